Source: an optimization exercise on an open RTL-to-GDS flow (aim: small area). Production flows keep margins and buffers that such runs may drop. RTL that was checked went through simulation tests only; none was proved equivalent to the original. Runs are listed by start time; runs that overlapped did not see each other's results, and the first one shown may already differ from the original design. The series may have gaps, and a smaller design here may also do less where the tests do not look. For runs 2 and 3, only the layout was checked, not whether the RTL still works. Power and IR drop assume default switching activity.

===== flow/run.sh =====
#!/bin/bash
# synth_recipe.tcl (not shown) runs the flow's synth.tcl, then flattens the netlist and writes it again
# the make line also repeats each setting of config.mk as NAME=value (left out here)
make -C /OpenROAD-flow-scripts/flow DESIGN_CONFIG=/design/flow/config.mk WORK_HOME=/design/flow/orfs CLKGATE_MAP_FILE= SYNTH_SCRIPT=/design/flow/synth_recipe.tcl finish

===== flow/config.mk =====
export PLATFORM = sky130hd
export DESIGN_NAME = filter
export DESIGN_NICKNAME = filter
export VERILOG_FILES = /design/flow/design.v
export SDC_FILE = /design/flow/constraint.sdc
export NUM_CORES = 4
export LEC_CHECK = 0
export CAP_MARGIN = 20
export CORE_MARGIN = 2
export CORE_UTILIZATION = 40
export SLEW_MARGIN = 20

===== flow/constraint.sdc =====
create_clock -name core_clock -period 20.0 [get_ports {clk}]
set_input_delay 4.0000 -clock core_clock [delete_from_list [all_inputs] [get_ports {clk}]]
set_output_delay 4.0000 -clock core_clock [all_outputs]
set_load 0.01 [all_outputs]

===== flow/design.v =====
module filter (
  input  wire               clk,        
  input  wire               reset,      
  input  wire signed [15:0] data_in,    
  output reg  signed [34:0] data_out    
);
  localparam INPUT_WIDTH  = 16;
  localparam COEFF_WIDTH  = 16;
  localparam OUTPUT_WIDTH = 35;
  localparam NUM_TAPS     = 101;
  localparam [NUM_TAPS*COEFF_WIDTH-1:0] COEFFS = {
    -16'sd7,
    -16'sd24,
    -16'sd61,
    -16'sd123,
    -16'sd214,
    -16'sd327,
    -16'sd446,
    -16'sd539,
    -16'sd568,
    -16'sd493,
    -16'sd287,
    16'sd58,
    16'sd512,
    16'sd1017,
    16'sd1485,
    16'sd1820,
    16'sd1943,
    16'sd1813,
    16'sd1445,
    16'sd916,
    16'sd343,
    -16'sd140,
    -16'sd419,
    -16'sd436,
    -16'sd210,
    16'sd170,
    16'sd567,
    16'sd837,
    16'sd878,
    16'sd664,
    16'sd258,
    -16'sd206,
    -16'sd567,
    -16'sd691,
    -16'sd522,
    -16'sd108,
    16'sd408,
    16'sd833,
    16'sd984,
    16'sd763,
    16'sd201,
    -16'sd537,
    -16'sd1186,
    -16'sd1461,
    -16'sd1143,
    -16'sd156,
    16'sd1387,
    16'sd3210,
    16'sd4925,
    16'sd6149,
    16'sd6590,
    16'sd6149,
    16'sd4925,
    16'sd3210,
    16'sd1387,
    -16'sd156,
    -16'sd1143,
    -16'sd1461,
    -16'sd1186,
    -16'sd537,
    16'sd201,
    16'sd763,
    16'sd984,
    16'sd833,
    16'sd408,
    -16'sd108,
    -16'sd522,
    -16'sd691,
    -16'sd567,
    -16'sd206,
    16'sd258,
    16'sd664,
    16'sd878,
    16'sd837,
    16'sd567,
    16'sd170,
    -16'sd210,
    -16'sd436,
    -16'sd419,
    -16'sd140,
    16'sd343,
    16'sd916,
    16'sd1445,
    16'sd1813,
    16'sd1943,
    16'sd1820,
    16'sd1485,
    16'sd1017,
    16'sd512,
    16'sd58,
    -16'sd287,
    -16'sd493,
    -16'sd568,
    -16'sd539,
    -16'sd446,
    -16'sd327,
    -16'sd214,
    -16'sd123,
    -16'sd61,
    -16'sd24,
    -16'sd7
  };
  reg signed [INPUT_WIDTH-1:0] x [0:NUM_TAPS-1];
  integer k;
  always @(posedge clk) begin
    if (reset) begin
      for (k = 0; k < NUM_TAPS; k = k + 1)
        x[k] <= 0;
    end else begin
      x[0] <= data_in;
      for (k = 1; k < NUM_TAPS; k = k + 1)
        x[k] <= x[k-1];
    end
  end
  wire signed [INPUT_WIDTH+COEFF_WIDTH-1:0] prod [0:NUM_TAPS-1];
  genvar g;
  generate
    for (g = 0; g < NUM_TAPS; g = g + 1) begin : taps
      assign prod[g] = x[g] * $signed(COEFFS[g*COEFF_WIDTH +: COEFF_WIDTH]);
    end
  endgenerate
  reg signed [OUTPUT_WIDTH-1:0] acc;
  integer t;
  always @(*) begin
    acc = 0;
    for (t = 0; t < NUM_TAPS; t = t + 1)
      acc = acc + prod[t];
  end
  always @(posedge clk) begin
    if (reset)
      data_out <= 0;
    else
      data_out <= acc;
  end
endmodule

==> impl_metrics.py, run 1 <==
metrics = {
    "global_route": {
        "gr-total-overflow": 0,
        "grt_pass1_vias": 290000,
        "antenna_found_initial": 45,
        "grt_pass1_wl_um": 1820000,
        "grt_usage_pct": 24.3,
        "grt_max_degree": 112,
    },
    "timing": {
        "finalWorstSetupSlack_ps": 5120,
        "fin_crit_sh_pct": 74.4,
        "setup_violations": 0,
        "rsz0062_at_grt": "false",
        "max_freq_mhz": 67.2,
        "drv_slew": 0,
        "hold_violations": 0,
        "tns_ps": 0,
        "hold_ws_ps": 478,
        "fin_skew_ps": 110,
        "slew_headroom_pct": 20.6,
        "layout_min_cycle_time_ps": 14880,
        "tightestPinTransition_ps": 1180,
    },
    "synth": {
        "synth.avg_cell_area_sq_um": 9.69,
        "ys.flop_type": "dfxtp_1",
        "syn_nets": 56200,
        "yosysTopAreaCell": "fa_1",
        "synth_most_common_cell": "inv_1",
        "synth_area_sq_um": 397000,
        "muxShareOfSynthArea_pct": 0.295,
        "synth_compound_area_share_pct": 6.18,
        "synth-edff-count": 0,
        "synth_fa_ha_area_share_pct": 62.1,
        "async_flop_share_pct": 0,
        "netlist_instances": 40900,
        "yosysTopAreaCellShare_pct": 37.5,
        "ys_seq_area_share_pct": 8.33,
        "synth_top_family_by_area": "adder cells",
        "yosys.area_share.simple_pct": 6.15,
        "yosys_warnings": 2,
        "synth.distinct_cells": 94,
        "synth_xor_area_share_pct": 5.03,
        "synthTopCellsByArea": "fa_1 (37%), ha_1 (25%), inv_1 (12%)",
        "ys_ff_latch": 1651,
        "synth_commonest_cells": "inv_1 (12400), ha_1 (7802), fa_1 (7434), nor2_1 (2278), dfxtp_1 (1651)",
    },
    "route": {
        "vias": 270000,
        "postRouteAntennaNets": 0,
        "drt_pre_antenna_iters": 6,
        "first_iter_violations": 16700,
        "drcViolationCount": 0,
        "vias_per_cell": 4.94,
        "routedWlPerCell_um": 21.9,
        "drt-total-wl_um": 1200000,
    },
    "cts": {
        "hold_buffers": 0,
        "clock_latency_ps": 1050,
        "cts_buffer_depth": 5,
        "clkSinkCount": 1651,
        "cts_root_buffer": "clkbuf_16",
        "cts-htree-levels": 5,
        "cts_tree": "done",
        "cts_setup_buffers": 0,
        "cts_buffers": 282,
        "cts.repair.resized": 0,
        "cts.clk_slew.worst_paths_ps": 60,
    },
    "outcome": {
        "status": "no timing/DRC/antenna violations",
    },
    "final_layout": {
        "seq_area_sq_um": 33100,
        "area_growth_pct": 6.76,
        "nFillCells": 95900,
        "final_net_count": 56400,
        "multi_input_area_sq_um": 317000,
        "drive_above_1_share_pct": 1.83,
    },
    "flow_run": {
        "drv_cap": 0,
    },
    "floorplan": {
        "coreArea_sq_um": 988000,
        "die_h_um": 1000,
        "fp.dieW_um": 1000,
        "die_area_sq_um": 1000000,
        "start_util_pct": 40.2,
        "ioPinCount": 53,
        "rows": 365,
    },
    "worst_setup_path": {
        "crit_fanout": 6,
        "crit_path_end_kind": "flop",
        "critPathKind": "flop to flop",
        "path_common_cell": "fa_1",
        "required_ps": 20920,
        "max_stage_delay_ps": 830,
        "crit_buf_inv": 7,
        "critical_path.top_delay_family": "adder cells",
        "slowest_stage": "fa_1",
        "arrival_ps": 15800,
        "start_kind": "flop",
    },
    "place": {
        "port_buffers": 52,
        "hpwl_um": 1070000,
        "post-place-ws_ps": 5080,
        "gp_congestion": 1.02,
    },
    "pwr": {
        "powerDensity_nw_per_um2": 87.5,
        "leakage_nw": 233,
        "ir_drop_mv": 1.40,
        "power_w": 0.0371,
    },
    "min_path": {
        "min_path_type": "flop to flop",
    },
}
[logic make-up (layout without fill, tap and decap cells)]
family,Yosys count,after routing
XOR/XNOR,2280,2280
buffers and inverters,12600,13000
AND/OR/NAND/NOR,5216,5216
AO/OA/AOI/OAI,3850,3850
multiplexers,109,109
adder cells (fa/ha/maj),15200,15200
flip-flops,1651,1651
other,0,80
[layout make-up]
cell class,count,area share [%]
diodes,80,0.0472
clock buffers,376,1.91
clock inverters,110,0.415
inverters,12400,10.9
multi-input cells,26700,74.7
flip-flops and latches,1651,7.80
well taps,13200,3.90
repair buffers,125,0.261
[power breakdown]
| group | leakage [nW] | switching, W | total [W] | internal (W) |
|---|---|---|---|---|
| Sequential | 13.3 | 0.0000916 | 0.00355 | 0.00345 |
| Combinational | 215 | 0.0183 | 0.0280 | 0.00975 |
| Clock | 4.80 | 0.00214 | 0.00553 | 0.00339 |
| Total | 233 | 0.0205 | 0.0371 | 0.0166 |
[worst paths after layout]
path	from	end	slack, ps	cells past startpoint
max	x[13][4]	data_out[34]	5120	42
min	x[62][2]	x[63][2]	480	1
max reg2reg	x[13][4]	data_out[34]	5120	42
min reg2reg	x[62][2]	x[63][2]	480	1
[layout by cell type, fill, tap and decap left out, drive strengths merged, types with 41 or more instances in the layout]
cell	count
nand2	709
a211o	48
or3	162
o211ai	65
o21bai	190
clkdlybuf4s50	51
nor2b	680
o31ai	63
inv	12400
a21boi	86
nor3	393
a21oi	1230
clkbuf	376
xnor2	1539
fa	7434
o41ai	56
xor2	741
ha	7802
nor2	2278
diode	80
a21o	402
dfxtp	1651
or2	113
mux2i	46
and3	130
nand2b	270
a211oi	110
clkinv	47
mux2	63
a31oi	116
bufinv	43
and2	73
o21ai	809
nand4	41
nand3	289
buf	74
o21a	266
[registers in the layout, summed over array words and instances (netlist names)]
name      count
data_out     35
x          1616
[through the flow]
stage                     cells  area, sq um  utilization [%]
after floorplan           40900       397000                -
after global placement    54000       414000             41.9
after detailed placement  54000       414000             41.9
after CTS                 54500       424000             42.9
after global routing      54600       424000             42.9
final                     54600       424000             42.9
[per-layer routing]
layer	vias up	routed length [um]	GRT usage [%]
li1	125000	-	-
met1	137000	530000	33.3
met2	6058	529000	38.1
met3	1321	81200	4.86
met4	20	54900	9.02
met5	-	1360	0.643
==> run 2: too many edits to list; what changed since run 1 <==
flow/design.v: 146 -> 12982 lines; modules unchanged: 0
  fa: new, 4 lines
  ha: new, 4 lines
  filter: edited, 146 -> 12974 lines, shown in part
==> module fa as of run 2 <==
module fa (input wire a, input wire b, input wire c, output wire s, output wire co);
  assign s  = a ^ b ^ c;
  assign co = (a & b) | (a & c) | (b & c);
endmodule
==> module ha as of run 2 <==
module ha (input wire a, input wire b, output wire s, output wire co);
  assign s  = a ^ b;
  assign co = a & b;
endmodule
==> module filter, changes in run 2, first 96 of 13113 lines <==
@@ -1,146 +1,12974 @@
 module filter (
-  input  wire               clk,        
-  input  wire               reset,      
-  input  wire signed [15:0] data_in,    
-  output reg  signed [34:0] data_out    
+  input  wire               clk,
+  input  wire               reset,
+  input  wire signed [15:0] data_in,
+  output wire signed [34:0] data_out
 );
-  localparam INPUT_WIDTH  = 16;
-  localparam COEFF_WIDTH  = 16;
-  localparam OUTPUT_WIDTH = 35;
-  localparam NUM_TAPS     = 101;
-  localparam [NUM_TAPS*COEFF_WIDTH-1:0] COEFFS = {
-    -16'sd7,
-    -16'sd24,
-    -16'sd61,
-    -16'sd123,
-    -16'sd214,
-    -16'sd327,
-    -16'sd446,
-    -16'sd539,
-    -16'sd568,
-    -16'sd493,
-    -16'sd287,
-    16'sd58,
-    16'sd512,
-    16'sd1017,
-    16'sd1485,
-    16'sd1820,
-    16'sd1943,
-    16'sd1813,
-    16'sd1445,
-    16'sd916,
-    16'sd343,
-    -16'sd140,
-    -16'sd419,
-    -16'sd436,
-    -16'sd210,
-    16'sd170,
-    16'sd567,
-    16'sd837,
-    16'sd878,
-    16'sd664,
-    16'sd258,
-    -16'sd206,
-    -16'sd567,
-    -16'sd691,
-    -16'sd522,
-    -16'sd108,
-    16'sd408,
-    16'sd833,
-    16'sd984,
-    16'sd763,
-    16'sd201,
-    -16'sd537,
-    -16'sd1186,
-    -16'sd1461,
-    -16'sd1143,
-    -16'sd156,
-    16'sd1387,
-    16'sd3210,
-    16'sd4925,
-    16'sd6149,
-    16'sd6590,
-    16'sd6149,
-    16'sd4925,
-    16'sd3210,
-    16'sd1387,
-    -16'sd156,
-    -16'sd1143,
-    -16'sd1461,
-    -16'sd1186,
-    -16'sd537,
-    16'sd201,
-    16'sd763,
-    16'sd984,
-    16'sd833,
-    16'sd408,
-    -16'sd108,
-    -16'sd522,
-    -16'sd691,
-    -16'sd567,
-    -16'sd206,
-    16'sd258,
-    16'sd664,
-    16'sd878,
-    16'sd837,
-    16'sd567,
-    16'sd170,
-    -16'sd210,
-    -16'sd436,
-    -16'sd419,
-    -16'sd140,
--- a/flow/config.mk
+++ b/flow/config.mk
@@ -6,6 +6,9 @@
 export NUM_CORES = 4
 export LEC_CHECK = 0
+export ABC_AREA = 1
 export CAP_MARGIN = 20
 export CORE_MARGIN = 2
 export CORE_UTILIZATION = 40
 export SLEW_MARGIN = 20
+export SYNTH_HIERARCHICAL = 1
+export SYNTH_MINIMUM_KEEP_SIZE = 0
==> impl_metrics.py, run 2 <==
metrics = {
    "outcome": {
        "status": "did not finish",
        "stop_stage": "5_1_grt",
        "error": "[ERROR GRT-0116] Global routing finished with congestion. Check the congestion regions in the DRC Viewer.",
    },
    "floorplan": {
        "start_util_pct": 40.1,
        "ioPinCount": 53,
        "fp.dieW_um": 563,
        "rows": 205,
        "die_h_um": 563,
    },
    "place": {
        "hpwl_um": 628000,
        "gp_congestion": 1.26,
        "place_area_sq_um": 152000,
        "port_buffers": 52,
        "post-place-ws_ps": -4480,
    },
    "synth": {
        "yosysTopAreaCellShare_pct": 66.5,
        "syn_nets": 12200,
        "async_flop_share_pct": 0,
        "ys_ff_latch": 1632,
        "synth.avg_cell_area_sq_um": 15.7,
        "synth-edff-count": 0,
        "synth_commonest_cells": "fa_1 (4158), dfxtp_1 (1632), nand2_1 (816), nor2_1 (816), inv_1 (293)",
        "yosys_warnings": 7,
        "synth_area_sq_um": 125000,
        "synth.distinct_cells": 10,
        "synthTopCellsByArea": "fa_1 (67%), dfxtp_1 (26%), nand2_1 (2.4%)",
        "yosysTopAreaCell": "fa_1",
        "synth_most_common_cell": "fa_1",
        "ys.flop_type": "dfxtp_1",
        "ys_seq_area_share_pct": 26.1,
        "netlist_instances": 7977,
    },
    "cts": {
        "clkSinkCount": 1632,
        "cts-htree-levels": 4,
        "cts_buffer_depth": 4,
        "cts_buffers": 180,
        "cts_root_buffer": "clkbuf_16",
    },
    "global_route": {
        "grt_max_degree": 203,
    },
}
==> run 2: timing repair <==
action                                  in CTS
pin swaps                                   58
endpoints found under the setup margin      15
resized for setup                          248
buffers inserted                            18
hold buffers                                 0
==> run 2: cell families after synthesis <==
family	Yosys count	share of synthesized area (%)
flip-flops	1632	26.1
adder cells (fa/ha/maj)	4216	67.1
AND/OR/NAND/NOR	1632	4.90
buffers and inverters	497	1.89
==> run 2: Yosys stat by module, one instance, submodules excluded <==
module,cell area (sq um),cells inside,times used,flip-flops and latches
fa,20.0,1,4158,0
ha,12.5,1,52,0
filter,41200,3767,1,1632
==> run 2: how the worst max path moves through the flow <==
stage               startpoint      endpoint  slack [ps]  cells after the start
CTS                     x15[0]  data_out[34]       -4270                     46
detailed placement      x39[0]  data_out[34]       -4480                     48
global placement        x39[0]  data_out[33]       -4580                     48
floorplan               x19[0]  data_out[32]       -2100                     47
==> run 2: stage by stage <==
stage | TNS [ps] | hold WS (ps) | instances
CTS | -30260 | 353 | 14200
detailed placement | -32790 | 355 | 13900
global placement | -33800 | 353 | 13900
floorplan | -9590 | 351 | 7977
## Run 3: large edit since run 2, in outline
flow/design.v: 12982 -> 13481 lines; modules unchanged: 2
  filter: edited, 12974 -> 13473 lines, shown in part
==> module filter as of run 3, first 97 of 13473 lines <==
module filter (
  input  wire               clk,
  input  wire               reset,
  input  wire signed [15:0] data_in,
  output wire signed [34:0] data_out
);
  reg [15:0] x0;
  reg [15:0] x1;
  reg [15:0] x2;
  reg [15:0] x3;
  reg [15:0] x4;
  reg [15:0] x5;
  reg [15:0] x6;
  reg [15:0] x7;
  reg [15:0] x8;
  reg [15:0] x9;
  reg [15:0] x10;
  reg [15:0] x11;
  reg [15:0] x12;
  reg [15:0] x13;
  reg [15:0] x14;
  reg [15:0] x15;
  reg [15:0] x16;
  reg [15:0] x17;
  reg [15:0] x18;
  reg [15:0] x19;
  reg [15:0] x20;
  reg [15:0] x21;
  reg [15:0] x22;
  reg [15:0] x23;
  reg [15:0] x24;
  reg [15:0] x25;
  reg [15:0] x26;
  reg [15:0] x27;
  reg [15:0] x28;
  reg [15:0] x29;
  reg [15:0] x30;
  reg [15:0] x31;
  reg [15:0] x32;
  reg [15:0] x33;
  reg [15:0] x34;
  reg [15:0] x35;
  reg [15:0] x36;
  reg [15:0] x37;
  reg [15:0] x38;
  reg [15:0] x39;
  reg [15:0] x40;
  reg [15:0] x41;
  reg [15:0] x42;
  reg [15:0] x43;
  reg [15:0] x44;
  reg [15:0] x45;
  reg [15:0] x46;
  reg [15:0] x47;
  reg [15:0] x48;
  reg [15:0] x49;
  reg [15:0] x50;
  reg [15:0] x51;
  reg [15:0] x52;
  reg [15:0] x53;
  reg [15:0] x54;
  reg [15:0] x55;
  reg [15:0] x56;
  reg [15:0] x57;
  reg [15:0] x58;
  reg [15:0] x59;
  reg [15:0] x60;
  reg [15:0] x61;
  reg [15:0] x62;
  reg [15:0] x63;
  reg [15:0] x64;
  reg [15:0] x65;
  reg [15:0] x66;
  reg [15:0] x67;
  reg [15:0] x68;
  reg [15:0] x69;
  reg [15:0] x70;
  reg [15:0] x71;
  reg [15:0] x72;
  reg [15:0] x73;
  reg [15:0] x74;
  reg [15:0] x75;
  reg [15:0] x76;
  reg [15:0] x77;
  reg [15:0] x78;
  reg [15:0] x79;
  reg [15:0] x80;
  reg [15:0] x81;
  reg [15:0] x82;
  reg [15:0] x83;
  reg [15:0] x84;
  reg [15:0] x85;
  reg [15:0] x86;
  reg [15:0] x87;
  reg [15:0] x88;
  reg [15:0] x89;
  reg [15:0] x90;
==> impl_metrics.py, run 3 <==
metrics = {
    "route": {
        "first_iter_violations": 7410,
        "postRouteAntennaNets": 0,
        "drt_pre_antenna_iters": 5,
        "wl_met2_um": 238000,
        "routedWlPerCell_um": 41.0,
        "drcViolationCount": 0,
        "vias": 67600,
        "drt-total-wl_um": 516000,
        "wl_met3_um": 38900,
        "top_layer": "met4",
        "vias_per_cell": 5.38,
        "wl_met1_um": 200000,
    },
    "synth": {
        "synth_most_common_cell": "fa_1",
        "yosysTopAreaCell": "fa_1",
        "ys.flop_type": "dfxtp_1",
        "synth_area_sq_um": 126000,
        "yosysTopAreaCellShare_pct": 65.7,
        "async_flop_share_pct": 0,
        "synth_commonest_cells": "fa_1 (4154), dfxtp_1 (1658), nand2_1 (860), nor2_1 (845), inv_1 (257)",
        "syn_nets": 12400,
        "synth.avg_cell_area_sq_um": 15.5,
        "yosys_warnings": 7,
        "synth-edff-count": 0,
        "synth.distinct_cells": 28,
        "ys_seq_area_share_pct": 26.2,
        "netlist_instances": 8154,
        "synthTopCellsByArea": "fa_1 (66%), dfxtp_1 (26%), nand2_1 (2.6%)",
        "ys_ff_latch": 1658,
    },
    "flow_run": {
        "drv_cap": 0,
    },
    "timing": {
        "fin_skew_ps": 108,
        "setup_violations": 0,
        "drv_slew": 0,
        "hold_violations": 0,
        "fin_crit_sh_pct": 74.5,
        "tns_ps": 0,
        "tightestPinTransition_ps": 1080,
        "slew_headroom_pct": 27.6,
        "layout_min_cycle_time_ps": 14900,
        "max_freq_mhz": 67.1,
        "rsz0062_at_grt": "false",
        "hold_ws_ps": 345,
    },
    "worst_setup_path": {
        "critPathLaunch": "x82[0]",
        "endpoint": "r22_0",
        "reg2reg_slack_ps": 5100,
        "timing.rr.start": "x82[0]",
        "slowest_stage": "fa_1",
        "rr_worst_depth": 30,
        "path_common_cell": "fa_1",
        "crit_fanout": 6,
        "required_ps": 20760,
        "r2r_end": "r22_0",
        "crit_path_end_kind": "flop",
        "max_stage_delay_ps": 750,
        "start_kind": "flop",
        "arrival_ps": 15650,
        "critPathKind": "flop to flop",
    },
    "cts": {
        "cts_setup_buffers": 0,
        "hold_buffers": 0,
        "cts_tree": "done",
        "cts_root_buffer": "clkbuf_16",
        "cts.clk_slew.worst_paths_ps": 60,
        "cts_buffer_depth": 4,
        "clkSinkCount": 1658,
        "cts_buffers": 196,
        "cts-htree-levels": 4,
        "cts.repair.resized": 0,
        "clock_latency_ps": 980,
    },
    "final_layout": {
        "final_net_count": 12500,
        "layout_commonest_cell": "fa_1",
        "drive_above_1_share_pct": 4.78,
        "most-common-layout-cells": "fa_1 (4154), dfxtp_1 (1658), nand2_1 (860), nor2_1 (845), inv_1 (257)",
        "stdcell_area_sq_um": 138000,
        "area_growth_pct": 9.23,
    },
    "pwr": {
        "leakage_nw": 51.2,
        "powerDensity_nw_per_um2": 144,
        "ir_drop_mv": 1.31,
    },
    "min_path": {
        "hp-start": "x91[3]",
        "min_path_type": "flop to flop",
    },
    "place": {
        "hpwl_um": 464000,
        "place_area_sq_um": 131000,
        "gp_congestion": 1.03,
        "port_buffers": 52,
    },
    "global_route": {
        "gr-total-overflow": 0,
        "grt_pass1_wl_um": 713000,
        "grt_usage_pct": 33.6,
        "antenna_found_initial": 4,
        "grt_max_degree": 136,
        "grt_pass1_vias": 79700,
    },
    "floorplan": {
        "fp.dieW_um": 566,
        "die_h_um": 566,
        "start_util_pct": 40.2,
        "ioPinCount": 53,
        "die_area_sq_um": 321000,
        "coreArea_sq_um": 315000,
        "rows": 206,
    },
    "outcome": {
        "status": "no timing/DRC/antenna violations",
    },
}
[run 3: cell types whose count changed after synthesis, moves of 13 or more]
| cell | change |
|---|---|
| buf_6 | -25 |
| nor2_1 | +29 |
| buf_2 | +27 |
| or2_2 | +17 |
| ha_1 | +35 |
| nand2_1 | +44 |
| dfxtp_1 | +26 |
| inv_1 | -36 |
| clkbuf_1 | +13 |
[run 3: per-layer routing]
layer	GRT usage (%)	vias to the layer above
li1	-	24600
met1	44.9	38900
met2	51.5	3363
met3	6.78	824
met4	19.5	0
met5	0	-
[run 3: worst max-delay path: cells and delay by family (launching register included)]
family	cells	cell delay, ps
fa+ha+maj	28	14260
buf+inv	1	80
flops	1	320
simple gates	1	40
[run 3: metrics by stage]
stage,worst slack (ps),util [%],power (W),cells
after floorplan,6670,-,0.0117,8154
after global placement,5140,41.8,0.0163,12200
after detailed placement,5170,41.8,0.0163,12200
after CTS,5130,43.9,0.0201,12500
after global routing,4790,43.9,0.0210,12600
final,5100,43.9,0.0198,12600
[run 3: report_power, final]
group | internal (W) | switching [W]
clock | 0.00221 | 0.00155
combinational | 0.00484 | 0.00775
sequential | 0.00346 | 0.0000243
[run 3: worst min path at each step]
stage	endpoint	cells past startpoint
2_1_floorplan	x1[0]	1
3_3_place_gp	x1[11]	1
3_5_place_dp	x1[14]	1
4_1_cts	x92[3]	1
5_1_grt	x92[3]	1
6_report	x92[3]	1
[run 3: per-module statistics from Yosys (local to each module, per instance)]
| module | area, sq um | cells inside | flops+latches |
|---|---|---|---|
| filter | 42700 | 3949 | 1658 |
| fa | 20.0 | 1 | 0 |
| ha | 12.5 | 1 | 0 |
[run 3: logic make-up (layout without fill, tap and decap cells)]
group	count (synthesis)	in the layout	synth area share, %
compound gates	16	16	0.0712
fa+ha+maj	4247	4247	66.7
xor+xnor	9	9	0.0623
flops	1658	1658	26.2
other cells	0	24	0
simple gates	1746	1746	5.27
buf+inv	478	711	1.69
[run 3: area by class of cell]
cell class	count	area (sq um)
fillers	27900	177000
repair buffers	100	898
flip-flops and latches	1658	33200
inverters	259	980
clock buffers	279	5740
clock inverters	73	936
multi-input cells	6018	91200
diodes	24	60.1
well taps	4160	5200
## Run 4: large edit since run 3, in outline
flow/design.v: 13481 -> 9856 lines; modules unchanged: 2
  filter: edited, 13473 -> 9848 lines, shown in part
==> module filter, changes in run 4, first 90 of 9154 lines <==
@@ -334,9 +334,12 @@
   reg r17_1;
   reg r18_0;
+  reg r18_1;
   reg r19_0;
   reg r20_0;
+  reg r20_1;
   reg r21_0;
   reg r21_1;
   reg r22_0;
+  reg r22_1;
   reg r23_0;
   reg r23_1;
@@ -346,5 +349,4 @@
   reg r25_1;
   reg r26_0;
-  reg r26_1;
   reg r27_0;
   reg r27_1;
@@ -353,5 +355,7 @@
   reg r29_1;
   reg r30_0;
+  reg r30_1;
   reg r31_0;
+  reg r31_1;
   reg r32_0;
   always @(posedge clk) begin
@@ -360,86 +364,94 @@
       r1_0 <= 1'b0;
       r2_0 <= 1'b0;
-      r3_0 <= 1'b1;
-      r4_0 <= 1'b0;
+      r3_0 <= 1'b0;
+      r4_0 <= 1'b1;
       r5_0 <= 1'b0;
-      r6_0 <= 1'b0;
+      r6_0 <= 1'b1;
       r7_0 <= 1'b0;
-      r8_0 <= 1'b1;
+      r8_0 <= 1'b0;
       r9_0 <= 1'b0;
-      r10_0 <= 1'b1;
-      r11_0 <= 1'b1;
+      r10_0 <= 1'b0;
+      r11_0 <= 1'b0;
       r12_0 <= 1'b0;
-      r13_0 <= 1'b1;
+      r13_0 <= 1'b0;
       r14_0 <= 1'b0;
       r15_0 <= 1'b0;
       r16_0 <= 1'b0;
-      r16_1 <= 1'b0;
-      r17_0 <= 1'b1;
-      r17_1 <= 1'b0;
+      r16_1 <= 1'b1;
+      r17_0 <= 1'b0;
+      r17_1 <= 1'b1;
       r18_0 <= 1'b0;
-      r19_0 <= 1'b0;
-      r20_0 <= 1'b1;
+      r18_1 <= 1'b1;
+      r19_0 <= 1'b1;
+      r20_0 <= 1'b0;
+      r20_1 <= 1'b1;
       r21_0 <= 1'b0;
       r21_1 <= 1'b1;
       r22_0 <= 1'b0;
-      r23_0 <= 1'b0;
-      r23_1 <= 1'b0;
+      r22_1 <= 1'b1;
+      r23_0 <= 1'b1;
+      r23_1 <= 1'b1;
       r24_0 <= 1'b1;
-      r24_1 <= 1'b0;
-      r25_0 <= 1'b0;
-      r25_1 <= 1'b0;
-      r26_0 <= 1'b1;
-      r26_1 <= 1'b1;
-      r27_0 <= 1'b1;
-      r27_1 <= 1'b1;
-      r28_0 <= 1'b1;
+      r24_1 <= 1'b1;
+      r25_0 <= 1'b1;
+      r25_1 <= 1'b1;
+      r26_0 <= 1'b0;
+      r27_0 <= 1'b0;
+      r27_1 <= 1'b0;
+      r28_0 <= 1'b0;
       r29_0 <= 1'b1;
       r29_1 <= 1'b0;
==> impl_metrics.py, run 4 <==
metrics = {
    "timing": {
        "layout_min_cycle_time_ps": 19240,
        "setup_violations": 0,
        "fin_crit_sh_pct": 96.2,
        "drv_slew": 0,
        "fin_skew_ps": 83.4,
        "hold_violations": 0,
        "tns_ps": 0,
        "max_freq_mhz": 52.0,
        "tightestPinTransition_ps": 1190,
        "slew_headroom_pct": 20.4,
        "rsz0062_at_grt": "false",
    },
    "worst_setup_path": {
        "max_stage_delay_ps": 790,
        "crit_path_end_kind": "flop",
        "crit_buf_inv": 5,
        "crit_fanout": 2,
        "start_kind": "flop",
        "required_ps": 20720,
        "critical_path.top_delay_family": "adder cells",
        "slowest_stage": "fa_1",
        "arrival_ps": 19960,
        "critPathLaunch": "x16[0]",
        "timing.rr.start": "x16[0]",
        "r2r_end": "r26_0",
        "critPathKind": "flop to flop",
        "reg2reg_slack_ps": 760,
        "rr_worst_depth": 45,
        "path_common_cell": "fa_1",
    },
    "flow_run": {
        "drv_cap": 0,
    },
    "final_layout": {
        "instances_no_fill": 11000,
        "nFillCells": 23000,
        "layout_commonest_cell": "fa_1",
        "drive_above_1_share_pct": 5.21,
        "multi_input_area_sq_um": 65400,
        "seq_area_sq_um": 33300,
        "most-common-layout-cells": "fa_1 (2785), dfxtp_1 (1662), nand2_1 (856), nor2_1 (846), inv_1 (707)",
        "final_core_util_pct": 44.5,
        "final_net_count": 10500,
        "stdcell_area_sq_um": 113000,
        "area_growth_pct": 10.4,
    },
    "cts": {
        "hold_buffers": 0,
        "cts.repair.resized": 0,
        "cts_buffers": 193,
        "clkSinkCount": 1662,
        "cts-htree-levels": 4,
        "cts_setup_buffers": 0,
        "cts_tree": "done",
        "cts_buffer_depth": 4,
        "cts.clk_slew.worst_paths_ps": 70,
        "cts_root_buffer": "clkbuf_16",
        "clock_latency_ps": 910,
    },
    "route": {
        "vias_per_cell": 5.09,
        "drt-total-wl_um": 470000,
        "drcViolationCount": 0,
        "drt_pre_antenna_iters": 5,
        "first_iter_violations": 4718,
        "postRouteAntennaNets": 0,
        "routedWlPerCell_um": 42.7,
        "vias": 56000,
    },
    "global_route": {
        "grt_pass1_wl_um": 619000,
        "grt_usage_pct": 37.3,
        "gr-total-overflow": 0,
        "grt_pass1_vias": 64200,
        "grt_max_degree": 194,
        "antenna_found_initial": 10,
    },
    "synth": {
        "synth.avg_cell_area_sq_um": 13.9,
        "yosysTopAreaCellShare_pct": 54.4,
        "async_flop_share_pct": 0,
        "synth_most_common_cell": "fa_1",
        "syn_nets": 10400,
        "yosysTopAreaCell": "fa_1",
        "synth.distinct_cells": 24,
        "ys.flop_type": "dfxtp_1",
        "synthTopCellsByArea": "fa_1 (54%), dfxtp_1 (32%), nand2_1 (3.1%)",
        "yosys_warnings": 7,
        "synth_commonest_cells": "fa_1 (2785), dfxtp_1 (1662), nand2_1 (856), nor2_1 (846), inv_1 (707)",
        "synth-edff-count": 0,
        "ys_seq_area_share_pct": 32.5,
        "ys_ff_latch": 1662,
        "netlist_instances": 7369,
        "synth_area_sq_um": 103000,
    },
    "floorplan": {
        "ioPinCount": 53,
        "coreArea_sq_um": 254000,
        "fp.dieW_um": 510,
        "start_util_pct": 40.3,
        "rows": 185,
        "die_area_sq_um": 260000,
        "die_h_um": 510,
    },
    "place": {
        "dp.cells": 10600,
        "gp_congestion": 1.07,
        "port_buffers": 52,
        "place_area_sq_um": 106000,
        "hpwl_um": 429000,
    },
    "min_path": {
        "min_path_type": "flop to flop",
        "min_to": "x68[11]",
        "min_path_cells": 1,
        "hp-start": "x67[11]",
    },
    "outcome": {
        "status": "no timing/DRC/antenna violations",
    },
}
[run 4: how the worst max path moves through the flow]
stage            end  slack, ps  depth (start not counted)
5_1_grt        r26_0        420                         45
4_1_cts        r26_0        760                         45
3_5_place_dp   r26_0        810                         45
6_report       r26_0        760                         45
2_1_floorplan  r26_0       2360                         46
3_3_place_gp   r26_0        690                         45
[run 4: logic make-up after synthesis]
| logic type | synth area share, % |
|---|---|
| buffers and inverters | 3.75 |
| and+or+nand+nor | 6.51 |
| adders and majority gates | 57.0 |
| AOI/OAI and AO/OA | 0.0537 |
| DFF | 32.5 |
| xor gates and xnor gates | 0.188 |
[run 4: cell type report]
cell class,count,share of cell area [%]
sequential,1662,29.4
clock buffer,259,4.79
clock inverter,90,1.09
timing repair buffer,98,0.806
antenna,24,0.0531
inverter,708,2.36
tap,3366,3.72
multi-input combinational,4780,57.8
[run 4: worst register-to-register path: cells and delay by family (launching register included)]
family                     cells  cell delay (ps)
and+or+nand+nor                1               40
adders and majority gates     39            18360
buffers and inverters          5              380
DFF                            1              320
[run 4: Yosys stat by module, one instance, submodules excluded]
module / copies in the design / cells inside
fa: 2781 / 1
ha: 133 / 1
filter: 1 / 4455
[run 4: layer usage]
layer | track usage, % | vias to the layer above | part of all wire [%]
met5 | 0 | - | 0.0058
met4 | 31.7 | 4 | 11
met3 | 5.14 | 884 | 4.3
met2 | 62.5 | 1958 | 50
met1 | 42.4 | 31200 | 35
li1 | - | 21900 | -
[run 4: per-stage QoR]
| step | hold WS [ps] | setup slack (ps) |
|---|---|---|
| 2_1_floorplan | 368 | 2360 |
| 3_3_place_gp | 373 | 688 |
| 3_5_place_dp | 372 | 812 |
| 4_1_cts | 333 | 761 |
| 5_1_grt | 380 | 425 |
| 6_report | 349 | 756 |
Power of run 4 is not shown: the default activity estimate is doubtful for this run.
==> inputs of run 5 (changes only) <==
--- a/flow/config.mk
+++ b/flow/config.mk
@@ -9,5 +9,7 @@
 export CAP_MARGIN = 20
 export CORE_MARGIN = 2
-export CORE_UTILIZATION = 40
+export CORE_UTILIZATION = 50
+export CTS_BUF_LIST = sky130_fd_sc_hd__clkbuf_4 sky130_fd_sc_hd__clkbuf_8
+export CTS_CLUSTER_SIZE = 30
 export SLEW_MARGIN = 20
 export SYNTH_HIERARCHICAL = 1
==> impl_metrics.py, run 5 <==
metrics = {
    "final_layout": {
        "stdcell_area_sq_um": 112000,
        "instances_no_fill": 10400,
        "nFillCells": 16800,
        "multi_input_area_sq_um": 65400,
        "drive_above_1_share_pct": 7.53,
        "most-common-layout-cells": "fa_1 (2785), dfxtp_1 (1662), nand2_1 (856), nor2_1 (846), inv_1 (707)",
        "seq_area_sq_um": 33300,
        "final_net_count": 10600,
        "layout_commonest_cell": "fa_1",
        "area_growth_pct": 8.99,
    },
    "outcome": {
        "status": "no timing/DRC/antenna violations",
    },
    "min_path": {
        "min_path_type": "flop to flop",
        "min_path_cells": 1,
    },
    "synth": {
        "synth.distinct_cells": 24,
        "yosys_warnings": 7,
        "synthTopCellsByArea": "fa_1 (54%), dfxtp_1 (32%), nand2_1 (3.1%)",
        "syn_nets": 10400,
        "synth_most_common_cell": "fa_1",
        "ys_ff_latch": 1662,
        "ys_seq_area_share_pct": 32.5,
        "async_flop_share_pct": 0,
        "synth_commonest_cells": "fa_1 (2785), dfxtp_1 (1662), nand2_1 (856), nor2_1 (846), inv_1 (707)",
        "synth_area_sq_um": 103000,
        "synth-edff-count": 0,
        "yosysTopAreaCell": "fa_1",
        "synth.avg_cell_area_sq_um": 13.9,
        "ys.flop_type": "dfxtp_1",
        "netlist_instances": 7369,
        "yosysTopAreaCellShare_pct": 54.4,
    },
    "route": {
        "drt-total-wl_um": 457000,
        "first_iter_violations": 5855,
        "routedWlPerCell_um": 43.8,
        "drt_pre_antenna_iters": 5,
        "drcViolationCount": 0,
        "vias": 58700,
        "vias_per_cell": 5.61,
        "postRouteAntennaNets": 0,
    },
    "worst_setup_path": {
        "slowest_stage": "fa_1",
        "critPathLaunch": "x16[0]",
        "crit_fanout": 2,
        "max_stage_delay_ps": 710,
        "crit_path_end_kind": "flop",
        "timing.rr.start": "x16[0]",
        "reg2reg_slack_ps": 520,
        "r2r_end": "r26_0",
        "endpoint": "r26_0",
        "arrival_ps": 20350,
        "start_kind": "flop",
        "required_ps": 20880,
        "path_common_cell": "fa_1",
        "rr_worst_depth": 45,
        "critPathKind": "flop to flop",
    },
    "global_route": {
        "grt_pass1_wl_um": 607000,
        "grt_util_met3_pct": 10.2,
        "grt_max_degree": 216,
        "use_met1_pct": 50.1,
        "grt_usage_pct": 45.4,
        "gr-total-overflow": 0,
        "grt.met2_usage_pct": 71.1,
        "grt_pass1_vias": 67000,
        "grt.busiest_layer": "met2",
        "antenna_found_initial": 12,
    },
    "cts": {
        "cts.repair.resized": 0,
        "cts-htree-levels": 5,
        "cts_buffers": 300,
        "clock_latency_ps": 1170,
        "hold_buffers": 0,
        "cts_setup_buffers": 0,
        "cts_root_buffer": "clkbuf_8",
        "clkSinkCount": 1662,
        "cts_buffer_depth": 4,
        "cts_tree": "done",
        "cts.clk_slew.worst_paths_ps": 70,
    },
    "place": {
        "hpwl_um": 414000,
        "dp.cells": 9948,
        "post-place-ws_ps": 635,
        "place_area_sq_um": 106000,
        "port_buffers": 52,
        "gp_congestion": 1.09,
    },
    "floorplan": {
        "fp.dieW_um": 457,
        "ioPinCount": 53,
        "die_h_um": 457,
        "die_area_sq_um": 209000,
        "coreArea_sq_um": 204000,
        "rows": 166,
        "start_util_pct": 50.2,
    },
    "timing": {
        "slew_headroom_pct": 24.4,
        "setup_violations": 0,
        "fin_skew_ps": 137,
        "tightestPinTransition_ps": 1130,
        "max_freq_mhz": 51.3,
        "drv_slew": 0,
        "finalWorstSetupSlack_ps": 524,
        "fin_crit_sh_pct": 97.4,
        "hold_violations": 0,
        "rsz0062_at_grt": "false",
        "layout_min_cycle_time_ps": 19480,
        "tns_ps": 0,
    },
    "flow_run": {
        "drv_cap": 0,
    },
}
[run 5: cells by family (layout without fill, tap and decap cells)]
logic type / Yosys count / after routing / share of synthesized area (%)
AO/OA/AOI/OAI: 9 / 9 / 0.0537
XOR/XNOR: 22 / 22 / 0.188
adder cells (fa/ha/maj): 3002 / 3002 / 57.0
buffers and inverters: 927 / 1311 / 3.75
flip-flops: 1662 / 1662 / 32.5
other: 0 / 8 / 0
AND/OR/NAND/NOR: 1747 / 1747 / 6.51
[run 5: layout make-up]
class,count,share of cell area [%]
Antenna cell,8,0.0179
Clock buffer,433,4.90
Sequential cell,1662,29.8
Inverter,708,2.39
Timing Repair Buffer,111,0.889
Tap cell,2688,3.01
Multi-Input combinational cell,4780,58.5
Clock inverter,59,0.483
[run 5: per-layer routing]
layer / vias to the layer above / share of wire, % / wire (um)
met5: - / 0.010 / 48
li1: 22200 / - / -
met1: 31800 / 33 / 151000
met3: 1456 / 7.0 / 32100
met2: 3221 / 47 / 214000
met4: 8 / 13 / 60600
[run 5: critical path, delay by kind of cell (launching register included)]
kind | cells | cell delay, ps
fa+ha+maj | 39 | 18500
buf+inv | 5 | 420
flops | 1 | 320
simple gates | 1 | 50
[run 5: modules after synthesis (local to each module, per instance)]
module | flops+latches | cells | area [sq um]
ha | 0 | 1 | 12.5
filter | 1662 | 4455 | 45200
fa | 0 | 1 | 20.0
[run 5: worst min-delay path by stage]
stage,startpoint,end,slack (ps)
after floorplan,x0[0],x1[0],370
after global placement,x0[15],x1[15],370
after detailed placement,x0[11],x1[11],370
after CTS,x91[12],x92[12],330
after global routing,x91[12],x92[12],340
final,x25[8],x26[8],340
[run 5: stage by stage]
step	util [%]	hold slack (ps)
6_report	54.7	341
5_1_grt	54.7	343
4_1_cts	54.7	331
3_5_place_dp	51.8	371
3_3_place_gp	51.8	370
2_1_floorplan	-	368
Power of run 5 is not shown: default switching activity piles up to over one toggle a cycle in this logic, so the estimate is an artifact.
--- run 6: outline of the changes from run 5 ---
flow/design.v: 9856 -> 9347 lines; modules unchanged: 2
  filter: edited, 9848 -> 9339 lines, shown in part
==> module filter, changes in run 6, first 93 of 6880 lines <==
@@ -330,14 +330,9 @@
   reg r15_0;
   reg r16_0;
-  reg r16_1;
   reg r17_0;
-  reg r17_1;
   reg r18_0;
-  reg r18_1;
   reg r19_0;
   reg r20_0;
-  reg r20_1;
   reg r21_0;
-  reg r21_1;
   reg r22_0;
   reg r22_1;
@@ -345,8 +340,8 @@
   reg r23_1;
   reg r24_0;
-  reg r24_1;
   reg r25_0;
   reg r25_1;
   reg r26_0;
+  reg r26_1;
   reg r27_0;
   reg r27_1;
@@ -355,13 +350,13 @@
   reg r29_1;
   reg r30_0;
-  reg r30_1;
   reg r31_0;
   reg r31_1;
   reg r32_0;
+  reg r32_1;
   always @(posedge clk) begin
     if (reset) begin
-      r0_0 <= 1'b1;
+      r0_0 <= 1'b0;
       r1_0 <= 1'b0;
-      r2_0 <= 1'b0;
+      r2_0 <= 1'b1;
       r3_0 <= 1'b0;
       r4_0 <= 1'b1;
@@ -369,5 +364,5 @@
       r6_0 <= 1'b1;
       r7_0 <= 1'b0;
-      r8_0 <= 1'b0;
+      r8_0 <= 1'b1;
       r9_0 <= 1'b0;
       r10_0 <= 1'b0;
@@ -375,83 +370,73 @@
       r12_0 <= 1'b0;
       r13_0 <= 1'b0;
-      r14_0 <= 1'b0;
+      r14_0 <= 1'b1;
       r15_0 <= 1'b0;
       r16_0 <= 1'b0;
-      r16_1 <= 1'b1;
       r17_0 <= 1'b0;
-      r17_1 <= 1'b1;
       r18_0 <= 1'b0;
-      r18_1 <= 1'b1;
-      r19_0 <= 1'b1;
+      r19_0 <= 1'b0;
       r20_0 <= 1'b0;
-      r20_1 <= 1'b1;
-      r21_0 <= 1'b0;
-      r21_1 <= 1'b1;
-      r22_0 <= 1'b0;
-      r22_1 <= 1'b1;
-      r23_0 <= 1'b1;
+      r21_0 <= 1'b1;
+      r22_0 <= 1'b1;
+      r22_1 <= 1'b0;
+      r23_0 <= 1'b0;
       r23_1 <= 1'b1;
-      r24_0 <= 1'b1;
-      r24_1 <= 1'b1;
-      r25_0 <= 1'b1;
+      r24_0 <= 1'b0;
+      r25_0 <= 1'b0;
       r25_1 <= 1'b1;
-      r26_0 <= 1'b0;
-      r27_0 <= 1'b0;
+      r26_0 <= 1'b1;
+      r26_1 <= 1'b1;
+      r27_0 <= 1'b1;
       r27_1 <= 1'b0;
-      r28_0 <= 1'b0;
+      r28_0 <= 1'b1;
       r29_0 <= 1'b1;
-      r29_1 <= 1'b0;
+      r29_1 <= 1'b1;
       r30_0 <= 1'b1;
--- a/flow/config.mk
+++ b/flow/config.mk
@@ -10,6 +10,4 @@
 export CORE_MARGIN = 2
 export CORE_UTILIZATION = 50
-export CTS_BUF_LIST = sky130_fd_sc_hd__clkbuf_4 sky130_fd_sc_hd__clkbuf_8
-export CTS_CLUSTER_SIZE = 30
 export SLEW_MARGIN = 20
 export SYNTH_HIERARCHICAL = 1
==> impl_metrics.py, run 6 <==
metrics = {
    "timing": {
        "tns_ps": 0,
        "rsz0062_at_grt": "false",
        "drv_slew": 0,
        "hold_violations": 0,
        "fin_skew_ps": 77.1,
        "tightestPinTransition_ps": 1290,
        "slew_headroom_pct": 13.7,
        "layout_min_cycle_time_ps": 18020,
        "max_freq_mhz": 55.5,
        "fin_crit_sh_pct": 90.1,
        "setup_violations": 0,
    },
    "floorplan": {
        "ioPinCount": 53,
        "coreArea_sq_um": 197000,
        "die_area_sq_um": 202000,
        "rows": 163,
        "fp.dieW_um": 450,
        "start_util_pct": 50.4,
        "die_h_um": 450,
    },
    "global_route": {
        "gr-total-overflow": 0,
        "grt_pass1_vias": 61600,
        "grt_pass1_wl_um": 554000,
        "grt_max_degree": 205,
        "grt_usage_pct": 42.8,
        "antenna_found_initial": 20,
    },
    "synth": {
        "synth.distinct_cells": 16,
        "synthTopCellsByArea": "fa_1 (54%), dfxtp_1 (33%), nand2_1 (3.1%)",
        "ys.flop_type": "dfxtp_1",
        "yosys_warnings": 7,
        "synth_most_common_cell": "fa_1",
        "synth.avg_cell_area_sq_um": 14.2,
        "syn_nets": 9934,
        "netlist_instances": 7018,
        "synth_area_sq_um": 99400,
        "yosysTopAreaCellShare_pct": 54.3,
        "async_flop_share_pct": 0,
        "ys_ff_latch": 1657,
        "synth_commonest_cells": "fa_1 (2698), dfxtp_1 (1657), nand2_1 (834), nor2_1 (825), inv_1 (550)",
        "synth-edff-count": 0,
        "yosysTopAreaCell": "fa_1",
        "ys_seq_area_share_pct": 33.4,
    },
    "route": {
        "drt_pre_antenna_iters": 5,
        "vias": 56400,
        "routedWlPerCell_um": 43.1,
        "postRouteAntennaNets": 0,
        "vias_per_cell": 5.73,
        "drt-total-wl_um": 424000,
        "first_iter_violations": 7502,
        "drcViolationCount": 0,
    },
    "worst_setup_path": {
        "timing.rr.start": "x16[0]",
        "endpoint": "r28_0",
        "max_stage_delay_ps": 900,
        "critPathLaunch": "x16[0]",
        "arrival_ps": 18740,
        "crit_fanout": 2,
        "required_ps": 20710,
        "rr_worst_depth": 38,
        "reg2reg_slack_ps": 1980,
        "path_common_cell": "fa_1",
        "start_kind": "flop",
        "crit_path_end_kind": "flop",
        "r2r_end": "r28_0",
        "critPathKind": "flop to flop",
        "slowest_stage": "fa_1",
    },
    "outcome": {
        "status": "no timing/DRC/antenna violations",
    },
    "cts": {
        "hold_buffers": 0,
        "cts_tree": "done",
        "clock_latency_ps": 880,
        "cts.repair.resized": 0,
        "cts_setup_buffers": 0,
        "cts_buffer_depth": 3,
        "cts.clk_slew.worst_paths_ps": 60,
        "cts_root_buffer": "clkbuf_16",
        "cts_buffers": 175,
        "cts-htree-levels": 4,
        "clkSinkCount": 1657,
    },
    "final_layout": {
        "most-common-layout-cells": "fa_1 (2698), dfxtp_1 (1657), nand2_1 (834), nor2_1 (825), inv_1 (550)",
        "final_net_count": 9966,
        "area_growth_pct": 9.07,
        "final_core_util_pct": 54.9,
        "layout_commonest_cell": "fa_1",
        "drive_above_1_share_pct": 4.53,
    },
    "place": {
        "gp_congestion": 1.08,
        "port_buffers": 52,
        "hpwl_um": 378000,
    },
    "flow_run": {
        "drv_cap": 0,
    },
    "min_path": {
        "min_path_type": "flop to flop",
        "min_path_cells": 1,
    },
}
## run 6: worst min path at each step
stage,to,slack [ps],start
CTS,x34[0],370,x33[0]
global route,x34[0],390,x33[0]
detailed placement,x28[0],380,x27[0]
global placement,x50[0],380,x49[0]
finish,x34[0],380,x33[0]
floorplan,x88[0],370,x87[0]
## run 6: through the flow
stage                     hold WS [ps]  instances  setup WS, ps  area (sq um)
after floorplan                    370       7018          3460         99400
after global placement             376       9513          2120        102000
after CTS                          373       9832          2030        108000
after global routing               395       9833          1710        108000
after detailed placement           378       9513          2090        102000
final                              379       9839          1980        108000
## run 6: per-layer routing
metal / part of all wire, % / up-vias / global-route usage, %
li1: - / 20900 / -
met1: 44 / 31700 / 64.5
met2: 37 / 3432 / 51.5
met3: 17 / 408 / 26.8
met4: 2.1 / 16 / 8.22
met5: 0.030 / - / 0
## run 6: final cells by class
cell class | instances | area [sq um]
fillers | 16200 | 89000
multi-input cells | 4598 | 63000
flip-flops and latches | 1657 | 33200
clock buffers | 238 | 4990
well taps | 2640 | 3300
inverters | 551 | 2080
clock inverters | 81 | 1150
repair buffers | 67 | 688
diodes | 7 | 17.5
## run 6: modules after synthesis, one instance, submodules excluded
module | times used | flip-flops and latches | cell area (sq um) | cells inside
fa | 2695 | 0 | 20.0 | 1
ha | 139 | 0 | 12.5 | 1
filter | 1 | 1657 | 43700 | 4184
## run 6: kinds of logic (layout without fill, tap and decap cells)
group | count (synthesis) | after routing | share of synthesized area (%)
simple gates | 1680 | 1680 | 6.39
xor+xnor | 19 | 19 | 0.167
compound gates | 1 | 1 | 0.00503
fa+ha+maj | 2898 | 2898 | 56.8
flops | 1657 | 1657 | 33.4
buf+inv | 763 | 937 | 3.23
other cells | 0 | 7 | 0
## run 6: critical path: cells and delay by family (launching register included)
| family | cells | cell delay [ps] |
|---|---|---|
| adder cells (fa/ha/maj) | 37 | 17190 |
| flip-flops | 1 | 330 |
| AND/OR/NAND/NOR | 1 | 290 |
Power of run 6 is not shown: the default activity estimate is doubtful for this run.
==> inputs of run 7 (changes only) <==
==> flow/flow/run.sh (new file) <==
#!/bin/bash
# The standard layout, except for the clock tree: sinks are clustered in
# groups of at most 16 within 100 um, driven by clkbuf_8 leaf buffers, and no
# dummy balancing loads are added.  Everything else (synthesis, floorplan,
# placement, routing) is the standard flow.
set -euo pipefail
export CTS_ARGS="-sink_clustering_enable -repair_clock_nets -dont_use_dummy_load -buf_list sky130_fd_sc_hd__clkbuf_8 -sink_clustering_size 16 -sink_clustering_max_diameter 100"
bash standard.sh > standard.log 2>&1
==> flow/standard.sh (new file) <==
#!/bin/bash
# synth_recipe.tcl (not shown) runs the flow's synth.tcl, then flattens the netlist and writes it again
# the make line also repeats each setting of config.mk as NAME=value (left out here)
make -C /OpenROAD-flow-scripts/flow DESIGN_CONFIG=/design/flow/config.mk WORK_HOME=/design/flow/orfs CLKGATE_MAP_FILE= SYNTH_SCRIPT=/design/flow/synth_recipe.tcl "${@:-finish}"
removed: flow/run.sh
==> impl_metrics.py, run 7 <==
metrics = {
    "floorplan": {
        "die_area_sq_um": 202000,
        "coreArea_sq_um": 197000,
        "start_util_pct": 50.4,
        "fp.dieW_um": 450,
        "rows": 163,
        "ioPinCount": 53,
        "die_h_um": 450,
    },
    "worst_setup_path": {
        "crit_path_end_kind": "flop",
        "arrival_ps": 18820,
        "reg2reg_slack_ps": 1990,
        "crit_fanout": 2,
        "critPathKind": "flop to flop",
        "start_kind": "flop",
        "r2r_end": "r28_0",
        "required_ps": 20810,
        "path_common_cell": "fa_1",
        "max_stage_delay_ps": 910,
        "timing.rr.start": "x16[0]",
        "slowest_stage": "fa_1",
        "rr_worst_depth": 38,
    },
    "synth": {
        "synth.distinct_cells": 16,
        "ys_seq_area_share_pct": 33.4,
        "synth-edff-count": 0,
        "yosys_warnings": 7,
        "yosysTopAreaCell": "fa_1",
        "synth.avg_cell_area_sq_um": 14.2,
        "ys.flop_type": "dfxtp_1",
        "synth_commonest_cells": "fa_1 (2698), dfxtp_1 (1657), nand2_1 (834), nor2_1 (825), inv_1 (550)",
        "async_flop_share_pct": 0,
        "synth_area_sq_um": 99400,
        "syn_nets": 9934,
        "synth_most_common_cell": "fa_1",
        "yosysTopAreaCellShare_pct": 54.3,
        "synthTopCellsByArea": "fa_1 (54%), dfxtp_1 (33%), nand2_1 (3.1%)",
        "ys_ff_latch": 1657,
        "netlist_instances": 7018,
    },
    "place": {
        "port_buffers": 52,
        "gp_congestion": 1.08,
        "place_area_sq_um": 102000,
        "post-place-ws_ps": 2090,
        "hpwl_um": 378000,
    },
    "global_route": {
        "antenna_found_initial": 21,
        "grt_pass1_vias": 60700,
        "grt_pass1_wl_um": 550000,
        "grt_usage_pct": 42.6,
        "grt_max_degree": 205,
        "gr-total-overflow": 0,
    },
    "route": {
        "drcViolationCount": 0,
        "vias_per_cell": 5.78,
        "drt_pre_antenna_iters": 8,
        "postRouteAntennaNets": 0,
        "drt-total-wl_um": 422000,
        "first_iter_violations": 7750,
        "routedWlPerCell_um": 43.7,
        "vias": 55800,
    },
    "final_layout": {
        "area_growth_pct": 4.70,
        "drive_above_1_share_pct": 2.34,
        "most-common-layout-cells": "fa_1 (2698), dfxtp_1 (1657), nand2_1 (834), nor2_1 (825), inv_1 (550)",
        "nFillCells": 16700,
        "layout_commonest_cell": "fa_1",
        "stdcell_area_sq_um": 104000,
        "final_net_count": 9921,
    },
    "outcome": {
        "status": "no timing/DRC/antenna violations",
    },
    "timing": {
        "rsz0062_at_grt": "false",
        "finalWorstSetupSlack_ps": 1990,
        "hold_ws_ps": 358,
        "max_freq_mhz": 55.5,
        "setup_violations": 0,
        "fin_skew_ps": 109,
        "layout_min_cycle_time_ps": 18010,
        "fin_crit_sh_pct": 90.0,
        "drv_slew": 0,
        "hold_violations": 0,
        "tns_ps": 0,
        "tightestPinTransition_ps": 1310,
        "slew_headroom_pct": 12.2,
    },
    "cts": {
        "cts.clk_slew.worst_paths_ps": 110,
        "cts_buffers": 130,
        "cts_buffer_depth": 3,
        "cts_tree": "done",
        "hold_buffers": 0,
        "clkSinkCount": 1657,
        "cts-htree-levels": 4,
        "cts_setup_buffers": 0,
        "cts_root_buffer": "clkbuf_8",
        "clock_latency_ps": 950,
        "cts.repair.resized": 0,
    },
    "min_path": {
        "min_path_cells": 1,
        "min_to": "x6[14]",
        "hp-start": "x5[14]",
        "min_path_type": "flop to flop",
    },
    "flow_run": {
        "drv_cap": 0,
    },
}
[run 7: cell count changes in the layout (fill, tap and decap cells not counted), sizes merged]
cell | before | now
bufinv | 15 | 0
diode | 7 | 10
clkinvlp | 10 | 0
inv | 559 | 551
clkbuf | 238 | 130
clkinv | 48 | 0
[run 7: worst max-delay path by stage]
stage | slack [ps] | to | startpoint
floorplan | 3460 | r28_0 | x20[0]
global placement | 2120 | r28_0 | x20[0]
detailed placement | 2090 | r28_0 | x16[0]
CTS | 2050 | r28_0 | x16[0]
global route | 1710 | r28_0 | x16[0]
finish | 1990 | r28_0 | x16[0]
[run 7: area by class of cell]
type                            count  area (sq um)  area share [%]
Sequential cell                  1657         33200            31.9
Inverter                          551          2080            1.99
Tap cell                         2640          3300            3.17
Clock buffer                      130          1790            1.72
Timing Repair Buffer               67           688           0.661
Multi-Input combinational cell   4598         63000            60.6
Antenna cell                       10          25.0          0.0240
[run 7: cells by family after synthesis]
family	after synthesis	synth area share (%)
AO/OA/AOI/OAI	1	0.00503
XOR/XNOR	19	0.167
adder cells (fa/ha/maj)	2898	56.8
buffers and inverters	763	3.23
flip-flops	1657	33.4
AND/OR/NAND/NOR	1680	6.39
[run 7: through the flow]
| step | utilization, % | cells |
|---|---|---|
| after floorplan | - | 7018 |
| after global placement | 51.8 | 9513 |
| after detailed placement | 51.8 | 9513 |
| after CTS | 52.7 | 9643 |
| after global routing | 52.7 | 9649 |
| final | 52.7 | 9653 |
[run 7: layer usage]
metal	vias up	track usage [%]	part of all wire (%)
met5	-	0	0.038
met4	22	7.84	2.1
met3	384	26.9	18
met2	3322	51.1	36
met1	31500	64.2	43
li1	20600	-	-
[run 7: Yosys stat by module (local to each module, per instance)]
module / area (sq um) / flops+latches / copies in the design
fa: 20.0 / 0 / 2695
ha: 12.5 / 0 / 139
filter: 43700 / 1657 / 1
[run 7: critical path: cells and delay by family (launching register included)]
| family | cells | cell delay, ps |
|---|---|---|
| fa+ha+maj | 37 | 17210 |
| flops | 1 | 340 |
| simple gates | 1 | 290 |
Power of run 7 is not shown: the default activity estimate is doubtful for this run.
--- run 8: outline of the changes from run 7 ---
flow/design.v: 9347 -> 9214 lines; modules unchanged: 2
  filter: edited, 9339 -> 9206 lines, shown in part
==> module filter, changes in run 8, first 90 of 4670 lines <==
@@ -336,20 +336,16 @@
   reg r21_0;
   reg r22_0;
-  reg r22_1;
   reg r23_0;
-  reg r23_1;
   reg r24_0;
   reg r25_0;
-  reg r25_1;
   reg r26_0;
   reg r26_1;
   reg r27_0;
-  reg r27_1;
   reg r28_0;
+  reg r28_1;
   reg r29_0;
-  reg r29_1;
   reg r30_0;
+  reg r30_1;
   reg r31_0;
-  reg r31_1;
   reg r32_0;
   reg r32_1;
@@ -358,12 +354,12 @@
       r0_0 <= 1'b0;
       r1_0 <= 1'b0;
-      r2_0 <= 1'b1;
+      r2_0 <= 1'b0;
       r3_0 <= 1'b0;
-      r4_0 <= 1'b1;
+      r4_0 <= 1'b0;
       r5_0 <= 1'b0;
       r6_0 <= 1'b1;
       r7_0 <= 1'b0;
       r8_0 <= 1'b1;
-      r9_0 <= 1'b0;
+      r9_0 <= 1'b1;
       r10_0 <= 1'b0;
       r11_0 <= 1'b0;
@@ -377,66 +373,58 @@
       r19_0 <= 1'b0;
       r20_0 <= 1'b0;
-      r21_0 <= 1'b1;
-      r22_0 <= 1'b1;
-      r22_1 <= 1'b0;
+      r21_0 <= 1'b0;
+      r22_0 <= 1'b0;
       r23_0 <= 1'b0;
-      r23_1 <= 1'b1;
       r24_0 <= 1'b0;
-      r25_0 <= 1'b0;
-      r25_1 <= 1'b1;
+      r25_0 <= 1'b1;
       r26_0 <= 1'b1;
-      r26_1 <= 1'b1;
-      r27_0 <= 1'b1;
-      r27_1 <= 1'b0;
-      r28_0 <= 1'b1;
+      r26_1 <= 1'b0;
+      r27_0 <= 1'b0;
+      r28_0 <= 1'b0;
+      r28_1 <= 1'b0;
       r29_0 <= 1'b1;
-      r29_1 <= 1'b1;
       r30_0 <= 1'b1;
-      r31_0 <= 1'b1;
-      r31_1 <= 1'b0;
-      r32_0 <= 1'b1;
+      r30_1 <= 1'b1;
+      r31_0 <= 1'b0;
+      r32_0 <= 1'b0;
       r32_1 <= 1'b0;
     end else begin
-      r0_0 <= s3593;
-      r1_0 <= s3621;
-      r2_0 <= s3661;
-      r3_0 <= s3713;
-      r4_0 <= s3773;
-      r5_0 <= s3839;
-      r6_0 <= s3909;
-      r7_0 <= s3989;
-      r8_0 <= s4075;
-      r9_0 <= s4171;
-      r10_0 <= s4275;
-      r11_0 <= s4385;
-      r12_0 <= s4499;
-      r13_0 <= s4615;
-      r14_0 <= s4731;
-      r15_0 <= s4849;
-      r16_0 <= s4967;
removed: flow/flow/run.sh
removed: flow/standard.sh
==> flow/run.sh (new file) <==
#!/bin/bash
# synth_recipe.tcl (not shown) runs the flow's synth.tcl, then flattens the netlist and writes it again
# the make line also repeats each setting of config.mk as NAME=value (left out here)
make -C /OpenROAD-flow-scripts/flow DESIGN_CONFIG=/design/flow/config.mk WORK_HOME=/design/flow/orfs CLKGATE_MAP_FILE= SYNTH_SCRIPT=/design/flow/synth_recipe.tcl finish
==> impl_metrics.py, run 8 <==
metrics = {
    "worst_setup_path": {
        "r2r_end": "r29_0",
        "crit_fanout": 2,
        "start_kind": "flop",
        "path_common_cell": "fa_1",
        "max_stage_delay_ps": 750,
        "crit_buf_inv": 3,
        "critical_path.top_delay_family": "adder cells",
        "crit_path_end_kind": "flop",
        "required_ps": 20680,
        "reg2reg_slack_ps": 410,
        "rr_worst_depth": 43,
        "critPathKind": "flop to flop",
        "slowest_stage": "fa_1",
        "timing.rr.start": "x45[0]",
        "arrival_ps": 20270,
    },
    "route": {
        "drt-total-wl_um": 397000,
        "drcViolationCount": 0,
        "routedWlPerCell_um": 40.0,
        "vias_per_cell": 5.36,
        "drt_pre_antenna_iters": 7,
        "postRouteAntennaNets": 0,
        "first_iter_violations": 4622,
        "vias": 53200,
    },
    "place": {
        "gp_congestion": 1.06,
        "port_buffers": 52,
        "place_area_sq_um": 103000,
        "hpwl_um": 360000,
    },
    "final_layout": {
        "layout_commonest_cell": "fa_1",
        "most-common-layout-cells": "fa_1 (2664), dfxtp_1 (1653), nor2_1 (828), nand2_1 (827), inv_1 (575)",
        "drive_above_1_share_pct": 6.02,
        "final_net_count": 10000,
        "area_growth_pct": 10.1,
        "stdcell_area_sq_um": 109000,
    },
    "timing": {
        "max_freq_mhz": 51.0,
        "tns_ps": 0,
        "layout_min_cycle_time_ps": 19590,
        "fin_skew_ps": 57.6,
        "fin_crit_sh_pct": 98.0,
        "hold_violations": 0,
        "slew_headroom_pct": 29.9,
        "setup_violations": 0,
        "tightestPinTransition_ps": 1050,
        "rsz0062_at_grt": "false",
        "drv_slew": 0,
    },
    "synth": {
        "synth_area_sq_um": 99000,
        "synth_most_common_cell": "fa_1",
        "ys.flop_type": "dfxtp_1",
        "netlist_instances": 6994,
        "syn_nets": 9883,
        "yosysTopAreaCell": "fa_1",
        "yosysTopAreaCellShare_pct": 54.3,
        "async_flop_share_pct": 0,
        "synth.distinct_cells": 15,
        "synthTopCellsByArea": "fa_1 (54%), dfxtp_1 (33%), nor2_1 (3.1%)",
        "synth.avg_cell_area_sq_um": 14.1,
        "yosys_warnings": 7,
        "synth-edff-count": 0,
        "ys_seq_area_share_pct": 33.4,
        "ys_ff_latch": 1653,
        "synth_commonest_cells": "fa_1 (2682), dfxtp_1 (1653), nor2_1 (828), nand2_1 (827), inv_1 (575)",
    },
    "floorplan": {
        "die_h_um": 449,
        "start_util_pct": 50.2,
        "die_area_sq_um": 201000,
        "coreArea_sq_um": 197000,
        "rows": 163,
        "ioPinCount": 53,
        "fp.dieW_um": 449,
    },
    "cts": {
        "clkSinkCount": 1653,
        "cts_tree": "done",
        "cts.clk_slew.worst_paths_ps": 60,
        "cts_buffers": 180,
        "cts-htree-levels": 4,
        "clock_latency_ps": 850,
        "hold_buffers": 0,
        "cts_root_buffer": "clkbuf_16",
        "cts_buffer_depth": 3,
    },
    "global_route": {
        "grt_max_degree": 162,
        "grt_usage_pct": 41.1,
        "grt_pass1_vias": 61800,
        "gr-total-overflow": 0,
        "grt_pass1_wl_um": 541000,
        "antenna_found_initial": 8,
    },
    "min_path": {
        "min_to": "x96[13]",
        "min_path_cells": 1,
        "min_path_type": "flop to flop",
        "hp-start": "x95[13]",
    },
    "outcome": {
        "status": "no timing/DRC/antenna violations",
    },
    "flow_run": {
        "drv_cap": 0,
    },
}
-- run 8: cell type report --
| cell class | instances | area (sq um) |
|---|---|---|
| inverters | 576 | 2170 |
| clock inverters | 71 | 1110 |
| fillers | 16300 | 88100 |
| multi-input cells | 4552 | 62500 |
| diodes | 3 | 7.51 |
| well taps | 2640 | 3300 |
| repair buffers | 168 | 1500 |
| clock buffers | 259 | 5240 |
| flip-flops and latches | 1653 | 33100 |
-- run 8: logic make-up (layout without fill, tap and decap cells) --
group | after synthesis | after routing | synth area share (%)
DFF | 1653 | 1653 | 33.4
and+or+nand+nor | 1666 | 1666 | 6.34
adders and majority gates | 2871 | 2871 | 56.6
xor gates and xnor gates | 15 | 15 | 0.133
buffers and inverters | 789 | 1074 | 3.44
other | 0 | 3 | 0
-- run 8: modules after synthesis (local to each module, per instance) --
module	cell area, sq um	flops+latches	times used	cells inside
filter	43700	1653	1	4183
fa	20.0	0	2678	1
ha	12.5	0	133	1
-- run 8: stage by stage --
stage	std cells	utilization (%)	setup WS, ps	hold slack [ps]
after floorplan	6994	-	1400	369
after global placement	9588	52.0	350	378
after detailed placement	9588	52.0	348	380
after CTS	9918	55.3	302	366
after global routing	9921	55.3	1.62	401
final	9922	55.3	409	366
-- run 8: timing repair --
action	4_1_cts	5_1_grt
buffers inserted	0	1
endpoints found under the hold margin	0	0
gates resized for setup	0	18
endpoints found under the setup margin	0	4
-- run 8: metal layers --
metal / track usage (%) / share of wire [%] / wire [um]
met1: 46.9 / 34 / 137000
met2: 67.1 / 49 / 193000
met3: 5.36 / 4.3 / 17100
met4: 39.3 / 13 / 49900
met5: 0 / 0 / 0
-- run 8: worst max path at each step --
stage	start	to	slack, ps	cells after the start
finish	x45[0]	r29_0	410	43
global route	x19[0]	r29_0	2	45
CTS	x9[0]	r29_0	300	44
detailed placement	x9[0]	r29_0	350	44
global placement	x4[0]	r29_0	350	44
floorplan	x14[0]	r29_0	1400	44
Power of run 8 is not shown: default switching activity piles up to over one toggle a cycle in this logic, so the estimate is an artifact.
==> inputs of run 9 (changes only) <==
==> flow/flow/run.sh (new file) <==
#!/bin/bash
# The standard layout (standard.sh, every step unchanged) with two
# settings of its own:
#  - clock tree: sinks clustered in groups of at most 12 within 80 um, each
#    cluster driven by a clkbuf_8, and no dummy balancing loads;
#  - port buffers: buf_1 cells.
# The make output goes to standard.log; each step's log is under orfs/logs.
set -euo pipefail
export CTS_ARGS="-sink_clustering_enable -repair_clock_nets -dont_use_dummy_load -buf_list sky130_fd_sc_hd__clkbuf_8 -sink_clustering_size 12 -sink_clustering_max_diameter 80"
export BUFFER_PORTS_ARGS="-buffer_cell sky130_fd_sc_hd__buf_1"
bash standard.sh > standard.log 2>&1
==> flow/standard.sh (new file) <==
#!/bin/bash
# synth_recipe.tcl (not shown) runs the flow's synth.tcl, then flattens the netlist and writes it again
# the make line also repeats each setting of config.mk as NAME=value (left out here)
make -C /OpenROAD-flow-scripts/flow DESIGN_CONFIG=/design/flow/config.mk WORK_HOME=/design/flow/orfs CLKGATE_MAP_FILE= SYNTH_SCRIPT=/design/flow/synth_recipe.tcl "${@:-finish}"
removed: flow/run.sh
==> impl_metrics.py, run 9 <==
metrics = {
    "place": {
        "port_buffers": 52,
        "gp_congestion": 1.06,
        "post-place-ws_ps": 344,
        "hpwl_um": 368000,
    },
    "global_route": {
        "grt_pass1_wl_um": 546000,
        "antenna_found_initial": 10,
        "gr-total-overflow": 0,
        "grt_usage_pct": 41.7,
        "grt_max_degree": 123,
        "grt_pass1_vias": 61600,
    },
    "timing": {
        "drv_slew": 0,
        "setup_violations": 0,
        "tns_ps": 0,
        "tightestPinTransition_ps": 1120,
        "hold_violations": 0,
        "fin_crit_sh_pct": 97.8,
        "fin_skew_ps": 113,
        "finalWorstSetupSlack_ps": 448,
        "max_freq_mhz": 51.1,
        "slew_headroom_pct": 25.2,
        "hold_ws_ps": 361,
        "layout_min_cycle_time_ps": 19550,
    },
    "route": {
        "drt_pre_antenna_iters": 5,
        "first_iter_violations": 4535,
        "drcViolationCount": 0,
        "vias_per_cell": 5.39,
        "vias": 52900,
        "postRouteAntennaNets": 0,
        "routedWlPerCell_um": 41.1,
        "drt-total-wl_um": 403000,
    },
    "synth": {
        "async_flop_share_pct": 0,
        "synth-edff-count": 0,
        "netlist_instances": 6994,
        "synth_fa_ha_area_share_pct": 56.6,
        "yosys.area_share.simple_pct": 6.34,
        "muxShareOfSynthArea_pct": 0,
        "synth.distinct_cells": 15,
        "syn_nets": 9883,
        "yosysTopAreaCellShare_pct": 54.3,
        "synth_top_family_by_area": "adder cells",
        "ys_seq_area_share_pct": 33.4,
        "synth_commonest_cells": "fa_1 (2682), dfxtp_1 (1653), nor2_1 (828), nand2_1 (827), inv_1 (575)",
        "yosysTopAreaCell": "fa_1",
        "synth_xor_area_share_pct": 0.133,
        "yosys_warnings": 7,
        "ys.flop_type": "dfxtp_1",
        "synth_most_common_cell": "fa_1",
        "synthTopCellsByArea": "fa_1 (54%), dfxtp_1 (33%), nor2_1 (3.1%)",
        "ys_ff_latch": 1653,
        "synth_compound_area_share_pct": 0,
        "synth.avg_cell_area_sq_um": 14.1,
        "synth_area_sq_um": 99000,
    },
    "flow_run": {
        "drv_cap": 0,
    },
    "worst_setup_path": {
        "path_common_cell": "fa_1",
        "arrival_ps": 20300,
        "max_stage_delay_ps": 750,
        "crit_path_end_kind": "flop",
        "required_ps": 20740,
        "critPathKind": "flop to flop",
        "crit_fanout": 2,
        "slowest_stage": "fa_1",
        "start_kind": "flop",
    },
    "final_layout": {
        "final_core_util_pct": 53.3,
        "final_net_count": 10100,
        "area_growth_pct": 6.06,
        "drive_above_1_share_pct": 5.14,
        "nFillCells": 16700,
        "most-common-layout-cells": "fa_1 (2658), dfxtp_1 (1653), nor2_1 (828), nand2_1 (827), inv_1 (575)",
        "layout_commonest_cell": "fa_1",
    },
    "cts": {
        "cts_buffers": 167,
        "clock_latency_ps": 960,
        "cts.clk_slew.worst_paths_ps": 80,
        "cts_buffer_depth": 3,
        "cts_root_buffer": "clkbuf_8",
        "hold_buffers": 0,
        "cts_tree": "done",
        "clkSinkCount": 1653,
        "cts-htree-levels": 4,
    },
    "floorplan": {
        "ioPinCount": 53,
        "die_h_um": 449,
        "rows": 163,
        "start_util_pct": 50.2,
        "die_area_sq_um": 201000,
        "coreArea_sq_um": 197000,
        "fp.dieW_um": 449,
    },
    "outcome": {
        "status": "no timing/DRC/antenna violations",
    },
    "min_path": {
        "min_path_type": "flop to flop",
    },
}
[run 9: changes by cell type in the layout (fill, tap and decap cells not counted), sizes merged]
cell	previous run	this run
buf	117	217
clkdlybuf4s50	51	0
clkinvlp	8	0
clkinv	33	0
inv	587	576
clkbuf	259	168
bufinv	19	0
diode	3	8
[run 9: layer usage]
metal	vias to the layer above	global-route usage [%]	routed length (um)
met5	-	0.0237	0
li1	20900	-	-
met2	2014	69.1	199000
met3	1008	4.93	15400
met4	0	40.9	51900
met1	29000	46.3	136000
[run 9: critical path: cells and delay by family (launching register included)]
family / cells / cell delay (ps)
buffers and inverters: 3 / 200
AND/OR/NAND/NOR: 1 / 270
flip-flops: 1 / 320
adder cells (fa/ha/maj): 40 / 18530
[run 9: final cells by class]
cell class / instances / area (sq um) / area share (%)
multi-input combinational: 4552 / 62500 / 59.6
timing repair buffer: 218 / 1550 / 1.47
clock buffer: 167 / 2300 / 2.19
sequential: 1653 / 33100 / 31.5
inverter: 576 / 2170 / 2.07
tap: 2640 / 3300 / 3.15
antenna: 8 / 20.0 / 0.0191
[run 9: Yosys stat by module (local to each module, per instance)]
module,area [sq um],copies in the design
fa,20.0,2678
filter,43700,1
ha,12.5,133
[run 9: worst paths after layout]
kind	start	end	slack, ps	cells after the start
worst max-delay path	x14[0]	r29_0	450	44
worst min-delay path	x93[14]	x94[14]	360	1
worst max register to register	x14[0]	r29_0	450	44
worst min register to register	x93[14]	x94[14]	360	1
[run 9: cells by family (layout without fill, tap and decap cells)]
kind of cell / after synthesis / count (layout)
fa+ha+maj: 2871 / 2871
simple gates: 1666 / 1666
flops: 1653 / 1653
buf+inv: 789 / 961
xor+xnor: 15 / 15
other cells: 0 / 8
[run 9: per-stage QoR]
stage / instance area, sq um / std cells
after floorplan: 99000 / 6994
after global placement: 103000 / 9638
after detailed placement: 103000 / 9638
after CTS: 105000 / 9805
after global routing: 105000 / 9813
final: 105000 / 9814
[run 9: what timing repair did]
action	in CTS	in global routing
buffers inserted	0	1
gates resized for setup	0	24
endpoints found under the setup margin	0	4
Power of run 9 is left out for the same reason.
==> inputs of run 10 (changes only) <==
==> flow/flow/run.sh (replaced) <==
#!/bin/bash
# The standard layout (standard.sh, every step unchanged) with one
# settings of its own:
#  - clock tree: sinks clustered in groups of at most 12 within 80 um, each
#    cluster driven by a clkbuf_8, and no dummy balancing loads;

# The make output goes to standard.log; each step's log is under orfs/logs.
set -euo pipefail
export CTS_ARGS="-sink_clustering_enable -repair_clock_nets -dont_use_dummy_load -buf_list sky130_fd_sc_hd__clkbuf_8 -sink_clustering_size 12 -sink_clustering_max_diameter 80"
bash standard.sh > standard.log 2>&1
--- a/flow/config.mk
+++ b/flow/config.mk
@@ -10,4 +10,5 @@
 export CORE_MARGIN = 2
 export CORE_UTILIZATION = 50
+export GPL_TIMING_DRIVEN = 0
 export SLEW_MARGIN = 20
 export SYNTH_HIERARCHICAL = 1
==> impl_metrics.py, run 10 <==
metrics = {
    "outcome": {
        "status": "no timing/DRC/antenna violations",
    },
    "place": {
        "hpwl_um": 410000,
        "gp_congestion": 1.07,
        "port_buffers": 51,
        "place_area_sq_um": 103000,
    },
    "synth": {
        "syn_nets": 9883,
        "ys.flop_type": "dfxtp_1",
        "synth_commonest_cells": "fa_1 (2682), dfxtp_1 (1653), nor2_1 (828), nand2_1 (827), inv_1 (575)",
        "synth_most_common_cell": "fa_1",
        "netlist_instances": 6994,
        "yosys_warnings": 7,
        "ys_seq_area_share_pct": 33.4,
        "synth.distinct_cells": 15,
        "async_flop_share_pct": 0,
        "synthTopCellsByArea": "fa_1 (54%), dfxtp_1 (33%), nor2_1 (3.1%)",
        "ys_ff_latch": 1653,
        "synth_area_sq_um": 99000,
        "yosysTopAreaCell": "fa_1",
        "synth.avg_cell_area_sq_um": 14.1,
        "yosysTopAreaCellShare_pct": 54.3,
        "synth-edff-count": 0,
    },
    "timing": {
        "fin_skew_ps": 93.1,
        "rsz0062_at_grt": "false",
        "max_freq_mhz": 51.0,
        "setup_violations": 0,
        "layout_min_cycle_time_ps": 19620,
        "slew_headroom_pct": 24.1,
        "drv_slew": 0,
        "tightestPinTransition_ps": 1130,
        "hold_ws_ps": 348,
        "hold_violations": 0,
        "fin_crit_sh_pct": 98.1,
    },
    "worst_setup_path": {
        "slowest_stage": "fa_2",
        "crit_fanout": 2,
        "timing.rr.start": "x8[0]",
        "rr_worst_depth": 42,
        "path_common_cell": "fa_1",
        "arrival_ps": 20510,
        "critPathKind": "flop to flop",
        "start_kind": "flop",
        "required_ps": 20890,
        "crit_path_end_kind": "flop",
        "reg2reg_slack_ps": 380,
        "r2r_end": "r29_0",
        "max_stage_delay_ps": 770,
        "critPathLaunch": "x8[0]",
    },
    "global_route": {
        "grt_pass1_wl_um": 586000,
        "grt_pass1_vias": 61700,
        "antenna_found_initial": 15,
        "grt_usage_pct": 45.6,
        "gr-total-overflow": 0,
        "grt_max_degree": 17,
    },
    "cts": {
        "cts_buffers": 164,
        "cts_root_buffer": "clkbuf_8",
        "cts_tree": "done",
        "cts_buffer_depth": 3,
        "clkSinkCount": 1653,
        "cts-htree-levels": 4,
        "cts.clk_slew.worst_paths_ps": 80,
        "clock_latency_ps": 1050,
    },
    "min_path": {
        "min_path_type": "flop to flop",
        "hp-start": "x83[0]",
        "min_path_cells": 1,
        "min_to": "x84[0]",
    },
    "route": {
        "routedWlPerCell_um": 44.7,
        "drcViolationCount": 0,
        "drt-total-wl_um": 442000,
        "vias_per_cell": 5.62,
        "postRouteAntennaNets": 0,
        "vias": 55700,
        "first_iter_violations": 6352,
        "drt_pre_antenna_iters": 6,
    },
    "final_layout": {
        "drive_above_1_share_pct": 7.68,
        "area_growth_pct": 6.84,
        "final_net_count": 10100,
        "final_core_util_pct": 53.7,
        "most-common-layout-cells": "fa_1 (2562), dfxtp_1 (1650), nor2_1 (828), nand2_1 (827), inv_1 (575)",
        "layout_commonest_cell": "fa_1",
        "stdcell_area_sq_um": 106000,
    },
    "floorplan": {
        "fp.dieW_um": 449,
        "ioPinCount": 53,
        "rows": 163,
        "die_area_sq_um": 201000,
        "coreArea_sq_um": 197000,
        "die_h_um": 449,
        "start_util_pct": 50.2,
    },
    "flow_run": {
        "drv_cap": 0,
    },
}
## run 10: area by class of cell
| class | count | area, sq um |
|---|---|---|
| Fill cell | 16800 | 91300 |
| Multi-Input combinational cell | 4552 | 62800 |
| Sequential cell | 1653 | 33100 |
| Tap cell | 2640 | 3300 |
| Clock buffer | 164 | 2260 |
| Inverter | 576 | 2160 |
| Buffer | 213 | 1240 |
| Timing Repair Buffer | 81 | 761 |
| Antenna cell | 23 | 57.6 |
## run 10: repair_timing
item                                    in CTS  in global routing
endpoints found under the setup margin       9                  5
hold endpoints to repair                     0                  0
hold buffers                                 0                  0
cloned                                       0                  0
pin swaps                                    9                 36
buffers inserted                             7                 22
gates resized for setup                     40                103
## run 10: routing by layer
| metal | vias to the layer above | GRT usage (%) | share of wire [%] |
|---|---|---|---|
| li1 | 21000 | - | - |
| met1 | 30500 | 55.6 | 36 |
| met2 | 3072 | 68.1 | 45 |
| met3 | 1060 | 7.83 | 6.7 |
| met4 | 2 | 45.5 | 13 |
| met5 | - | 0 | 0.0029 |
## run 10: cells by family (layout without fill, tap and decap cells)
group,Yosys count,count (layout),synth area share [%]
adder cells (fa/ha/maj),2871,2871,56.6
AND/OR/NAND/NOR,1666,1666,6.34
flip-flops,1653,1653,33.4
buffers and inverters,789,1034,3.44
XOR/XNOR,15,15,0.133
other,0,23,0
## run 10: through the flow
step,setup WS [ps],TNS [ps],cells
2_1_floorplan,1400,0,6994
3_3_place_gp,-541,-1790,9685
3_5_place_dp,-669,-2770,9686
4_1_cts,3.68,0,9857
5_1_grt,3.44,0,9898
6_report,381,0,9902
## run 10: worst max-delay path: cells and delay by family (launching register included)
family / cells / cell delay (ps)
flip-flops: 1 / 320
buffers and inverters: 3 / 190
AND/OR/NAND/NOR: 1 / 280
adder cells (fa/ha/maj): 38 / 18640
## run 10: worst max path at each step
stage                  to  slack (ps)  cells after the start
floorplan           r29_0        1400                     44
global placement    r29_0        -540                     44
detailed placement  r29_0        -670                     44
CTS                 r29_0           4                     44
global route        r29_0           3                     45
finish              r29_0         380                     42
## run 10: modules after synthesis, one instance, submodules excluded
module,cells inside,copies in the design,flops+latches,cell area [sq um]
fa,1,2678,0,20.0
filter,4183,1,1653,43700
ha,1,133,0,12.5
Power of run 10 is left out for the same reason.
==> inputs of run 11 (changes only) <==
==> flow/design.v: back to that of run 6 <==
--- a/flow/flow/run.sh
+++ b/flow/flow/run.sh
@@ -1,5 +1,5 @@
 #!/bin/bash
 # The standard layout (standard.sh, every step unchanged) with one
-# settings of its own:
+# setting of its own:
 #  - clock tree: sinks clustered in groups of at most 12 within 80 um, each
 #    cluster driven by a clkbuf_8, and no dummy balancing loads;
--- a/flow/config.mk
+++ b/flow/config.mk
@@ -10,5 +10,4 @@
 export CORE_MARGIN = 2
 export CORE_UTILIZATION = 50
-export GPL_TIMING_DRIVEN = 0
 export SLEW_MARGIN = 20
 export SYNTH_HIERARCHICAL = 1
==> impl_metrics.py, run 11 <==
metrics = {
    "outcome": {
        "status": "no timing/DRC/antenna violations",
    },
    "worst_setup_path": {
        "critPathKind": "flop to flop",
        "required_ps": 20800,
        "max_stage_delay_ps": 890,
        "slowest_stage": "fa_1",
        "start_kind": "flop",
        "path_common_cell": "fa_1",
        "arrival_ps": 18820,
        "crit_fanout": 2,
        "crit_path_end_kind": "flop",
    },
    "cts": {
        "cts-htree-levels": 4,
        "cts.clk_slew.worst_paths_ps": 90,
        "cts_buffers": 169,
        "cts_buffer_depth": 3,
        "cts_root_buffer": "clkbuf_8",
        "hold_buffers": 0,
        "cts.repair.resized": 0,
        "cts_tree": "done",
        "cts_setup_buffers": 0,
        "clock_latency_ps": 1000,
        "clkSinkCount": 1657,
    },
    "route": {
        "drcViolationCount": 0,
        "vias_per_cell": 5.79,
        "postRouteAntennaNets": 0,
        "drt_pre_antenna_iters": 6,
        "first_iter_violations": 7569,
        "vias": 56100,
        "drt-total-wl_um": 422000,
        "routedWlPerCell_um": 43.6,
    },
    "place": {
        "port_buffers": 52,
        "dp.cells": 9513,
        "hpwl_um": 378000,
        "gp_congestion": 1.08,
    },
    "global_route": {
        "grt.busiest_layer": "met1",
        "grt_max_degree": 205,
        "gr-total-overflow": 0,
        "grt_util_met3_pct": 26.7,
        "grt_usage_pct": 42.6,
        "antenna_found_initial": 16,
        "use_met1_pct": 64.5,
        "grt.met2_usage_pct": 51.2,
        "grt_pass1_wl_um": 552000,
        "grt_pass1_vias": 61000,
    },
    "synth": {
        "synth_most_common_cell": "fa_1",
        "synth_area_sq_um": 99400,
        "async_flop_share_pct": 0,
        "synth-edff-count": 0,
        "synthTopCellsByArea": "fa_1 (54%), dfxtp_1 (33%), nand2_1 (3.1%)",
        "ys.flop_type": "dfxtp_1",
        "yosysTopAreaCellShare_pct": 54.3,
        "yosysTopAreaCell": "fa_1",
        "synth.avg_cell_area_sq_um": 14.2,
        "syn_nets": 9934,
        "ys_seq_area_share_pct": 33.4,
        "synth_commonest_cells": "fa_1 (2698), dfxtp_1 (1657), nand2_1 (834), nor2_1 (825), inv_1 (550)",
        "netlist_instances": 7018,
        "synth.distinct_cells": 16,
        "yosys_warnings": 7,
        "ys_ff_latch": 1657,
    },
    "floorplan": {
        "die_area_sq_um": 202000,
        "fp.dieW_um": 450,
        "rows": 163,
        "start_util_pct": 50.4,
        "ioPinCount": 53,
        "die_h_um": 450,
        "coreArea_sq_um": 197000,
    },
    "final_layout": {
        "seq_area_sq_um": 33200,
        "drive_above_1_share_pct": 2.90,
        "most-common-layout-cells": "fa_1 (2698), dfxtp_1 (1657), nand2_1 (834), nor2_1 (825), inv_1 (550)",
        "instances_no_fill": 9691,
        "nFillCells": 16700,
        "final_core_util_pct": 53.0,
        "layout_commonest_cell": "fa_1",
        "area_growth_pct": 5.24,
        "multi_input_area_sq_um": 63000,
        "final_net_count": 9960,
    },
    "timing": {
        "hold_ws_ps": 338,
        "drv_slew": 0,
        "tightestPinTransition_ps": 1270,
        "rsz0062_at_grt": "false",
        "layout_min_cycle_time_ps": 18010,
        "slew_headroom_pct": 15.1,
        "fin_skew_ps": 111,
        "hold_violations": 0,
        "setup_violations": 0,
        "tns_ps": 0,
        "max_freq_mhz": 55.5,
        "fin_crit_sh_pct": 90.1,
    },
    "flow_run": {
        "drv_cap": 0,
    },
    "min_path": {
        "min_path_type": "flop to flop",
    },
}
-- run 11: cell types whose count changed after synthesis, moves of 2 or more --
cell,previous run,this run
ha_1,189,200
or2_2,9,17
nand3_1,2,4
nand2_1,827,834
buf_4,65,32
clkbuf_1,1,4
dfxtp_1,1653,1657
xnor2_1,8,14
nor2_1,828,825
buf_2,145,175
inv_1,575,550
fa_1,2682,2698
xor2_1,7,5
-- run 11: layer usage --
layer	wire (um)	share of wire [%]	vias to the layer above
li1	-	-	20700
met4	8390	2.0	10
met2	155000	37	3393
met3	75100	18	379
met1	184000	44	31700
met5	92	0.022	-
-- run 11: Yosys stat by module (local to each module, per instance) --
module / copies in the design / flip-flops and latches / cell area (sq um)
fa: 2695 / 0 / 20.0
filter: 1 / 1657 / 43700
ha: 139 / 0 / 12.5
-- run 11: path summary, 6_finish.rpt --
kind / startpoint / to / slack [ps] / cells after the start
worst max-delay path: x16[0] / r28_0 / 1990 / 38
worst min-delay path: x73[12] / x74[12] / 340 / 1
worst max register to register: x16[0] / r28_0 / 1990 / 38
worst min register to register: x73[12] / x74[12] / 340 / 1
-- run 11: cells by family after synthesis --
| logic type | synth area share [%] |
|---|---|
| flops | 33.4 |
| compound gates | 0.00503 |
| xor+xnor | 0.167 |
| buf+inv | 3.23 |
| simple gates | 6.39 |
| fa+ha+maj | 56.8 |
-- run 11: through the flow --
step / cell area, sq um / setup slack (ps)
5_1_grt: 105000 / 1740
4_1_cts: 105000 / 2030
6_report: 105000 / 1990
3_5_place_dp: 102000 / 2090
3_3_place_gp: 102000 / 2120
2_1_floorplan: 99400 / 3460
-- run 11: critical path: cells and delay by family (launching register included) --
| family | cells | cell delay, ps |
|---|---|---|
| AND/OR/NAND/NOR | 1 | 290 |
| adder cells (fa/ha/maj) | 37 | 17180 |
| flip-flops | 1 | 330 |
-- run 11: area by class of cell --
cell class                      instances  area share, %
Clock buffer                          169           2.22
Antenna cell                            9         0.0215
Tap cell                             2640           3.16
Multi-Input combinational cell       4598           60.3
Sequential cell                      1657           31.7
Inverter                              551           1.98
Timing Repair Buffer                   67          0.658
Power of run 11 is not shown: the default activity estimate is doubtful for this run.
## Run 12: large edit since run 11, in outline
flow/design.v: 9347 -> 9320 lines; modules unchanged: 2
  filter: edited, 9339 -> 9312 lines, shown in part
==> module filter, changes in run 12, first 89 of 4733 lines <==
@@ -336,5 +336,4 @@
   reg r21_0;
   reg r22_0;
-  reg r22_1;
   reg r23_0;
   reg r23_1;
@@ -343,23 +342,22 @@
   reg r25_1;
   reg r26_0;
-  reg r26_1;
   reg r27_0;
-  reg r27_1;
   reg r28_0;
+  reg r28_1;
   reg r29_0;
   reg r29_1;
   reg r30_0;
+  reg r30_1;
   reg r31_0;
-  reg r31_1;
   reg r32_0;
   reg r32_1;
   always @(posedge clk) begin
     if (reset) begin
-      r0_0 <= 1'b0;
+      r0_0 <= 1'b1;
       r1_0 <= 1'b0;
-      r2_0 <= 1'b1;
+      r2_0 <= 1'b0;
       r3_0 <= 1'b0;
-      r4_0 <= 1'b1;
-      r5_0 <= 1'b0;
+      r4_0 <= 1'b0;
+      r5_0 <= 1'b1;
       r6_0 <= 1'b1;
       r7_0 <= 1'b0;
@@ -367,5 +365,5 @@
       r9_0 <= 1'b0;
       r10_0 <= 1'b0;
-      r11_0 <= 1'b0;
+      r11_0 <= 1'b1;
       r12_0 <= 1'b0;
       r13_0 <= 1'b0;
@@ -377,66 +375,62 @@
       r19_0 <= 1'b0;
       r20_0 <= 1'b0;
-      r21_0 <= 1'b1;
-      r22_0 <= 1'b1;
-      r22_1 <= 1'b0;
+      r21_0 <= 1'b0;
+      r22_0 <= 1'b0;
       r23_0 <= 1'b0;
-      r23_1 <= 1'b1;
+      r23_1 <= 1'b0;
       r24_0 <= 1'b0;
-      r25_0 <= 1'b0;
-      r25_1 <= 1'b1;
-      r26_0 <= 1'b1;
-      r26_1 <= 1'b1;
-      r27_0 <= 1'b1;
-      r27_1 <= 1'b0;
-      r28_0 <= 1'b1;
-      r29_0 <= 1'b1;
-      r29_1 <= 1'b1;
-      r30_0 <= 1'b1;
-      r31_0 <= 1'b1;
-      r31_1 <= 1'b0;
-      r32_0 <= 1'b1;
+      r25_0 <= 1'b1;
+      r25_1 <= 1'b0;
+      r26_0 <= 1'b0;
+      r27_0 <= 1'b0;
+      r28_0 <= 1'b0;
+      r28_1 <= 1'b0;
+      r29_0 <= 1'b0;
+      r29_1 <= 1'b0;
+      r30_0 <= 1'b0;
+      r30_1 <= 1'b0;
+      r31_0 <= 1'b0;
+      r32_0 <= 1'b0;
       r32_1 <= 1'b0;
     end else begin
-      r0_0 <= s3593;
-      r1_0 <= s3621;
-      r2_0 <= s3661;
-      r3_0 <= s3713;
-      r4_0 <= s3773;
-      r5_0 <= s3839;
-      r6_0 <= s3909;
==> flow/flow/run.sh (replaced) <==
#!/bin/bash
# The standard layout (standard.sh, every step unchanged) with one
# setting of its own: the clock tree clusters its sinks in groups of at most
# 14 within 70 um, drives each cluster with a clkbuf_8, and adds no dummy
# balancing loads.
# The make output goes to standard.log; each step's log is under orfs/logs.
set -euo pipefail
export CTS_ARGS="-sink_clustering_enable -repair_clock_nets -dont_use_dummy_load -buf_list sky130_fd_sc_hd__clkbuf_8 -sink_clustering_size 14 -sink_clustering_max_diameter 70"
bash standard.sh > standard.log 2>&1
==> impl_metrics.py, run 12 <==
metrics = {
    "final_layout": {
        "area_growth_pct": 4.92,
        "layout_commonest_cell": "fa_1",
        "final_net_count": 9920,
        "drive_above_1_share_pct": 2.55,
        "most-common-layout-cells": "fa_1 (2688), dfxtp_1 (1655), nand2_1 (840), nor2_1 (836), inv_1 (536)",
    },
    "place": {
        "hpwl_um": 370000,
        "gp_congestion": 1.10,
        "port_buffers": 52,
    },
    "timing": {
        "hold_ws_ps": 383,
        "max_freq_mhz": 52.8,
        "hold_violations": 0,
        "slew_headroom_pct": 20.0,
        "drv_slew": 0,
        "setup_violations": 0,
        "tns_ps": 0,
        "tightestPinTransition_ps": 1200,
        "fin_skew_ps": 104,
        "fin_crit_sh_pct": 94.7,
        "rsz0062_at_grt": "false",
        "layout_min_cycle_time_ps": 18940,
    },
    "flow_run": {
        "drv_cap": 0,
    },
    "route": {
        "postRouteAntennaNets": 0,
        "wl_met3_um": 69600,
        "vias_per_cell": 5.70,
        "vias": 55100,
        "drt_pre_antenna_iters": 5,
        "routedWlPerCell_um": 42.6,
        "drcViolationCount": 0,
        "first_iter_violations": 7009,
        "drt-total-wl_um": 412000,
        "top_layer": "met5",
        "wl_met2_um": 157000,
        "wl_met1_um": 176000,
    },
    "cts": {
        "cts_buffers": 149,
        "cts.clk_slew.worst_paths_ps": 90,
        "clock_latency_ps": 980,
        "cts.repair.resized": 0,
        "cts_root_buffer": "clkbuf_8",
        "clkSinkCount": 1655,
        "cts-htree-levels": 4,
        "cts_setup_buffers": 0,
        "hold_buffers": 0,
        "cts_tree": "done",
        "cts_buffer_depth": 3,
    },
    "synth": {
        "yosysTopAreaCellShare_pct": 54.3,
        "synth_fa_ha_area_share_pct": 56.8,
        "synth_commonest_cells": "fa_1 (2688), dfxtp_1 (1655), nand2_1 (840), nor2_1 (836), inv_1 (536)",
        "synth_most_common_cell": "fa_1",
        "synth_compound_area_share_pct": 0.0202,
        "yosys.area_share.simple_pct": 6.43,
        "async_flop_share_pct": 0,
        "syn_nets": 9908,
        "synth_top_family_by_area": "adder cells",
        "ys_seq_area_share_pct": 33.4,
        "ys.flop_type": "dfxtp_1",
        "ys_ff_latch": 1655,
        "netlist_instances": 7001,
        "synth.distinct_cells": 16,
        "yosysTopAreaCell": "fa_1",
        "synth_area_sq_um": 99200,
        "synth.avg_cell_area_sq_um": 14.2,
        "yosys_warnings": 7,
        "synth-edff-count": 0,
        "synth_xor_area_share_pct": 0.115,
        "synthTopCellsByArea": "fa_1 (54%), dfxtp_1 (33%), nand2_1 (3.2%)",
        "muxShareOfSynthArea_pct": 0,
    },
    "global_route": {
        "gr-total-overflow": 0,
        "grt_pass1_wl_um": 545000,
        "grt_pass1_vias": 61200,
        "antenna_found_initial": 15,
        "grt_usage_pct": 41.9,
        "grt_max_degree": 170,
    },
    "worst_setup_path": {
        "required_ps": 20740,
        "max_stage_delay_ps": 740,
        "crit_fanout": 3,
        "critPathKind": "flop to flop",
        "path_common_cell": "fa_1",
        "crit_buf_inv": 4,
        "start_kind": "flop",
        "slowest_stage": "fa_1",
        "crit_path_end_kind": "flop",
        "critical_path.top_delay_family": "adder cells",
        "arrival_ps": 19680,
    },
    "floorplan": {
        "start_util_pct": 50.3,
        "ioPinCount": 53,
        "rows": 163,
        "coreArea_sq_um": 197000,
        "die_area_sq_um": 202000,
        "die_h_um": 449,
        "fp.dieW_um": 449,
    },
    "outcome": {
        "status": "no timing/DRC/antenna violations",
    },
    "min_path": {
        "min_path_type": "flop to flop",
    },
}
[run 12: changes by cell type in the layout (fill, tap and decap cells not counted), moves of 3 or more]
cell / delta
clkbuf_8: -20
inv_1: -14
nor2_1: +11
fa_1: -10
or2_2: -10
buf_4: +8
nand2_1: +6
xnor2_1: -6
a21oi_1: +3
diode_2: -3
nand3_1: +3
[run 12: worst paths after layout]
| check | start | to | slack, ps | cells past startpoint |
|---|---|---|---|---|
| setup / recovery | x14[0] | r29_1 | 1060 | 43 |
| hold / removal | x87[7] | x88[7] | 380 | 1 |
| setup reg to reg | x14[0] | r29_1 | 1060 | 43 |
| hold reg to reg | x87[7] | x88[7] | 380 | 1 |
[run 12: metal layers]
layer | vias up | track usage [%]
met5 | - | 0
met1 | 30900 | 61.5
met3 | 420 | 25.4
li1 | 20600 | -
met2 | 3185 | 52.8
met4 | 14 | 7.92
[run 12: final cells by class]
| cell class | instances | area, sq um |
|---|---|---|
| antenna | 6 | 15.0 |
| clock buffer | 149 | 2050 |
| fill | 16900 | 93100 |
| inverter | 537 | 2020 |
| multi-input combinational | 4597 | 62800 |
| sequential | 1655 | 33100 |
| tap | 2640 | 3300 |
| timing repair buffer | 73 | 708 |
[run 12: cells by family after synthesis]
group                    after synthesis
adder cells (fa/ha/maj)             2889
AND/OR/NAND/NOR                     1691
flip-flops                          1655
buffers and inverters                749
XOR/XNOR                              13
AO/OA/AOI/OAI                          4
[run 12: modules after synthesis (local to each module, per instance)]
module | cells inside | times used | cell area (sq um) | flops+latches
filter | 4176 | 1 | 43700 | 1655
fa | 1 | 2686 | 20.0 | 0
ha | 1 | 139 | 12.5 | 0
[run 12: stage by stage]
stage                     cells  cell area, sq um  setup WS [ps]  util, %
after detailed placement   9502            102000           1320     51.7
final                      9657            104000           1060     52.8
after global routing       9654            104000            863     52.8
after floorplan            7001             99200           3050        -
after global placement     9502            102000           1400     51.7
after CTS                  9651            104000           1240     52.8
Power of run 12 is not shown: the default activity estimate is doubtful for this run.
==> run 13: too many edits to list; what changed since run 12 <==
flow/design.v: 9320 -> 8587 lines; modules unchanged: 2
  filter: edited, 9312 -> 8579 lines, shown in part
==> module filter, changes in run 13, first 89 of 6587 lines <==
@@ -337,10 +337,10 @@
   reg r22_0;
   reg r23_0;
-  reg r23_1;
   reg r24_0;
   reg r25_0;
-  reg r25_1;
   reg r26_0;
+  reg r26_1;
   reg r27_0;
+  reg r27_1;
   reg r28_0;
   reg r28_1;
@@ -348,29 +348,29 @@
   reg r29_1;
   reg r30_0;
-  reg r30_1;
   reg r31_0;
+  reg r31_1;
   reg r32_0;
   reg r32_1;
   always @(posedge clk) begin
     if (reset) begin
-      r0_0 <= 1'b1;
+      r0_0 <= 1'b0;
       r1_0 <= 1'b0;
       r2_0 <= 1'b0;
-      r3_0 <= 1'b0;
+      r3_0 <= 1'b1;
       r4_0 <= 1'b0;
       r5_0 <= 1'b1;
-      r6_0 <= 1'b1;
+      r6_0 <= 1'b0;
       r7_0 <= 1'b0;
-      r8_0 <= 1'b1;
-      r9_0 <= 1'b0;
+      r8_0 <= 1'b0;
+      r9_0 <= 1'b1;
       r10_0 <= 1'b0;
-      r11_0 <= 1'b1;
+      r11_0 <= 1'b0;
       r12_0 <= 1'b0;
       r13_0 <= 1'b0;
-      r14_0 <= 1'b1;
-      r15_0 <= 1'b0;
+      r14_0 <= 1'b0;
+      r15_0 <= 1'b1;
       r16_0 <= 1'b0;
       r17_0 <= 1'b0;
-      r18_0 <= 1'b0;
+      r18_0 <= 1'b1;
       r19_0 <= 1'b0;
       r20_0 <= 1'b0;
@@ -378,59 +378,59 @@
       r22_0 <= 1'b0;
       r23_0 <= 1'b0;
-      r23_1 <= 1'b0;
       r24_0 <= 1'b0;
-      r25_0 <= 1'b1;
-      r25_1 <= 1'b0;
+      r25_0 <= 1'b0;
       r26_0 <= 1'b0;
-      r27_0 <= 1'b0;
+      r26_1 <= 1'b1;
+      r27_0 <= 1'b1;
+      r27_1 <= 1'b1;
       r28_0 <= 1'b0;
-      r28_1 <= 1'b0;
-      r29_0 <= 1'b0;
-      r29_1 <= 1'b0;
+      r28_1 <= 1'b1;
+      r29_0 <= 1'b1;
+      r29_1 <= 1'b1;
       r30_0 <= 1'b0;
-      r30_1 <= 1'b0;
-      r31_0 <= 1'b0;
-      r32_0 <= 1'b0;
+      r31_0 <= 1'b1;
+      r31_1 <= 1'b0;
+      r32_0 <= 1'b1;
       r32_1 <= 1'b0;
     end else begin
-      r0_0 <= s3661;
-      r1_0 <= s3683;
-      r2_0 <= s3715;
-      r3_0 <= s3757;
-      r4_0 <= s3805;
-      r5_0 <= s3861;
-      r6_0 <= s3927;
==> impl_metrics.py, run 13 <==
metrics = {
    "synth": {
        "yosysTopAreaCellShare_pct": 52.7,
        "synth_most_common_cell": "fa_1",
        "ys_ff_latch": 1655,
        "ys_seq_area_share_pct": 34.6,
        "async_flop_share_pct": 0,
        "synth-edff-count": 0,
        "synth.avg_cell_area_sq_um": 13.8,
        "syn_nets": 9635,
        "synthTopCellsByArea": "fa_1 (53%), dfxtp_1 (35%), nand2_1 (3.3%)",
        "synth_area_sq_um": 95700,
        "yosys_warnings": 7,
        "netlist_instances": 6952,
        "synth.distinct_cells": 16,
        "synth_commonest_cells": "fa_1 (2518), dfxtp_1 (1655), nand2_1 (830), nor2_1 (827), inv_1 (740)",
        "ys.flop_type": "dfxtp_1",
        "yosysTopAreaCell": "fa_1",
    },
    "cts": {
        "cts_buffers": 150,
        "cts_buffer_depth": 3,
        "cts_tree": "done",
        "cts-htree-levels": 4,
        "clock_latency_ps": 1030,
        "clkSinkCount": 1655,
        "hold_buffers": 0,
        "cts_root_buffer": "clkbuf_8",
        "cts.repair.resized": 0,
        "cts.clk_slew.worst_paths_ps": 90,
        "cts_setup_buffers": 0,
    },
    "floorplan": {
        "rows": 160,
        "die_h_um": 442,
        "ioPinCount": 53,
        "start_util_pct": 50.3,
        "die_area_sq_um": 195000,
        "coreArea_sq_um": 190000,
        "fp.dieW_um": 442,
    },
    "timing": {
        "slew_headroom_pct": 23.4,
        "fin_skew_ps": 139,
        "drv_slew": 0,
        "tns_ps": 0,
        "fin_crit_sh_pct": 95.4,
        "rsz0062_at_grt": "false",
        "hold_violations": 0,
        "tightestPinTransition_ps": 1150,
        "layout_min_cycle_time_ps": 19090,
        "max_freq_mhz": 52.4,
        "setup_violations": 0,
    },
    "min_path": {
        "min_to": "x47[8]",
        "min_path_cells": 1,
        "hp-start": "x46[8]",
        "min_path_type": "flop to flop",
    },
    "route": {
        "vias": 52400,
        "drcViolationCount": 0,
        "drt-total-wl_um": 358000,
        "postRouteAntennaNets": 0,
        "vias_per_cell": 5.53,
        "first_iter_violations": 5478,
        "drt_pre_antenna_iters": 5,
        "routedWlPerCell_um": 37.8,
    },
    "worst_setup_path": {
        "crit_path_end_kind": "flop",
        "rr_worst_depth": 43,
        "crit_fanout": 3,
        "required_ps": 20820,
        "max_stage_delay_ps": 770,
        "arrival_ps": 19900,
        "critPathKind": "flop to flop",
        "start_kind": "flop",
        "r2r_end": "r31_0",
        "timing.rr.start": "x46[0]",
        "slowest_stage": "fa_1",
        "path_common_cell": "fa_1",
        "reg2reg_slack_ps": 910,
    },
    "final_layout": {
        "nFillCells": 16300,
        "seq_area_sq_um": 33100,
        "multi_input_area_sq_um": 58600,
        "layout_commonest_cell": "fa_1",
        "area_growth_pct": 4.91,
        "drive_above_1_share_pct": 2.62,
        "final_net_count": 9643,
        "most-common-layout-cells": "fa_1 (2518), dfxtp_1 (1655), nand2_1 (830), nor2_1 (827), inv_1 (740)",
    },
    "place": {
        "hpwl_um": 320000,
        "port_buffers": 52,
        "gp_congestion": 1.10,
    },
    "flow_run": {
        "drv_cap": 0,
    },
    "global_route": {
        "grt_pass1_wl_um": 486000,
        "grt_usage_pct": 38.3,
        "antenna_found_initial": 27,
        "grt_pass1_vias": 58100,
        "gr-total-overflow": 0,
        "grt_max_degree": 222,
    },
    "outcome": {
        "status": "no timing/DRC/antenna violations",
    },
}
## run 13: cell types whose count changed after synthesis, moves of 6 or more
cell     change
inv_1      +204
xnor2_1      -6
nor2_1       -9
ha_1        -54
fa_1       -170
nand2_1     -10
or2_2        +6
## run 13: per-module statistics from Yosys (local to each module, per instance)
module  times used  cells  flip-flops and latches  cell area, sq um
fa            2516      1                       0              20.0
filter           1   4352                    1655             44300
ha              84      1                       0              12.5
## run 13: through the flow
stage / setup WS, ps / hold slack, ps / instance area [sq um] / util, % / instances
after floorplan: 2310 / 369 / 95700 / - / 6952
after global placement: 1100 / 376 / 98400 / 51.7 / 9319
after detailed placement: 1010 / 380 / 98400 / 51.7 / 9319
after CTS: 930 / 319 / 100000 / 52.8 / 9469
after global routing: 478 / 342 / 100000 / 52.8 / 9472
final: 913 / 324 / 100000 / 52.8 / 9477
## run 13: layout make-up
type,instances,area share (%)
diodes,8,0.0199
clock buffers,150,2.06
inverters,741,2.78
multi-input cells,4343,58.3
flip-flops and latches,1655,33.0
well taps,2511,3.13
repair buffers,69,0.688
## run 13: per-layer routing
layer / share of wire, % / track usage, %
met3: 12 / 16.9
met5: 0.12 / 0.220
met2: 43 / 54.4
met4: 4.4 / 14.3
met1: 40 / 52.0
## run 13: how the worst max path moves through the flow
stage	start	endpoint
global route	x46[0]	r31_0
floorplan	x46[0]	r31_0
detailed placement	x46[0]	r31_0
finish	x46[0]	r31_0
global placement	x43[0]	r26_1
CTS	x46[0]	r31_0
## run 13: worst max-delay path, delay by kind of cell, from the launching register on
kind / cells / cell delay, ps
AND/OR/NAND/NOR: 1 / 280
flip-flops: 1 / 330
adder cells (fa/ha/maj): 42 / 18310
## run 13: kinds of logic after synthesis
group	share of synthesized area [%]
XOR/XNOR	0.0274
AND/OR/NAND/NOR	6.61
buffers and inverters	4.18
flip-flops	34.6
adder cells (fa/ha/maj)	54.6
Power of run 13 is left out: the tool's default activity adds up to more than one toggle a clock period on the data nets, which glitch-free logic cannot reach.
==> run 14: too many edits to list; what changed since run 13 <==
flow/design.v: 8587 -> 8519 lines; modules unchanged: 2
  filter: edited, 8579 -> 8511 lines, shown in part
==> module filter, changes in run 14, first 86 of 5737 lines <==
@@ -342,35 +342,33 @@
   reg r26_1;
   reg r27_0;
-  reg r27_1;
   reg r28_0;
   reg r28_1;
   reg r29_0;
-  reg r29_1;
   reg r30_0;
+  reg r30_1;
   reg r31_0;
-  reg r31_1;
   reg r32_0;
   reg r32_1;
   always @(posedge clk) begin
     if (reset) begin
-      r0_0 <= 1'b0;
-      r1_0 <= 1'b0;
+      r0_0 <= 1'b1;
+      r1_0 <= 1'b1;
       r2_0 <= 1'b0;
-      r3_0 <= 1'b1;
+      r3_0 <= 1'b0;
       r4_0 <= 1'b0;
-      r5_0 <= 1'b1;
+      r5_0 <= 1'b0;
       r6_0 <= 1'b0;
       r7_0 <= 1'b0;
-      r8_0 <= 1'b0;
-      r9_0 <= 1'b1;
+      r8_0 <= 1'b1;
+      r9_0 <= 1'b0;
       r10_0 <= 1'b0;
-      r11_0 <= 1'b0;
+      r11_0 <= 1'b1;
       r12_0 <= 1'b0;
-      r13_0 <= 1'b0;
+      r13_0 <= 1'b1;
       r14_0 <= 1'b0;
-      r15_0 <= 1'b1;
+      r15_0 <= 1'b0;
       r16_0 <= 1'b0;
       r17_0 <= 1'b0;
-      r18_0 <= 1'b1;
+      r18_0 <= 1'b0;
       r19_0 <= 1'b0;
       r20_0 <= 1'b0;
@@ -382,55 +380,51 @@
       r26_0 <= 1'b0;
       r26_1 <= 1'b1;
-      r27_0 <= 1'b1;
-      r27_1 <= 1'b1;
+      r27_0 <= 1'b0;
       r28_0 <= 1'b0;
       r28_1 <= 1'b1;
-      r29_0 <= 1'b1;
-      r29_1 <= 1'b1;
-      r30_0 <= 1'b0;
-      r31_0 <= 1'b1;
-      r31_1 <= 1'b0;
-      r32_0 <= 1'b1;
+      r29_0 <= 1'b0;
+      r30_0 <= 1'b1;
+      r30_1 <= 1'b0;
+      r31_0 <= 1'b0;
+      r32_0 <= 1'b0;
       r32_1 <= 1'b0;
     end else begin
-      r0_0 <= s4541;
-      r1_0 <= s4549;
-      r2_0 <= s4559;
-      r3_0 <= s4571;
-      r4_0 <= s4585;
-      r5_0 <= s4601;
-      r6_0 <= s4621;
-      r7_0 <= s4645;
-      r8_0 <= s4671;
-      r9_0 <= s4699;
-      r10_0 <= s4731;
-      r11_0 <= s4765;
-      r12_0 <= s4801;
-      r13_0 <= s4837;
-      r14_0 <= s4873;
-      r15_0 <= s4909;
-      r16_0 <= s4947;
-      r17_0 <= s4983;
--- a/flow/config.mk
+++ b/flow/config.mk
@@ -9,5 +9,5 @@
 export CAP_MARGIN = 20
 export CORE_MARGIN = 2
-export CORE_UTILIZATION = 50
+export CORE_UTILIZATION = 65
 export SLEW_MARGIN = 20
 export SYNTH_HIERARCHICAL = 1
==> impl_metrics.py, run 14 <==
metrics = {
    "timing": {
        "slew_headroom_pct": 27.4,
        "tightestPinTransition_ps": 1090,
        "layout_min_cycle_time_ps": 19630,
        "hold_violations": 0,
        "drv_slew": 0,
        "rsz0062_at_grt": "false",
        "tns_ps": 0,
        "fin_skew_ps": 173,
        "max_freq_mhz": 50.9,
        "setup_violations": 0,
        "fin_crit_sh_pct": 98.2,
    },
    "cts": {
        "cts.clk_slew.worst_paths_ps": 90,
        "cts_setup_buffers": 0,
        "cts_buffer_depth": 3,
        "cts_buffers": 147,
        "cts_tree": "done",
        "cts_root_buffer": "clkbuf_8",
        "clkSinkCount": 1653,
        "cts-htree-levels": 4,
        "clock_latency_ps": 970,
    },
    "floorplan": {
        "die_area_sq_um": 149000,
        "die_h_um": 386,
        "rows": 140,
        "ioPinCount": 53,
        "start_util_pct": 65.4,
        "coreArea_sq_um": 145000,
        "fp.dieW_um": 386,
    },
    "place": {
        "port_buffers": 52,
        "hpwl_um": 324000,
        "gp_congestion": 1.16,
    },
    "worst_setup_path": {
        "arrival_ps": 20410,
        "required_ps": 20780,
        "crit_path_end_kind": "flop",
        "rr_worst_depth": 48,
        "slowest_stage": "fa_1",
        "crit_fanout": 2,
        "path_common_cell": "fa_1",
        "critPathKind": "flop to flop",
        "start_kind": "flop",
        "max_stage_delay_ps": 890,
    },
    "min_path": {
        "min_path_type": "flop to flop",
        "min_path_cells": 1,
    },
    "global_route": {
        "use_met1_pct": 68.8,
        "grt_pass1_wl_um": 488000,
        "grt.met2_usage_pct": 62.5,
        "grt_usage_pct": 50.4,
        "grt_util_met3_pct": 34.4,
        "grt_pass1_vias": 59000,
        "antenna_found_initial": 22,
        "gr-total-overflow": 0,
        "grt.busiest_layer": "met1",
        "grt_max_degree": 170,
    },
    "route": {
        "first_iter_violations": 8028,
        "vias_per_cell": 6.32,
        "drt-total-wl_um": 365000,
        "postRouteAntennaNets": 0,
        "drcViolationCount": 0,
        "vias": 55500,
        "routedWlPerCell_um": 41.5,
        "drt_pre_antenna_iters": 8,
    },
    "synth": {
        "ys_seq_area_share_pct": 34.8,
        "synthTopCellsByArea": "fa_1 (53%), dfxtp_1 (35%), nor2_1 (3.3%)",
        "synth-edff-count": 0,
        "yosys_warnings": 7,
        "yosysTopAreaCellShare_pct": 52.8,
        "ys.flop_type": "dfxtp_1",
        "synth_commonest_cells": "fa_1 (2509), dfxtp_1 (1653), nor2_1 (832), nand2_1 (829), inv_1 (664)",
        "async_flop_share_pct": 0,
        "synth.avg_cell_area_sq_um": 13.9,
        "ys_ff_latch": 1653,
        "netlist_instances": 6853,
        "synth_most_common_cell": "fa_1",
        "syn_nets": 9516,
        "synth_area_sq_um": 95100,
        "synth.distinct_cells": 17,
        "yosysTopAreaCell": "fa_1",
    },
    "final_layout": {
        "multi_input_area_sq_um": 58300,
        "layout_commonest_cell": "fa_1",
        "drive_above_1_share_pct": 2.71,
        "area_growth_pct": 4.18,
        "nFillCells": 10200,
        "seq_area_sq_um": 33100,
        "final_net_count": 9529,
        "most-common-layout-cells": "fa_1 (2505), dfxtp_1 (1653), nor2_1 (832), nand2_1 (829), inv_1 (664)",
    },
    "flow_run": {
        "drv_cap": 0,
    },
    "outcome": {
        "status": "no timing/DRC/antenna violations",
    },
}
[run 14: critical path, delay by kind of cell (launching register included)]
family / cells / cell delay (ps)
adders and majority gates: 43 / 18760
buffers and inverters: 4 / 280
DFF: 1 / 350
and+or+nand+nor: 1 / 90
[run 14: path summary, 6_finish.rpt]
path	slack, ps	end	from
worst max register to register	370	r31_0	x27[0]
worst min register to register	340	x76[11]	x75[11]
worst max-delay path	370	r31_0	x27[0]
worst min-delay path	340	x76[11]	x75[11]
[run 14: what timing repair did]
action | CTS | global route
hold buffers | 0 | 0
gates resized for setup | 0 | 5
setup endpoints to repair | 0 | 2
[run 14: through the flow]
stage	instances	hold WS [ps]	instance area, sq um	util (%)	setup slack [ps]
after floorplan	6853	369	95100	-	1900
after global placement	8634	377	97000	66.7	609
after detailed placement	8634	378	97000	66.7	492
after CTS	8781	330	99000	68.1	371
after global routing	8784	345	99000	68.1	19.3
final	8787	336	99000	68.1	370
[run 14: logic make-up after synthesis]
kind of cell / after synthesis / synth area share, %
xor gates and xnor gates: 4 / 0.0369
buffers and inverters: 878 / 3.90
adders and majority gates: 2645 / 54.6
DFF: 1653 / 34.8
and+or+nand+nor: 1673 / 6.63
[run 14: cell type report]
type / instances / share of cell area (%)
inverter: 665 / 2.53
tap: 1917 / 2.42
antenna: 6 / 0.0152
clock buffer: 147 / 2.04
timing repair buffer: 77 / 0.733
sequential: 1653 / 33.4
multi-input combinational: 4322 / 58.8
[run 14: layer usage]
layer  wire length (um)  up-vias
met3              75200      835
met5                725        -
met2             139000     4925
li1                   -    19900
met1             132000    29800
met4              17700       42
[run 14: modules after synthesis (local to each module, per instance)]
module | area, sq um | cells inside | copies in the design | flip-flops and latches
fa | 20.0 | 1 | 2508 | 0
filter | 44000 | 4273 | 1 | 1653
ha | 12.5 | 1 | 72 | 0
Power of run 14 is left out for the same reason.
==> inputs of run 15 (changes only) <==
==> flow/flow/run.sh (replaced) <==
#!/bin/bash
# The standard layout (standard.sh, every step unchanged) with two
# settings of its own:
#  - the clock tree clusters its sinks in groups of at most 14 within 70 um,
#    drives each cluster with a clkbuf_8, and adds no dummy balancing loads;
#  - the port buffers are buf_2 cells.
# The make output goes to standard.log; each step's log is under orfs/logs.
set -euo pipefail
export CTS_ARGS="-sink_clustering_enable -repair_clock_nets -dont_use_dummy_load -buf_list sky130_fd_sc_hd__clkbuf_8 -sink_clustering_size 14 -sink_clustering_max_diameter 70"
export BUFFER_PORTS_ARGS="-buffer_cell sky130_fd_sc_hd__buf_2"
bash standard.sh > standard.log 2>&1
==> impl_metrics.py, run 15 <==
metrics = {
    "global_route": {
        "gr-total-overflow": 0,
        "antenna_found_initial": 21,
        "grt_pass1_vias": 59400,
        "grt_max_degree": 174,
        "grt_usage_pct": 50.4,
        "grt_pass1_wl_um": 489000,
    },
    "final_layout": {
        "layout_commonest_cell": "fa_1",
        "most-common-layout-cells": "fa_1 (2509), dfxtp_1 (1653), nor2_1 (832), nand2_1 (829), inv_1 (664)",
        "area_growth_pct": 3.95,
        "nFillCells": 10300,
        "final_net_count": 9529,
        "multi_input_area_sq_um": 58300,
        "drive_above_1_share_pct": 3.38,
        "seq_area_sq_um": 33100,
    },
    "timing": {
        "max_freq_mhz": 51.5,
        "tns_ps": 0,
        "layout_min_cycle_time_ps": 19430,
        "slew_headroom_pct": 24.4,
        "rsz0062_at_grt": "false",
        "drv_slew": 0,
        "setup_violations": 0,
        "tightestPinTransition_ps": 1130,
        "fin_crit_sh_pct": 97.2,
        "fin_skew_ps": 128,
        "hold_violations": 0,
    },
    "place": {
        "port_buffers": 52,
        "gp_congestion": 1.14,
        "hpwl_um": 325000,
    },
    "route": {
        "postRouteAntennaNets": 0,
        "drt-total-wl_um": 365000,
        "vias": 55600,
        "drt_pre_antenna_iters": 8,
        "drcViolationCount": 0,
        "vias_per_cell": 6.31,
        "first_iter_violations": 8136,
        "routedWlPerCell_um": 41.5,
    },
    "outcome": {
        "status": "no timing/DRC/antenna violations",
    },
    "worst_setup_path": {
        "reg2reg_slack_ps": 570,
        "timing.rr.start": "x14[0]",
        "crit_fanout": 2,
        "slowest_stage": "fa_1",
        "required_ps": 20860,
        "rr_worst_depth": 47,
        "arrival_ps": 20290,
        "crit_path_end_kind": "flop",
        "r2r_end": "r31_0",
        "start_kind": "flop",
        "critPathKind": "flop to flop",
        "path_common_cell": "fa_1",
        "max_stage_delay_ps": 790,
    },
    "synth": {
        "yosysTopAreaCellShare_pct": 52.8,
        "syn_nets": 9516,
        "ys_ff_latch": 1653,
        "synth_area_sq_um": 95100,
        "synth_commonest_cells": "fa_1 (2509), dfxtp_1 (1653), nor2_1 (832), nand2_1 (829), inv_1 (664)",
        "netlist_instances": 6853,
        "yosys_warnings": 7,
        "synth.avg_cell_area_sq_um": 13.9,
        "yosysTopAreaCell": "fa_1",
        "synth.distinct_cells": 17,
        "ys_seq_area_share_pct": 34.8,
        "synth_most_common_cell": "fa_1",
        "ys.flop_type": "dfxtp_1",
        "synth-edff-count": 0,
        "async_flop_share_pct": 0,
        "synthTopCellsByArea": "fa_1 (53%), dfxtp_1 (35%), nor2_1 (3.3%)",
    },
    "floorplan": {
        "ioPinCount": 53,
        "start_util_pct": 65.4,
        "coreArea_sq_um": 145000,
        "die_area_sq_um": 149000,
        "die_h_um": 386,
        "rows": 140,
        "fp.dieW_um": 386,
    },
    "min_path": {
        "min_path_type": "flop to flop",
        "min_path_cells": 1,
        "min_to": "x82[12]",
        "hp-start": "x81[12]",
    },
    "cts": {
        "cts.repair.resized": 0,
        "clkSinkCount": 1653,
        "hold_buffers": 0,
        "cts_buffers": 148,
        "cts_root_buffer": "clkbuf_8",
        "cts_setup_buffers": 0,
        "cts-htree-levels": 4,
        "cts.clk_slew.worst_paths_ps": 100,
        "clock_latency_ps": 970,
        "cts_tree": "done",
        "cts_buffer_depth": 3,
    },
    "flow_run": {
        "drv_cap": 0,
    },
}
-- run 15: cell count changes in the layout (fill, tap and decap cells not counted) --
cell             delta
clkdlybuf4s50_1    -51
buf_4               -1
ha_2                -1
fa_2                -4
diode_2            +17
clkbuf_8            +1
ha_1                +1
buf_2              +51
fa_1                +4
-- run 15: final cells by class --
cell class | instances | share of cell area, %
multi-input cells | 4322 | 59.0
diodes | 23 | 0.0582
flip-flops and latches | 1653 | 33.5
repair buffers | 76 | 0.468
well taps | 1917 | 2.43
inverters | 665 | 2.53
clock buffers | 148 | 2.06
-- run 15: worst max path at each step --
stage | from | to | slack (ps)
after floorplan | x14[0] | r31_0 | 1900
after global placement | x14[0] | r31_0 | 650
after detailed placement | x48[0] | r31_0 | 670
after CTS | x14[0] | r31_0 | 660
after global routing | x48[0] | r31_0 | 180
final | x14[0] | r31_0 | 570
-- run 15: Yosys stat by module, one instance, submodules excluded --
module / flip-flops and latches / cells inside / times used / cell area [sq um]
ha: 0 / 1 / 72 / 12.5
filter: 1653 / 4273 / 1 / 44000
fa: 0 / 1 / 2508 / 20.0
-- run 15: cells by family (layout without fill, tap and decap cells) --
group                    count (synthesis)  count (layout)  synth area share, %
XOR/XNOR                                 4               4               0.0369
adder cells (fa/ha/maj)               2645            2645                 54.6
buffers and inverters                  878             889                 3.90
flip-flops                            1653            1653                 34.8
other                                    0              23                    0
AND/OR/NAND/NOR                       1673            1673                 6.63
-- run 15: through the flow --
stage	setup WS [ps]	area (sq um)	utilization, %	instances	hold WS, ps
3_3_place_gp	654	96700	66.5	8633	376
3_5_place_dp	672	96700	66.5	8633	377
5_1_grt	184	98800	67.9	8784	368
4_1_cts	664	98800	67.9	8781	346
6_report	566	98800	68.0	8804	359
2_1_floorplan	1900	95100	-	6853	369
-- run 15: per-layer routing --
metal / global-route usage, % / vias to the layer above / share of wire [%]
met4: 17.1 / 32 / 4.3
met5: 3.77 / - / 0.30
li1: - / 20000 / -
met2: 62.4 / 4808 / 38
met3: 37.1 / 832 / 21
met1: 67.9 / 29900 / 36
-- run 15: worst max-delay path: cells and delay by family (launching register included) --
| kind | cells | cell delay (ps) |
|---|---|---|
| fa+ha+maj | 42 | 18640 |
| flops | 1 | 340 |
| buf+inv | 4 | 270 |
| simple gates | 1 | 100 |
Power of run 15 is left out for the same reason.
==> inputs of run 16 (changes only) <==
--- a/flow/design.v
+++ b/flow/design.v
@@ -5719,51 +5719,18 @@
   wire g5281;
   wire g5282;
-  wire g5283;
-  wire g5284;
-  wire g5285;
-  wire g5286;
-  wire g5287;
-  wire g5288;
-  wire g5289;
-  wire g5290;
-  wire g5291;
-  wire g5292;
-  wire g5293;
-  wire g5294;
-  wire g5295;
-  wire g5296;
-  wire g5297;
-  wire g5298;
-  wire g5299;
-  wire g5300;
-  wire g5301;
-  wire g5302;
-  wire g5303;
-  wire g5304;
-  wire g5305;
-  wire g5306;
-  wire g5307;
-  wire g5308;
-  wire g5309;
-  wire g5310;
-  wire g5311;
-  wire g5312;
-  wire g5313;
-  wire g5314;
-  wire g5315;
-  wire g5316;
-  wire g5317;
-  wire g5318;
-  wire g5319;
-  wire g5320;
-  wire g5321;
-  wire g5322;
-  wire g5323;
-  wire g5324;
-  wire g5325;
-  wire g5326;
-  wire g5327;
-  wire g5328;
-  wire g5329;
+  wire s5283;
+  wire c5284;
+  wire s5285;
+  wire c5286;
+  wire s5287;
+  wire c5288;
+  wire s5289;
+  wire c5290;
+  wire s5291;
+  wire c5292;
+  wire s5293;
+  wire c5294;
+  wire s5295;
+  wire c5296;
   ha us1 (.a(x48[0]), .b(x52[0]), .s(s1), .co(c2));
   fa us3 (.a(x48[1]), .b(x52[1]), .c(c2), .s(s3), .co(c4));
@@ -8468,52 +8435,13 @@
   assign g5281 = ~(s5279 ^ c5278);
   assign g5282 = s5279 | c5278;
-  assign g5283 = r26_0 & ~r26_1;
-  assign g5284 = r26_0 ^ ~r26_1;
-  assign g5285 = r28_0 & ~r28_1;
-  assign g5286 = r28_0 ^ ~r28_1;
-  assign g5287 = ~r30_0 & r30_1;
-  assign g5288 = ~r30_0 ^ r30_1;
-  assign g5289 = r32_0 & r32_1;
-  assign g5290 = r32_0 ^ r32_1;
-  assign g5291 = r21_0 & r20_0;
-  assign g5292 = r23_0 & r22_0;
-  assign g5293 = r25_0 & r24_0;
-  assign g5294 = r27_0 & g5283;
-  assign g5295 = r27_0 & g5284;
-  assign g5296 = r29_0 & g5285;
-  assign g5297 = r29_0 & g5286;
-  assign g5298 = r31_0 & g5287;
-  assign g5299 = r31_0 & g5288;
-  assign g5300 = r22_0 & g5291;
-  assign g5301 = g5292 & g5291;
-  assign g5302 = g5284 & g5293;
-  assign g5303 = g5295 & g5293;
-  assign g5304 = g5287 | (g5288 & g5296);
-  assign g5305 = g5288 & g5297;
-  assign g5306 = g5298 | (g5299 & g5296);
-  assign g5307 = g5299 & g5297;
-  assign g5308 = r24_0 & g5301;
-  assign g5309 = g5293 & g5301;
-  assign g5310 = g5302 & g5301;
-  assign g5311 = g5303 & g5301;
-  assign g5312 = g5289 | (g5290 & g5306);
-  assign g5313 = g5290 & g5307;
-  assign g5314 = g5285 | (g5286 & g5294);
-  assign g5315 = g5286 & g5311;
-  assign g5316 = g5296 | (g5297 & g5294);
-  assign g5317 = g5297 & g5311;
-  assign g5318 = g5304 | (g5305 & g5294);
-  assign g5319 = g5305 & g5311;
-  assign g5320 = g5306 | (g5307 & g5294);
-  assign g5321 = g5307 & g5311;
-  assign g5322 = g5312 | (g5313 & g5294);
-  assign g5323 = g5313 & g5311;
-  assign g5324 = r27_0 ^ g5283;
-  assign g5325 = g5286 ^ g5294;
-  assign g5326 = r29_0 ^ g5314;
-  assign g5327 = g5288 ^ g5316;
-  assign g5328 = r31_0 ^ g5318;
-  assign g5329 = g5290 ^ g5320;
-  wire [32:0] y = {g5329, g5328, g5327, g5326, g5325, g5324, g5284, r25_0, r24_0, r23_0, r22_0, r21_0, r20_0, r19_0, r18_0, r17_0, r16_0, r15_0, r14_0, ~r13_0, r12_0, ~r11_0, r10_0, r9_0, ~r8_0, r7_0, r6_0, r5_0, r4_0, r3_0, r2_0, ~r1_0, ~r0_0};
+  assign s5283 = r26_0 ^ ~r26_1;
+  assign c5284 = r26_0 & ~r26_1;
+  ha us5285 (.a(r27_0), .b(c5284), .s(s5285), .co(c5286));
+  fa us5287 (.a(r28_0), .b(~r28_1), .c(c5286), .s(s5287), .co(c5288));
+  ha us5289 (.a(r29_0), .b(c5288), .s(s5289), .co(c5290));
+  fa us5291 (.a(r30_1), .b(~r30_0), .c(c5290), .s(s5291), .co(c5292));
+  ha us5293 (.a(r31_0), .b(c5292), .s(s5293), .co(c5294));
+  fa us5295 (.a(r32_1), .b(r32_0), .c(c5294), .s(s5295), .co(c5296));
+  wire [32:0] y = {s5295, s5293, s5291, s5289, s5287, s5285, s5283, r25_0, r24_0, r23_0, r22_0, r21_0, r20_0, r19_0, r18_0, r17_0, r16_0, r15_0, r14_0, ~r13_0, r12_0, ~r11_0, r10_0, r9_0, ~r8_0, r7_0, r6_0, r5_0, r4_0, r3_0, r2_0, ~r1_0, ~r0_0};
   assign data_out = {y[32], y[32], y};
 endmodule
==> impl_metrics.py, run 16 <==
metrics = {
    "outcome": {
        "status": "no timing/DRC/antenna violations",
    },
    "global_route": {
        "gr-total-overflow": 0,
        "antenna_found_initial": 24,
        "grt_pass1_wl_um": 490000,
        "grt_usage_pct": 51.2,
        "grt_max_degree": 166,
        "grt_pass1_vias": 58800,
    },
    "synth": {
        "synth_area_sq_um": 95000,
        "synth_compound_area_share_pct": 0,
        "synth.distinct_cells": 13,
        "synth_top_family_by_area": "adder cells",
        "synthTopCellsByArea": "fa_1 (53%), dfxtp_1 (35%), nor2_1 (3.3%)",
        "synth-edff-count": 0,
        "synth_most_common_cell": "fa_1",
        "netlist_instances": 6833,
        "muxShareOfSynthArea_pct": 0,
        "synth_commonest_cells": "fa_1 (2511), dfxtp_1 (1653), nor2_1 (829), nand2_1 (820), inv_1 (663)",
        "ys_ff_latch": 1653,
        "async_flop_share_pct": 0,
        "synth.avg_cell_area_sq_um": 13.9,
        "synth_xor_area_share_pct": 0,
        "yosysTopAreaCell": "fa_1",
        "ys.flop_type": "dfxtp_1",
        "syn_nets": 9498,
        "yosys.area_share.simple_pct": 6.56,
        "synth_fa_ha_area_share_pct": 54.7,
        "yosys_warnings": 7,
        "yosysTopAreaCellShare_pct": 52.9,
        "ys_seq_area_share_pct": 34.8,
    },
    "final_layout": {
        "seq_area_sq_um": 33100,
        "most-common-layout-cells": "fa_1 (2509), dfxtp_1 (1653), nor2_1 (829), nand2_1 (820), inv_1 (663)",
        "final_core_util_pct": 68.0,
        "multi_input_area_sq_um": 58200,
        "area_growth_pct": 4.00,
        "layout_commonest_cell": "fa_1",
        "drive_above_1_share_pct": 3.52,
        "nFillCells": 10400,
        "final_net_count": 9519,
    },
    "worst_setup_path": {
        "arrival_ps": 20370,
        "crit_fanout": 3,
        "r2r_end": "r31_0",
        "crit_path_end_kind": "flop",
        "endpoint": "r31_0",
        "rr_worst_depth": 48,
        "max_stage_delay_ps": 950,
        "slowest_stage": "fa_1",
        "reg2reg_slack_ps": 400,
        "path_common_cell": "fa_1",
        "timing.rr.start": "x48[0]",
        "critPathLaunch": "x48[0]",
        "critPathKind": "flop to flop",
        "start_kind": "flop",
        "required_ps": 20770,
    },
    "timing": {
        "drv_slew": 0,
        "finalWorstSetupSlack_ps": 404,
        "hold_violations": 0,
        "tns_ps": 0,
        "slew_headroom_pct": 28.6,
        "setup_violations": 0,
        "tightestPinTransition_ps": 1070,
        "hold_ws_ps": 351,
        "rsz0062_at_grt": "false",
        "fin_crit_sh_pct": 98.0,
        "layout_min_cycle_time_ps": 19600,
        "max_freq_mhz": 51.0,
        "fin_skew_ps": 145,
    },
    "min_path": {
        "min_path_type": "flop to flop",
    },
    "cts": {
        "hold_buffers": 0,
        "cts.repair.resized": 0,
        "cts-htree-levels": 4,
        "cts_tree": "done",
        "cts_setup_buffers": 0,
        "cts_root_buffer": "clkbuf_8",
        "clock_latency_ps": 990,
        "cts.clk_slew.worst_paths_ps": 90,
        "clkSinkCount": 1653,
        "cts_buffer_depth": 3,
        "cts_buffers": 149,
    },
    "floorplan": {
        "coreArea_sq_um": 145000,
        "die_h_um": 386,
        "start_util_pct": 65.3,
        "die_area_sq_um": 149000,
        "fp.dieW_um": 386,
        "rows": 140,
        "ioPinCount": 53,
    },
    "route": {
        "drt_pre_antenna_iters": 8,
        "drt-total-wl_um": 366000,
        "drcViolationCount": 0,
        "vias": 55200,
        "postRouteAntennaNets": 0,
        "wl_met3_um": 68400,
        "routedWlPerCell_um": 41.7,
        "wl_met2_um": 142000,
        "top_layer": "met5",
        "wl_met1_um": 131000,
        "first_iter_violations": 7749,
        "vias_per_cell": 6.29,
    },
    "place": {
        "post-place-ws_ps": 574,
        "hpwl_um": 328000,
        "port_buffers": 52,
        "gp_congestion": 1.12,
    },
    "flow_run": {
        "drv_cap": 0,
    },
}
## run 16: changes by cell type in the layout (fill, tap and decap cells not counted), sizes merged, moves of 2 or more
cell | previous run | this run
diode | 23 | 13
nand2 | 829 | 820
nor2 | 832 | 829
xor2 | 3 | 0
fa | 2509 | 2511
buf | 76 | 83
nand3 | 3 | 0
## run 16: cell type report
type / instances / area share, %
antenna: 13 / 0.0329
multi-input combinational: 4303 / 58.9
tap: 1917 / 2.43
sequential: 1653 / 33.5
inverter: 664 / 2.53
timing repair buffer: 83 / 0.522
clock buffer: 149 / 2.08
## run 16: worst max-delay path: cells and delay by family, from the launching register on
family / cells / cell delay [ps]
adder cells (fa/ha/maj): 42 / 18610
buffers and inverters: 5 / 450
flip-flops: 1 / 340
AND/OR/NAND/NOR: 1 / 100
## run 16: cells by family (layout without fill, tap and decap cells)
kind of cell  after synthesis  in the layout
fa+ha+maj                2647           2647
buf+inv                   877            896
other cells                 0             13
flops                    1653           1653
simple gates             1656           1656
## run 16: modules after synthesis, one instance, submodules excluded
module	flip-flops and latches	copies in the design	cell area, sq um	cells inside
fa	0	2511	20.0	1
ha	0	75	12.5	1
filter	1653	1	43800	4247
## run 16: through the flow
step                cell area, sq um  cells
finish                         98800   8782
global route                   98800   8770
CTS                            98800   8769
detailed placement             96700   8620
global placement               96700   8620
floorplan                      95000   6833
## run 16: worst min path at each step
stage / start / endpoint / slack [ps] / cells after the start
floorplan: x9[0] / x10[0] / 370 / 1
global placement: x51[0] / x52[0] / 370 / 1
detailed placement: x69[0] / x70[0] / 380 / 1
CTS: x9[0] / x10[0] / 350 / 1
global route: x9[0] / x10[0] / 370 / 1
finish: x9[0] / x10[0] / 350 / 1
## run 16: per-layer routing
layer  GRT usage [%]  vias up
met5          0.0325        -
met4            26.6       22
met3            31.0      940
met2            64.6     4637
met1            68.9    29700
li1                -    19900
Power of run 16 is left out for the same reason.
==> run 17: too many edits to list; what changed since run 16 <==
flow/design.v: 8447 -> 8431 lines; modules unchanged: 2
  filter: edited, 8439 -> 8423 lines, shown in part
==> module filter, changes in run 17, first 86 of 5682 lines <==
@@ -337,5 +337,7 @@
   reg r22_0;
   reg r23_0;
+  reg r23_1;
   reg r24_0;
+  reg r24_1;
   reg r25_0;
   reg r26_0;
@@ -345,4 +347,5 @@
   reg r28_1;
   reg r29_0;
+  reg r29_1;
   reg r30_0;
   reg r30_1;
@@ -352,9 +355,9 @@
   always @(posedge clk) begin
     if (reset) begin
-      r0_0 <= 1'b1;
+      r0_0 <= 1'b0;
       r1_0 <= 1'b1;
       r2_0 <= 1'b0;
       r3_0 <= 1'b0;
-      r4_0 <= 1'b0;
+      r4_0 <= 1'b1;
       r5_0 <= 1'b0;
       r6_0 <= 1'b0;
@@ -363,5 +366,5 @@
       r9_0 <= 1'b0;
       r10_0 <= 1'b0;
-      r11_0 <= 1'b1;
+      r11_0 <= 1'b0;
       r12_0 <= 1'b0;
       r13_0 <= 1'b1;
@@ -376,55 +379,61 @@
       r22_0 <= 1'b0;
       r23_0 <= 1'b0;
+      r23_1 <= 1'b0;
       r24_0 <= 1'b0;
+      r24_1 <= 1'b0;
       r25_0 <= 1'b0;
       r26_0 <= 1'b0;
-      r26_1 <= 1'b1;
+      r26_1 <= 1'b0;
       r27_0 <= 1'b0;
-      r28_0 <= 1'b0;
-      r28_1 <= 1'b1;
+      r28_0 <= 1'b1;
+      r28_1 <= 1'b0;
       r29_0 <= 1'b0;
-      r30_0 <= 1'b1;
-      r30_1 <= 1'b0;
+      r29_1 <= 1'b1;
+      r30_0 <= 1'b0;
+      r30_1 <= 1'b1;
       r31_0 <= 1'b0;
       r32_0 <= 1'b0;
-      r32_1 <= 1'b0;
+      r32_1 <= 1'b1;
     end else begin
-      r0_0 <= s4531;
-      r1_0 <= s4539;
-      r2_0 <= s4551;
-      r3_0 <= s4565;
-      r4_0 <= s4581;
-      r5_0 <= s4597;
-      r6_0 <= s4615;
-      r7_0 <= s4635;
-      r8_0 <= s4655;
-      r9_0 <= s4681;
-      r10_0 <= s4711;
-      r11_0 <= s4743;
-      r12_0 <= s4777;
-      r13_0 <= s4811;
+      r0_0 <= s4427;
+      r1_0 <= s4439;
+      r2_0 <= s4457;
+      r3_0 <= s4479;
+      r4_0 <= s4503;
+      r5_0 <= s4529;
+      r6_0 <= s4557;
+      r7_0 <= s4587;
+      r8_0 <= s4617;
+      r9_0 <= s4651;
+      r10_0 <= s4687;
+      r11_0 <= s4725;
+      r12_0 <= s4765;
==> impl_metrics.py, run 17 <==
metrics = {
    "timing": {
        "fin_crit_sh_pct": 97.5,
        "drv_slew": 0,
        "tightestPinTransition_ps": 1060,
        "setup_violations": 0,
        "hold_ws_ps": 317,
        "hold_violations": 0,
        "max_freq_mhz": 51.3,
        "slew_headroom_pct": 29.6,
        "tns_ps": 0,
        "layout_min_cycle_time_ps": 19500,
        "fin_skew_ps": 85.7,
        "rsz0062_at_grt": "false",
    },
    "final_layout": {
        "instances_no_fill": 8725,
        "stdcell_area_sq_um": 98500,
        "area_growth_pct": 3.17,
        "drive_above_1_share_pct": 3.40,
        "layout_commonest_cell": "fa_1",
        "most-common-layout-cells": "fa_1 (2509), dfxtp_1 (1656), nor2_1 (832), nand2_1 (822), inv_1 (619)",
        "nFillCells": 10500,
        "final_net_count": 9461,
    },
    "synth": {
        "synth_fa_ha_area_share_pct": 54.4,
        "synth.distinct_cells": 12,
        "yosysTopAreaCell": "fa_1",
        "muxShareOfSynthArea_pct": 0,
        "ys.flop_type": "dfxtp_1",
        "synth_xor_area_share_pct": 0,
        "yosys_warnings": 7,
        "ys_seq_area_share_pct": 34.7,
        "yosysTopAreaCellShare_pct": 52.6,
        "syn_nets": 9455,
        "synth_most_common_cell": "fa_1",
        "ys_ff_latch": 1656,
        "synth_compound_area_share_pct": 0,
        "synth_commonest_cells": "fa_1 (2511), dfxtp_1 (1656), nor2_1 (832), nand2_1 (822), inv_1 (619)",
        "synth-edff-count": 0,
        "synthTopCellsByArea": "fa_1 (53%), dfxtp_1 (35%), nor2_1 (3.3%)",
        "synth.avg_cell_area_sq_um": 14.1,
        "yosys.area_share.simple_pct": 6.55,
        "async_flop_share_pct": 0,
        "synth_top_family_by_area": "adder cells",
        "netlist_instances": 6795,
        "synth_area_sq_um": 95500,
    },
    "min_path": {
        "min_to": "x8[0]",
        "min_path_type": "flop to flop",
        "min_path_cells": 1,
        "hp-start": "x7[0]",
    },
    "floorplan": {
        "coreArea_sq_um": 146000,
        "die_area_sq_um": 150000,
        "rows": 140,
        "fp.dieW_um": 387,
        "ioPinCount": 53,
        "start_util_pct": 65.5,
        "die_h_um": 387,
    },
    "outcome": {
        "status": "no timing/DRC/antenna violations",
    },
    "cts": {
        "clock_latency_ps": 920,
        "cts_buffer_depth": 3,
        "cts_buffers": 143,
        "cts_setup_buffers": 0,
        "cts.clk_slew.worst_paths_ps": 90,
        "cts_tree": "done",
        "cts_root_buffer": "clkbuf_8",
        "clkSinkCount": 1656,
        "cts.repair.resized": 0,
        "hold_buffers": 0,
        "cts-htree-levels": 4,
    },
    "worst_setup_path": {
        "rr_worst_depth": 45,
        "crit_path_end_kind": "flop",
        "r2r_end": "r31_0",
        "slowest_stage": "fa_1",
        "crit_fanout": 2,
        "arrival_ps": 20240,
        "required_ps": 20740,
        "path_common_cell": "fa_1",
        "critPathKind": "flop to flop",
        "max_stage_delay_ps": 650,
        "start_kind": "flop",
        "reg2reg_slack_ps": 500,
        "timing.rr.start": "x93[0]",
    },
    "global_route": {
        "grt_pass1_wl_um": 467000,
        "gr-total-overflow": 0,
        "grt_usage_pct": 47.3,
        "grt_pass1_vias": 58600,
        "grt_max_degree": 176,
        "antenna_found_initial": 7,
    },
    "route": {
        "drcViolationCount": 0,
        "routedWlPerCell_um": 38.3,
        "top_layer": "met5",
        "vias_per_cell": 5.88,
        "postRouteAntennaNets": 0,
        "drt_pre_antenna_iters": 6,
        "vias": 51300,
        "drt-total-wl_um": 334000,
        "first_iter_violations": 5359,
        "wl_met2_um": 157000,
        "wl_met3_um": 21900,
        "wl_met1_um": 103000,
    },
    "place": {
        "dp.cells": 8573,
        "place_area_sq_um": 96500,
        "hpwl_um": 297000,
        "gp_congestion": 1.09,
        "port_buffers": 52,
    },
    "flow_run": {
        "drv_cap": 0,
    },
}
[run 17: how the worst max path moves through the flow]
stage / slack (ps) / cells after the start / endpoint / from
final: 500 / 45 / r31_0 / x93[0]
after global routing: 10 / 44 / r31_0 / x29[0]
after CTS: 480 / 44 / r31_0 / x29[0]
after detailed placement: 410 / 44 / r31_0 / x29[0]
after global placement: 590 / 44 / r31_0 / x29[0]
after floorplan: 1580 / 43 / r30_1 / x2[0]
[run 17: final cells by class]
type	count	area, sq um	share of cell area [%]
multi-input combinational	4304	58200	59.0
sequential	1656	33200	33.6
tap	1917	2400	2.43
inverter	620	2330	2.37
clock buffer	143	1970	2.00
timing repair buffer	76	474	0.481
antenna	9	22.5	0.0229
[run 17: through the flow]
step,setup slack [ps],utilization [%]
finish,498,67.6
global route,14.7,67.6
CTS,479,67.6
detailed placement,412,66.2
global placement,586,66.2
floorplan,1580,-
[run 17: kinds of logic (layout without fill, tap and decap cells)]
logic type    after synthesis  in the layout
fa+ha+maj                2642           2642
simple gates             1662           1662
flops                    1656           1656
buf+inv                   835            839
other cells                 0              9
[run 17: layer usage]
| metal | track usage [%] | vias up |
|---|---|---|
| met2 | 73.6 | 2965 |
| met4 | 54.6 | 4 |
| met3 | 8.63 | 1354 |
| met1 | 51.7 | 27200 |
| met5 | 0 | - |
| li1 | - | 19800 |
[run 17: worst max-delay path: cells and delay by family (launching register included)]
kind,cells,cell delay [ps]
adders and majority gates,43,18860
and+or+nand+nor,1,40
DFF,1,330
buffers and inverters,1,80
[run 17: per-module statistics from Yosys (local to each module, per instance)]
module	flip-flops and latches	area (sq um)
filter	1656	44200
ha	0	12.5
fa	0	20.0
Power of run 17 is left out for the same reason.
--- run 18: outline of the changes from run 17 ---
flow/design.v: 8431 -> 8449 lines; modules unchanged: 2
  filter: edited, 8423 -> 8441 lines, shown in part
==> module filter, changes in run 18, first 86 of 5302 lines <==
@@ -334,8 +334,10 @@
   reg r19_0;
   reg r20_0;
+  reg r20_1;
   reg r21_0;
+  reg r21_1;
   reg r22_0;
+  reg r22_1;
   reg r23_0;
-  reg r23_1;
   reg r24_0;
   reg r24_1;
@@ -356,19 +358,19 @@
     if (reset) begin
       r0_0 <= 1'b0;
-      r1_0 <= 1'b1;
+      r1_0 <= 1'b0;
       r2_0 <= 1'b0;
-      r3_0 <= 1'b0;
-      r4_0 <= 1'b1;
+      r3_0 <= 1'b1;
+      r4_0 <= 1'b0;
       r5_0 <= 1'b0;
       r6_0 <= 1'b0;
       r7_0 <= 1'b0;
-      r8_0 <= 1'b1;
-      r9_0 <= 1'b0;
+      r8_0 <= 1'b0;
+      r9_0 <= 1'b1;
       r10_0 <= 1'b0;
       r11_0 <= 1'b0;
       r12_0 <= 1'b0;
-      r13_0 <= 1'b1;
+      r13_0 <= 1'b0;
       r14_0 <= 1'b0;
-      r15_0 <= 1'b0;
+      r15_0 <= 1'b1;
       r16_0 <= 1'b0;
       r17_0 <= 1'b0;
@@ -376,9 +378,11 @@
       r19_0 <= 1'b0;
       r20_0 <= 1'b0;
+      r20_1 <= 1'b0;
       r21_0 <= 1'b0;
+      r21_1 <= 1'b0;
       r22_0 <= 1'b0;
+      r22_1 <= 1'b0;
       r23_0 <= 1'b0;
-      r23_1 <= 1'b0;
-      r24_0 <= 1'b0;
+      r24_0 <= 1'b1;
       r24_1 <= 1'b0;
       r25_0 <= 1'b0;
@@ -386,54 +390,56 @@
       r26_1 <= 1'b0;
       r27_0 <= 1'b0;
-      r28_0 <= 1'b1;
+      r28_0 <= 1'b0;
       r28_1 <= 1'b0;
       r29_0 <= 1'b0;
-      r29_1 <= 1'b1;
+      r29_1 <= 1'b0;
       r30_0 <= 1'b0;
       r30_1 <= 1'b1;
       r31_0 <= 1'b0;
-      r32_0 <= 1'b0;
-      r32_1 <= 1'b1;
+      r32_0 <= 1'b1;
+      r32_1 <= 1'b0;
     end else begin
-      r0_0 <= s4427;
-      r1_0 <= s4439;
-      r2_0 <= s4457;
-      r3_0 <= s4479;
-      r4_0 <= s4503;
-      r5_0 <= s4529;
-      r6_0 <= s4557;
-      r7_0 <= s4587;
-      r8_0 <= s4617;
-      r9_0 <= s4651;
-      r10_0 <= s4687;
-      r11_0 <= s4725;
-      r12_0 <= s4765;
-      r13_0 <= s4805;
-      r14_0 <= s4847;
-      r15_0 <= s4889;
==> impl_metrics.py, run 18 <==
metrics = {
    "outcome": {
        "status": "no timing/DRC/antenna violations",
    },
    "floorplan": {
        "ioPinCount": 53,
        "start_util_pct": 65.4,
        "coreArea_sq_um": 146000,
        "rows": 140,
        "die_h_um": 387,
        "fp.dieW_um": 387,
        "die_area_sq_um": 150000,
    },
    "timing": {
        "slew_headroom_pct": 30.0,
        "layout_min_cycle_time_ps": 18980,
        "tns_ps": 0,
        "fin_crit_sh_pct": 94.9,
        "tightestPinTransition_ps": 1050,
        "fin_skew_ps": 143,
        "max_freq_mhz": 52.7,
        "drv_slew": 0,
        "rsz0062_at_grt": "false",
        "setup_violations": 0,
        "hold_violations": 0,
    },
    "route": {
        "postRouteAntennaNets": 0,
        "drt_pre_antenna_iters": 8,
        "routedWlPerCell_um": 40.2,
        "first_iter_violations": 7615,
        "vias": 54300,
        "drcViolationCount": 0,
        "vias_per_cell": 6.21,
        "drt-total-wl_um": 351000,
    },
    "synth": {
        "synthTopCellsByArea": "fa_1 (53%), dfxtp_1 (35%), nor2_1 (3.3%)",
        "ys.flop_type": "dfxtp_1",
        "yosysTopAreaCellShare_pct": 52.9,
        "synth_most_common_cell": "fa_1",
        "synth.distinct_cells": 10,
        "synth_area_sq_um": 95200,
        "synth.avg_cell_area_sq_um": 13.9,
        "ys_seq_area_share_pct": 34.9,
        "ys_ff_latch": 1658,
        "yosysTopAreaCell": "fa_1",
        "yosys_warnings": 7,
        "synth_commonest_cells": "fa_1 (2514), dfxtp_1 (1658), nor2_1 (836), nand2_1 (822), inv_1 (648)",
        "netlist_instances": 6829,
        "synth-edff-count": 0,
        "syn_nets": 9495,
        "async_flop_share_pct": 0,
    },
    "cts": {
        "cts-htree-levels": 4,
        "hold_buffers": 0,
        "cts_buffers": 146,
        "cts.clk_slew.worst_paths_ps": 90,
        "cts_root_buffer": "clkbuf_8",
        "cts_buffer_depth": 3,
        "clkSinkCount": 1658,
        "cts.repair.resized": 0,
        "cts_tree": "done",
        "cts_setup_buffers": 0,
        "clock_latency_ps": 970,
    },
    "flow_run": {
        "drv_cap": 0,
    },
    "global_route": {
        "gr-total-overflow": 0,
        "grt_max_degree": 200,
        "grt_usage_pct": 48.6,
        "antenna_found_initial": 13,
        "grt_pass1_vias": 59200,
        "grt_pass1_wl_um": 474000,
    },
    "final_layout": {
        "area_growth_pct": 3.73,
        "final_net_count": 9495,
        "layout_commonest_cell": "fa_1",
        "instances_no_fill": 8752,
        "stdcell_area_sq_um": 98700,
        "most-common-layout-cells": "fa_1 (2514), dfxtp_1 (1658), nor2_1 (836), nand2_1 (822), inv_1 (648)",
        "drive_above_1_share_pct": 3.15,
        "final_core_util_pct": 67.8,
    },
    "worst_setup_path": {
        "arrival_ps": 19690,
        "critPathLaunch": "x33[0]",
        "crit_path_end_kind": "flop",
        "path_common_cell": "fa_1",
        "critPathKind": "flop to flop",
        "slowest_stage": "fa_1",
        "start_kind": "flop",
        "required_ps": 20710,
        "max_stage_delay_ps": 790,
        "timing.rr.start": "x33[0]",
        "crit_fanout": 2,
    },
    "min_path": {
        "min_path_type": "flop to flop",
        "hp-start": "x76[14]",
    },
    "place": {
        "gp_congestion": 1.15,
        "place_area_sq_um": 96700,
        "port_buffers": 52,
        "dp.cells": 8597,
        "hpwl_um": 311000,
    },
}
run 18: changes by cell type in the layout (fill, tap and decap cells not counted), moves of 4 or more:
cell and change:
buf_4 -8, fa_1 +5, ha_1 +4, inv_1 +29
nor2_1 +4, or2_2 -8
run 18: kinds of logic after synthesis:
kind of cell	count (synthesis)	synth area share, %
fa+ha+maj	2648	54.6
buf+inv	865	3.96
flops	1658	34.9
simple gates	1658	6.54
run 18: critical path, delay by kind of cell, from the launching register on:
family        cells  cell delay [ps]
simple gates      1               40
fa+ha+maj        39            18320
buf+inv           1               50
flops             1              330
run 18: layout make-up:
type	count	area (sq um)
Antenna cell	8	20.0
Clock buffer	146	2010
Fill cell	10200	46800
Inverter	649	2440
Multi-Input combinational cell	4306	58200
Sequential cell	1658	33200
Tap cell	1917	2400
Timing Repair Buffer	68	448
run 18: layer usage:
metal  vias to the layer above  GRT usage, %  wire length [um]
met3                       602          36.1             75600
met2                      4363          59.1            131000
met5                         -          3.67              1080
met1                     29500          68.4            133000
li1                      19900             -                 -
met4                        32          11.2             10300
run 18: Yosys stat by module, one instance, submodules excluded:
| module | area (sq um) | copies in the design | cells | flops+latches |
|---|---|---|---|---|
| filter | 43800 | 1 | 4230 | 1658 |
| fa | 20.0 | 2514 | 1 | 0 |
| ha | 12.5 | 85 | 1 | 0 |
run 18: worst paths after layout:
kind,end,slack (ps),cells past startpoint
max,r27_0,1020,41
min reg2reg,x77[14],360,1
max reg2reg,r27_0,1020,41
min,x77[14],360,1
run 18: through the flow:
stage / worst slack (ps) / hold WS [ps]
6_report: 1020 / 356
5_1_grt: 823 / 378
4_1_cts: 1250 / 351
3_5_place_dp: 1320 / 380
3_3_place_gp: 1300 / 374
2_1_floorplan: 2590 / 369
Power of run 18 is left out for the same reason.
--- run 19: outline of the changes from run 18 ---
flow/design.v: 8449 -> 8412 lines; modules unchanged: 2
  filter: edited, 8441 -> 8404 lines, shown in part
==> module filter, changes in run 19, first 84 of 5256 lines <==
@@ -340,6 +340,6 @@
   reg r22_1;
   reg r23_0;
+  reg r23_1;
   reg r24_0;
-  reg r24_1;
   reg r25_0;
   reg r26_0;
@@ -359,12 +359,12 @@
       r0_0 <= 1'b0;
       r1_0 <= 1'b0;
-      r2_0 <= 1'b0;
-      r3_0 <= 1'b1;
-      r4_0 <= 1'b0;
+      r2_0 <= 1'b1;
+      r3_0 <= 1'b0;
+      r4_0 <= 1'b1;
       r5_0 <= 1'b0;
       r6_0 <= 1'b0;
       r7_0 <= 1'b0;
       r8_0 <= 1'b0;
-      r9_0 <= 1'b1;
+      r9_0 <= 1'b0;
       r10_0 <= 1'b0;
       r11_0 <= 1'b0;
@@ -381,65 +381,65 @@
       r21_0 <= 1'b0;
       r21_1 <= 1'b0;
-      r22_0 <= 1'b0;
+      r22_0 <= 1'b1;
       r22_1 <= 1'b0;
-      r23_0 <= 1'b0;
-      r24_0 <= 1'b1;
-      r24_1 <= 1'b0;
+      r23_0 <= 1'b1;
+      r23_1 <= 1'b0;
+      r24_0 <= 1'b0;
       r25_0 <= 1'b0;
       r26_0 <= 1'b0;
-      r26_1 <= 1'b0;
+      r26_1 <= 1'b1;
       r27_0 <= 1'b0;
       r28_0 <= 1'b0;
-      r28_1 <= 1'b0;
-      r29_0 <= 1'b0;
-      r29_1 <= 1'b0;
-      r30_0 <= 1'b0;
+      r28_1 <= 1'b1;
+      r29_0 <= 1'b1;
+      r29_1 <= 1'b1;
+      r30_0 <= 1'b1;
       r30_1 <= 1'b1;
       r31_0 <= 1'b0;
-      r32_0 <= 1'b1;
-      r32_1 <= 1'b0;
+      r32_0 <= 1'b0;
+      r32_1 <= 1'b1;
     end else begin
-      r0_0 <= s4547;
-      r1_0 <= s4557;
-      r2_0 <= s4571;
-      r3_0 <= s4587;
-      r4_0 <= s4607;
-      r5_0 <= s4627;
-      r6_0 <= s4647;
-      r7_0 <= s4671;
-      r8_0 <= s4697;
-      r9_0 <= s4725;
-      r10_0 <= s4755;
-      r11_0 <= s4787;
-      r12_0 <= s4821;
-      r13_0 <= s4855;
-      r14_0 <= s4889;
-      r15_0 <= s4923;
-      r16_0 <= s4959;
-      r17_0 <= s4995;
-      r18_0 <= s5031;
-      r19_0 <= s5063;
-      r20_0 <= c5064;
-      r20_1 <= s5091;
-      r21_0 <= c5092;
-      r21_1 <= g5115;
-      r22_0 <= s5135;
-      r22_1 <= g5137;
==> impl_metrics.py, run 19 <==
metrics = {
    "timing": {
        "fin_skew_ps": 108,
        "hold_violations": 0,
        "tns_ps": 0,
        "rsz0062_at_grt": "false",
        "finalWorstSetupSlack_ps": 478,
        "slew_headroom_pct": 29.2,
        "setup_violations": 0,
        "fin_crit_sh_pct": 97.6,
        "drv_slew": 0,
        "layout_min_cycle_time_ps": 19520,
        "max_freq_mhz": 51.2,
        "tightestPinTransition_ps": 1060,
    },
    "synth": {
        "yosysTopAreaCell": "fa_1",
        "netlist_instances": 6771,
        "ys.flop_type": "dfxtp_1",
        "synth.distinct_cells": 13,
        "ys_ff_latch": 1658,
        "yosysTopAreaCellShare_pct": 52.8,
        "yosys_warnings": 7,
        "syn_nets": 9427,
        "synth.avg_cell_area_sq_um": 14.0,
        "async_flop_share_pct": 0,
        "synth_most_common_cell": "fa_1",
        "synth_area_sq_um": 95100,
        "ys_seq_area_share_pct": 34.9,
        "synthTopCellsByArea": "fa_1 (53%), dfxtp_1 (35%), nor2_1 (3.3%)",
        "synth-edff-count": 0,
        "synth_commonest_cells": "fa_1 (2509), dfxtp_1 (1658), nor2_1 (830), nand2_1 (823), inv_1 (595)",
    },
    "final_layout": {
        "instances_no_fill": 8692,
        "drive_above_1_share_pct": 3.29,
        "final_net_count": 9427,
        "most-common-layout-cells": "fa_1 (2509), dfxtp_1 (1658), nor2_1 (830), nand2_1 (823), inv_1 (595)",
        "area_growth_pct": 3.52,
        "layout_commonest_cell": "fa_1",
    },
    "min_path": {
        "min_path_type": "flop to flop",
    },
    "cts": {
        "cts.repair.resized": 0,
        "clock_latency_ps": 930,
        "hold_buffers": 0,
        "cts_buffer_depth": 3,
        "cts_tree": "done",
        "cts_setup_buffers": 0,
        "cts-htree-levels": 4,
        "cts_root_buffer": "clkbuf_8",
        "clkSinkCount": 1658,
        "cts.clk_slew.worst_paths_ps": 90,
        "cts_buffers": 144,
    },
    "place": {
        "post-place-ws_ps": 549,
        "gp_congestion": 1.11,
        "hpwl_um": 297000,
        "dp.cells": 8541,
        "port_buffers": 52,
    },
    "route": {
        "drt_pre_antenna_iters": 5,
        "vias": 51400,
        "vias_per_cell": 5.91,
        "drcViolationCount": 0,
        "drt-total-wl_um": 333000,
        "routedWlPerCell_um": 38.3,
        "postRouteAntennaNets": 0,
        "first_iter_violations": 4754,
    },
    "global_route": {
        "grt_usage_pct": 47.4,
        "grt_pass1_wl_um": 468000,
        "grt_pass1_vias": 58900,
        "gr-total-overflow": 0,
        "grt_max_degree": 180,
        "antenna_found_initial": 9,
    },
    "floorplan": {
        "die_area_sq_um": 149000,
        "fp.dieW_um": 386,
        "rows": 140,
        "start_util_pct": 65.4,
        "die_h_um": 386,
        "coreArea_sq_um": 145000,
        "ioPinCount": 53,
    },
    "worst_setup_path": {
        "slowest_stage": "fa_1",
        "required_ps": 20750,
        "crit_buf_inv": 5,
        "crit_path_end_kind": "flop",
        "arrival_ps": 20270,
        "start_kind": "flop",
        "critPathKind": "flop to flop",
        "critical_path.top_delay_family": "adder cells",
        "path_common_cell": "fa_1",
        "crit_fanout": 2,
        "reg2reg_slack_ps": 480,
        "max_stage_delay_ps": 760,
    },
    "flow_run": {
        "drv_cap": 0,
    },
    "outcome": {
        "status": "no timing/DRC/antenna violations",
    },
}
==> run 19: cell types whose count changed after synthesis <==
cell and change:
buf_2 -22, fa_1 -5, nor2_1 -6, clkbuf_1 +1
inv_1 -53, or2_1 +2, nand2_1 +1, ha_1 -5
buf_4 -19, or2_2 +10, buf_6 +38
==> run 19: metal layers <==
| metal | routed length [um] | vias to the layer above | global-route usage [%] |
|---|---|---|---|
| met4 | 50900 | 2 | 53.6 |
| met1 | 103000 | 27500 | 51.6 |
| met3 | 22000 | 1303 | 9.57 |
| li1 | - | 19700 | - |
| met2 | 158000 | 2821 | 74.0 |
| met5 | 13 | - | 0 |
==> run 19: cell type report <==
class,instances,area [sq um]
Inverter,596,2240
Antenna cell,6,15.0
Sequential cell,1658,33200
Multi-Input combinational cell,4303,58100
Timing Repair Buffer,68,460
Clock buffer,144,1980
Tap cell,1917,2400
Fill cell,10400,47000
==> run 19: per-stage QoR <==
stage | util, % | cell area (sq um) | hold WS [ps]
after detailed placement | 66.3 | 96400 | 381
after global placement | 66.3 | 96400 | 373
after global routing | 67.7 | 98400 | 367
final | 67.7 | 98400 | 375
after floorplan | - | 95100 | 369
after CTS | 67.7 | 98400 | 363
==> run 19: worst register-to-register path, delay by kind of cell, from the launching register on <==
| kind | cells | cell delay (ps) |
|---|---|---|
| flops | 1 | 330 |
| simple gates | 1 | 270 |
| buf+inv | 5 | 470 |
| fa+ha+maj | 40 | 18310 |
==> run 19: cells by family after synthesis <==
logic type	after synthesis	synth area share [%]
adder cells (fa/ha/maj)	2638	54.5
flip-flops	1658	34.9
AND/OR/NAND/NOR	1665	6.61
buffers and inverters	810	3.95
==> run 19: worst paths after layout <==
path | startpoint | to | cells after the start
max reg2reg | x33[0] | r28_1 | 46
min reg2reg | x91[12] | x92[12] | 1
min | x91[12] | x92[12] | 1
max | x33[0] | r28_1 | 46
==> run 19: modules after synthesis (local to each module, per instance) <==
module / copies in the design / cells inside / flops+latches
fa: 2509 / 1 / 0
filter: 1 / 4175 / 1658
ha: 87 / 1 / 0
Power of run 19 is left out for the same reason.

[port drivers added, routing unchanged]
In the flow no input, the clock included, has a driving cell. The finished layouts below were timed again as built, in two steps.
Step 1 sets driving cells, clkbuf_16 on the clock port and buf_2 on the other inputs (assumed; they add their load-dependent delay and slew).
Step 2 moves the port delays by t, midway between the first and last clock arrival at a register: inputs arrive t later, outputs are due t later. That takes back most of the time a late clock gives input paths.
a / b / c = ideal / step 1 / step 2; a / b = the first two.
run | t (ns) | slack for setup (ns) | worst setup path after step 2
run 1 | 1.170 | 5.122 / 5.122 / 5.122 | register to register
run 3 | 1.012 | 5.101 / 5.101 / 5.101 | register to register
run 4 | 0.978 | 0.756 / 0.756 / 0.756 | register to register
run 5 | 1.181 | 0.524 / 0.524 / 0.524 | register to register
run 6 | 0.945 | 1.976 / 1.976 / 1.976 | register to register
run 7 | 1.000 | 1.993 / 1.993 / 1.993 | register to register
run 8 | 0.921 | 0.409 / 0.409 / 0.409 | register to register
run 9 | 0.997 | 0.448 / 0.448 / 0.448 | register to register
run 10 | 1.075 | 0.381 / 0.381 / 0.381 | register to register
run 11 | 1.022 | 1.985 / 1.985 / 1.985 | register to register
run 12 | 1.002 | 1.060 / 1.060 / 1.060 | register to register
run 13 | 1.040 | 0.913 / 0.913 / 0.913 | register to register
run 14 | 0.981 | 0.370 / 0.370 / 0.370 | register to register
run 15 | 0.993 | 0.566 / 0.566 / 0.566 | register to register
run 16 | 0.993 | 0.404 / 0.404 / 0.404 | register to register
run 17 | 0.958 | 0.498 / 0.498 / 0.498 | register to register
run 18 | 0.987 | 1.021 / 1.021 / 1.021 | register to register
run 19 | 0.960 | 0.478 / 0.478 / 0.478 | register to register
After both steps setup and hold are still met in every run listed.
